What follows belongs to an exercise in optimizing a design on an open flow for small area; a production flow would make more cautious choices.
Only simulation tests tie the RTL to the original design; equivalence was not proved.
Order is by start time. A run may have started before the one above it ended, and the first run may already hold edits.
The series may have gaps, and a smaller design here may also do less where the tests do not look.
Power and IR drop assume default switching activity.

### design.v
module tv80_alu ( 
  Q, F_Out, 
  Arith16, Z16, ALU_Op, IR, ISet, BusA, BusB, F_In
  );
  parameter		Mode   = 0;
  parameter		Flag_C = 0;
  parameter		Flag_N = 1;
  parameter		Flag_P = 2;
  parameter		Flag_X = 3;
  parameter		Flag_H = 4;
  parameter		Flag_Y = 5;
  parameter		Flag_Z = 6;
  parameter		Flag_S = 7;
  input 		Arith16;
  input 		Z16;
  input [3:0]           ALU_Op ;
  input [5:0]           IR;
  input [1:0]           ISet;
  input [7:0]           BusA;
  input [7:0]           BusB;
  input [7:0]           F_In;
  output [7:0]          Q;
  output [7:0]          F_Out;
  reg [7:0]             Q;
  reg [7:0]             F_Out;
  function [4:0] AddSub4;
    input [3:0] A;
    input [3:0] B;
    input Sub;
    input Carry_In;
    begin
      AddSub4 = { 1'b0, A } + { 1'b0, (Sub)?~B:B } + Carry_In;
    end
  endfunction  
  function [3:0] AddSub3;
    input [2:0] A;
    input [2:0] B;
    input Sub;
    input Carry_In;
    begin
      AddSub3 = { 1'b0, A } + { 1'b0, (Sub)?~B:B } + Carry_In;
    end
  endfunction  
  function [1:0] AddSub1;
    input A;
    input B;
    input Sub;
    input Carry_In;
    begin
      AddSub1 = { 1'b0, A } + { 1'b0, (Sub)?~B:B } + Carry_In;
    end
  endfunction  
  reg UseCarry;
  reg Carry7_v;
  reg OverFlow_v;
  reg HalfCarry_v;
  reg Carry_v;
  reg [7:0] Q_v;
  reg [7:0] BitMask;
  always @( ALU_Op or BusA or BusB or F_In or IR)
    begin
      case (IR[5:3])
        3'b000 : BitMask = 8'b00000001;
        3'b001 : BitMask = 8'b00000010;
        3'b010 : BitMask = 8'b00000100; 
        3'b011 : BitMask = 8'b00001000; 
        3'b100 : BitMask = 8'b00010000; 
        3'b101 : BitMask = 8'b00100000; 
        3'b110 : BitMask = 8'b01000000; 
        default: BitMask = 8'b10000000; 
      endcase  
      UseCarry = ~ ALU_Op[2] && ALU_Op[0];
      { HalfCarry_v, Q_v[3:0] } = AddSub4(BusA[3:0], BusB[3:0], ALU_Op[1], ALU_Op[1] ^ (UseCarry && F_In[Flag_C]) );
      { Carry7_v, Q_v[6:4]  } = AddSub3(BusA[6:4], BusB[6:4], ALU_Op[1], HalfCarry_v);
      { Carry_v, Q_v[7] } = AddSub1(BusA[7], BusB[7], ALU_Op[1], Carry7_v);
      OverFlow_v = Carry_v ^ Carry7_v;
    end  
  reg [7:0] Q_t;
  reg [8:0] DAA_Q;
  always @ ( ALU_Op or Arith16 or BitMask or BusA or BusB
	    or Carry_v or F_In or HalfCarry_v or IR or ISet
	    or OverFlow_v or Q_v or Z16)
    begin
      Q_t = 8'hxx;
      DAA_Q = {9{1'bx}};
      F_Out = F_In;
      case (ALU_Op)
	4'b0000, 4'b0001,  4'b0010, 4'b0011, 4'b0100, 4'b0101, 4'b0110, 4'b0111 :
          begin
	    F_Out[Flag_N] = 1'b0;
	    F_Out[Flag_C] = 1'b0;
	    case (ALU_Op[2:0])
	      3'b000, 3'b001 :  
                begin
		  Q_t = Q_v;
		  F_Out[Flag_C] = Carry_v;
		  F_Out[Flag_H] = HalfCarry_v;
		  F_Out[Flag_P] = OverFlow_v;
                end
	      3'b010, 3'b011, 3'b111 :  
                begin
		  Q_t = Q_v;
		  F_Out[Flag_N] = 1'b1;
		  F_Out[Flag_C] = ~ Carry_v;
		  F_Out[Flag_H] = ~ HalfCarry_v;
		  F_Out[Flag_P] = OverFlow_v;
                end
	      3'b100 :  
                begin
		  Q_t[7:0] = BusA & BusB;
		  F_Out[Flag_H] = 1'b1;
                end
	      3'b101 :  
                begin
		  Q_t[7:0] = BusA ^ BusB;
		  F_Out[Flag_H] = 1'b0;
                end
	      default :  
                begin
		  Q_t[7:0] = BusA | BusB;
		  F_Out[Flag_H] = 1'b0;
                end
	    endcase  
	    if (ALU_Op[2:0] == 3'b111 ) 
              begin  
		F_Out[Flag_X] = BusB[3];
		F_Out[Flag_Y] = BusB[5];
	      end 
            else 
              begin
		F_Out[Flag_X] = Q_t[3];
		F_Out[Flag_Y] = Q_t[5];
	      end
	    if (Q_t[7:0] == 8'b00000000 ) 
              begin
		F_Out[Flag_Z] = 1'b1;
		if (Z16 == 1'b1 ) 
                  begin
		    F_Out[Flag_Z] = F_In[Flag_Z];	 
		  end
	      end 
            else 
              begin
		F_Out[Flag_Z] = 1'b0;
	      end  
	    F_Out[Flag_S] = Q_t[7];
	    case (ALU_Op[2:0])
	      3'b000, 3'b001, 3'b010, 3'b011, 3'b111 :  
                ;
	      default :
	        F_Out[Flag_P] = ~(^Q_t);                    
	    endcase  
	    if (Arith16 == 1'b1 ) 
              begin
		F_Out[Flag_S] = F_In[Flag_S];
		F_Out[Flag_Z] = F_In[Flag_Z];
		F_Out[Flag_P] = F_In[Flag_P];
	      end
          end  
	4'b1100 :
          begin
	    F_Out[Flag_H] = F_In[Flag_H];
	    F_Out[Flag_C] = F_In[Flag_C];
	    DAA_Q[7:0] = BusA;
	    DAA_Q[8] = 1'b0;
	    if (F_In[Flag_N] == 1'b0 ) 
              begin
		if (DAA_Q[3:0] > 9 || F_In[Flag_H] == 1'b1 ) 
                  begin
		    if ((DAA_Q[3:0] > 9) ) 
                      begin
			F_Out[Flag_H] = 1'b1;
		      end 
                    else 
                      begin
			F_Out[Flag_H] = 1'b0;
		      end
		    DAA_Q = DAA_Q + 6;
		  end  
		if (DAA_Q[8:4] > 9 || F_In[Flag_C] == 1'b1 ) 
                  begin
		    DAA_Q = DAA_Q + 96;  
		  end
	      end 
            else 
              begin
		if (DAA_Q[3:0] > 9 || F_In[Flag_H] == 1'b1 ) 
                  begin
		    if (DAA_Q[3:0] > 5 ) 
                      begin
			F_Out[Flag_H] = 1'b0;
		      end
		    DAA_Q[7:0] = DAA_Q[7:0] - 6;
		  end
		if (BusA > 153 || F_In[Flag_C] == 1'b1 ) 
                  begin
		    DAA_Q = DAA_Q - 352;  
		  end
	      end  
	    F_Out[Flag_X] = DAA_Q[3];
	    F_Out[Flag_Y] = DAA_Q[5];
	    F_Out[Flag_C] = F_In[Flag_C] || DAA_Q[8];
	    Q_t = DAA_Q[7:0];
	    if (DAA_Q[7:0] == 8'b00000000 ) 
              begin
		F_Out[Flag_Z] = 1'b1;
	      end 
            else 
              begin
		F_Out[Flag_Z] = 1'b0;
	      end
	    F_Out[Flag_S] = DAA_Q[7];
	    F_Out[Flag_P] = ~ (^DAA_Q);
          end  
	4'b1101, 4'b1110 :
          begin
	    Q_t[7:4] = BusA[7:4];
	    if (ALU_Op[0] == 1'b1 ) 
              begin
		Q_t[3:0] = BusB[7:4];
	      end 
            else 
              begin
		Q_t[3:0] = BusB[3:0];
	      end
	    F_Out[Flag_H] = 1'b0;
	    F_Out[Flag_N] = 1'b0;
	    F_Out[Flag_X] = Q_t[3];
	    F_Out[Flag_Y] = Q_t[5];
	    if (Q_t[7:0] == 8'b00000000 ) 
              begin
		F_Out[Flag_Z] = 1'b1;
	      end 
            else 
              begin
		F_Out[Flag_Z] = 1'b0;
	      end
	    F_Out[Flag_S] = Q_t[7];
            F_Out[Flag_P] = ~(^Q_t);
          end  
	4'b1001 :
          begin
	    Q_t[7:0] = BusB & BitMask;
	    F_Out[Flag_S] = Q_t[7];
	    if (Q_t[7:0] == 8'b00000000 ) 
              begin
		F_Out[Flag_Z] = 1'b1;
		F_Out[Flag_P] = 1'b1;
	      end 
            else 
              begin
		F_Out[Flag_Z] = 1'b0;
		F_Out[Flag_P] = 1'b0;
	      end
	    F_Out[Flag_H] = 1'b1;
	    F_Out[Flag_N] = 1'b0;
	    F_Out[Flag_X] = 1'b0;
	    F_Out[Flag_Y] = 1'b0;
	    if (IR[2:0] != 3'b110 ) 
              begin
		F_Out[Flag_X] = BusB[3];
		F_Out[Flag_Y] = BusB[5];
	      end
          end  
	4'b1010 :
	  Q_t[7:0] = BusB | BitMask;
	4'b1011 :
	  Q_t[7:0] = BusB & ~ BitMask;
	4'b1000 :
          begin
	    case (IR[5:3])
	      3'b000 :  
                begin
		  Q_t[7:1] = BusA[6:0];
		  Q_t[0] = BusA[7];
		  F_Out[Flag_C] = BusA[7];
                end
	      3'b010 :  
                begin
		  Q_t[7:1] = BusA[6:0];
		  Q_t[0] = F_In[Flag_C];
		  F_Out[Flag_C] = BusA[7];
                end
	      3'b001 :  
                begin
		  Q_t[6:0] = BusA[7:1];
		  Q_t[7] = BusA[0];
		  F_Out[Flag_C] = BusA[0];
                end
	      3'b011 :  
                begin                        
		  Q_t[6:0] = BusA[7:1];
		  Q_t[7] = F_In[Flag_C];
		  F_Out[Flag_C] = BusA[0];
                end
	      3'b100 :  
                begin
		  Q_t[7:1] = BusA[6:0];
		  Q_t[0] = 1'b0;
		  F_Out[Flag_C] = BusA[7];
                end
	      3'b110 :  
                begin
		  if (Mode == 3 ) 
                    begin
		      Q_t[7:4] = BusA[3:0];
		      Q_t[3:0] = BusA[7:4];
		      F_Out[Flag_C] = 1'b0;                            
		    end 
                  else 
                    begin
		      Q_t[7:1] = BusA[6:0];
		      Q_t[0] = 1'b1;
		      F_Out[Flag_C] = BusA[7];
		    end  
                end  
	      3'b101 :  
                begin
		  Q_t[6:0] = BusA[7:1];
		  Q_t[7] = BusA[7];
		  F_Out[Flag_C] = BusA[0];
                end
	      default :  
                begin
		  Q_t[6:0] = BusA[7:1];
		  Q_t[7] = 1'b0;
		  F_Out[Flag_C] = BusA[0];
                end
	    endcase  
	    F_Out[Flag_H] = 1'b0;
	    F_Out[Flag_N] = 1'b0;
	    F_Out[Flag_X] = Q_t[3];
	    F_Out[Flag_Y] = Q_t[5];
	    F_Out[Flag_S] = Q_t[7];
	    if (Q_t[7:0] == 8'b00000000 ) 
              begin
		F_Out[Flag_Z] = 1'b1;
	      end 
            else 
              begin
		F_Out[Flag_Z] = 1'b0;
	      end
            F_Out[Flag_P] = ~(^Q_t);
	    if (ISet == 2'b00 ) 
              begin
		F_Out[Flag_P] = F_In[Flag_P];
		F_Out[Flag_S] = F_In[Flag_S];
		F_Out[Flag_Z] = F_In[Flag_Z];
	      end
          end  
	default :
	  ;
      endcase  
      Q = Q_t;
    end  
endmodule  
module tv80_mcode 
  ( 
   MCycles, TStates, Prefix, Inc_PC, Inc_WZ, IncDec_16, Read_To_Reg, 
   Read_To_Acc, Set_BusA_To, Set_BusB_To, ALU_Op, Save_ALU, PreserveC, 
   Arith16, Set_Addr_To, IORQ, Jump, JumpE, JumpXY, Call, RstP, LDZ, 
   LDW, LDSPHL, Special_LD, ExchangeDH, ExchangeRp, ExchangeAF, 
   ExchangeRS, I_DJNZ, I_CPL, I_CCF, I_SCF, I_RETN, I_BT, I_BC, I_BTR, 
   I_RLD, I_RRD, I_INRC, SetDI, SetEI, IMode, Halt, NoRead, Write, 
   IR, ISet, MCycle, F, NMICycle, IntCycle
   );
  parameter             Mode   = 0;
  parameter             Flag_C = 0;
  parameter             Flag_N = 1;
  parameter             Flag_P = 2;
  parameter             Flag_X = 3;
  parameter             Flag_H = 4;
  parameter             Flag_Y = 5;
  parameter             Flag_Z = 6;
  parameter             Flag_S = 7;
  input [7:0]           IR;
  input [1:0]           ISet                    ;
  input [6:0]           MCycle                  ;
  input [7:0]           F                       ;
  input                 NMICycle                ;
  input                 IntCycle                ;
  output [2:0]          MCycles                 ;
  output [2:0]          TStates                 ;
  output [1:0]          Prefix                  ;  
  output                Inc_PC                  ;
  output                Inc_WZ                  ;
  output [3:0]          IncDec_16               ;  
  output                Read_To_Reg             ;
  output                Read_To_Acc             ;
  output [3:0]          Set_BusA_To     ;  
  output [3:0]          Set_BusB_To     ;  
  output [3:0]          ALU_Op                  ;
  output                Save_ALU                ;
  output                PreserveC               ;
  output                Arith16                 ;
  output [2:0]          Set_Addr_To             ;  
  output                IORQ                    ;
  output                Jump                    ;
  output                JumpE                   ;
  output                JumpXY                  ;
  output                Call                    ;
  output                RstP                    ;
  output                LDZ                     ;
  output                LDW                     ;
  output                LDSPHL                  ;
  output [2:0]          Special_LD              ;  
  output                ExchangeDH              ;
  output                ExchangeRp              ;
  output                ExchangeAF              ;
  output                ExchangeRS              ;
  output                I_DJNZ                  ;
  output                I_CPL                   ;
  output                I_CCF                   ;
  output                I_SCF                   ;
  output                I_RETN                  ;
  output                I_BT                    ;
  output                I_BC                    ;
  output                I_BTR                   ;
  output                I_RLD                   ;
  output                I_RRD                   ;
  output                I_INRC                  ;
  output                SetDI                   ;
  output                SetEI                   ;
  output [1:0]          IMode                   ;
  output                Halt                    ;
  output                NoRead                  ;
  output                Write   ;                
  reg [2:0]             MCycles                 ;
  reg [2:0]             TStates                 ;
  reg [1:0]             Prefix                  ;  
  reg                   Inc_PC                  ;
  reg                   Inc_WZ                  ;
  reg [3:0]             IncDec_16               ;  
  reg                   Read_To_Reg             ;
  reg                   Read_To_Acc             ;
  reg [3:0]             Set_BusA_To     ;  
  reg [3:0]             Set_BusB_To     ;  
  reg [3:0]             ALU_Op                  ;
  reg                   Save_ALU                ;
  reg                   PreserveC               ;
  reg                   Arith16                 ;
  reg [2:0]             Set_Addr_To             ;  
  reg                   IORQ                    ;
  reg                   Jump                    ;
  reg                   JumpE                   ;
  reg                   JumpXY                  ;
  reg                   Call                    ;
  reg                   RstP                    ;
  reg                   LDZ                     ;
  reg                   LDW                     ;
  reg                   LDSPHL                  ;
  reg [2:0]             Special_LD              ;  
  reg                   ExchangeDH              ;
  reg                   ExchangeRp              ;
  reg                   ExchangeAF              ;
  reg                   ExchangeRS              ;
  reg                   I_DJNZ                  ;
  reg                   I_CPL                   ;
  reg                   I_CCF                   ;
  reg                   I_SCF                   ;
  reg                   I_RETN                  ;
  reg                   I_BT                    ;
  reg                   I_BC                    ;
  reg                   I_BTR                   ;
  reg                   I_RLD                   ;
  reg                   I_RRD                   ;
  reg                   I_INRC                  ;
  reg                   SetDI                   ;
  reg                   SetEI                   ;
  reg [1:0]             IMode                   ;
  reg                   Halt                    ;
  reg                   NoRead                  ;
  reg                   Write   ;                
  parameter             aNone   = 3'b111;
  parameter             aBC     = 3'b000;
  parameter             aDE     = 3'b001;
  parameter             aXY     = 3'b010;
  parameter             aIOA    = 3'b100;
  parameter             aSP     = 3'b101;
  parameter             aZI     = 3'b110;
  function is_cc_true;
    input [7:0] F;
    input [2:0] cc;
    begin
      if (Mode == 3 ) 
        begin
          case (cc)
            3'b000  : is_cc_true = F[7] == 1'b0;  
            3'b001  : is_cc_true = F[7] == 1'b1;  
            3'b010  : is_cc_true = F[4] == 1'b0;  
            3'b011  : is_cc_true = F[4] == 1'b1;  
            3'b100  : is_cc_true = 0;
            3'b101  : is_cc_true = 0;
            3'b110  : is_cc_true = 0;
            3'b111  : is_cc_true = 0;
          endcase
        end 
      else 
        begin
          case (cc)
            3'b000  : is_cc_true = F[6] == 1'b0;  
            3'b001  : is_cc_true = F[6] == 1'b1;  
            3'b010  : is_cc_true = F[0] == 1'b0;  
            3'b011  : is_cc_true = F[0] == 1'b1;  
            3'b100  : is_cc_true = F[2] == 1'b0;  
            3'b101  : is_cc_true = F[2] == 1'b1;  
            3'b110  : is_cc_true = F[7] == 1'b0;  
            3'b111  : is_cc_true = F[7] == 1'b1;  
          endcase
        end
    end
  endfunction  
  reg [2:0] DDD;
  reg [2:0] SSS;
  reg [1:0] DPAIR;
  reg [7:0] IRB;
  always @ ( F or IR or ISet or IntCycle or MCycle
            or NMICycle)
    begin
      DDD = IR[5:3];
      SSS = IR[2:0];
      DPAIR = IR[5:4];
      IRB = IR;
      MCycles = 3'b001;
      if (MCycle[0] ) 
        begin
          TStates = 3'b100;
        end 
      else 
        begin
          TStates = 3'b011;
        end
      Prefix = 2'b00;
      Inc_PC = 1'b0;
      Inc_WZ = 1'b0;
      IncDec_16 = 4'b0000;
      Read_To_Acc = 1'b0;
      Read_To_Reg = 1'b0;
      Set_BusB_To = 4'b0000;
      Set_BusA_To = 4'b0000;
      ALU_Op = { 1'b0, IR[5:3] };
      Save_ALU = 1'b0;
      PreserveC = 1'b0;
      Arith16 = 1'b0;
      IORQ = 1'b0;
      Set_Addr_To = aNone;
      Jump = 1'b0;
      JumpE = 1'b0;
      JumpXY = 1'b0;
      Call = 1'b0;
      RstP = 1'b0;
      LDZ = 1'b0;
      LDW = 1'b0;
      LDSPHL = 1'b0;
      Special_LD = 3'b000;
      ExchangeDH = 1'b0;
      ExchangeRp = 1'b0;
      ExchangeAF = 1'b0;
      ExchangeRS = 1'b0;
      I_DJNZ = 1'b0;
      I_CPL = 1'b0;
      I_CCF = 1'b0;
      I_SCF = 1'b0;
      I_RETN = 1'b0;
      I_BT = 1'b0;
      I_BC = 1'b0;
      I_BTR = 1'b0;
      I_RLD = 1'b0;
      I_RRD = 1'b0;
      I_INRC = 1'b0;
      SetDI = 1'b0;
      SetEI = 1'b0;
      IMode = 2'b11;
      Halt = 1'b0;
      NoRead = 1'b0;
      Write = 1'b0;
      case (ISet)
        2'b00  :
          begin
            casex (IRB)
              8'b01xxxxxx :
                begin
                  if (IRB[5:0] == 6'b110110)
                    Halt = 1'b1;
                  else if (IRB[2:0] == 3'b110)
                    begin
                      MCycles = 3'b010;
                      if (MCycle[0])
                        Set_Addr_To = aXY;
                      if (MCycle[1])
                        begin
                          Set_BusA_To[2:0] = DDD;
                          Read_To_Reg = 1'b1;
                        end
                    end  
                  else if (IRB[5:3] == 3'b110)
                    begin
                      MCycles = 3'b010;
                      if (MCycle[0])
                        begin
                          Set_Addr_To = aXY;
                          Set_BusB_To[2:0] = SSS;
                          Set_BusB_To[3] = 1'b0;
                        end
                      if (MCycle[1])
                        Write = 1'b1;
                    end  
                  else
                    begin
                      Set_BusB_To[2:0] = SSS;
                      ExchangeRp = 1'b1;
                      Set_BusA_To[2:0] = DDD;
                      Read_To_Reg = 1'b1;
                    end  
                end  
              8'b00xxx110 :
                begin
                  if (IRB[5:3] == 3'b110)
                    begin
                      MCycles = 3'b011;
                      if (MCycle[1])
                        begin
                          Inc_PC = 1'b1;
                          Set_Addr_To = aXY;
                          Set_BusB_To[2:0] = SSS;
                          Set_BusB_To[3] = 1'b0;
                        end
                      if (MCycle[2])
                        Write = 1'b1;
                    end  
                  else
                    begin
                      MCycles = 3'b010;
                      if (MCycle[1])
                        begin
                          Inc_PC = 1'b1;
                          Set_BusA_To[2:0] = DDD;
                          Read_To_Reg = 1'b1;
                        end
                    end
                end
              8'b00001010  :
                begin
                  MCycles = 3'b010;
                  if (MCycle[0])
                    Set_Addr_To = aBC;
                  if (MCycle[1])
                    Read_To_Acc = 1'b1;
                end  
              8'b00011010  :
                begin
                  MCycles = 3'b010;
                  if (MCycle[0])
                    Set_Addr_To = aDE;
                  if (MCycle[1])
                    Read_To_Acc = 1'b1;
                end  
              8'b00111010  :
                begin
                  if (Mode == 3 ) 
                    begin
                      MCycles = 3'b010;
                      if (MCycle[0])
                        Set_Addr_To = aXY;
                      if (MCycle[1])
                        begin
                          Read_To_Acc = 1'b1;
                          IncDec_16 = 4'b1110;
                        end
                    end 
                  else 
                    begin
                      MCycles = 3'b100;
                      if (MCycle[1])
                        begin
                          Inc_PC = 1'b1;
                          LDZ = 1'b1;
                        end
                      if (MCycle[2])
                        begin
                          Set_Addr_To = aZI;
                          Inc_PC = 1'b1;
                        end
                      if (MCycle[3])
                        begin
                          Read_To_Acc = 1'b1;
                        end
                    end  
                end  
              8'b00000010  :
                begin
                  MCycles = 3'b010;
                  if (MCycle[0])
                    begin
                      Set_Addr_To = aBC;
                      Set_BusB_To = 4'b0111;
                    end
                  if (MCycle[1])
                    begin
                      Write = 1'b1;
                    end
                end  
              8'b00010010  :
                begin
                  MCycles = 3'b010;
                  case (1'b1)  
                    MCycle[0] :
                      begin
                        Set_Addr_To = aDE;
                        Set_BusB_To = 4'b0111;
                      end
                    MCycle[1] :
                      Write = 1'b1;
                    default :;
                  endcase  
                end  
              8'b00110010  :
                begin
                  if (Mode == 3 ) 
                    begin
                      MCycles = 3'b010;
                      case (1'b1)  
                        MCycle[0] :
                          begin
                            Set_Addr_To = aXY;
                            Set_BusB_To = 4'b0111;
                          end
                        MCycle[1] :
                          begin
                            Write = 1'b1;
                            IncDec_16 = 4'b1110;
                          end
                        default :;
                      endcase  
                    end 
                  else 
                    begin
                      MCycles = 3'b100;
                      case (1'b1)  
                        MCycle[1] :
                          begin
                            Inc_PC = 1'b1;
                            LDZ = 1'b1;
                          end
                        MCycle[2] :
                          begin
                            Set_Addr_To = aZI;
                            Inc_PC = 1'b1;
                            Set_BusB_To = 4'b0111;
                          end
                        MCycle[3] :
                          begin
                            Write = 1'b1;
                          end
                        default :;
                      endcase
                    end  
                end  
              8'b00000001,8'b00010001,8'b00100001,8'b00110001  :
                begin
                  MCycles = 3'b011;
                  case (1'b1)  
                    MCycle[1] :
                      begin
                        Inc_PC = 1'b1;
                        Read_To_Reg = 1'b1;
                        if (DPAIR == 2'b11 ) 
                          begin
                            Set_BusA_To[3:0] = 4'b1000;
                          end 
                        else 
                          begin
                            Set_BusA_To[2:1] = DPAIR;
                            Set_BusA_To[0] = 1'b1;
                          end
                      end  
                    MCycle[2] :
                      begin
                        Inc_PC = 1'b1;
                        Read_To_Reg = 1'b1;
                        if (DPAIR == 2'b11 ) 
                          begin
                            Set_BusA_To[3:0] = 4'b1001;
                          end 
                        else 
                          begin
                            Set_BusA_To[2:1] = DPAIR;
                            Set_BusA_To[0] = 1'b0;
                          end
                      end  
                    default :;
                  endcase  
                end  
              8'b00101010  :
                begin
                  if (Mode == 3 ) 
                    begin
                      MCycles = 3'b010;
                      case (1'b1)  
                        MCycle[0] :
                          Set_Addr_To = aXY;
                        MCycle[1] :
                          begin
                            Read_To_Acc = 1'b1;
                            IncDec_16 = 4'b0110;
                          end
                        default :;
                      endcase
                    end 
                  else 
                    begin
                      MCycles = 3'b101;
                      case (1'b1)  
                        MCycle[1] :
                          begin
                            Inc_PC = 1'b1;
                            LDZ = 1'b1;
                          end
                        MCycle[2] :
                          begin
                            Set_Addr_To = aZI;
                            Inc_PC = 1'b1;
                            LDW = 1'b1;
                          end
                        MCycle[3] :
                          begin
                            Set_BusA_To[2:0] = 3'b101;  
                            Read_To_Reg = 1'b1;
                            Inc_WZ = 1'b1;
                            Set_Addr_To = aZI;
                          end
                        MCycle[4] :
                          begin
                            Set_BusA_To[2:0] = 3'b100;  
                            Read_To_Reg = 1'b1;
                          end
                        default :;
                      endcase
                    end  
                end  
              8'b00100010  :
                begin
                  if (Mode == 3 ) 
                    begin
                      MCycles = 3'b010;
                      case (1'b1)  
                        MCycle[0] :
                          begin
                            Set_Addr_To = aXY;
                            Set_BusB_To = 4'b0111;
                          end
                        MCycle[1] :
                          begin
                            Write = 1'b1;
                            IncDec_16 = 4'b0110;
                          end
                        default :;
                      endcase
                    end 
                  else 
                    begin
                      MCycles = 3'b101;
                      case (1'b1)  
                        MCycle[1] :
                          begin
                            Inc_PC = 1'b1;
                            LDZ = 1'b1;
                          end
                        MCycle[2] :
                          begin
                            Set_Addr_To = aZI;
                            Inc_PC = 1'b1;
                            LDW = 1'b1;
                            Set_BusB_To = 4'b0101;  
                          end
                        MCycle[3] :
                          begin
                            Inc_WZ = 1'b1;
                            Set_Addr_To = aZI;
                            Write = 1'b1;
                            Set_BusB_To = 4'b0100;  
                          end
                        MCycle[4] :                          
                          Write = 1'b1;
                        default :;
                      endcase
                    end  
                end  
              8'b11111001  :
                begin
                  TStates = 3'b110;
                  LDSPHL = 1'b1;
                end
              8'b11xx0101 :
                begin
                  MCycles = 3'b011;
                  case (1'b1)  
                    MCycle[0] :
                      begin
                        TStates = 3'b101;
                        IncDec_16 = 4'b1111;
                        Set_Addr_To = aSP;
                        if (DPAIR == 2'b11 ) 
                          begin
                            Set_BusB_To = 4'b0111;
                          end 
                        else
                          begin
                            Set_BusB_To[2:1] = DPAIR;
                            Set_BusB_To[0] = 1'b0;
                            Set_BusB_To[3] = 1'b0;
                          end
                      end  
                    MCycle[1] :
                      begin
                        IncDec_16 = 4'b1111;
                        Set_Addr_To = aSP;
                        if (DPAIR == 2'b11 ) 
                          begin
                            Set_BusB_To = 4'b1011;
                          end 
                        else 
                          begin
                            Set_BusB_To[2:1] = DPAIR;
                            Set_BusB_To[0] = 1'b1;
                            Set_BusB_To[3] = 1'b0;
                          end
                        Write = 1'b1;
                      end  
                    MCycle[2] :
                      Write = 1'b1;
                    default :;
                  endcase  
                end  
              8'b11xx0001 :
                begin
                  MCycles = 3'b011;
                  case (1'b1)  
                    MCycle[0] :
                      Set_Addr_To = aSP;
                    MCycle[1] :
                      begin
                        IncDec_16 = 4'b0111;
                        Set_Addr_To = aSP;
                        Read_To_Reg = 1'b1;
                        if (DPAIR == 2'b11 ) 
                          begin
                            Set_BusA_To[3:0] = 4'b1011;
                          end 
                        else 
                          begin
                            Set_BusA_To[2:1] = DPAIR;
                            Set_BusA_To[0] = 1'b1;
                          end
                      end  
                    MCycle[2] :
                      begin
                        IncDec_16 = 4'b0111;
                        Read_To_Reg = 1'b1;
                        if (DPAIR == 2'b11 ) 
                          begin
                            Set_BusA_To[3:0] = 4'b0111;
                          end 
                        else 
                          begin
                            Set_BusA_To[2:1] = DPAIR;
                            Set_BusA_To[0] = 1'b0;
                          end
                      end  
                    default :;
                  endcase  
                end  
              8'b11101011  :
                begin
                  if (Mode != 3 ) 
                    begin
                      ExchangeDH = 1'b1;
                    end
                end
              8'b00001000  :
                begin
                  if (Mode == 3 ) 
                    begin
                      MCycles = 3'b101;
                      case (1'b1)  
                        MCycle[1] :
                          begin
                            Inc_PC = 1'b1;
                            LDZ = 1'b1;
                          end
                        MCycle[2] :
                          begin
                            Set_Addr_To = aZI;
                            Inc_PC = 1'b1;
                            LDW = 1'b1;
                            Set_BusB_To = 4'b1000;
                          end
                        MCycle[3] :
                          begin
                            Inc_WZ = 1'b1;
                            Set_Addr_To = aZI;
                            Write = 1'b1;
                            Set_BusB_To = 4'b1001;
                          end
                        MCycle[4] :
                          Write = 1'b1;
                        default :;
                      endcase
                    end 
                  else if (Mode < 2 ) 
                    begin
                      ExchangeAF = 1'b1;
                    end
                end  
              8'b11011001  :
                begin
                  if (Mode == 3 ) 
                    begin
                      MCycles = 3'b011;
                      case (1'b1)  
                        MCycle[0] :
                          Set_Addr_To = aSP;
                        MCycle[1] :
                          begin
                            IncDec_16 = 4'b0111;
                            Set_Addr_To = aSP;
                            LDZ = 1'b1;
                          end
                        MCycle[2] :
                          begin
                            Jump = 1'b1;
                            IncDec_16 = 4'b0111;
                            I_RETN = 1'b1;
                            SetEI = 1'b1;
                          end
                        default :;
                      endcase
                    end 
                  else if (Mode < 2 ) 
                    begin
                      ExchangeRS = 1'b1;
                    end
                end  
              8'b11100011  :
                begin
                  if (Mode != 3 ) 
                    begin
                      MCycles = 3'b101;
                      case (1'b1)  
                        MCycle[0] :
                          Set_Addr_To = aSP;
                        MCycle[1] :
                          begin
                            Read_To_Reg = 1'b1;
                            Set_BusA_To = 4'b0101;
                            Set_BusB_To = 4'b0101;
                            Set_Addr_To = aSP;
                          end
                        MCycle[2] :
                          begin
                            IncDec_16 = 4'b0111;
                            Set_Addr_To = aSP;
                            TStates = 3'b100;
                            Write = 1'b1;
                          end
                        MCycle[3] :
                          begin
                            Read_To_Reg = 1'b1;
                            Set_BusA_To = 4'b0100;
                            Set_BusB_To = 4'b0100;
                            Set_Addr_To = aSP;
                          end
                        MCycle[4] :
                          begin
                            IncDec_16 = 4'b1111;
                            TStates = 3'b101;
                            Write = 1'b1;
                          end
                        default :;
                      endcase
                    end  
                end  
              8'b10xxxxxx :
                begin
                  if (IR[2:0] == 3'b110)
                    begin
                      MCycles = 3'b010;
                      case (1'b1)  
                        MCycle[0] :
                          Set_Addr_To = aXY;
                        MCycle[1] :
                          begin
                            Read_To_Reg = 1'b1;
                            Save_ALU = 1'b1;
                            Set_BusB_To[2:0] = SSS;
                            Set_BusA_To[2:0] = 3'b111;
                          end
                        default :;
                      endcase  
                    end  
                  else
                    begin
                      Set_BusB_To[2:0] = SSS;
                      Set_BusA_To[2:0] = 3'b111;
                      Read_To_Reg = 1'b1;
                      Save_ALU = 1'b1;
                    end  
                end  
              8'b11xxx110 :
                begin
                  MCycles = 3'b010;
                  if (MCycle[1] ) 
                    begin
                      Inc_PC = 1'b1;
                      Read_To_Reg = 1'b1;
                      Save_ALU = 1'b1;
                      Set_BusB_To[2:0] = SSS;
                      Set_BusA_To[2:0] = 3'b111;
                    end
                end
              8'b00xxx100 :
                begin
                  if (IRB[5:3] == 3'b110)
                    begin
                      MCycles = 3'b011;
                      case (1'b1)  
                        MCycle[0] :
                          Set_Addr_To = aXY;
                        MCycle[1] :
                          begin
                            TStates = 3'b100;
                            Set_Addr_To = aXY;
                            Read_To_Reg = 1'b1;
                            Save_ALU = 1'b1;
                            PreserveC = 1'b1;
                            ALU_Op = 4'b0000;
                            Set_BusB_To = 4'b1010;
                            Set_BusA_To[2:0] = DDD;
                          end  
                        MCycle[2] :
                          Write = 1'b1;
                        default :;
                      endcase  
                    end  
                  else
                    begin
                      Set_BusB_To = 4'b1010;
                      Set_BusA_To[2:0] = DDD;
                      Read_To_Reg = 1'b1;
                      Save_ALU = 1'b1;
                      PreserveC = 1'b1;
                      ALU_Op = 4'b0000;
                    end
                end
              8'b00xxx101 :
                begin               
                  if (IRB[5:3] == 3'b110)
                    begin
                      MCycles = 3'b011;
                      case (1'b1)  
                        MCycle[0] :
                          Set_Addr_To = aXY;
                        MCycle[1] :
                          begin
                            TStates = 3'b100;
                            Set_Addr_To = aXY;
                            ALU_Op = 4'b0010;
                            Read_To_Reg = 1'b1;
                            Save_ALU = 1'b1;
                            PreserveC = 1'b1;
                            Set_BusB_To = 4'b1010;
                            Set_BusA_To[2:0] = DDD;
                          end  
                        MCycle[2] :
                          Write = 1'b1;
                        default :;
                      endcase  
                    end
                  else
                    begin
                      Set_BusB_To = 4'b1010;
                      Set_BusA_To[2:0] = DDD;
                      Read_To_Reg = 1'b1;
                      Save_ALU = 1'b1;
                      PreserveC = 1'b1;
                      ALU_Op = 4'b0010;
                    end
                end
              8'b00100111  :
                begin
                  Set_BusA_To[2:0] = 3'b111;
                  Read_To_Reg = 1'b1;
                  ALU_Op = 4'b1100;
                  Save_ALU = 1'b1;
                end
              8'b00101111  :
                I_CPL = 1'b1;
              8'b00111111  :
                I_CCF = 1'b1;
              8'b00110111  :
                I_SCF = 1'b1;
              8'b00000000  :
                begin
                  if (NMICycle == 1'b1 ) 
                    begin
                      MCycles = 3'b011;
                      case (1'b1)  
                        MCycle[0] :
                          begin
                            TStates = 3'b101;
                            IncDec_16 = 4'b1111;
                            Set_Addr_To = aSP;
                            Set_BusB_To = 4'b1101;
                          end
                        MCycle[1] :
                          begin
                            TStates = 3'b100;
                            Write = 1'b1;
                            IncDec_16 = 4'b1111;
                            Set_Addr_To = aSP;
                            Set_BusB_To = 4'b1100;
                          end
                        MCycle[2] :
                          begin
                            TStates = 3'b100;
                            Write = 1'b1;
                          end
                        default :;
                      endcase  
                    end 
                  else if (IntCycle == 1'b1 ) 
                    begin
                      MCycles = 3'b101;
                      case (1'b1)  
                        MCycle[0] :
                          begin
                            LDZ = 1'b1;
                            TStates = 3'b101;
                            IncDec_16 = 4'b1111;
                            Set_Addr_To = aSP;
                            Set_BusB_To = 4'b1101;
                          end
                        MCycle[1] :
                          begin
                            TStates = 3'b100;
                            Write = 1'b1;
                            IncDec_16 = 4'b1111;
                            Set_Addr_To = aSP;
                            Set_BusB_To = 4'b1100;
                          end
                        MCycle[2] :
                          begin
                            TStates = 3'b100;
                            Write = 1'b1;
                          end
                        MCycle[3] :
                          begin
                            Inc_PC = 1'b1;
                            LDZ = 1'b1;
                          end
                        MCycle[4] :
                          Jump = 1'b1;
                        default :;
                      endcase
                    end
                end  
              8'b11110011  :
                SetDI = 1'b1;
              8'b11111011  :
                SetEI = 1'b1;
              8'b00001001,8'b00011001,8'b00101001,8'b00111001  :
                begin
                  MCycles = 3'b011;
                  case (1'b1)  
                    MCycle[1] :
                      begin
                        NoRead = 1'b1;
                        ALU_Op = 4'b0000;
                        Read_To_Reg = 1'b1;
                        Save_ALU = 1'b1;
                        Set_BusA_To[2:0] = 3'b101;
                        case (IR[5:4])
                          0,1,2  :
                            begin
                              Set_BusB_To[2:1] = IR[5:4];
                              Set_BusB_To[0] = 1'b1;
                            end
                          default :
                            Set_BusB_To = 4'b1000;
                        endcase  
                        TStates = 3'b100;
                        Arith16 = 1'b1;
                      end  
                    MCycle[2] :
                      begin
                        NoRead = 1'b1;
                        Read_To_Reg = 1'b1;
                        Save_ALU = 1'b1;
                        ALU_Op = 4'b0001;
                        Set_BusA_To[2:0] = 3'b100;
                        case (IR[5:4])
                          0,1,2  :
                            Set_BusB_To[2:1] = IR[5:4];
                          default :
                            Set_BusB_To = 4'b1001;
                        endcase
                        Arith16 = 1'b1;
                      end  
                    default :;
                  endcase  
                end  
              8'b00000011,8'b00010011,8'b00100011,8'b00110011  :
                begin
                  TStates = 3'b110;
                  IncDec_16[3:2] = 2'b01;
                  IncDec_16[1:0] = DPAIR;
                end
              8'b00001011,8'b00011011,8'b00101011,8'b00111011  :
                begin
                  TStates = 3'b110;
                  IncDec_16[3:2] = 2'b11;
                  IncDec_16[1:0] = DPAIR;
                end
              8'b00000111,
                  8'b00010111,
                  8'b00001111,
                  8'b00011111 :
                    begin
                      Set_BusA_To[2:0] = 3'b111;
                      ALU_Op = 4'b1000;
                      Read_To_Reg = 1'b1;
                      Save_ALU = 1'b1;
                    end  
              8'b11000011  :
                begin
                  MCycles = 3'b011;
                  if (MCycle[1])
                    begin
                      Inc_PC = 1'b1;
                      LDZ = 1'b1;
                    end
                  if (MCycle[2])
                    begin
                      Inc_PC = 1'b1;
                      Jump = 1'b1;
                    end
                end  
              8'b11000010,8'b11001010,8'b11010010,8'b11011010,8'b11100010,8'b11101010,8'b11110010,8'b11111010  :
                begin
                  if (IR[5] == 1'b1 && Mode == 3 ) 
                    begin
                      case (IRB[4:3])
                        2'b00  :
                          begin
                            MCycles = 3'b010;
                            case (1'b1)  
                              MCycle[0] :
                                begin
                                  Set_Addr_To = aBC;
                                  Set_BusB_To   = 4'b0111;
                                end
                              MCycle[1] :
                                begin
                                  Write = 1'b1;
                                  IORQ = 1'b1;
                                end
                              default :;
                            endcase  
                          end  
                        2'b01  :
                          begin
                            MCycles = 3'b100;
                            case (1'b1)  
                              MCycle[1] :
                                begin
                                  Inc_PC = 1'b1;
                                  LDZ = 1'b1;
                                end
                              MCycle[2] :
                                begin
                                  Set_Addr_To = aZI;
                                  Inc_PC = 1'b1;
                                  Set_BusB_To = 4'b0111;
                                end
                              MCycle[3] :
                                Write = 1'b1;
                              default :;
                            endcase  
                          end  
                        2'b10  :
                          begin
                            MCycles = 3'b010;
                            case (1'b1)  
                              MCycle[0] :
                                Set_Addr_To = aBC;
                              MCycle[1] :
                                begin
                                  Read_To_Acc = 1'b1;
                                  IORQ = 1'b1;
                                end
                              default :;
                            endcase  
                          end  
                        2'b11  :
                          begin
                            MCycles = 3'b100;
                            case (1'b1)  
                              MCycle[1] :
                                begin
                                  Inc_PC = 1'b1;
                                  LDZ = 1'b1;
                                end
                              MCycle[2] :
                                begin
                                  Set_Addr_To = aZI;
                                  Inc_PC = 1'b1;
                                end
                              MCycle[3] :
                                Read_To_Acc = 1'b1;
                              default :;
                            endcase  
                          end
                      endcase
                    end 
                  else 
                    begin
                      MCycles = 3'b011;
                      case (1'b1)  
                        MCycle[1] :
                          begin
                            Inc_PC = 1'b1;
                            LDZ = 1'b1;
                          end
                        MCycle[2] :
                          begin
                            Inc_PC = 1'b1;
                            if (is_cc_true(F, IR[5:3]) ) 
                              begin
                                Jump = 1'b1;
                              end
                          end
                        default :;
                      endcase
                    end  
                end  
              8'b00011000  :
                begin
                  if (Mode != 2 ) 
                    begin
                      MCycles = 3'b011;
                      case (1'b1)  
                        MCycle[1] :
                          Inc_PC = 1'b1;
                        MCycle[2] :
                          begin
                            NoRead = 1'b1;
                            JumpE = 1'b1;
                            TStates = 3'b101;
                          end
                        default :;
                      endcase
                    end  
                end  
              8'b00111000  :
                begin
                  if (Mode != 2 ) 
                    begin
                      MCycles = 3'b011;
                      case (1'b1)  
                        MCycle[1] :
                          begin
                            Inc_PC = 1'b1;
                            if (F[Flag_C] == 1'b0 ) 
                              begin
                                MCycles = 3'b010;
                              end
                          end
                        MCycle[2] :
                          begin
                            NoRead = 1'b1;
                            JumpE = 1'b1;
                            TStates = 3'b101;
                          end
                        default :;
                      endcase
                    end  
                end  
              8'b00110000  :
                begin
                  if (Mode != 2 ) 
                    begin
                      MCycles = 3'b011;
                      case (1'b1)  
                        MCycle[1] :
                          begin
                            Inc_PC = 1'b1;
                            if (F[Flag_C] == 1'b1 ) 
                              begin
                                MCycles = 3'b010;
                              end
                          end
                        MCycle[2] :
                          begin
                            NoRead = 1'b1;
                            JumpE = 1'b1;
                            TStates = 3'b101;
                          end
                        default :;
                      endcase
                    end  
                end  
              8'b00101000  :
                begin
                  if (Mode != 2 ) 
                    begin
                      MCycles = 3'b011;
                      case (1'b1)  
                        MCycle[1] :
                          begin
                            Inc_PC = 1'b1;
                            if (F[Flag_Z] == 1'b0 ) 
                              begin
                                MCycles = 3'b010;
                              end
                          end
                        MCycle[2] :
                          begin
                            NoRead = 1'b1;
                            JumpE = 1'b1;
                            TStates = 3'b101;
                          end
                        default :;
                      endcase
                    end  
                end  
              8'b00100000  :
                begin
                  if (Mode != 2 ) 
                    begin
                      MCycles = 3'b011;
                      case (1'b1)  
                        MCycle[1] :
                          begin
                            Inc_PC = 1'b1;
                            if (F[Flag_Z] == 1'b1 ) 
                              begin
                                MCycles = 3'b010;
                              end
                          end
                        MCycle[2] :
                          begin                            
                            NoRead = 1'b1;
                            JumpE = 1'b1;
                            TStates = 3'b101;
                          end
                        default :;
                      endcase
                    end  
                end  
              8'b11101001  :
                JumpXY = 1'b1;
              8'b00010000  :
                begin
                  if (Mode == 3 ) 
                    begin
                      I_DJNZ = 1'b1;
                    end 
                  else if (Mode < 2 ) 
                    begin
                      MCycles = 3'b011;
                      case (1'b1)  
                        MCycle[0] :
                          begin
                            TStates = 3'b101;
                            I_DJNZ = 1'b1;
                            Set_BusB_To = 4'b1010;
                            Set_BusA_To[2:0] = 3'b000;
                            Read_To_Reg = 1'b1;
                            Save_ALU = 1'b1;
                            ALU_Op = 4'b0010;
                          end
                        MCycle[1] :
                          begin
                            I_DJNZ = 1'b1;
                            Inc_PC = 1'b1;
                          end
                        MCycle[2] :
                          begin
                            NoRead = 1'b1;
                            JumpE = 1'b1;
                            TStates = 3'b101;
                          end
                        default :;
                      endcase
                    end  
                end  
              8'b11001101  :
                begin
                  MCycles = 3'b101;
                  case (1'b1)  
                    MCycle[1] :
                      begin
                        Inc_PC = 1'b1;
                        LDZ = 1'b1;
                      end
                    MCycle[2] :
                      begin
                        IncDec_16 = 4'b1111;
                        Inc_PC = 1'b1;
                        TStates = 3'b100;
                        Set_Addr_To = aSP;
                        LDW = 1'b1;
                        Set_BusB_To = 4'b1101;
                      end
                    MCycle[3] :
                      begin
                        Write = 1'b1;
                        IncDec_16 = 4'b1111;
                        Set_Addr_To = aSP;
                        Set_BusB_To = 4'b1100;
                      end
                    MCycle[4] :
                      begin
                        Write = 1'b1;
                        Call = 1'b1;
                      end
                    default :;
                  endcase  
                end  
              8'b11000100,8'b11001100,8'b11010100,8'b11011100,8'b11100100,8'b11101100,8'b11110100,8'b11111100  :
                begin
                  if (IR[5] == 1'b0 || Mode != 3 ) 
                    begin
                      MCycles = 3'b101;
                      case (1'b1)  
                        MCycle[1] :
                          begin
                            Inc_PC = 1'b1;
                            LDZ = 1'b1;
                          end
                        MCycle[2] :
                          begin
                            Inc_PC = 1'b1;
                            LDW = 1'b1;
                            if (is_cc_true(F, IR[5:3]) ) 
                              begin
                                IncDec_16 = 4'b1111;
                                Set_Addr_To = aSP;
                                TStates = 3'b100;
                                Set_BusB_To = 4'b1101;
                              end 
                            else 
                              begin
                                MCycles = 3'b011;
                              end  
                          end  
                        MCycle[3] :
                          begin
                            Write = 1'b1;
                            IncDec_16 = 4'b1111;
                            Set_Addr_To = aSP;
                            Set_BusB_To = 4'b1100;
                          end
                        MCycle[4] :
                          begin
                            Write = 1'b1;
                            Call = 1'b1;
                          end
                        default :;
                      endcase
                    end  
                end  
              8'b11001001  :
                begin
                  MCycles = 3'b011;
                  case (1'b1)  
                    MCycle[0] :
                      begin
                        TStates = 3'b101;
                        Set_Addr_To = aSP;
                      end
                    MCycle[1] :
                      begin
                        IncDec_16 = 4'b0111;
                        Set_Addr_To = aSP;
                        LDZ = 1'b1;
                      end
                    MCycle[2] :
                      begin
                        Jump = 1'b1;
                        IncDec_16 = 4'b0111;
                      end
                    default :;
                  endcase  
                end  
              8'b11000000,8'b11001000,8'b11010000,8'b11011000,8'b11100000,8'b11101000,8'b11110000,8'b11111000  :
                begin                  
                  if (IR[5] == 1'b1 && Mode == 3 ) 
                    begin
                      case (IRB[4:3])
                        2'b00  :
                          begin
                            MCycles = 3'b011;
                            case (1'b1)  
                              MCycle[1] :
                                begin
                                  Inc_PC = 1'b1;
                                  Set_Addr_To = aIOA;
                                  Set_BusB_To   = 4'b0111;
                                end
                              MCycle[2] :
                                Write = 1'b1;
                              default :;
                            endcase  
                          end  
                        2'b01  :
                          begin
                            MCycles = 3'b011;
                            case (1'b1)  
                              MCycle[1] :
                                begin
                                  ALU_Op = 4'b0000;
                                  Inc_PC = 1'b1;
                                  Read_To_Reg = 1'b1;
                                  Save_ALU = 1'b1;
                                  Set_BusA_To = 4'b1000;
                                  Set_BusB_To = 4'b0110;
                                end
                              MCycle[2] :
                                begin
                                  NoRead = 1'b1;
                                  Read_To_Reg = 1'b1;
                                  Save_ALU = 1'b1;
                                  ALU_Op = 4'b0001;
                                  Set_BusA_To = 4'b1001;
                                  Set_BusB_To = 4'b1110;         
                                end
                              default :;
                            endcase  
                          end  
                        2'b10  :
                          begin
                            MCycles = 3'b011;
                            case (1'b1)  
                              MCycle[1] :
                                begin
                                  Inc_PC = 1'b1;
                                  Set_Addr_To = aIOA;
                                end
                              MCycle[2] :
                                Read_To_Acc = 1'b1;
                              default :;
                            endcase  
                          end  
                        2'b11  :
                          begin
                            MCycles = 3'b101;
                            case (1'b1)  
                              MCycle[1] :
                                begin
                                  Inc_PC = 1'b1;
                                  LDZ = 1'b1;
                                end
                              MCycle[2] :
                                begin
                                  Set_Addr_To = aZI;
                                  Inc_PC = 1'b1;
                                  LDW = 1'b1;
                                end
                              MCycle[3] :
                                begin
                                  Set_BusA_To[2:0] = 3'b101;  
                                  Read_To_Reg = 1'b1;
                                  Inc_WZ = 1'b1;
                                  Set_Addr_To = aZI;
                                end
                              MCycle[4] :
                                begin
                                  Set_BusA_To[2:0] = 3'b100;  
                                  Read_To_Reg = 1'b1;
                                end
                              default :;
                            endcase  
                          end  
                      endcase  
                    end 
                  else 
                    begin
                      MCycles = 3'b011;
                      case (1'b1)  
                        MCycle[0] :
                          begin
                            if (is_cc_true(F, IR[5:3]) )                              
                              begin
                                Set_Addr_To = aSP;
                              end 
                            else 
                              begin
                                MCycles = 3'b001;
                              end
                            TStates = 3'b101;
                          end  
                        MCycle[1] :
                          begin
                            IncDec_16 = 4'b0111;
                            Set_Addr_To = aSP;
                            LDZ = 1'b1;
                          end
                        MCycle[2] :
                          begin
                            Jump = 1'b1;
                            IncDec_16 = 4'b0111;
                          end
                        default :;
                      endcase
                    end  
                end  
              8'b11000111,8'b11001111,8'b11010111,8'b11011111,8'b11100111,8'b11101111,8'b11110111,8'b11111111  :
                begin
                  MCycles = 3'b011;
                  case (1'b1)  
                    MCycle[0] :
                      begin
                        TStates = 3'b101;
                        IncDec_16 = 4'b1111;
                        Set_Addr_To = aSP;
                        Set_BusB_To = 4'b1101;
                      end
                    MCycle[1] :
                      begin
                        Write = 1'b1;
                        IncDec_16 = 4'b1111;
                        Set_Addr_To = aSP;
                        Set_BusB_To = 4'b1100;
                      end
                    MCycle[2] :
                      begin
                        Write = 1'b1;
                        RstP = 1'b1;
                      end
                    default :;
                  endcase  
                end  
              8'b11011011  :
                begin
                  if (Mode != 3 ) 
                    begin
                      MCycles = 3'b011;
                      case (1'b1)  
                        MCycle[1] :
                          begin
                            Inc_PC = 1'b1;
                            Set_Addr_To = aIOA;
                          end
                        MCycle[2] :
                          begin
                            Read_To_Acc = 1'b1;
                            IORQ = 1'b1;
                          end
                        default :;
                      endcase
                    end  
                end  
              8'b11010011  :
                begin
                  if (Mode != 3 ) 
                    begin
                      MCycles = 3'b011;
                      case (1'b1)  
                        MCycle[1] :
                          begin
                            Inc_PC = 1'b1;
                            Set_Addr_To = aIOA;
                            Set_BusB_To = 4'b0111;
                          end
                        MCycle[2] :
                          begin
                            Write = 1'b1;
                            IORQ = 1'b1;
                          end
                        default :;
                      endcase
                    end  
                end  
              8'b11001011  :
                begin
                  if (Mode != 2 ) 
                    begin
                      Prefix = 2'b01;
                    end
                end              
              8'b11101101  :
                begin
                  if (Mode < 2 ) 
                    begin
                      Prefix = 2'b10;
                    end
                end
              8'b11011101,8'b11111101  :
                begin
                  if (Mode < 2 ) 
                    begin
                      Prefix = 2'b11;
                    end
                end
            endcase  
          end  
        2'b01  :
          begin
            Set_BusA_To[2:0] = IR[2:0];
            Set_BusB_To[2:0] = IR[2:0];
            case (IRB)
              8'b00000000,8'b00000001,8'b00000010,8'b00000011,8'b00000100,8'b00000101,8'b00000111,
              8'b00010000,8'b00010001,8'b00010010,8'b00010011,8'b00010100,8'b00010101,8'b00010111,
              8'b00001000,8'b00001001,8'b00001010,8'b00001011,8'b00001100,8'b00001101,8'b00001111,
              8'b00011000,8'b00011001,8'b00011010,8'b00011011,8'b00011100,8'b00011101,8'b00011111,
              8'b00100000,8'b00100001,8'b00100010,8'b00100011,8'b00100100,8'b00100101,8'b00100111,
              8'b00101000,8'b00101001,8'b00101010,8'b00101011,8'b00101100,8'b00101101,8'b00101111,
              8'b00110000,8'b00110001,8'b00110010,8'b00110011,8'b00110100,8'b00110101,8'b00110111,
              8'b00111000,8'b00111001,8'b00111010,8'b00111011,8'b00111100,8'b00111101,8'b00111111 :
                begin
                  if (MCycle[0] ) begin
                    ALU_Op = 4'b1000;
                    Read_To_Reg = 1'b1;
                    Save_ALU = 1'b1;
                  end
                end  
              8'b00000110,8'b00010110,8'b00001110,8'b00011110,8'b00101110,8'b00111110,8'b00100110,8'b00110110  :
                begin
                  MCycles = 3'b011;
                  case (1'b1)  
                    MCycle[0], MCycle[6] :
                      Set_Addr_To = aXY;
                    MCycle[1] :
                      begin
                        ALU_Op = 4'b1000;
                        Read_To_Reg = 1'b1;
                        Save_ALU = 1'b1;
                        Set_Addr_To = aXY;
                        TStates = 3'b100;
                      end
                    MCycle[2] :
                      Write = 1'b1;
                    default :;
                  endcase  
                end  
              8'b01000000,8'b01000001,8'b01000010,8'b01000011,8'b01000100,8'b01000101,8'b01000111,
                  8'b01001000,8'b01001001,8'b01001010,8'b01001011,8'b01001100,8'b01001101,8'b01001111,
                  8'b01010000,8'b01010001,8'b01010010,8'b01010011,8'b01010100,8'b01010101,8'b01010111,
                  8'b01011000,8'b01011001,8'b01011010,8'b01011011,8'b01011100,8'b01011101,8'b01011111,
                  8'b01100000,8'b01100001,8'b01100010,8'b01100011,8'b01100100,8'b01100101,8'b01100111,
                  8'b01101000,8'b01101001,8'b01101010,8'b01101011,8'b01101100,8'b01101101,8'b01101111,
                  8'b01110000,8'b01110001,8'b01110010,8'b01110011,8'b01110100,8'b01110101,8'b01110111,
                  8'b01111000,8'b01111001,8'b01111010,8'b01111011,8'b01111100,8'b01111101,8'b01111111 :
                    begin
                      if (MCycle[0] )
                        begin
                          Set_BusB_To[2:0] = IR[2:0];
                          ALU_Op = 4'b1001;
                        end
                    end  
              8'b01000110,8'b01001110,8'b01010110,8'b01011110,8'b01100110,8'b01101110,8'b01110110,8'b01111110  :
                begin
                  MCycles = 3'b010;
                  case (1'b1)  
                    MCycle[0], MCycle[6] :
                      Set_Addr_To = aXY;
                    MCycle[1] :
                      begin
                        ALU_Op = 4'b1001;
                        TStates = 3'b100;
                      end
                    default :;
                  endcase  
                end  
              8'b11000000,8'b11000001,8'b11000010,8'b11000011,8'b11000100,8'b11000101,8'b11000111,
                  8'b11001000,8'b11001001,8'b11001010,8'b11001011,8'b11001100,8'b11001101,8'b11001111,
                  8'b11010000,8'b11010001,8'b11010010,8'b11010011,8'b11010100,8'b11010101,8'b11010111,
                  8'b11011000,8'b11011001,8'b11011010,8'b11011011,8'b11011100,8'b11011101,8'b11011111,
                  8'b11100000,8'b11100001,8'b11100010,8'b11100011,8'b11100100,8'b11100101,8'b11100111,
                  8'b11101000,8'b11101001,8'b11101010,8'b11101011,8'b11101100,8'b11101101,8'b11101111,
                  8'b11110000,8'b11110001,8'b11110010,8'b11110011,8'b11110100,8'b11110101,8'b11110111,
                  8'b11111000,8'b11111001,8'b11111010,8'b11111011,8'b11111100,8'b11111101,8'b11111111 :
                    begin
                      if (MCycle[0] ) 
                        begin
                          ALU_Op = 4'b1010;
                          Read_To_Reg = 1'b1;
                          Save_ALU = 1'b1;
                        end
                    end  
              8'b11000110,8'b11001110,8'b11010110,8'b11011110,8'b11100110,8'b11101110,8'b11110110,8'b11111110  :
                begin
                  MCycles = 3'b011;
                  case (1'b1)  
                    MCycle[0], MCycle[6] :
                      Set_Addr_To = aXY;
                    MCycle[1] :
                      begin
                        ALU_Op = 4'b1010;
                        Read_To_Reg = 1'b1;
                        Save_ALU = 1'b1;
                        Set_Addr_To = aXY;
                        TStates = 3'b100;
                      end
                    MCycle[2] :
                      Write = 1'b1;
                    default :;
                  endcase  
                end  
              8'b10000000,8'b10000001,8'b10000010,8'b10000011,8'b10000100,8'b10000101,8'b10000111,
                  8'b10001000,8'b10001001,8'b10001010,8'b10001011,8'b10001100,8'b10001101,8'b10001111,
                  8'b10010000,8'b10010001,8'b10010010,8'b10010011,8'b10010100,8'b10010101,8'b10010111,
                  8'b10011000,8'b10011001,8'b10011010,8'b10011011,8'b10011100,8'b10011101,8'b10011111,
                  8'b10100000,8'b10100001,8'b10100010,8'b10100011,8'b10100100,8'b10100101,8'b10100111,
                  8'b10101000,8'b10101001,8'b10101010,8'b10101011,8'b10101100,8'b10101101,8'b10101111,
                  8'b10110000,8'b10110001,8'b10110010,8'b10110011,8'b10110100,8'b10110101,8'b10110111,
                  8'b10111000,8'b10111001,8'b10111010,8'b10111011,8'b10111100,8'b10111101,8'b10111111 :
                    begin
                      if (MCycle[0] ) 
                        begin
                          ALU_Op = 4'b1011;
                          Read_To_Reg = 1'b1;
                          Save_ALU = 1'b1;
                        end
                    end  
              8'b10000110,8'b10001110,8'b10010110,8'b10011110,8'b10100110,8'b10101110,8'b10110110,8'b10111110  :
                begin
                  MCycles = 3'b011;
                  case (1'b1)  
                    MCycle[0], MCycle[6] :
                      Set_Addr_To = aXY;
                    MCycle[1] :
                      begin
                        ALU_Op = 4'b1011;
                        Read_To_Reg = 1'b1;
                        Save_ALU = 1'b1;
                        Set_Addr_To = aXY;
                        TStates = 3'b100;
                      end
                    MCycle[2] :
                      Write = 1'b1;
                    default :;
                  endcase  
                end  
            endcase  
          end  
        default :
          begin : default_ed_block
            case (IRB)
              8'b00000000,8'b00000001,8'b00000010,8'b00000011,8'b00000100,8'b00000101,8'b00000110,8'b00000111
                ,8'b00001000,8'b00001001,8'b00001010,8'b00001011,8'b00001100,8'b00001101,8'b00001110,8'b00001111
                  ,8'b00010000,8'b00010001,8'b00010010,8'b00010011,8'b00010100,8'b00010101,8'b00010110,8'b00010111
                    ,8'b00011000,8'b00011001,8'b00011010,8'b00011011,8'b00011100,8'b00011101,8'b00011110,8'b00011111
                      ,8'b00100000,8'b00100001,8'b00100010,8'b00100011,8'b00100100,8'b00100101,8'b00100110,8'b00100111
                        ,8'b00101000,8'b00101001,8'b00101010,8'b00101011,8'b00101100,8'b00101101,8'b00101110,8'b00101111
                          ,8'b00110000,8'b00110001,8'b00110010,8'b00110011,8'b00110100,8'b00110101,8'b00110110,8'b00110111
                            ,8'b00111000,8'b00111001,8'b00111010,8'b00111011,8'b00111100,8'b00111101,8'b00111110,8'b00111111
                              ,8'b10000000,8'b10000001,8'b10000010,8'b10000011,8'b10000100,8'b10000101,8'b10000110,8'b10000111
                                ,8'b10001000,8'b10001001,8'b10001010,8'b10001011,8'b10001100,8'b10001101,8'b10001110,8'b10001111
                                  ,8'b10010000,8'b10010001,8'b10010010,8'b10010011,8'b10010100,8'b10010101,8'b10010110,8'b10010111
                                    ,8'b10011000,8'b10011001,8'b10011010,8'b10011011,8'b10011100,8'b10011101,8'b10011110,8'b10011111
                                      ,                                            8'b10100100,8'b10100101,8'b10100110,8'b10100111
                                        ,                                            8'b10101100,8'b10101101,8'b10101110,8'b10101111
                                          ,                                            8'b10110100,8'b10110101,8'b10110110,8'b10110111
                                            ,                                            8'b10111100,8'b10111101,8'b10111110,8'b10111111
                                              ,8'b11000000,8'b11000001,8'b11000010,8'b11000011,8'b11000100,8'b11000101,8'b11000110,8'b11000111
                                                ,8'b11001000,8'b11001001,8'b11001010,8'b11001011,8'b11001100,8'b11001101,8'b11001110,8'b11001111
                                                  ,8'b11010000,8'b11010001,8'b11010010,8'b11010011,8'b11010100,8'b11010101,8'b11010110,8'b11010111
                                                    ,8'b11011000,8'b11011001,8'b11011010,8'b11011011,8'b11011100,8'b11011101,8'b11011110,8'b11011111
                                                      ,8'b11100000,8'b11100001,8'b11100010,8'b11100011,8'b11100100,8'b11100101,8'b11100110,8'b11100111
                                                        ,8'b11101000,8'b11101001,8'b11101010,8'b11101011,8'b11101100,8'b11101101,8'b11101110,8'b11101111
                                                          ,8'b11110000,8'b11110001,8'b11110010,8'b11110011,8'b11110100,8'b11110101,8'b11110110,8'b11110111
                                                            ,8'b11111000,8'b11111001,8'b11111010,8'b11111011,8'b11111100,8'b11111101,8'b11111110,8'b11111111 :
                                                              ;  
              8'b01111110,8'b01111111  :
                ;
              8'b01010111  :
                begin
                  Special_LD = 3'b100;
                  TStates = 3'b101;
                end
              8'b01011111  :
                begin
                  Special_LD = 3'b101;
                  TStates = 3'b101;
                end
              8'b01000111  :
                begin
                  Special_LD = 3'b110;
                  TStates = 3'b101;
                end
              8'b01001111  :
                begin
                  Special_LD = 3'b111;
                  TStates = 3'b101;
                end
              8'b01001011,8'b01011011,8'b01101011,8'b01111011  :
                begin
                  MCycles = 3'b101;
                  case (1'b1)  
                    MCycle[1] :
                      begin
                        Inc_PC = 1'b1;
                        LDZ = 1'b1;
                      end
                    MCycle[2] :
                      begin
                        Set_Addr_To = aZI;
                        Inc_PC = 1'b1;
                        LDW = 1'b1;
                      end
                    MCycle[3] :
                      begin
                        Read_To_Reg = 1'b1;
                        if (IR[5:4] == 2'b11 ) 
                          begin
                            Set_BusA_To = 4'b1000;
                          end 
                        else 
                          begin
                            Set_BusA_To[2:1] = IR[5:4];
                            Set_BusA_To[0] = 1'b1;
                          end
                        Inc_WZ = 1'b1;
                        Set_Addr_To = aZI;
                      end  
                    MCycle[4] :
                      begin
                        Read_To_Reg = 1'b1;
                        if (IR[5:4] == 2'b11 ) 
                          begin
                            Set_BusA_To = 4'b1001;
                          end 
                        else 
                          begin
                            Set_BusA_To[2:1] = IR[5:4];
                            Set_BusA_To[0] = 1'b0;
                          end
                      end  
                    default :;
                  endcase  
                end  
              8'b01000011,8'b01010011,8'b01100011,8'b01110011  :
                begin
                  MCycles = 3'b101;
                  case (1'b1)  
                    MCycle[1] :
                      begin
                        Inc_PC = 1'b1;
                        LDZ = 1'b1;
                      end
                    MCycle[2] :
                      begin
                        Set_Addr_To = aZI;
                        Inc_PC = 1'b1;
                        LDW = 1'b1;
                        if (IR[5:4] == 2'b11 ) 
                          begin
                            Set_BusB_To = 4'b1000;
                          end 
                        else 
                          begin
                            Set_BusB_To[2:1] = IR[5:4];
                            Set_BusB_To[0] = 1'b1;
                            Set_BusB_To[3] = 1'b0;
                          end
                      end  
                    MCycle[3] :
                      begin
                        Inc_WZ = 1'b1;
                        Set_Addr_To = aZI;
                        Write = 1'b1;
                        if (IR[5:4] == 2'b11 ) 
                          begin
                            Set_BusB_To = 4'b1001;
                          end 
                        else 
                          begin
                            Set_BusB_To[2:1] = IR[5:4];
                            Set_BusB_To[0] = 1'b0;
                            Set_BusB_To[3] = 1'b0;
                          end
                      end  
                    MCycle[4] :
                      begin
                        Write = 1'b1;
                      end
                    default :;
                  endcase  
                end  
              8'b10100000 , 8'b10101000 , 8'b10110000 , 8'b10111000  :
                begin
                  MCycles = 3'b100;
                  case (1'b1)  
                    MCycle[0] :
                      begin
                        Set_Addr_To = aXY;
                        IncDec_16 = 4'b1100;  
                      end
                    MCycle[1] :
                      begin
                        Set_BusB_To = 4'b0110;
                        Set_BusA_To[2:0] = 3'b111;
                        ALU_Op = 4'b0000;
                        Set_Addr_To = aDE;
                        if (IR[3] == 1'b0 ) 
                          begin
                            IncDec_16 = 4'b0110;  
                          end 
                        else 
                          begin
                            IncDec_16 = 4'b1110;
                          end
                      end  
                    MCycle[2] :
                      begin
                        I_BT = 1'b1;
                        TStates = 3'b101;
                        Write = 1'b1;
                        if (IR[3] == 1'b0 ) 
                          begin
                            IncDec_16 = 4'b0101;  
                          end 
                        else 
                          begin
                            IncDec_16 = 4'b1101;
                          end
                      end  
                    MCycle[3] :
                      begin
                        NoRead = 1'b1;
                        TStates = 3'b101;
                      end
                    default :;
                  endcase  
                end  
              8'b10100001 , 8'b10101001 , 8'b10110001 , 8'b10111001  :
                begin
                  MCycles = 3'b100;
                  case (1'b1)  
                    MCycle[0] :
                      begin
                        Set_Addr_To = aXY;
                        IncDec_16 = 4'b1100;  
                      end
                    MCycle[1] :
                      begin
                        Set_BusB_To = 4'b0110;
                        Set_BusA_To[2:0] = 3'b111;
                        ALU_Op = 4'b0111;
                        Save_ALU = 1'b1;
                        PreserveC = 1'b1;
                        if (IR[3] == 1'b0 ) 
                          begin
                            IncDec_16 = 4'b0110;
                          end 
                        else 
                          begin
                            IncDec_16 = 4'b1110;
                          end
                      end  
                    MCycle[2] :
                      begin
                        NoRead = 1'b1;
                        I_BC = 1'b1;
                        TStates = 3'b101;
                      end
                    MCycle[3] :
                      begin
                        NoRead = 1'b1;
                        TStates = 3'b101;
                      end
                    default :;
                  endcase  
                end  
              8'b01000100,8'b01001100,8'b01010100,8'b01011100,8'b01100100,8'b01101100,8'b01110100,8'b01111100  :
                begin
                  ALU_Op = 4'b0010;
                  Set_BusB_To = 4'b0111;
                  Set_BusA_To = 4'b1010;
                  Read_To_Acc = 1'b1;
                  Save_ALU = 1'b1;
                end
              8'b01000110,8'b01001110,8'b01100110,8'b01101110  :
                begin
                  IMode = 2'b00;
                end
              8'b01010110,8'b01110110  :
                IMode = 2'b01;
              8'b01011110,8'b01110111  :
                IMode = 2'b10;
              8'b01001010,8'b01011010,8'b01101010,8'b01111010  :
                begin
                  MCycles = 3'b011;
                  case (1'b1)  
                    MCycle[1] :
                      begin
                        NoRead = 1'b1;
                        ALU_Op = 4'b0001;
                        Read_To_Reg = 1'b1;
                        Save_ALU = 1'b1;
                        Set_BusA_To[2:0] = 3'b101;
                        case (IR[5:4])
                          0,1,2  :
                            begin
                              Set_BusB_To[2:1] = IR[5:4];
                              Set_BusB_To[0] = 1'b1;
                            end
                          default :
                            Set_BusB_To = 4'b1000;
                        endcase
                        TStates = 3'b100;
                      end  
                    MCycle[2] :
                      begin
                        NoRead = 1'b1;
                        Read_To_Reg = 1'b1;
                        Save_ALU = 1'b1;
                        ALU_Op = 4'b0001;
                        Set_BusA_To[2:0] = 3'b100;
                        case (IR[5:4])
                          0,1,2  :
                            begin
                              Set_BusB_To[2:1] = IR[5:4];
                              Set_BusB_To[0] = 1'b0;
                            end
                          default :
                            Set_BusB_To = 4'b1001;
                        endcase  
                      end  
                    default :;
                  endcase  
                end  
              8'b01000010,8'b01010010,8'b01100010,8'b01110010  :
                begin
                  MCycles = 3'b011;
                  case (1'b1)  
                    MCycle[1] :
                      begin
                        NoRead = 1'b1;
                        ALU_Op = 4'b0011;
                        Read_To_Reg = 1'b1;
                        Save_ALU = 1'b1;
                        Set_BusA_To[2:0] = 3'b101;
                        case (IR[5:4])
                          0,1,2  :
                            begin
                              Set_BusB_To[2:1] = IR[5:4];
                              Set_BusB_To[0] = 1'b1;
                            end
                          default :
                            Set_BusB_To = 4'b1000;
                        endcase
                        TStates = 3'b100;
                      end  
                    MCycle[2] :
                      begin
                        NoRead = 1'b1;
                        ALU_Op = 4'b0011;
                        Read_To_Reg = 1'b1;
                        Save_ALU = 1'b1;
                        Set_BusA_To[2:0] = 3'b100;
                        case (IR[5:4])
                          0,1,2  :
                            Set_BusB_To[2:1] = IR[5:4];
                          default :
                            Set_BusB_To = 4'b1001;
                        endcase
                      end  
                    default :;
                  endcase  
                end  
              8'b01101111  :
                begin
                  MCycles = 3'b100;
                  case (1'b1)  
                    MCycle[1] :
                      begin
                        NoRead = 1'b1;
                        Set_Addr_To = aXY;
                      end
                    MCycle[2] :
                      begin
                        Read_To_Reg = 1'b1;
                        Set_BusB_To[2:0] = 3'b110;
                        Set_BusA_To[2:0] = 3'b111;
                        ALU_Op = 4'b1101;
                        TStates = 3'b100;
                        Set_Addr_To = aXY;
                        Save_ALU = 1'b1;
                      end
                    MCycle[3] :
                      begin
                        I_RLD = 1'b1;
                        Write = 1'b1;
                      end
                    default :;
                  endcase  
                end  
              8'b01100111  :
                begin
                  MCycles = 3'b100;
                  case (1'b1)  
                    MCycle[1] :
                      Set_Addr_To = aXY;
                    MCycle[2] :
                      begin
                        Read_To_Reg = 1'b1;
                        Set_BusB_To[2:0] = 3'b110;
                        Set_BusA_To[2:0] = 3'b111;
                        ALU_Op = 4'b1110;
                        TStates = 3'b100;
                        Set_Addr_To = aXY;
                        Save_ALU = 1'b1;
                      end
                    MCycle[3] :
                      begin
                        I_RRD = 1'b1;
                        Write = 1'b1;
                      end
                    default :;
                  endcase  
                end  
              8'b01000101,8'b01001101,8'b01010101,8'b01011101,8'b01100101,8'b01101101,8'b01110101,8'b01111101  :
                begin
                  MCycles = 3'b011;
                  case (1'b1)  
                    MCycle[0] :
                      Set_Addr_To = aSP;
                    MCycle[1] :
                      begin
                        IncDec_16 = 4'b0111;
                        Set_Addr_To = aSP;
                        LDZ = 1'b1;
                      end
                    MCycle[2] :
                      begin
                        Jump = 1'b1;
                        IncDec_16 = 4'b0111;
                        I_RETN = 1'b1;
                      end
                    default :;
                  endcase  
                end  
              8'b01000000,8'b01001000,8'b01010000,8'b01011000,8'b01100000,8'b01101000,8'b01110000,8'b01111000  :
                begin
                  MCycles = 3'b010;
                  case (1'b1)  
                    MCycle[0] :
                      Set_Addr_To = aBC;
                    MCycle[1] :
                      begin
                        IORQ = 1'b1;
                        if (IR[5:3] != 3'b110 ) 
                          begin
                            Read_To_Reg = 1'b1;
                            Set_BusA_To[2:0] = IR[5:3];
                          end
                        I_INRC = 1'b1;
                      end
                    default :;
                  endcase  
                end  
              8'b01000001,8'b01001001,8'b01010001,8'b01011001,8'b01100001,8'b01101001,8'b01110001,8'b01111001  :
                begin
                  MCycles = 3'b010;
                  case (1'b1)  
                    MCycle[0] :
                      begin
                        Set_Addr_To = aBC;
                        Set_BusB_To[2:0]        = IR[5:3];
                        if (IR[5:3] == 3'b110 ) 
                          begin
                            Set_BusB_To[3] = 1'b1;
                          end
                      end
                    MCycle[1] :
                      begin
                        Write = 1'b1;
                        IORQ = 1'b1;
                      end
                    default :;
                  endcase  
                end  
              8'b10100010 , 8'b10101010 , 8'b10110010 , 8'b10111010  :
                begin
                  MCycles = 3'b100;
                  case (1'b1)  
                    MCycle[0] :
                      begin
                        Set_Addr_To = aBC;
                        Set_BusB_To = 4'b1010;
                        Set_BusA_To = 4'b0000;
                        Read_To_Reg = 1'b1;
                        Save_ALU = 1'b1;
                        ALU_Op = 4'b0010;
                      end
                    MCycle[1] :
                      begin
                        IORQ = 1'b1;
                        Set_BusB_To = 4'b0110;
                        Set_Addr_To = aXY;
                      end
                    MCycle[2] :
                      begin
                        if (IR[3] == 1'b0 ) 
                          begin
			    IncDec_16 = 4'b0110;
                          end 
                        else 
                          begin
			    IncDec_16 = 4'b1110;
                          end
                        TStates = 3'b100;
                        Write = 1'b1;
                        I_BTR = 1'b1;
                      end  
                    MCycle[3] :
                      begin
                        NoRead = 1'b1;
                        TStates = 3'b101;
                      end
                    default :;
                  endcase  
                end  
              8'b10100011 , 8'b10101011 , 8'b10110011 , 8'b10111011  :
                begin
                  MCycles = 3'b100;
                  case (1'b1)  
                    MCycle[0] :
                      begin
                        TStates = 3'b101;
                        Set_Addr_To = aXY;
                        Set_BusB_To = 4'b1010;
                        Set_BusA_To = 4'b0000;
                        Read_To_Reg = 1'b1;
                        Save_ALU = 1'b1;
                        ALU_Op = 4'b0010;
                      end
                    MCycle[1] :
                      begin
                        Set_BusB_To = 4'b0110;
                        Set_Addr_To = aBC;
                        if (IR[3] == 1'b0 ) 
                          begin
                            IncDec_16 = 4'b0110;
                          end 
                        else 
                          begin
                            IncDec_16 = 4'b1110;
                          end
                      end
                    MCycle[2] :
                      begin
                        if (IR[3] == 1'b0 ) 
                          begin
                            IncDec_16 = 4'b0010;
                          end 
                        else 
                          begin
                            IncDec_16 = 4'b1010;
                          end
                        IORQ = 1'b1;
                        Write = 1'b1;
                        I_BTR = 1'b1;
                      end  
                    MCycle[3] :
                      begin
                        NoRead = 1'b1;
                        TStates = 3'b101;
                      end
                    default :;
                  endcase  
                end  
            endcase  
          end  
      endcase  
      if (Mode == 1 ) 
        begin
          if (MCycle[0] ) 
            begin
            end 
          else 
            begin
              TStates = 3'b011;
            end
        end
      if (Mode == 3 ) 
        begin
          if (MCycle[0] ) 
            begin
            end 
          else 
            begin
              TStates = 3'b100;
            end
        end
      if (Mode < 2 ) 
        begin
          if (MCycle[5] ) 
            begin
              Inc_PC = 1'b1;
              if (Mode == 1 ) 
                begin
                  Set_Addr_To = aXY;
                  TStates = 3'b100;
                  Set_BusB_To[2:0] = SSS;
                  Set_BusB_To[3] = 1'b0;
                end
              if (IRB == 8'b00110110 || IRB == 8'b11001011 ) 
                begin
                  Set_Addr_To = aNone;
                end
            end
          if (MCycle[6] ) 
            begin
              if (Mode == 0 ) 
                begin
                  TStates = 3'b101;
                end
              if (ISet != 2'b01 ) 
                begin
                  Set_Addr_To = aXY;
                end
              Set_BusB_To[2:0] = SSS;
              Set_BusB_To[3] = 1'b0;
              if (IRB == 8'b00110110 || ISet == 2'b01 ) 
                begin
                  Inc_PC = 1'b1;
                end 
              else 
                begin
                  NoRead = 1'b1;
                end
            end
        end  
    end  
endmodule  
module tv80_reg ( 
  DOBH, DOAL, DOCL, DOBL, DOCH, DOAH, 
  AddrC, AddrA, AddrB, DIH, DIL, clk, CEN, WEH, WEL
  );
    input  [2:0] AddrC;
    output [7:0] DOBH;
    input  [2:0] AddrA;
    input  [2:0] AddrB;
    input  [7:0] DIH;
    output [7:0] DOAL;
    output [7:0] DOCL;
    input  [7:0] DIL;
    output [7:0] DOBL;
    output [7:0] DOCH;
    output [7:0] DOAH;
    input  clk, CEN, WEH, WEL;
  reg [7:0] RegsH [0:7];
  reg [7:0] RegsL [0:7];
  always @(posedge clk)
    begin
      if (CEN)
        begin
          if (WEH) RegsH[AddrA] <= DIH;
          if (WEL) RegsL[AddrA] <= DIL;
        end
    end
  assign DOAH = RegsH[AddrA];
  assign DOAL = RegsL[AddrA];
  assign DOBH = RegsH[AddrB];
  assign DOBL = RegsL[AddrB];
  assign DOCH = RegsH[AddrC];
  assign DOCL = RegsL[AddrC];
  wire [7:0] H = RegsH[2];
  wire [7:0] L = RegsL[2];
endmodule
module tv80_core ( 
  m1_n, iorq, no_read, write, rfsh_n, halt_n, busak_n, A, data_out, mc, ts,
  intcycle_n, IntE, stop, 
  reset_n, clk, cen, wait_n, int_n, nmi_n, busrq_n, dinst, data_in
  );
  parameter Mode = 1;    
  parameter IOWait = 1;  
  parameter Flag_C = 0;
  parameter Flag_N = 1;
  parameter Flag_P = 2;
  parameter Flag_X = 3;
  parameter Flag_H = 4;
  parameter Flag_Y = 5;
  parameter Flag_Z = 6;
  parameter Flag_S = 7;
  input     reset_n;            
  input     clk;                
  input     cen;                
  input     wait_n;             
  input     int_n;              
  input     nmi_n;              
  input     busrq_n;            
  output    m1_n;               
  output    iorq;               
  output    no_read;            
  output    write;              
  output    rfsh_n;             
  output    halt_n;             
  output    busak_n;            
  output [15:0] A; 
  input [7:0]   dinst;  
  input [7:0]   data_in;
  output [7:0]  data_out;
  output [6:0]  mc;     
  output [6:0]  ts;     
  output        intcycle_n;     
  output        IntE;           
  output        stop;           
  reg    m1_n;          
  reg    iorq;          
  reg    rfsh_n;                
  reg    halt_n;                
  reg    busak_n;               
  reg [15:0] A; 
  reg [7:0]  data_out;
  reg [6:0]  mc;        
  reg [6:0]  ts;        
  reg   intcycle_n;     
  reg   IntE;           
  reg   stop;           
  parameter     aNone    = 3'b111;
  parameter     aBC      = 3'b000;
  parameter     aDE      = 3'b001;
  parameter     aXY      = 3'b010;
  parameter     aIOA     = 3'b100;
  parameter     aSP      = 3'b101;
  parameter     aZI      = 3'b110;
  reg [7:0]     ACC, F;
  reg [7:0]     Ap, Fp;
  reg [7:0]     I;
  reg [7:0]     R;
  reg [15:0]    SP, PC;
  reg [7:0]     RegDIH;
  reg [7:0]     RegDIL;
  wire [15:0]   RegBusA;
  wire [15:0]   RegBusB;
  wire [15:0]   RegBusC;
  reg [2:0]     RegAddrA_r;
  reg [2:0]     RegAddrA;
  reg [2:0]     RegAddrB_r;
  reg [2:0]     RegAddrB;
  reg [2:0]     RegAddrC;
  reg           RegWEH;
  reg           RegWEL;
  reg           Alternate;
  reg [15:0]    TmpAddr;         
  reg [7:0]     IR;              
  reg [1:0]     ISet;            
  reg [15:0]    RegBusA_r;
  reg [15:0]    ID16;
  reg [7:0]     Save_Mux;
  reg [6:0]     tstate;
  reg [6:0]     mcycle;
  reg           last_mcycle, last_tstate;
  reg           IntE_FF1;
  reg           IntE_FF2;
  reg           Halt_FF;
  reg           BusReq_s;
  reg           BusAck;
  reg           ClkEn;
  reg           NMI_s;
  reg           INT_s;
  reg [1:0]     IStatus;
  reg [7:0]     data_in_reg;
  reg           T_Res;
  reg [1:0]     XY_State;
  reg [2:0]     Pre_XY_F_M;
  reg           NextIs_XY_Fetch;
  reg           XY_Ind;
  reg           No_BTR;
  reg           BTR_r;
  reg           Auto_Wait;
  reg           Auto_Wait_t1;
  reg           Auto_Wait_t2;
  reg           IncDecZ;
  reg [7:0]     BusB;
  reg [7:0]     BusA;
  wire [7:0]    ALU_Q;
  wire [7:0]    F_Out;
  reg [4:0]     Read_To_Reg_r;
  reg           Arith16_r;
  reg           Z16_r;
  reg [3:0]     ALU_Op_r;
  reg           Save_ALU_r;
  reg           PreserveC_r;
  reg [2:0]     mcycles;
  wire [2:0]    mcycles_d;
  wire [2:0]    tstates;
  reg           IntCycle;
  reg           NMICycle;
  wire          Inc_PC;
  wire          Inc_WZ;
  wire [3:0]    IncDec_16;
  wire [1:0]    Prefix;
  wire          Read_To_Acc;
  wire          Read_To_Reg;
  wire [3:0]     Set_BusB_To;
  wire [3:0]     Set_BusA_To;
  wire [3:0]     ALU_Op;
  wire           Save_ALU;
  wire           PreserveC;
  wire           Arith16;
  wire [2:0]     Set_Addr_To;
  wire           Jump;
  wire           JumpE;
  wire           JumpXY;
  wire           Call;
  wire           RstP;
  wire           LDZ;
  wire           LDW;
  wire           LDSPHL;
  wire           iorq_i;
  wire [2:0]     Special_LD;
  wire           ExchangeDH;
  wire           ExchangeRp;
  wire           ExchangeAF;
  wire           ExchangeRS;
  wire           I_DJNZ;
  wire           I_CPL;
  wire           I_CCF;
  wire           I_SCF;
  wire           I_RETN;
  wire           I_BT;
  wire           I_BC;
  wire           I_BTR;
  wire           I_RLD;
  wire           I_RRD;
  wire           I_INRC;
  wire           SetDI;
  wire           SetEI;
  wire [1:0]     IMode;
  wire           Halt;
  reg [15:0]     PC16;
  reg [15:0]     PC16_B;
  reg [15:0]     SP16, SP16_A, SP16_B;
  reg [15:0]     ID16_B;
  reg            Oldnmi_n;
  tv80_mcode #(Mode, Flag_C, Flag_N, Flag_P, Flag_X, Flag_H, Flag_Y, Flag_Z, Flag_S) i_mcode
    (
     .IR                   (IR),
     .ISet                 (ISet),
     .MCycle               (mcycle),
     .F                    (F),
     .NMICycle             (NMICycle),
     .IntCycle             (IntCycle),
     .MCycles              (mcycles_d),
     .TStates              (tstates),
     .Prefix               (Prefix),
     .Inc_PC               (Inc_PC),
     .Inc_WZ               (Inc_WZ),
     .IncDec_16            (IncDec_16),
     .Read_To_Acc          (Read_To_Acc),
     .Read_To_Reg          (Read_To_Reg),
     .Set_BusB_To          (Set_BusB_To),
     .Set_BusA_To          (Set_BusA_To),
     .ALU_Op               (ALU_Op),
     .Save_ALU             (Save_ALU),
     .PreserveC            (PreserveC),
     .Arith16              (Arith16),
     .Set_Addr_To          (Set_Addr_To),
     .IORQ                 (iorq_i),
     .Jump                 (Jump),
     .JumpE                (JumpE),
     .JumpXY               (JumpXY),
     .Call                 (Call),
     .RstP                 (RstP),
     .LDZ                  (LDZ),
     .LDW                  (LDW),
     .LDSPHL               (LDSPHL),
     .Special_LD           (Special_LD),
     .ExchangeDH           (ExchangeDH),
     .ExchangeRp           (ExchangeRp),
     .ExchangeAF           (ExchangeAF),
     .ExchangeRS           (ExchangeRS),
     .I_DJNZ               (I_DJNZ),
     .I_CPL                (I_CPL),
     .I_CCF                (I_CCF),
     .I_SCF                (I_SCF),
     .I_RETN               (I_RETN),
     .I_BT                 (I_BT),
     .I_BC                 (I_BC),
     .I_BTR                (I_BTR),
     .I_RLD                (I_RLD),
     .I_RRD                (I_RRD),
     .I_INRC               (I_INRC),
     .SetDI                (SetDI),
     .SetEI                (SetEI),
     .IMode                (IMode),
     .Halt                 (Halt),
     .NoRead               (no_read),
     .Write                (write)
     );
  tv80_alu #(Mode, Flag_C, Flag_N, Flag_P, Flag_X, Flag_H, Flag_Y, Flag_Z, Flag_S) i_alu
    (
     .Arith16              (Arith16_r),
     .Z16                  (Z16_r),
     .ALU_Op               (ALU_Op_r),
     .IR                   (IR[5:0]),
     .ISet                 (ISet),
     .BusA                 (BusA),
     .BusB                 (BusB),
     .F_In                 (F),
     .Q                    (ALU_Q),
     .F_Out                (F_Out)
     );
  function [6:0] number_to_bitvec;
    input [2:0] num;
    begin
      case (num)
        1 : number_to_bitvec = 7'b0000001;
        2 : number_to_bitvec = 7'b0000010;
        3 : number_to_bitvec = 7'b0000100;
        4 : number_to_bitvec = 7'b0001000;
        5 : number_to_bitvec = 7'b0010000;
        6 : number_to_bitvec = 7'b0100000;
        7 : number_to_bitvec = 7'b1000000;
        default : number_to_bitvec = 7'bx;
      endcase  
    end
  endfunction  
  always @( mcycle or mcycles or tstate or tstates)
    begin
      case (mcycles)
        1 : last_mcycle = mcycle[0];
        2 : last_mcycle = mcycle[1];
        3 : last_mcycle = mcycle[2];
        4 : last_mcycle = mcycle[3];
        5 : last_mcycle = mcycle[4];
        6 : last_mcycle = mcycle[5];
        7 : last_mcycle = mcycle[6];
        default : last_mcycle = 1'bx;
      endcase  
      case (tstates)
        0 : last_tstate = tstate[0];
        1 : last_tstate = tstate[1];
        2 : last_tstate = tstate[2];
        3 : last_tstate = tstate[3];
        4 : last_tstate = tstate[4];
        5 : last_tstate = tstate[5];
        6 : last_tstate = tstate[6];
        default : last_tstate = 1'bx;
      endcase
    end  
  always @( ALU_Q or BusAck or BusB or data_in_reg
           or ExchangeRp or IR or Save_ALU_r or Set_Addr_To or XY_Ind
           or XY_State or cen or last_tstate or mcycle)
    begin
      ClkEn = cen && ~ BusAck;
      if (last_tstate)
        T_Res = 1'b1;
      else T_Res = 1'b0;
      if (XY_State != 2'b00 && XY_Ind == 1'b0 &&
          ((Set_Addr_To == aXY) ||
           (mcycle[0] && IR == 8'b11001011) ||
           (mcycle[0] && IR == 8'b00110110)))
        NextIs_XY_Fetch = 1'b1;
      else 
        NextIs_XY_Fetch = 1'b0;
      if (ExchangeRp)
        Save_Mux = BusB;
      else if (!Save_ALU_r)
        Save_Mux = data_in_reg;
      else
        Save_Mux = ALU_Q;
    end  
  always @ (posedge clk)
    begin
      if (reset_n == 1'b0 ) 
        begin
          PC <= 0;   
          A <= 0;
          TmpAddr <= 0;
          IR <= 8'b00000000;
          ISet <= 2'b00;
          XY_State <= 2'b00;
          IStatus <= 2'b00;
          mcycles <= 3'b000;
          data_out <= 8'b00000000;
          ACC <= 8'hFF;
          F <= 8'hFF;
          Ap <= 8'hFF;
          Fp <= 8'hFF;
          I <= 0;
          R <= 0;
          SP <= 16'hFFFF;
          Alternate <= 1'b0;
          Read_To_Reg_r <= 5'b00000;
          Arith16_r <= 1'b0;
          BTR_r <= 1'b0;
          Z16_r <= 1'b0;
          ALU_Op_r <= 4'b0000;
          Save_ALU_r <= 1'b0;
          PreserveC_r <= 1'b0;
          XY_Ind <= 1'b0;
        end 
      else 
        begin
          if (ClkEn == 1'b1 ) 
            begin
              ALU_Op_r <= 4'b0000;
              Save_ALU_r <= 1'b0;
              Read_To_Reg_r <= 5'b00000;
              mcycles <= mcycles_d;
              if (IMode != 2'b11 ) 
                begin
                  IStatus <= IMode;
                end
              Arith16_r <= Arith16;
              PreserveC_r <= PreserveC;
              if (ISet == 2'b10 && ALU_Op[2] == 1'b0 && ALU_Op[0] == 1'b1 && mcycle[2] ) 
                begin
                  Z16_r <= 1'b1;
                end 
              else 
                begin
                  Z16_r <= 1'b0;
                end
              if (mcycle[0] && (tstate[1] | tstate[2] | tstate[3] )) 
                begin
                  if (tstate[2] && wait_n == 1'b1 ) 
                    begin
                      if (Mode < 2 ) 
                        begin
                          A[7:0] <= R;
                          A[15:8] <= I;
                          R[6:0] <= R[6:0] + 1;
                        end
                      if (Jump == 1'b0 && Call == 1'b0 && NMICycle == 1'b0 && IntCycle == 1'b0 && ~ (Halt_FF == 1'b1 || Halt == 1'b1) ) 
                        begin
                          PC <= PC16;
                        end
                      if (IntCycle == 1'b1 && IStatus == 2'b01 ) 
                        begin
                          IR <= 8'b11111111;
                        end 
                      else if (Halt_FF == 1'b1 || (IntCycle == 1'b1 && IStatus == 2'b10) || NMICycle == 1'b1 ) 
                        begin
                          IR <= 8'b00000000;
                        end 
                      else 
                        begin
                          IR <= dinst;
                        end
                      ISet <= 2'b00;
                      if (Prefix != 2'b00 ) 
                        begin
                          if (Prefix == 2'b11 ) 
                            begin
                              if (IR[5] == 1'b1 ) 
                                begin
                                  XY_State <= 2'b10;
                                end 
                              else 
                                begin
                                  XY_State <= 2'b01;
                                end
                            end 
                          else 
                            begin
                              if (Prefix == 2'b10 ) 
                                begin
                                  XY_State <= 2'b00;
                                  XY_Ind <= 1'b0;
                                end
                              ISet <= Prefix;
                            end
                        end 
                      else 
                        begin
                          XY_State <= 2'b00;
                          XY_Ind <= 1'b0;
                        end
                    end  
                end 
              else 
                begin
                  if (mcycle[5] ) 
                    begin
                      XY_Ind <= 1'b1;
                      if (Prefix == 2'b01 ) 
                        begin
                          ISet <= 2'b01;
                        end
                    end
                  if (T_Res == 1'b1 ) 
                    begin
                      BTR_r <= (I_BT || I_BC || I_BTR) && ~ No_BTR;
                      if (Jump == 1'b1 ) 
                        begin
                          A[15:8] <= data_in_reg;
                          A[7:0] <= TmpAddr[7:0];
                          PC[15:8] <= data_in_reg;
                          PC[7:0] <= TmpAddr[7:0];
                        end 
                      else if (JumpXY == 1'b1 ) 
                        begin
                          A <= RegBusC;
                          PC <= RegBusC;
                        end else if (Call == 1'b1 || RstP == 1'b1 ) 
                          begin
                            A <= TmpAddr;
                            PC <= TmpAddr;
                          end 
                        else if (last_mcycle && NMICycle == 1'b1 ) 
                          begin
                            A <= 16'b0000000001100110;
                            PC <= 16'b0000000001100110;
                          end 
                        else if (mcycle[2] && IntCycle == 1'b1 && IStatus == 2'b10 ) 
                          begin
                            A[15:8] <= I;
                            A[7:0] <= TmpAddr[7:0];
                            PC[15:8] <= I;
                            PC[7:0] <= TmpAddr[7:0];
                          end 
                        else 
                          begin
                            case (Set_Addr_To)
                              aXY :
                                begin
                                  if (XY_State == 2'b00 ) 
                                    begin
                                      A <= RegBusC;
                                    end 
                                  else 
                                    begin
                                      if (NextIs_XY_Fetch == 1'b1 )
                                        begin
                                          A <= PC;
                                        end 
                                      else 
                                        begin
                                          A <= TmpAddr;
                                        end
                                    end  
                                end  
                              aIOA :
                                begin
                                  if (Mode == 3 ) 
                                    begin
                                      A[15:8] <= 8'hFF;
                                    end 
                                  else if (Mode == 2 ) 
                                    begin
                                      A[15:8] <= data_in_reg;
                                    end 
                                  else 
                                    begin
                                      A[15:8] <= ACC;
                                    end
                                  A[7:0] <= data_in_reg;
                                end  
                              aSP :
                                begin
                                  A <= SP;
                                end
                              aBC :
                                begin
                                  if (Mode == 3 && iorq_i == 1'b1 ) 
                                    begin
                                      A[15:8] <= 8'hFF;
                                      A[7:0] <= RegBusC[7:0];
                                    end 
                                  else 
                                    begin
                                      A <= RegBusC;
                                    end
                                end  
                              aDE :
                                begin
                                  A <= RegBusC;
                                end
                              aZI :
                                begin                                  
                                  if (Inc_WZ == 1'b1 ) 
                                    begin
                                      A <= TmpAddr + 1;
                                    end 
                                  else 
                                    begin
                                      A[15:8] <= data_in_reg;
                                      A[7:0] <= TmpAddr[7:0];
                                    end
                                end  
                              default   :
                                begin                                    
                                  A <= PC;
                                end
                            endcase  
                          end  
                      Save_ALU_r <= Save_ALU;
                      ALU_Op_r <= ALU_Op;
                      if (I_CPL == 1'b1 ) 
                        begin
                          ACC <= ~ ACC;
                          F[Flag_Y] <= ~ ACC[5];
                          F[Flag_H] <= 1'b1;
                          F[Flag_X] <= ~ ACC[3];
                          F[Flag_N] <= 1'b1;
                        end
                      if (I_CCF == 1'b1 ) 
                        begin
                          F[Flag_C] <= ~ F[Flag_C];
                          F[Flag_Y] <= ACC[5];
                          F[Flag_H] <= F[Flag_C];
                          F[Flag_X] <= ACC[3];
                          F[Flag_N] <= 1'b0;
                        end
                      if (I_SCF == 1'b1 ) 
                        begin
                          F[Flag_C] <= 1'b1;
                          F[Flag_Y] <= ACC[5];
                          F[Flag_H] <= 1'b0;
                          F[Flag_X] <= ACC[3];
                          F[Flag_N] <= 1'b0;
                        end
                    end  
                  if (tstate[2] && wait_n == 1'b1 ) 
                    begin
                      if (ISet == 2'b01 && mcycle[6] ) 
                        begin
                          IR <= dinst;
                        end
                      if (JumpE == 1'b1 ) 
                        begin
                          PC <= PC16;
                        end 
                      else if (Inc_PC == 1'b1 ) 
                        begin
                          PC <= PC16;
                        end
                      if (BTR_r == 1'b1 ) 
                        begin
                          PC <= PC16;
                        end
                      if (RstP == 1'b1 ) 
                        begin
                          TmpAddr <= { 10'h0, IR[5:3], 3'h0 };
                        end
                    end
                  if (tstate[3] && mcycle[5] ) 
                    begin
                      TmpAddr <= SP16;
                    end
                  if ((tstate[2] && wait_n == 1'b1) || (tstate[4] && mcycle[0]) ) 
                    begin
                      if (IncDec_16[2:0] == 3'b111 ) 
                        begin
                          SP <= SP16;
                        end
                    end
                  if (LDSPHL == 1'b1 ) 
                    begin
                      SP <= RegBusC;
                    end
                  if (ExchangeAF == 1'b1 ) 
                    begin
                      Ap <= ACC;
                      ACC <= Ap;
                      Fp <= F;
                      F <= Fp;
                    end
                  if (ExchangeRS == 1'b1 ) 
                    begin
                      Alternate <= ~ Alternate;
                    end
                end  
              if (tstate[3] ) 
                begin
                  if (LDZ == 1'b1 ) 
                    begin
                      TmpAddr[7:0] <= data_in_reg;
                    end
                  if (LDW == 1'b1 ) 
                    begin
                      TmpAddr[15:8] <= data_in_reg;
                    end
                  if (Special_LD[2] == 1'b1 ) 
                    begin
                      case (Special_LD[1:0])
                        2'b00 :
                          begin
                            ACC <= I;
                            F[Flag_P] <= IntE_FF2;
                          end
                        2'b01 :
                          begin
                            ACC <= R;
                            F[Flag_P] <= IntE_FF2;
                          end
                        2'b10 :
                          I <= ACC;
                        default :
                          R <= ACC;
                      endcase
                    end
                end  
              if ((I_DJNZ == 1'b0 && Save_ALU_r == 1'b1) || ALU_Op_r == 4'b1001 ) 
                begin
                  if (Mode == 3 ) 
                    begin
                      F[6] <= F_Out[6];
                      F[5] <= F_Out[5];
                      F[7] <= F_Out[7];
                      if (PreserveC_r == 1'b0 ) 
                        begin
                          F[4] <= F_Out[4];
                        end
                    end 
                  else 
                    begin
                      F[7:1] <= F_Out[7:1];
                      if (PreserveC_r == 1'b0 ) 
                        begin
                          F[Flag_C] <= F_Out[0];
                        end
                    end
                end  
              if (T_Res == 1'b1 && I_INRC == 1'b1 ) 
                begin
                  F[Flag_H] <= 1'b0;
                  F[Flag_N] <= 1'b0;
                  if (data_in_reg[7:0] == 8'b00000000 )
                    begin
                      F[Flag_Z] <= 1'b1;
                    end 
                  else 
                    begin
                      F[Flag_Z] <= 1'b0;
                    end
                  F[Flag_S] <= data_in_reg[7];
                  F[Flag_P] <= ~ (^data_in_reg[7:0]);
                end  
              if (tstate[1] && Auto_Wait_t1 == 1'b0 ) 
                begin
                  data_out <= BusB;
                  if (I_RLD == 1'b1 ) 
                    begin
                      data_out[3:0] <= BusA[3:0];
                      data_out[7:4] <= BusB[3:0];
                    end
                  if (I_RRD == 1'b1 ) 
                    begin
                      data_out[3:0] <= BusB[7:4];
                      data_out[7:4] <= BusA[3:0];
                    end
                end
              if (T_Res == 1'b1 ) 
                begin
                  Read_To_Reg_r[3:0] <= Set_BusA_To;
                  Read_To_Reg_r[4] <= Read_To_Reg;
                  if (Read_To_Acc == 1'b1 ) 
                    begin
                      Read_To_Reg_r[3:0] <= 4'b0111;
                      Read_To_Reg_r[4] <= 1'b1;
                    end
                end
              if (tstate[1] && I_BT == 1'b1 ) 
                begin
                  F[Flag_X] <= ALU_Q[3];
                  F[Flag_Y] <= ALU_Q[1];
                  F[Flag_H] <= 1'b0;
                  F[Flag_N] <= 1'b0;
                end
              if (I_BC == 1'b1 || I_BT == 1'b1 ) 
                begin
                  F[Flag_P] <= IncDecZ;
                end
              if ((tstate[1] && Save_ALU_r == 1'b0 && Auto_Wait_t1 == 1'b0) ||
                  (Save_ALU_r == 1'b1 && ALU_Op_r != 4'b0111) ) 
                begin
                  case (Read_To_Reg_r)
                    5'b10111 :
                      ACC <= Save_Mux;
                    5'b10110 :
                      data_out <= Save_Mux;
                    5'b11000 :
                      SP[7:0] <= Save_Mux;
                    5'b11001 :
                      SP[15:8] <= Save_Mux;
                    5'b11011 :
                      F <= Save_Mux;
                  endcase
                end  
            end  
        end  
    end
  always @ (posedge clk)
    begin
      if (ClkEn == 1'b1 ) 
        begin
          RegAddrA_r <=  { Alternate, Set_BusA_To[2:1] };
          if (XY_Ind == 1'b0 && XY_State != 2'b00 && Set_BusA_To[2:1] == 2'b10 ) 
            begin
              RegAddrA_r <= { XY_State[1],  2'b11 };
            end
          RegAddrB_r <= { Alternate, Set_BusB_To[2:1] };
          if (XY_Ind == 1'b0 && XY_State != 2'b00 && Set_BusB_To[2:1] == 2'b10 ) 
            begin
              RegAddrB_r <= { XY_State[1],  2'b11 };
            end
          RegAddrC <= { Alternate,  Set_Addr_To[1:0] };
          if ((JumpXY == 1'b1 || LDSPHL == 1'b1) ) 
            begin
              RegAddrC <= { Alternate, 2'b10 };
            end
          if (((JumpXY == 1'b1 || LDSPHL == 1'b1) && XY_State != 2'b00) || (mcycle[5]) ) 
            begin
              RegAddrC <= { XY_State[1],  2'b11 };
            end
          if (I_DJNZ == 1'b1 && Save_ALU_r == 1'b1 && Mode < 2 ) 
            begin
              IncDecZ <= F_Out[Flag_Z];
            end
          if ((tstate[2] || (tstate[3] && mcycle[0])) && IncDec_16[2:0] == 3'b100 ) 
            begin
              if (ID16 == 0 ) 
                begin
                  IncDecZ <= 1'b0;
                end 
              else 
                begin
                  IncDecZ <= 1'b1;
                end
            end
          RegBusA_r <= RegBusA;
        end
    end  
  always @( Alternate or ExchangeDH or IncDec_16
           or RegAddrA_r or RegAddrB_r or XY_State or mcycle or tstate)
    begin
      if ((tstate[2] || (tstate[3] && mcycle[0] && IncDec_16[2] == 1'b1)) && XY_State == 2'b00)
        RegAddrA = { Alternate, IncDec_16[1:0] };
      else if ((tstate[2] || (tstate[3] && mcycle[0] && IncDec_16[2] == 1'b1)) && IncDec_16[1:0] == 2'b10)
        RegAddrA = { XY_State[1], 2'b11 };
      else if (ExchangeDH == 1'b1 && tstate[3])
        RegAddrA = { Alternate, 2'b10 };
      else if (ExchangeDH == 1'b1 && tstate[4])
        RegAddrA = { Alternate, 2'b01 };
      else
        RegAddrA = RegAddrA_r;
      if (ExchangeDH == 1'b1 && tstate[3])
        RegAddrB = { Alternate, 2'b01 };
      else
        RegAddrB = RegAddrB_r;
    end  
  always @( ALU_Op_r or Auto_Wait_t1 or ExchangeDH
           or IncDec_16 or Read_To_Reg_r or Save_ALU_r or mcycle
           or tstate or wait_n)
    begin
      RegWEH = 1'b0;
      RegWEL = 1'b0;
      if ((tstate[1] && Save_ALU_r == 1'b0 && Auto_Wait_t1 == 1'b0) ||
          (Save_ALU_r == 1'b1 && ALU_Op_r != 4'b0111) ) 
        begin
          case (Read_To_Reg_r)
            5'b10000 , 5'b10001 , 5'b10010 , 5'b10011 , 5'b10100 , 5'b10101 :
              begin
                RegWEH = ~ Read_To_Reg_r[0];
                RegWEL = Read_To_Reg_r[0];
              end
          endcase  
        end  
      if (ExchangeDH == 1'b1 && (tstate[3] || tstate[4]) ) 
        begin
          RegWEH = 1'b1;
          RegWEL = 1'b1;
        end
      if (IncDec_16[2] == 1'b1 && ((tstate[2] && wait_n == 1'b1 && mcycle != 3'b001) || (tstate[3] && mcycle[0])) ) 
        begin
          case (IncDec_16[1:0])
            2'b00 , 2'b01 , 2'b10 :
              begin
                RegWEH = 1'b1;
                RegWEL = 1'b1;
              end
          endcase
        end
    end  
  always @( ExchangeDH or ID16 or IncDec_16 or RegBusA_r
           or RegBusB or Save_Mux or mcycle or tstate)
    begin
      RegDIH = Save_Mux;
      RegDIL = Save_Mux;
      if (ExchangeDH == 1'b1 && tstate[3] ) 
        begin
          RegDIH = RegBusB[15:8];
          RegDIL = RegBusB[7:0];
        end
      else if (ExchangeDH == 1'b1 && tstate[4] ) 
        begin
          RegDIH = RegBusA_r[15:8];
          RegDIL = RegBusA_r[7:0];
        end
      else if (IncDec_16[2] == 1'b1 && ((tstate[2] && mcycle != 3'b001) || (tstate[3] && mcycle[0])) ) 
        begin
          RegDIH = ID16[15:8];
          RegDIL = ID16[7:0];
        end
    end
  tv80_reg i_reg
    (
     .clk                  (clk),
     .CEN                  (ClkEn),
     .WEH                  (RegWEH),
     .WEL                  (RegWEL),
     .AddrA                (RegAddrA),
     .AddrB                (RegAddrB),
     .AddrC                (RegAddrC),
     .DIH                  (RegDIH),
     .DIL                  (RegDIL),
     .DOAH                 (RegBusA[15:8]),
     .DOAL                 (RegBusA[7:0]),
     .DOBH                 (RegBusB[15:8]),
     .DOBL                 (RegBusB[7:0]),
     .DOCH                 (RegBusC[15:8]),
     .DOCL                 (RegBusC[7:0])
     );
  always @ (posedge clk)
    begin
      if (ClkEn == 1'b1 ) 
        begin
          case (Set_BusB_To)
            4'b0111 :
              BusB <= ACC;
            4'b0000 , 4'b0001 , 4'b0010 , 4'b0011 , 4'b0100 , 4'b0101 :
              begin
                if (Set_BusB_To[0] == 1'b1 ) 
                  begin
                    BusB <= RegBusB[7:0];
                  end 
                else 
                  begin
                    BusB <= RegBusB[15:8];
                  end
              end
            4'b0110 :
              BusB <= data_in_reg;
            4'b1000 :
              BusB <= SP[7:0];
            4'b1001 :
              BusB <= SP[15:8];
            4'b1010 :
              BusB <= 8'b00000001;
            4'b1011 :
              BusB <= F;
            4'b1100 :
              BusB <= PC[7:0];
            4'b1101 :
              BusB <= PC[15:8];
            4'b1110 :
              BusB <= 8'b00000000;
            default :
              BusB <= 8'hxx;
          endcase
          case (Set_BusA_To)
            4'b0111 :
              BusA <= ACC;
            4'b0000 , 4'b0001 , 4'b0010 , 4'b0011 , 4'b0100 , 4'b0101 :
              begin
                if (Set_BusA_To[0] == 1'b1 )
                  begin
                    BusA <= RegBusA[7:0];
                  end 
                else 
                  begin
                    BusA <= RegBusA[15:8];
                  end
              end
            4'b0110 :
              BusA <= data_in_reg;
            4'b1000 :
              BusA <= SP[7:0];
            4'b1001 :
              BusA <= SP[15:8];
            4'b1010 :
              BusA <= 8'b00000000;
            default :
              BusB <=  8'hxx;
          endcase
        end
    end
  always @ (posedge clk)
    begin
      if (reset_n == 1'b0 ) 
        begin
          rfsh_n <= 1'b1;
        end 
      else
        begin
          if (cen == 1'b1 ) 
            begin
              if (mcycle[0] && ((tstate[2]  && wait_n == 1'b1) || tstate[3]) ) 
                begin
                  rfsh_n <= 1'b0;
                end 
              else 
                begin
                  rfsh_n <= 1'b1;
                end
            end
        end
    end
  always @( BusAck or Halt_FF or I_DJNZ or IntCycle
           or IntE_FF1 or data_in or iorq_i or mcycle or tstate)
    begin
      mc = mcycle;
      ts = tstate;
      data_in_reg = data_in;
      halt_n = ~ Halt_FF;
      busak_n = ~ BusAck;
      intcycle_n = ~ IntCycle;
      IntE = IntE_FF1;
      iorq = iorq_i;
      stop = I_DJNZ;
    end
  always @ (posedge clk)
    begin : sync_inputs
      if (reset_n == 1'b0 ) 
        begin
          BusReq_s <= 1'b0;
          INT_s <= 1'b0;
          NMI_s <= 1'b0;
          Oldnmi_n <= 1'b0;
        end 
      else
        begin
          if (cen == 1'b1 ) 
            begin
              BusReq_s <= ~ busrq_n;
              INT_s <= ~ int_n;
              if (NMICycle == 1'b1 ) 
                begin
                  NMI_s <= 1'b0;
                end 
              else if (nmi_n == 1'b0 && Oldnmi_n == 1'b1 ) 
                begin
                  NMI_s <= 1'b1;
                end
              Oldnmi_n <= nmi_n;
            end
        end
    end
  always @ (posedge clk)
    begin
      if (reset_n == 1'b0 ) 
        begin
          mcycle <= 7'b0000001;
          tstate <= 7'b0000001;
          Pre_XY_F_M <= 3'b000;
          Halt_FF <= 1'b0;
          BusAck <= 1'b0;
          NMICycle <= 1'b0;
          IntCycle <= 1'b0;
          IntE_FF1 <= 1'b0;
          IntE_FF2 <= 1'b0;
          No_BTR <= 1'b0;
          Auto_Wait_t1 <= 1'b0;
          Auto_Wait_t2 <= 1'b0;
          m1_n <= 1'b1;
        end 
      else
        begin
          if (cen == 1'b1 ) 
            begin
              if (T_Res == 1'b1 ) 
                begin
                  Auto_Wait_t1 <= 1'b0;
                end 
              else 
                begin
                  Auto_Wait_t1 <= Auto_Wait || iorq_i;
                end
              Auto_Wait_t2 <= Auto_Wait_t1;
              No_BTR <= (I_BT && (~ IR[4] || ~ F[Flag_P])) ||
                        (I_BC && (~ IR[4] || F[Flag_Z] || ~ F[Flag_P])) ||
                        (I_BTR && (~ IR[4] || F[Flag_Z]));
              if (tstate[2] ) 
                begin
                  if (SetEI == 1'b1 ) 
                    begin
                      IntE_FF1 <= 1'b1;
                      IntE_FF2 <= 1'b1;
                    end
                  if (I_RETN == 1'b1 ) 
                    begin
                      IntE_FF1 <= IntE_FF2;
                    end
                end
              if (tstate[3] ) 
                begin
                  if (SetDI == 1'b1 ) 
                    begin
                      IntE_FF1 <= 1'b0;
                      IntE_FF2 <= 1'b0;
                    end
                end
              if (IntCycle == 1'b1 || NMICycle == 1'b1 ) 
                begin
                  Halt_FF <= 1'b0;
                end
              if (mcycle[0] && tstate[2] && wait_n == 1'b1 ) 
                begin
                  m1_n <= 1'b1;
                end
              if (BusReq_s == 1'b1 && BusAck == 1'b1 ) 
                begin
                end 
              else 
                begin
                  BusAck <= 1'b0;
                  if (tstate[2] && wait_n == 1'b0 ) 
                    begin
                    end 
                  else if (T_Res == 1'b1 ) 
                    begin
                      if (Halt == 1'b1 ) 
                        begin
                          Halt_FF <= 1'b1;
                        end
                      if (BusReq_s == 1'b1 ) 
                        begin
                          BusAck <= 1'b1;
                        end 
                      else 
                        begin
                          tstate <= 7'b0000010;
                          if (NextIs_XY_Fetch == 1'b1 ) 
                            begin
                              mcycle <= 7'b0100000;
                              Pre_XY_F_M <= mcycle;
                              if (IR == 8'b00110110 && Mode == 0 ) 
                                begin
                                  Pre_XY_F_M <= 3'b010;
                                end
                            end 
                          else if ((mcycle[6]) || (mcycle[5] && Mode == 1 && ISet != 2'b01) ) 
                            begin
                              mcycle <= number_to_bitvec(Pre_XY_F_M + 1);
                            end 
                          else if ((last_mcycle) ||
                                   No_BTR == 1'b1 ||
                                   (mcycle[1] && I_DJNZ == 1'b1 && IncDecZ == 1'b1) ) 
                            begin
                              m1_n <= 1'b0;
                              mcycle <= 7'b0000001;
                              IntCycle <= 1'b0;
                              NMICycle <= 1'b0;
                              if (NMI_s == 1'b1 && Prefix == 2'b00 ) 
                                begin
                                  NMICycle <= 1'b1;
                                  IntE_FF1 <= 1'b0;
                                end 
                              else if ((IntE_FF1 == 1'b1 && INT_s == 1'b1) && Prefix == 2'b00 && SetEI == 1'b0 ) 
                                begin
                                  IntCycle <= 1'b1;
                                  IntE_FF1 <= 1'b0;
                                  IntE_FF2 <= 1'b0;
                                end
                            end 
                          else 
                            begin
                              mcycle <= { mcycle[5:0], mcycle[6] };
                            end
                        end
                    end 
                  else 
                    begin    
                      if ( ~(Auto_Wait == 1'b1 && Auto_Wait_t2 == 1'b0) &&
                           ~(IOWait == 1 && iorq_i == 1'b1 && Auto_Wait_t1 == 1'b0) ) 
                        begin
                          tstate <= { tstate[5:0], tstate[6] };
                        end
                    end
                end
              if (tstate[0]) 
                begin
                  m1_n <= 1'b0;
                end
            end
        end
    end
  always @( BTR_r or data_in_reg or IncDec_16 or JumpE or PC
           or RegBusA or RegBusC or SP or tstate)
    begin
      if (JumpE == 1'b1 ) 
        begin
          PC16_B = { {8{data_in_reg[7]}}, data_in_reg };
        end 
      else if (BTR_r == 1'b1 ) 
        begin
          PC16_B = -2;
        end
      else
        begin
          PC16_B = 1;
        end
      if (tstate[3])
        begin
          SP16_A = RegBusC;
          SP16_B = { {8{data_in_reg[7]}}, data_in_reg };
        end
      else
        begin
          SP16_A = SP;
          if (IncDec_16[3] == 1'b1)
            SP16_B = -1;
          else
            SP16_B = 1;
        end
      if (IncDec_16[3])  
        ID16_B = -1;
      else
        ID16_B = 1;
      ID16 = RegBusA + ID16_B;
      PC16 = PC + PC16_B;
      SP16 = SP16_A + SP16_B;
    end  
  always @( IntCycle or NMICycle or mcycle)
    begin
      Auto_Wait = 1'b0;
      if (IntCycle == 1'b1 || NMICycle == 1'b1 ) 
        begin
          if (mcycle[0] ) 
            begin
              Auto_Wait = 1'b1;
            end
        end
    end  
endmodule  
module tv80s ( 
  m1_n, mreq_n, iorq_n, rd_n, wr_n, rfsh_n, halt_n, busak_n, A, data_out,
  reset_n, clk, wait_n, int_n, nmi_n, busrq_n, data_in
  );
  parameter Mode = 0;     
  parameter T2Write = 1;  
  parameter IOWait  = 1;  
  input         reset_n; 
  input         clk; 
  input         wait_n; 
  input         int_n; 
  input         nmi_n; 
  input         busrq_n; 
  output        m1_n; 
  output        mreq_n; 
  output        iorq_n; 
  output        rd_n; 
  output        wr_n; 
  output        rfsh_n; 
  output        halt_n; 
  output        busak_n; 
  output [15:0] A;
  input [7:0]   data_in;
  output [7:0]  data_out;
  reg           mreq_n; 
  reg           iorq_n; 
  reg           rd_n; 
  reg           wr_n; 
  wire          cen;
  wire          intcycle_n;
  wire          no_read;
  wire          write;
  wire          iorq;
  reg [7:0]     data_in_reg;
  wire [6:0]    mcycle;
  wire [6:0]    tstate;
  assign    cen = 1;
  tv80_core #(Mode, IOWait) i_tv80_core
    (
     .cen (cen),
     .m1_n (m1_n),
     .iorq (iorq),
     .no_read (no_read),
     .write (write),
     .rfsh_n (rfsh_n),
     .halt_n (halt_n),
     .wait_n (wait_n),
     .int_n (int_n),
     .nmi_n (nmi_n),
     .reset_n (reset_n),
     .busrq_n (busrq_n),
     .busak_n (busak_n),
     .clk (clk),
     .IntE (),
     .stop (),
     .A (A),
     .dinst (data_in),
     .data_in (data_in_reg),
     .data_out (data_out),
     .mc (mcycle),
     .ts (tstate),
     .intcycle_n (intcycle_n)
     );  
  always @(posedge clk)
    begin
      if (!reset_n)
        begin
          rd_n   <= 1'b1;
          wr_n   <= 1'b1;
          iorq_n <= 1'b1;
          mreq_n <= 1'b1;
          data_in_reg <= 0;
        end
      else
        begin
          rd_n <= 1'b1;
          wr_n <= 1'b1;
          iorq_n <= 1'b1;
          mreq_n <= 1'b1;
          if (mcycle[0])
            begin
              if (tstate[1] || (tstate[2] && wait_n == 1'b0))
                begin
                  rd_n <= ~ intcycle_n;
                  mreq_n <= ~ intcycle_n;
                  iorq_n <= intcycle_n;
                end
              if (tstate[3])
            mreq_n <= 1'b0;
            end  
          else
            begin
              if ((tstate[1] || (tstate[2] && wait_n == 1'b0)) && no_read == 1'b0 && write == 1'b0)
                begin
                  rd_n <= 1'b0;
                  iorq_n <= ~ iorq;
                  mreq_n <= iorq;
                end
              if (T2Write == 0)
                begin                          
                  if (tstate[2] && write == 1'b1)
                    begin
                      wr_n <= 1'b0;
                      iorq_n <= ~ iorq;
                      mreq_n <= iorq;
                    end
                end
              else
                begin
                  if ((tstate[1] || (tstate[2] && wait_n == 1'b0)) && write == 1'b1)
                    begin
                      wr_n <= 1'b0;
                      iorq_n <= ~ iorq;
                      mreq_n <= iorq;
                  end
                end  
            end  
          if (tstate[2] && wait_n == 1'b1)
            data_in_reg <= data_in;
        end  
    end  
endmodule  
### run.sh
#!/bin/bash
# synth_recipe.tcl (not shown) runs the flow's synth.tcl, then flattens the netlist and writes it again
# the make line also repeats each setting of config.mk as NAME=value (left out here)
make -C /OpenROAD-flow-scripts/flow DESIGN_CONFIG=/design/flow/config.mk WORK_HOME=/design/flow/orfs CLKGATE_MAP_FILE= SYNTH_SCRIPT=/design/flow/synth_recipe.tcl finish
### config.mk
export PLATFORM = sky130hd
export DESIGN_NAME = tv80s
export DESIGN_NICKNAME = tv80s
export VERILOG_FILES = /design/flow/design.v
export SDC_FILE = /design/flow/constraint.sdc
export NUM_CORES = 4
export LEC_CHECK = 0
export CAP_MARGIN = 20
export CORE_MARGIN = 2
export CORE_UTILIZATION = 40
export SLEW_MARGIN = 20
### constraint.sdc
create_clock -name core_clock -period 10.0 [get_ports {clk}]
set_input_delay 2.0000 -clock core_clock [delete_from_list [all_inputs] [get_ports {clk}]]
set_output_delay 2.0000 -clock core_clock [all_outputs]
set_load 0.01 [all_outputs]
==> results of run 1 <==
-- critical path, delay by kind of cell (launching register included) --
kind / cells / cell delay (ps)
adders and majority gates: 1 / 390
DFF: 1 / 880
and+or+nand+nor: 7 / 1820
buffers and inverters: 1 / 310
muxes: 2 / 200
AOI/OAI and AO/OA: 16 / 4570
xor gates and xnor gates: 1 / 170
-- final cells by class --
cell class / instances / area (um^2) / area share
clock buffer: 60 / 1285 / 0.03236
sequential: 367 / 9076 / 0.2285
tap: 1176 / 1471 / 0.03705
clock inverter: 22 / 282.8 / 0.007120
timing repair buffer: 294 / 2330 / 0.05866
multi-input combinational: 3959 / 24850 / 0.6258
inverter: 105 / 397.9 / 0.01002
antenna: 8 / 20.02 / 0.0005041
-- layout by cell type, fill, tap and decap left out, types with 35 or more instances in the layout --
cell type                         synthesis  layout
sky130_fd_sc_hd__a21oi_1                475     473
sky130_fd_sc_hd__ha_1                    98      98
sky130_fd_sc_hd__nor2_1                 545     534
sky130_fd_sc_hd__clkbuf_16                0      47
sky130_fd_sc_hd__a22oi_1                 70      70
sky130_fd_sc_hd__nand4_1                 41      41
sky130_fd_sc_hd__dfxtp_1                197     187
sky130_fd_sc_hd__clkdlybuf4s50_1          0      44
sky130_fd_sc_hd__o211ai_1                80      80
sky130_fd_sc_hd__edfxtp_1               170     170
sky130_fd_sc_hd__and2_1                  38      38
sky130_fd_sc_hd__a31oi_1                 94      94
sky130_fd_sc_hd__nor3_1                 154     144
sky130_fd_sc_hd__o221ai_1                35      35
sky130_fd_sc_hd__xor2_1                  37      37
sky130_fd_sc_hd__nand2_1                589     588
sky130_fd_sc_hd__inv_1                   97      96
sky130_fd_sc_hd__a21o_1                  38      38
sky130_fd_sc_hd__nand3_1                102     102
sky130_fd_sc_hd__a221oi_1                62      62
sky130_fd_sc_hd__o21ai_0                369     369
sky130_fd_sc_hd__o22ai_1                 84      84
sky130_fd_sc_hd__buf_4                   15     248
sky130_fd_sc_hd__nand2b_1                52      51
sky130_fd_sc_hd__a211oi_1               111     108
sky130_fd_sc_hd__xnor2_1                 69      69
sky130_fd_sc_hd__nor2b_1                 44      43
sky130_fd_sc_hd__mux4_2                  37      37
sky130_fd_sc_hd__mux2i_1                127     126
-- synthesized netlist by cell type, types with 17 or more instances --
library cell | instances | area (um^2)
sky130_fd_sc_hd__nand2_1 | 589 | 2211
sky130_fd_sc_hd__nor2_1 | 545 | 2046
sky130_fd_sc_hd__a21oi_1 | 475 | 2377
sky130_fd_sc_hd__o21ai_0 | 369 | 1847
sky130_fd_sc_hd__clkbuf_1 | 314 | 1179
sky130_fd_sc_hd__dfxtp_1 | 197 | 3944
sky130_fd_sc_hd__edfxtp_1 | 170 | 5105
sky130_fd_sc_hd__nor3_1 | 154 | 770.7
sky130_fd_sc_hd__mux2i_1 | 127 | 1271
sky130_fd_sc_hd__a211oi_1 | 111 | 833.3
sky130_fd_sc_hd__nand3_1 | 102 | 510.5
sky130_fd_sc_hd__ha_1 | 98 | 1226
sky130_fd_sc_hd__inv_1 | 97 | 364.1
sky130_fd_sc_hd__a31oi_1 | 94 | 588.1
sky130_fd_sc_hd__o22ai_1 | 84 | 525.5
sky130_fd_sc_hd__o211ai_1 | 80 | 600.6
sky130_fd_sc_hd__buf_2 | 77 | 385.4
sky130_fd_sc_hd__a22oi_1 | 70 | 525.5
sky130_fd_sc_hd__xnor2_1 | 69 | 604.3
sky130_fd_sc_hd__a221oi_1 | 62 | 543.0
sky130_fd_sc_hd__nand2b_1 | 52 | 325.3
sky130_fd_sc_hd__buf_1 | 46 | 172.7
sky130_fd_sc_hd__nor2b_1 | 44 | 275.3
sky130_fd_sc_hd__nand4_1 | 41 | 256.5
sky130_fd_sc_hd__nor4_1 | 39 | 244.0
sky130_fd_sc_hd__a21o_1 | 38 | 285.3
sky130_fd_sc_hd__and2_1 | 38 | 237.7
sky130_fd_sc_hd__mux4_2 | 37 | 833.3
sky130_fd_sc_hd__xor2_1 | 37 | 324.1
sky130_fd_sc_hd__o221ai_1 | 35 | 306.5
sky130_fd_sc_hd__o31ai_1 | 28 | 210.2
sky130_fd_sc_hd__and3_1 | 27 | 168.9
sky130_fd_sc_hd__or2_2 | 23 | 143.9
sky130_fd_sc_hd__mux2_2 | 22 | 247.7
sky130_fd_sc_hd__or3_1 | 22 | 137.6
sky130_fd_sc_hd__a32oi_1 | 21 | 183.9
sky130_fd_sc_hd__o2111ai_1 | 20 | 175.2
sky130_fd_sc_hd__o311ai_0 | 20 | 175.2
sky130_fd_sc_hd__a2111oi_0 | 18 | 157.7
sky130_fd_sc_hd__o21a_1 | 17 | 127.6
-- cells by family after synthesis --
kind of cell / after synthesis
muxes: 186
buffers and inverters: 568
and+or+nand+nor: 1805
AOI/OAI and AO/OA: 1755
xor gates and xnor gates: 107
DFF: 367
adders and majority gates: 106
-- worst min path at each step --
stage | from | endpoint | slack (ps)
finish | i_tv80_core.A[11] | i_tv80_core.A[11] | 460
global route | i_tv80_core.A[11] | i_tv80_core.A[11] | 470
CTS | i_tv80_core.A[11] | i_tv80_core.A[11] | 460
detailed placement | i_tv80_core.A[11] | i_tv80_core.A[11] | 450
global placement | i_tv80_core.A[8] | i_tv80_core.A[8] | 440
floorplan | i_tv80_core.Fp[5] | i_tv80_core.Fp[5] | 430
-- power by group --
part | leakage [uW] | internal (uW) | total [uW] | switching [uW]
clock network | 0.000760 | 1020 | 1760 | 744
registers | 0.00323 | 2010 | 2560 | 543
logic | 0.0103 | 2650 | 8200 | 5540
-- routing by layer --
layer,vias to the layer above,part of all wire,global-route usage
li1,18110,-,-
met5,-,0.0017,0.01602
met2,3736,0.39,0.6713
met1,21420,0.39,0.6425
met3,850,0.16,0.2124
met4,32,0.062,0.2470
-- metrics by stage --
step                total power [uW]  hold WS, ps
detailed placement             10280        447.4
finish                         12520        456.1
floorplan                       7196        434.0
CTS                            12060        456.7
global placement               10270        438.9
global route                   12930        473.3
==> metrics.json, run 1 <==
{
  "outcome": "complete, no violations",
  "combinational_family_with_the_most_area_after_synthesis": "compound AO/OA/AOI/OAI gates",
  "cts_setup_buffers": 0,
  "final.period_utilization": 0.8707,
  "dieWidth_um": 304.1,
  "r2r_setup_slack_ps": 1290,
  "post_synth_fa_ha_maj_area_fraction": 0.03848,
  "cp_data_required_time_ps": 10310,
  "setup_slack_ps": 1293,
  "fp-row-count": 110,
  "route.detailed.wl_per_inst_um": 39.29,
  "place_ws_ps": 1701,
  "synth_enable_flop_cells": 170,
  "vdd.ir_drop.worst_uv": 215.4,
  "detailed_placer_s_ending_hpwl_um": 177800,
  "firstDrtPassIters": 9,
  "worst_r2r_path_depth": 28,
  "tritoncts": "done",
  "final_core_util": 0.4432,
  "cts.clk_slew.worst_paths_ps": 60,
  "final_max_slew_viol_count": 0,
  "r2r_end": "i_tv80_core.i_reg.RegsH[0][6]",
  "numPlacedInstances": 5900,
  "fin_skew_ps": 58.31,
  "regToRegStartpoint": "i_tv80_core.IR[4]",
  "timing.critical_path.from_type": "flop",
  "postPlaceCellArea_um2": 38100,
  "fillCellCount": 9203,
  "reg_top3": "i_tv80_core.i_reg.RegsH (64), i_tv80_core.i_reg.RegsL (64)",
  "ys_types": 120,
  "remaining_number_of_nets_flagged_by_the_antenna_check_after_routing": 0,
  "vias": 44150,
  "hold_path_depth": 2,
  "clock_tree.htree_level_count": 2,
  "netlist_instances": 4894,
  "detailedRoute.firstIterationViolations": 7760,
  "clk-insertion-delay-late_ps": 660,
  "timing.max_slew.rel_slack": 0.09524,
  "grt_start_max_net_pins": 57,
  "finish.cell_count_without_fillers": 5991,
  "cts.repair.resized": 0,
  "portBuffers": 45,
  "cts-root-buf": "sky130_fd_sc_hd__clkbuf_16",
  "wl_um": 235400,
  "cellPowerDensity_nw_per_um2": 315.2,
  "path_common_cell": "sky130_fd_sc_hd__o21ai_0",
  "drt_drc_violations_left": 0,
  "maximum_fanout_along_the_worst_path": 53,
  "synth_top_flop_cell": "sky130_fd_sc_hd__dfxtp_1",
  "cts.sink_count": 367,
  "overflow": 0,
  "report.final.setup_viol": 0,
  "final_area_um2": 39710,
  "synth_xor_area_frac": 0.02622,
  "finalHoldViolCount": 0,
  "ioPinCount": 46,
  "area_fraction_in_and_or_nand_and_nor_cells_after_synthesis": 0.2364,
  "place.gp.congestion": 1.132,
  "count_of_yosys_warnings_during_synthesis": 5,
  "multiplexer_fraction_of_the_synthesized_cell_area": 0.06529,
  "coreArea_um2": 89600,
  "timing.critical_path.arrival_ps": 9010,
  "postSynthRegisterBits": 367,
  "setup_repair_after_global_routing_missed_its_margin": "no",
  "post_route_cells_drive_above_1_share": 0.1076,
  "synth_compound_gate_area_share": 0.3167,
  "max_stage_delay_ps": 880,
  "synth.net_count": 5014,
  "global_route.usage.total": 0.4885,
  "syn_area_per_cell_um2": 7.361,
  "layout_min_cycle_time_ps": 8707,
  "floorplan.initialDensity": 0.4021,
  "layout-area-overhead-vs-synth_pct": 10.24,
  "drv_cap": 0,
  "die_ar_um2": 92480,
  "fin_nets": 4892,
  "static-leakage-power_uw": 0.01428,
  "crit_path_end_kind": "flop",
  "first_global_vias": 40050,
  "max_slew.worst_pin.slew_ps": 1354,
  "viasPerCell": 7.369,
  "synthArstFlopShare": 0,
  "worst_setup_path_startpoint": "i_tv80_core.IR[4]",
  "synth.cell_area_um2": 36030,
  "fmax_ghz": 0.1149,
  "grt_pass1_wl_um": 323800,
  "cts.path.max_buffers": 3,
  "end_of_the_critical_path": "i_tv80_core.i_reg.RegsH[0][6]",
  "path_class": "flop to flop",
  "setup_tns_final_ps": 0,
  "cts_hold_buffers": 0,
  "die_height_um": 304.1,
  "antenna_violations_before_repair": 26,
  "hold_path_class": "flop to flop",
  "yosysSeqAreaShare": 0.2512,
  "cts_inserted_buffers": 45,
  "slowest_stage": "sky130_fd_sc_hd__dfxtp_4"
}
==> inputs of run 2 (changes only) <==
==> flow/run.sh (new file) <==
#!/bin/bash
# Standard synthesis, then an area-oriented re-mapping of the combinational
# logic only (flip-flops keep their names and cell types), then the standard
# layout steps.
set -euo pipefail
HERE=$(pwd)
R=$HERE/orfs/results/$FLOW_PLATFORM/tv80s/base
EXTRA=$(cat flow/extra_make_args 2>/dev/null || true)

bash standard.sh synth > $HERE/1_standard_synth.log 2>&1
cp $R/1_2_yosys.v $HERE/1_2_yosys.standard.v

export REMAP_LIB=$FLOW_HOME/platforms/$FLOW_PLATFORM/lib/sky130_fd_sc_hd__tt_025C_1v80.lib
export REMAP_IN=$HERE/1_2_yosys.standard.v
export REMAP_OUT=$HERE/1_2_yosys.remap.v
export REMAP_TOP=$FLOW_TOP
export REMAP_SCRIPT=$HERE/flow/remap.abc
export REMAP_DONT_USE="$(sed -n '/^export DONT_USE_CELLS += /,/^$/p' $FLOW_HOME/platforms/$FLOW_PLATFORM/config.mk | tr -d '\\' | sed 's/export DONT_USE_CELLS +=//' | grep -o 'sky130_[A-Za-z0-9_]*' | tr '\n' ' ')"
yosys -c flow/remap.tcl > $HERE/1_remap.log 2>&1

# the remapped netlist replaces the standard one; make then rebuilds only 1_synth.odb
cp $REMAP_OUT $R/1_2_yosys.v
rm -f $R/1_synth.odb $R/1_synth.sdc
bash standard.sh $EXTRA synth > $HERE/1_odb.log 2>&1
bash standard.sh $EXTRA finish > $HERE/2_finish.log 2>&1
==> flow/remap.abc (new file) <==
strash
&get -n
&deepsyn -T 120
&put
dch -f
map -D 5000
topo
==> flow/remap.tcl (new file) <==
# Re-map the combinational logic of the standard synthesis netlist with an
# area-oriented ABC script. Flip-flops (and their instance names and cell
# types) are kept exactly as the standard synthesis made them.
yosys -import
set lib $::env(REMAP_LIB)
read_liberty -ignore_miss_func $lib
read_verilog $::env(REMAP_IN)
hierarchy -top $::env(REMAP_TOP)
setattr -mod -set keep_hierarchy 1 sky130_fd_sc_hd__df* sky130_fd_sc_hd__edf* sky130_fd_sc_hd__sdf* sky130_fd_sc_hd__dl* sky130_fd_sc_hd__conb*
tee -o $::env(REMAP_OUT).before.stat stat
flatten
opt_clean -purge
set dontuse {}
foreach c $::env(REMAP_DONT_USE) { lappend dontuse -dont_use $c }
abc -liberty $lib {*}$dontuse -script $::env(REMAP_SCRIPT) $::env(REMAP_TOP)
opt_clean -purge
hilomap -singleton -hicell sky130_fd_sc_hd__conb_1 HI -locell sky130_fd_sc_hd__conb_1 LO $::env(REMAP_TOP)
splitnets
opt_clean -purge
tee -o $::env(REMAP_OUT).after.stat stat
select $::env(REMAP_TOP)
write_verilog -noattr -noexpr -nohex -nodec -selected $::env(REMAP_OUT)
==> standard.sh (new file) <==
#!/bin/bash
# synth_recipe.tcl (not shown) runs the flow's synth.tcl, then flattens the netlist and writes it again
# the make line also repeats each setting of config.mk as NAME=value (left out here)
make -C /OpenROAD-flow-scripts/flow DESIGN_CONFIG=/design/flow/config.mk WORK_HOME=/design/flow/orfs CLKGATE_MAP_FILE= SYNTH_SCRIPT=/design/flow/synth_recipe.tcl "${@:-finish}"
removed: run.sh
==> run 2 against run 1 <==
Against the previous run: synthesized area fell by 29%; critical path depth up 11; worst hold slack got worse by 2.7 ps; die area shrank 28%; clock-buffer cell count fell by 9; routed wire length down 28%; flip-flop and latch count is the same; combinational power decreased by 53%; cell count down 20%; maximum frequency is 2.6% lower; total power down 40%; first-iteration DRC count shrank 14%; critical path type unchanged; largest power group unchanged; highest routed layer unchanged.
==> metrics.json, run 2 <==
{
  "fillCellCount": 6551,
  "synth.net_count": 3684,
  "coreArea_um2": 63200,
  "cts_setup_buffers": 0,
  "detailed_placer_s_ending_hpwl_um": 132900,
  "clk-insertion-delay-late_ps": 620,
  "final.period_utilization": 0.8941,
  "vias": 33710,
  "crit_path_end_kind": "flop",
  "ioPinCount": 46,
  "fp-row-count": 92,
  "cts.path.max_buffers": 3,
  "cellPowerDensity_nw_per_um2": 252.0,
  "cts.clk_slew.worst_paths_ps": 60,
  "hold_path_class": "flop to flop",
  "tritoncts": "done",
  "cts_hold_buffers": 0,
  "timing.critical_path.from_type": "flop",
  "maximum_fanout_along_the_worst_path": 11,
  "antenna_violations_before_repair": 8,
  "route.detailed.wl_per_inst_um": 35.29,
  "die_height_um": 257.2,
  "finalHoldViolCount": 0,
  "outcome": "complete, no violations",
  "portBuffers": 45,
  "finish.cell_count_without_fillers": 4804,
  "firstDrtPassIters": 10,
  "max_slew.worst_pin.slew_ps": 1308,
  "drv_cap": 0,
  "fmax_ghz": 0.1119,
  "max_stage_delay_ps": 520,
  "timing.max_slew.rel_slack": 0.1214,
  "final_max_slew_viol_count": 0,
  "remaining_number_of_nets_flagged_by_the_antenna_check_after_routing": 0,
  "layout_commonest_cell": "sky130_fd_sc_hd__nor2_1",
  "vdd.ir_drop.worst_uv": 176.7,
  "cts-root-buf": "sky130_fd_sc_hd__clkbuf_16",
  "place.gp.congestion": 1.150,
  "register_area_um2": 9049,
  "syn_area_per_cell_um2": 6.988,
  "layout_common_cells": "605 x sky130_fd_sc_hd__nor2_1, 583 x sky130_fd_sc_hd__clkinv_1, 496 x sky130_fd_sc_hd__nand2_1",
  "cts.sink_count": 367,
  "clock_tree.htree_level_count": 2,
  "floorplan.initialDensity": 0.4058,
  "setup_repair_after_global_routing_missed_its_margin": "no",
  "cp_data_required_time_ps": 10390,
  "detailedRoute.firstIterationViolations": 6679,
  "fin_nets": 3932,
  "numPlacedInstances": 4719,
  "post_route_cells_drive_above_1_share": 0.06884,
  "cp_num_buf_inv": 7,
  "timing.critical_path.arrival_ps": 9330,
  "global_route.usage.total": 0.4950,
  "wl_um": 169500,
  "report.final.setup_viol": 0,
  "overflow": 0,
  "slowest_stage": "sky130_fd_sc_hd__nor2_1",
  "dieWidth_um": 257.2,
  "count_of_yosys_warnings_during_synthesis": 5,
  "worst_path_dominant_cell_family": "simple AND/OR/NAND/NOR gates",
  "first_global_vias": 30660,
  "setup_tns_final_ps": 0,
  "path_common_cell": "sky130_fd_sc_hd__clkinv_1",
  "cts.repair.resized": 0,
  "grt_start_max_net_pins": 45,
  "grt_pass1_wl_um": 234600,
  "netlist_instances": 3670,
  "reg_top3": "i_tv80_core.i_reg.RegsH (64), i_tv80_core.i_reg.RegsL (64)",
  "die_ar_um2": 66160,
  "layout-area-overhead-vs-synth_pct": 16.50,
  "viasPerCell": 7.017,
  "path_class": "flop to flop",
  "cts_inserted_buffers": 43,
  "synth.cell_area_um2": 25650,
  "multiInputGateArea_um2": 14480,
  "layout_min_cycle_time_ps": 8941,
  "drt_drc_violations_left": 0,
  "static-leakage-power_uw": 0.01035,
  "fin_skew_ps": 32.95
}
run 2: final timing paths:
| check | start | to | slack (ps) | cells past startpoint |
|---|---|---|---|---|
| hold / removal | i_tv80_core.Ap[7] | i_tv80_core.Ap[7] | 450 | 2 |
| setup reg to reg | i_tv80_core.IR[5] | i_tv80_core.i_reg.RegsH[3][7] | 1060 | 39 |
| hold reg to reg | i_tv80_core.Ap[7] | i_tv80_core.Ap[7] | 450 | 2 |
| setup / recovery | i_tv80_core.IR[5] | i_tv80_core.i_reg.RegsH[3][7] | 1060 | 39 |
run 2: worst register-to-register path, delay by kind of cell (launching register included):
family                 cells  cell delay (ps)
AND/OR/NAND/NOR           17             3650
buffers and inverters      7             1050
XOR/XNOR                   3              740
flip-flops                 1              310
AO/OA/AOI/OAI             11             2810
multiplexers               1              170
run 2: metal layers:
metal | track usage | up-vias | wire length, um
li1 | - | 13870 | -
met1 | 0.6259 | 15850 | 61910
met2 | 0.6995 | 3157 | 66800
met3 | 0.2030 | 831 | 27380
met4 | 0.2988 | 6 | 13330
met5 | 0.007310 | - | 95
run 2: layout make-up:
type,count,area share
clock buffer,51,0.03840
inverter,580,0.07287
clock inverter,27,0.01043
multi-input combinational,2723,0.4848
sequential,367,0.3029
tap,846,0.03543
timing repair buffer,203,0.05461
antenna,7,0.0005863
run 2: power breakdown:
part	internal (uW)	switching, uW	total (uW)
Clock	961	729	1690
Sequential	1770	225	1990
Combinational	1050	2800	3850
Total	3780	3750	7530
run 2: stage by stage:
stage / instance area [um^2] / power (uW) / hold slack [ps] / setup WS, ps / utilization
floorplan: 25650 / 4006 / 412.1 / 1707 / -
global placement: 28370 / 5622 / 441.1 / 1184 / 0.4490
finish: 29880 / 7529 / 453.4 / 1060 / 0.4728
detailed placement: 28380 / 5583 / 443.1 / 876.4 / 0.4491
global route: 29860 / 7717 / 470.0 / 98.35 / 0.4725
CTS: 29840 / 7258 / 453.8 / 833.0 / 0.4722
==> inputs of run 3 (changes only) <==
--- a/design.v
+++ b/design.v
@@ -2751,5 +2751,4 @@
   reg [7:0]     IR;              
   reg [1:0]     ISet;            
-  reg [15:0]    RegBusA_r;
   reg [15:0]    ID16;
   reg [7:0]     Save_Mux;
@@ -3428,5 +3427,4 @@
                 end
             end
-          RegBusA_r <= RegBusA;
         end
     end  
@@ -3482,5 +3480,5 @@
         end
     end  
-  always @( ExchangeDH or ID16 or IncDec_16 or RegBusA_r
+  always @( ExchangeDH or ID16 or IncDec_16 or BusA or BusB
            or RegBusB or Save_Mux or mcycle or tstate)
     begin
@@ -3494,6 +3492,6 @@
       else if (ExchangeDH == 1'b1 && tstate[4] ) 
         begin
-          RegDIH = RegBusA_r[15:8];
-          RegDIL = RegBusA_r[7:0];
+          RegDIH = BusA;
+          RegDIL = BusB;
         end
       else if (IncDec_16[2] == 1'b1 && ((tstate[2] && mcycle != 3'b001) || (tstate[3] && mcycle[0])) ) 
@@ -3583,4 +3581,9 @@
               BusB <=  8'hxx;
           endcase
+          if (ExchangeDH == 1'b1 && tstate[3])
+            begin
+              BusA <= RegBusA[15:8];
+              BusB <= RegBusA[7:0];
+            end
         end
     end
--- a/flow/run.sh
+++ b/flow/run.sh
@@ -6,5 +6,7 @@
 HERE=$(pwd)
 R=$HERE/orfs/results/$FLOW_PLATFORM/tv80s/base
-EXTRA=$(cat flow/extra_make_args 2>/dev/null || true)
+# extra make variables for the layout steps, one per line
+EXTRA=()
+if [[ -f flow/make_args.txt ]]; then mapfile -t EXTRA < flow/make_args.txt; fi
 
 bash standard.sh synth > $HERE/1_standard_synth.log 2>&1
@@ -22,4 +24,4 @@
 cp $REMAP_OUT $R/1_2_yosys.v
 rm -f $R/1_synth.odb $R/1_synth.sdc
-bash standard.sh $EXTRA synth > $HERE/1_odb.log 2>&1
-bash standard.sh $EXTRA finish > $HERE/2_finish.log 2>&1
+bash standard.sh "${EXTRA[@]}" synth > $HERE/1_odb.log 2>&1
+bash standard.sh "${EXTRA[@]}" finish > $HERE/2_finish.log 2>&1
==> flow/make_args.txt (new file) <==
BUFFER_PORTS_ARGS=-buffer_cell sky130_fd_sc_hd__buf_1
==> flow/remap.abc (replaced) <==
strash
&get -n
&deepsyn -T 600
&put
dch -f
map -D 5000 -F 1
topo
==> run 3 against run 2 <==
Against the previous run: still clean; setup slack got worse by 620 ps; utilization decreased by 0.72 points; final area decreased by 4.0%; combinational power increased by 28%; routed wire length decreased by 0.41%; sequential share of layout area decreased by 0.41 points; flip-flop and latch count decreased by 16; critical endpoint is now i_tv80_core.i_reg.RegsH[2][6]; largest cell class unchanged; largest power group unchanged; highest routed layer unchanged.
==> metrics.json, run 3 <==
{
  "syn_area_per_cell_um2": 6.911,
  "die_height_um": 253.2,
  "fin_skew_ps": 53.23,
  "route.met3.wl_um": 28230,
  "post_route_cells_drive_above_1_share": 0.06693,
  "timing.critical_path.arrival_ps": 9830,
  "drt_drc_violations_left": 0,
  "overflow": 0,
  "clock_tree.htree_level_count": 2,
  "cts.clk_slew.worst_paths_ps": 70,
  "cts.sink_count": 351,
  "wl_um": 168800,
  "power.sequential.fraction": 0.230,
  "clk-insertion-delay-late_ps": 620,
  "cts_hold_buffers": 0,
  "report.final.setup_viol": 0,
  "cts.repair.resized": 0,
  "final_max_slew_viol_count": 0,
  "final.period_utilization": 0.9562,
  "max_stage_delay_ps": 660,
  "grt_start_max_net_pins": 41,
  "path_class": "flop to flop",
  "place.gp.congestion": 1.189,
  "synth.net_count": 3609,
  "coreArea_um2": 61600,
  "remaining_number_of_nets_flagged_by_the_antenna_check_after_routing": 0,
  "vdd.ir_drop.worst_uv": 204.8,
  "cts_setup_buffers": 0,
  "met2RoutedLength_um": 64270,
  "setup_repair_after_global_routing_missed_its_margin": "no",
  "setup_tns_final_ps": 0,
  "slowest_stage": "sky130_fd_sc_hd__a31oi_1",
  "path_common_cell": "sky130_fd_sc_hd__nand2_1",
  "firstDrtPassIters": 9,
  "r2r_end": "i_tv80_core.i_reg.RegsH[2][6]",
  "cts.path.max_buffers": 3,
  "hp-start": "i_tv80_core.Ap[3]",
  "die_ar_um2": 64120,
  "layout-area-overhead-vs-synth_pct": 15.43,
  "maximum_fanout_along_the_worst_path": 13,
  "outcome": "complete, no violations",
  "final_area_um2": 28680,
  "detailed_placer_s_ending_hpwl_um": 134700,
  "hold_path_class": "flop to flop",
  "cts_inserted_buffers": 42,
  "worst_path_dominant_cell_family": "simple AND/OR/NAND/NOR gates",
  "crit_path_end_kind": "flop",
  "fmax_ghz": 0.1046,
  "grt_pass1_wl_um": 232100,
  "global_route.usage.total": 0.5144,
  "netlist_instances": 3595,
  "cts-root-buf": "sky130_fd_sc_hd__clkbuf_16",
  "finish.cell_count_without_fillers": 4721,
  "dieWidth_um": 253.2,
  "synth.cell_area_um2": 24840,
  "finalHoldViolCount": 0,
  "regToRegStartpoint": "i_tv80_core.IR[4]",
  "power_frac_comb": 0.582,
  "static-leakage-power_uw": 0.009698,
  "wl_met1_um": 62000,
  "route.detailed.wl_per_inst_um": 35.76,
  "portBuffers": 45,
  "p_switching_uw": 4618,
  "floorplan.initialDensity": 0.4033,
  "r2r_setup_slack_ps": 440,
  "reg_top3": "i_tv80_core.i_reg.RegsH (64), i_tv80_core.i_reg.RegsL (64)",
  "timing.critical_path.from_type": "flop",
  "layout_min_cycle_time_ps": 9562,
  "intPower_uw": 3878,
  "highest_routed_layer": "met5",
  "ioPinCount": 46,
  "first_global_vias": 30270,
  "cp_num_buf_inv": 7,
  "worst_r2r_path_depth": 41,
  "drv_cap": 0,
  "layout_commonest_cell": "sky130_fd_sc_hd__nor2_1",
  "clock_power_share": 0.188,
  "hold_path_depth": 2,
  "max_slew.worst_pin.slew_ps": 1271,
  "timing.max_slew.rel_slack": 0.1306,
  "fillCellCount": 6440,
  "cellPowerDensity_nw_per_um2": 296.2,
  "viasPerCell": 7.046,
  "power.switching_fraction": 0.5435,
  "numPlacedInstances": 4633,
  "fp-row-count": 91,
  "holdPathEnd": "i_tv80_core.Ap[3]",
  "count_of_yosys_warnings_during_synthesis": 5,
  "layout_common_cells": "621 x sky130_fd_sc_hd__nor2_1, 601 x sky130_fd_sc_hd__clkinv_1, 434 x sky130_fd_sc_hd__nand2_1",
  "fin_nets": 3854,
  "antenna_violations_before_repair": 19,
  "postPlaceCellArea_um2": 27250,
  "cp_data_required_time_ps": 10270,
  "tritoncts": "done",
  "vias": 33270,
  "detailedRoute.firstIterationViolations": 6293
}
## run 3: metal layers
| metal | up-vias | global-route usage |
|---|---|---|
| met3 | 883 | 0.2378 |
| met2 | 3337 | 0.7050 |
| met1 | 15490 | 0.6465 |
| li1 | 13550 | - |
| met4 | 12 | 0.3246 |
| met5 | - | 0 |
## run 3: worst reg2reg max path: cells and delay by family, from the launching register on
family          cells  cell delay (ps)
compound gates     12             3120
xor+xnor            3              450
buf+inv             7             1610
flops               1              630
simple gates       19             3380
## run 3: final cells by class
| type | count | area [um^2] | share of cell area |
|---|---|---|---|
| Sequential cell | 351 | 8568 | 0.2988 |
| Timing Repair Buffer | 201 | 1341 | 0.04677 |
| Clock inverter | 26 | 289.0 | 0.01008 |
| Antenna cell | 14 | 35.03 | 0.001222 |
| Clock buffer | 48 | 1094 | 0.03813 |
| Inverter | 598 | 2245 | 0.07827 |
| Tap cell | 837 | 1047 | 0.03652 |
| Multi-Input combinational cell | 2646 | 14060 | 0.4902 |
## run 3: stage by stage
step / power [uW] / worst slack, ps / utilization / hold slack (ps)
after detailed placement: 6504 / 996.2 / 0.4424 / 444.4
after global routing: 8615 / 19.72 / 0.4650 / 471.2
after CTS: 8086 / 964.4 / 0.4648 / 455.9
final: 8495 / 438.2 / 0.4656 / 455.9
after global placement: 6555 / 1319 / 0.4423 / 440.9
after floorplan: 4401 / 2195 / - / 414.9
## run 3: power by group through the flow
stage               Sequential [uW]  Clock (uW)  Combinational [uW]
global route                   1940        1630                5040
floorplan                      1890           0                2510
finish                         1950        1600                4940
detailed placement             1950           0                4550
global placement               1950           0                4610
CTS                            1920        1590                4580
## run 3: worst max path at each step
stage	from	end	slack, ps	depth (start not counted)
after floorplan	i_tv80_core.IR[3]	i_tv80_core.i_reg.RegsH[0][7]	2200	37
after global placement	i_tv80_core.IR[4]	i_tv80_core.i_reg.RegsH[0][6]	1320	41
after detailed placement	i_tv80_core.IR[4]	i_tv80_core.i_reg.RegsH[0][6]	1000	41
after CTS	i_tv80_core.IR[4]	i_tv80_core.i_reg.RegsH[5][6]	960	41
after global routing	i_tv80_core.IR[4]	i_tv80_core.i_reg.RegsH[2][6]	20	42
final	i_tv80_core.IR[4]	i_tv80_core.i_reg.RegsH[2][6]	440	41
==> inputs of run 4 (changes only) <==
--- a/config.mk
+++ b/config.mk
@@ -9,3 +9,4 @@
 export CORE_MARGIN = 2
 export CORE_UTILIZATION = 40
+export SETUP_SLACK_MARGIN = 0.3
 export SLEW_MARGIN = 20
==> run 4 against run 3 <==
Against the previous run: still clean; combinational power up 15%; clock skew decreased by 18 ps; sequential share of layout area increased by 0.16 points; clock-buffer cell count grew 2; flip-flop and latch count is the same; setup slack better by 530 ps; via count fell by 2.2%; largest power group unchanged.
==> metrics.json, run 4 <==
{
  "path_class": "flop to flop",
  "portBuffers": 45,
  "drt_drc_violations_left": 0,
  "r2r_end": "i_tv80_core.i_reg.RegsH[3][5]",
  "timing.critical_path.arrival_ps": 9360,
  "p_switching_uw": 5276,
  "grt_start_max_net_pins": 38,
  "static-leakage-power_uw": 0.009720,
  "remaining_number_of_nets_flagged_by_the_antenna_check_after_routing": 0,
  "timing.critical_path.from_type": "flop",
  "worst_setup_path_startpoint": "i_tv80_core.IR[0]",
  "synth.net_count": 3607,
  "layout_common_cells": "616 x sky130_fd_sc_hd__nor2_1, 567 x sky130_fd_sc_hd__clkinv_1, 498 x sky130_fd_sc_hd__nand2_1",
  "finish.cell_count_without_fillers": 4658,
  "grt_pass1_wl_um": 228200,
  "layout_commonest_cell": "sky130_fd_sc_hd__nor2_1",
  "power_frac_comb": 0.602,
  "cts.sink_count": 351,
  "final.period_utilization": 0.9033,
  "cts-root-buf": "sky130_fd_sc_hd__clkbuf_16",
  "coreArea_um2": 61480,
  "postPlaceCellArea_um2": 27020,
  "timing.max_slew.rel_slack": 0.05689,
  "overflow": 0,
  "reg_top3": "i_tv80_core.i_reg.RegsH (64), i_tv80_core.i_reg.RegsL (64)",
  "wl_um": 165400,
  "global_route.usage.total": 0.5050,
  "die_height_um": 252.8,
  "hold_path_class": "flop to flop",
  "end_of_the_critical_path": "i_tv80_core.i_reg.RegsH[3][5]",
  "cp_num_buf_inv": 7,
  "regToRegStartpoint": "i_tv80_core.IR[0]",
  "r2r_setup_slack_ps": 970,
  "fp-row-count": 91,
  "cts_inserted_buffers": 42,
  "detailedRoute.firstIterationViolations": 5341,
  "power.switching_fraction": 0.5603,
  "worst-path-stages": 43,
  "synth.cell_area_um2": 24760,
  "viasPerCell": 6.982,
  "setup_slack_ps": 966.7,
  "route.detailed.wl_per_inst_um": 35.52,
  "clock_power_share": 0.174,
  "power.sequential.fraction": 0.223,
  "post_route_cells_drive_above_1_share": 0.06737,
  "slowest_stage": "sky130_fd_sc_hd__nor2_1",
  "maximum_fanout_along_the_worst_path": 10,
  "cts_setup_buffers": 0,
  "cts.clk_slew.worst_paths_ps": 60,
  "tritoncts": "done",
  "finalHoldViolCount": 0,
  "report.final.setup_viol": 0,
  "crit_path_end_kind": "flop",
  "first_global_vias": 29780,
  "setup_tns_final_ps": 0,
  "cellPowerDensity_nw_per_um2": 330.1,
  "fin_nets": 3839,
  "intPower_uw": 4141,
  "vias": 32520,
  "antenna_violations_before_repair": 14,
  "firstDrtPassIters": 6,
  "fmax_ghz": 0.1107,
  "place_ws_ps": 789.7,
  "place.gp.congestion": 1.155,
  "drv_cap": 0,
  "syn_area_per_cell_um2": 6.891,
  "layout_min_cycle_time_ps": 9033,
  "outcome": "complete, no violations",
  "die_ar_um2": 63900,
  "max_stage_delay_ps": 510,
  "netlist_instances": 3593,
  "dieWidth_um": 252.8,
  "floorplan.initialDensity": 0.4027,
  "vdd.ir_drop.worst_uv": 221.9,
  "cp_data_required_time_ps": 10320,
  "clock_tree.htree_level_count": 2,
  "layout-area-overhead-vs-synth_pct": 15.22,
  "worst_r2r_path_depth": 43,
  "count_of_yosys_warnings_during_synthesis": 5,
  "fin_skew_ps": 35.30,
  "final_area_um2": 28530,
  "max_slew.worst_pin.slew_ps": 1405,
  "detailed_placer_s_ending_hpwl_um": 130600,
  "clk-insertion-delay-late_ps": 620,
  "cts.path.max_buffers": 3,
  "worst_path_dominant_cell_family": "simple AND/OR/NAND/NOR gates",
  "numPlacedInstances": 4571,
  "ioPinCount": 46,
  "final_max_slew_viol_count": 0,
  "setup_repair_after_global_routing_missed_its_margin": "no"
}
==> run 4: power by group through the flow <==
stage | combinational, uW | sequential, uW | clock, uW
3_3_place_gp | 5280 | 2090 | 0
4_1_cts | 5270 | 2050 | 1630
6_report | 5670 | 2100 | 1640
2_1_floorplan | 2990 | 1960 | 0
5_1_grt | 5840 | 2080 | 1680
3_5_place_dp | 5250 | 2080 | 0
==> run 4: tightest hold or removal path: stages (launching register included) <==
cell,delay [ps]
sky130_fd_sc_hd__dfxtp_1,300
sky130_fd_sc_hd__clkinv_1,50
sky130_fd_sc_hd__a22oi_1,60
==> run 4: worst min-delay path by stage <==
stage                             startpoint                       end  slack [ps]  cells after the start
floorplan           i_tv80_core.Auto_Wait_t1  i_tv80_core.Auto_Wait_t2         420                      2
global placement    i_tv80_core.Auto_Wait_t1  i_tv80_core.Auto_Wait_t2         440                      2
detailed placement  i_tv80_core.Auto_Wait_t1  i_tv80_core.Auto_Wait_t2         450                      2
CTS                        i_tv80_core.Fp[1]         i_tv80_core.Fp[1]         460                      2
global route               i_tv80_core.Fp[4]         i_tv80_core.Fp[4]         480                      2
finish                     i_tv80_core.Fp[0]         i_tv80_core.Fp[0]         460                      2
==> run 4: per-layer routing <==
metal | wire [um] | vias to the layer above | GRT usage
li1 | - | 13500 | -
met1 | 59010 | 15180 | 0.6163
met2 | 65940 | 2952 | 0.7194
met3 | 25220 | 876 | 0.1984
met4 | 15160 | 14 | 0.3665
met5 | 114 | - | 0
==> run 4: layout make-up <==
| cell class | instances | area [um^2] |
|---|---|---|
| Sequential cell | 351 | 8568 |
| Tap cell | 790 | 988.4 |
| Inverter | 565 | 2128 |
| Multi-Input combinational cell | 2677 | 14140 |
| Clock inverter | 28 | 267.8 |
| Clock buffer | 50 | 1164 |
| Antenna cell | 9 | 22.52 |
| Fill cell | 6537 | 32960 |
| Timing Repair Buffer | 188 | 1244 |
==> run 4: repair_timing <==
item / in CTS / in global routing
endpoints found under the setup margin: 0 / 42
gates resized for setup: 0 / 6
hold buffers: 0 / 0
==> run 4: per-stage QoR <==
stage,hold WS (ps),total power [uW],util
after floorplan,418.4,4954,-
after global placement,435.1,7364,0.4394
after detailed placement,447.0,7333,0.4395
after CTS,457.8,8962,0.4628
after global routing,480.5,9600,0.4636
final,460.5,9417,0.4640
==> inputs of run 5 (changes only) <==
--- a/config.mk
+++ b/config.mk
@@ -9,4 +9,5 @@
 export CORE_MARGIN = 2
 export CORE_UTILIZATION = 40
+export CTS_BUF_LIST = sky130_fd_sc_hd__clkbuf_8
 export SETUP_SLACK_MARGIN = 0.3
 export SLEW_MARGIN = 20
==> run 5 against run 4 <==
Against the previous run: register-to-register slack better by 190 ps; final area down 0.97%; sequential share of layout area up 0.30 points; synthesized cell count down 1.6%; largest cell class unchanged; still clean; largest power group unchanged; clock skew up 17 ps; clock-buffer cell count up 22; critical path depth down 2.
==> metrics.json, run 5 <==
{
  "outcome": "complete, no violations",
  "overflow": 0,
  "coreArea_um2": 61370,
  "antenna_violations_before_repair": 15,
  "fin_skew_ps": 52.20,
  "floorplan.initialDensity": 0.4020,
  "drv_cap": 0,
  "clk-insertion-delay-late_ps": 720,
  "synth.net_count": 3549,
  "fmax_ghz": 0.1131,
  "gr-usage-met2": 0.6990,
  "postPlaceCellArea_um2": 26940,
  "static-leakage-power_uw": 0.009630,
  "die_ar_um2": 63690,
  "timing.critical_path.arrival_ps": 9140,
  "max_stage_delay_ps": 550,
  "hold_path_class": "flop to flop",
  "netlist_instances": 3535,
  "cts-root-buf": "sky130_fd_sc_hd__clkbuf_8",
  "ioPinCount": 46,
  "timing.critical_path.from_type": "flop",
  "tritoncts": "done",
  "drt_drc_violations_left": 0,
  "max_slew.worst_pin.slew_ps": 1178,
  "final_area_um2": 28250,
  "cts.sink_count": 351,
  "reg_top3": "i_tv80_core.i_reg.RegsH (64), i_tv80_core.i_reg.RegsL (64)",
  "route.detailed.wl_per_inst_um": 35.12,
  "globalRoute.busiestLayer": "met2",
  "crit_path_end_kind": "flop",
  "path_class": "flop to flop",
  "cts_inserted_buffers": 66,
  "cp_data_required_time_ps": 10300,
  "syn_area_per_cell_um2": 6.980,
  "first_global_vias": 29670,
  "dieWidth_um": 252.4,
  "viasPerCell": 6.999,
  "grt_start_max_net_pins": 34,
  "grt_pass1_wl_um": 225500,
  "cts.path.max_buffers": 3,
  "final_max_slew_viol_count": 0,
  "fin_nets": 3810,
  "detailed_placer_s_ending_hpwl_um": 126000,
  "layout-area-overhead-vs-synth_pct": 14.50,
  "global_routing_usage_on_met3": 0.2042,
  "grt.met1_usage": 0.6213,
  "finalHoldViolCount": 0,
  "report.final.setup_viol": 0,
  "portBuffers": 45,
  "clock_tree.htree_level_count": 3,
  "cellPowerDensity_nw_per_um2": 315.9,
  "slowest_stage": "sky130_fd_sc_hd__dfxtp_2",
  "setup_repair_after_global_routing_missed_its_margin": "no",
  "maximum_fanout_along_the_worst_path": 10,
  "vdd.ir_drop.worst_uv": 138.7,
  "detailedRoute.firstIterationViolations": 5629,
  "fp-row-count": 91,
  "global_route.usage.total": 0.4987,
  "layout_min_cycle_time_ps": 8841,
  "firstDrtPassIters": 9,
  "vias": 32480,
  "timing.max_slew.rel_slack": 0.2114,
  "fillCellCount": 6563,
  "place.gp.congestion": 1.162,
  "wl_um": 163000,
  "die_height_um": 252.4,
  "post_route_cells_drive_above_1_share": 0.07386,
  "setup_tns_final_ps": 0,
  "layout_commonest_cell": "sky130_fd_sc_hd__nor2_1",
  "layout_common_cells": "575 x sky130_fd_sc_hd__nor2_1, 566 x sky130_fd_sc_hd__clkinv_1, 451 x sky130_fd_sc_hd__nand2_1",
  "synth.cell_area_um2": 24670,
  "cts.clk_slew.worst_paths_ps": 60,
  "remaining_number_of_nets_flagged_by_the_antenna_check_after_routing": 0,
  "count_of_yosys_warnings_during_synthesis": 5,
  "final.period_utilization": 0.8841
}
run 5: final timing paths:
check | cells past startpoint | to | from | slack, ps
setup / recovery | 41 | i_tv80_core.i_reg.RegsH[2][4] | i_tv80_core.IR[4] | 1160
setup reg to reg | 41 | i_tv80_core.i_reg.RegsH[2][4] | i_tv80_core.IR[4] | 1160
hold / removal | 2 | i_tv80_core.Auto_Wait_t2 | i_tv80_core.Auto_Wait_t1 | 440
hold reg to reg | 2 | i_tv80_core.Auto_Wait_t2 | i_tv80_core.Auto_Wait_t1 | 440
run 5: critical path, delay by kind of cell, from the launching register on:
family | cells | cell delay [ps]
compound gates | 16 | 3620
xor+xnor | 3 | 640
buf+inv | 8 | 1360
flops | 1 | 550
simple gates | 14 | 2260
run 5: layout make-up:
class | count | area [um^2] | share of cell area
Tap cell | 790 | 988.4 | 0.03499
Timing Repair Buffer | 193 | 1279 | 0.04526
Multi-Input combinational cell | 2621 | 14030 | 0.4967
Clock buffer | 72 | 991.0 | 0.03508
Inverter | 563 | 2117 | 0.07494
Sequential cell | 351 | 8569 | 0.3033
Antenna cell | 6 | 15.01 | 0.0005315
Clock inverter | 45 | 260.3 | 0.009212
run 5: per-stage QoR:
stage | worst slack (ps) | utilization | total power, uW | hold slack (ps) | std cells
after floorplan | 2508 | - | 4727 | 418.0 | 3535
after global placement | 997.7 | 0.4389 | 7095 | 432.1 | 4516
after detailed placement | 766.1 | 0.4390 | 7050 | 436.5 | 4517
after CTS | 757.4 | 0.4594 | 8477 | 445.8 | 4634
after global routing | 360.6 | 0.4602 | 9095 | 465.6 | 4637
final | 1159 | 0.4603 | 8925 | 443.0 | 4641
run 5: metal layers:
layer	wire length, um	vias to the layer above	share of wire
met5	108	-	0.00066
met4	14560	14	0.089
met3	25000	892	0.15
met2	63610	2992	0.39
met1	59720	15110	0.37
li1	-	13480	-
run 5: timing repair:
action / 4_1_cts / 5_1_grt
resized for setup: 0 / 5
endpoints found under the hold margin: 0 / 0
hold buffers: 0 / 0
setup buffers: 0 / 0
endpoints found under the setup margin: 0 / 33
run 5: report_power, final:
part	switching (uW)	internal, uW	leakage, uW
combinational	4050	1420	0.00584
sequential	273	1740	0.00306
clock	722	718	0.000729
==> inputs of run 6 (changes only) <==
==> flow/remap.abc (replaced) <==
strash
&get -n
&deepsyn -T 600
&put
dch -f
map -D 5000
topo
--- a/config.mk
+++ b/config.mk
@@ -9,5 +9,4 @@
 export CORE_MARGIN = 2
 export CORE_UTILIZATION = 40
-export CTS_BUF_LIST = sky130_fd_sc_hd__clkbuf_8
-export SETUP_SLACK_MARGIN = 0.3
+export SETUP_SLACK_MARGIN = 0.2
 export SLEW_MARGIN = 20
==> run 6 against run 5 <==
Against the previous run: total power up 3.4%; flip-flop and latch count stayed put; synthesized area is 0.17% higher; worst hold slack better by 2.5 ps; via count is 0.23% lower; routed wire length rose by 0.14%; first-iteration DRC count is 8.1% higher; setup slack got worse by 150 ps; clock power grew 17%; critical path depth up 2; highest routed layer unchanged.
==> metrics.json, run 6 <==
{
  "overflow": 0,
  "die_ar_um2": 63790,
  "holdPathEnd": "i_tv80_core.Auto_Wait_t2",
  "die_height_um": 252.6,
  "crit_path_end_kind": "flop",
  "layout_commonest_cell": "sky130_fd_sc_hd__nor2_1",
  "grt_pass1_wl_um": 225800,
  "dieWidth_um": 252.6,
  "vdd.ir_drop.worst_uv": 171.6,
  "clock_tree.htree_level_count": 2,
  "cts_hold_buffers": 0,
  "floorplan.initialDensity": 0.4027,
  "finalHoldViolCount": 0,
  "cp_data_required_time_ps": 10300,
  "detailedRoute.firstIterationViolations": 6085,
  "cts.sink_count": 351,
  "setup_repair_after_global_routing_missed_its_margin": "no",
  "path_class": "flop to flop",
  "drt_drc_violations_left": 0,
  "wl_um": 163200,
  "fp-row-count": 91,
  "cts.clk_slew.worst_paths_ps": 70,
  "power.switching_fraction": 0.5445,
  "maximum_fanout_along_the_worst_path": 8,
  "setup_tns_final_ps": 0,
  "grt_start_max_net_pins": 29,
  "hold_ws_ps": 445.5,
  "synth.net_count": 3566,
  "r2r_end": "i_tv80_core.i_reg.RegsH[6][6]",
  "cts.path.max_buffers": 3,
  "postPlaceCellArea_um2": 27110,
  "static-leakage-power_uw": 0.009770,
  "layout_min_cycle_time_ps": 8995,
  "hold_path_depth": 2,
  "slowest_stage": "sky130_fd_sc_hd__dfxtp_1",
  "cts.repair.resized": 0,
  "worst_path_dominant_cell_family": "compound AO/OA/AOI/OAI gates",
  "max_slew.worst_pin.slew_ps": 1351,
  "first_global_vias": 29410,
  "power.total_uw": 9226,
  "timing.critical_path.from_type": "flop",
  "timing.critical_path.arrival_ps": 9290,
  "final_area_um2": 28640,
  "worst_setup_path_startpoint": "i_tv80_core.IR[5]",
  "cts_setup_buffers": 0,
  "cellPowerDensity_nw_per_um2": 322.1,
  "timing.max_slew.rel_slack": 0.08974,
  "clk-insertion-delay-late_ps": 660,
  "netlist_instances": 3552,
  "count_of_yosys_warnings_during_synthesis": 5,
  "fmax_ghz": 0.1112,
  "final_max_slew_viol_count": 0,
  "drv_cap": 0,
  "regToRegStartpoint": "i_tv80_core.IR[5]",
  "r2r_setup_slack_ps": 1010,
  "antenna_violations_before_repair": 12,
  "layout_common_cells": "597 x sky130_fd_sc_hd__nor2_1, 570 x sky130_fd_sc_hd__clkinv_1, 463 x sky130_fd_sc_hd__nand2_1",
  "path_common_cell": "sky130_fd_sc_hd__clkinv_1",
  "fillCellCount": 6469,
  "report.final.setup_viol": 0,
  "vias": 32410,
  "cts_inserted_buffers": 43,
  "layout-area-overhead-vs-synth_pct": 15.88,
  "viasPerCell": 6.986,
  "portBuffers": 45,
  "post_route_cells_drive_above_1_share": 0.06976,
  "hold_path_class": "flop to flop",
  "global_route.usage.total": 0.4997,
  "cp_num_buf_inv": 9,
  "coreArea_um2": 61370,
  "route.detailed.wl_per_inst_um": 35.19,
  "fin_skew_ps": 36.50,
  "remaining_number_of_nets_flagged_by_the_antenna_check_after_routing": 0,
  "reg_top3": "i_tv80_core.i_reg.RegsH (64), i_tv80_core.i_reg.RegsL (64)",
  "place.gp.congestion": 1.132,
  "outcome": "complete, no violations",
  "hp-start": "i_tv80_core.Auto_Wait_t1",
  "syn_area_per_cell_um2": 6.958,
  "clock_power_share": 0.183,
  "synth.cell_area_um2": 24710,
  "tritoncts": "done",
  "worst_r2r_path_depth": 43,
  "max_stage_delay_ps": 530,
  "final_core_util": 0.4667,
  "firstDrtPassIters": 9,
  "intPower_uw": 4203,
  "fin_nets": 3821,
  "power_frac_comb": 0.597,
  "final.period_utilization": 0.8995,
  "cts-root-buf": "sky130_fd_sc_hd__clkbuf_16",
  "p_switching_uw": 5023,
  "power.sequential.fraction": 0.220,
  "ioPinCount": 46,
  "detailed_placer_s_ending_hpwl_um": 128400
}
[run 6: cell type report]
type	count	area (um^2)	share of cell area
timing repair buffer	210	1409	0.04919
sequential	351	8569	0.2992
multi-input combinational	2632	14040	0.4901
tap	790	988.4	0.03451
antenna	7	17.52	0.0006116
clock inverter	23	301.5	0.01053
clock buffer	57	1179	0.04115
inverter	569	2140	0.07470
[run 6: power by group through the flow]
stage,Sequential (uW),Clock [uW],Combinational (uW)
6_report,2030,1680,5510
5_1_grt,2020,1740,5650
4_1_cts,1990,1670,5150
3_5_place_dp,2020,0,5130
3_3_place_gp,2020,0,5180
2_1_floorplan,1950,0,2880
[run 6: worst max path at each step]
stage | to | cells after the start
6_report | i_tv80_core.i_reg.RegsH[6][6] | 43
3_5_place_dp | i_tv80_core.i_reg.RegsH[6][6] | 43
4_1_cts | i_tv80_core.i_reg.RegsH[6][6] | 43
3_3_place_gp | i_tv80_core.i_reg.RegsH[6][6] | 43
5_1_grt | i_tv80_core.i_reg.RegsH[3][6] | 43
2_1_floorplan | i_tv80_core.i_reg.RegsH[0][6] | 39
[run 6: worst register-to-register path, delay by kind of cell (launching register included)]
family                 cells  cell delay (ps)
AO/OA/AOI/OAI             14             3250
buffers and inverters      9             1570
XOR/XNOR                   3              690
AND/OR/NAND/NOR           17             2600
flip-flops                 1              530
[run 6: metrics by stage]
stage                     worst slack [ps]  std cells
after floorplan                       2037       3552
after global placement                1144       4550
after detailed placement              1038       4551
after CTS                            984.3       4631
after global routing                 348.9       4632
final                                 1005       4639
[run 6: per-layer routing]
metal / vias up / part of all wire / GRT usage
li1: 13470 / - / -
met1: 15240 / 0.37 / 0.6283
met2: 2858 / 0.39 / 0.6927
met3: 826 / 0.15 / 0.2055
met4: 11 / 0.088 / 0.3374
met5: - / 0.0011 / 0.01158

re-timing with driven ports:
In the flow no input, the clock included, has a driving cell. The finished layouts below were timed again as built, in two steps. Step 1: set_driving_cell puts a clkbuf_16 on clk and a buf_2 on each other input, an assumption about the parent block. Step 2 adds t to the input delays and takes it off the output delays; t is the mean of the earliest and latest rising clock arrival at the registers after step 1. Input paths then give back, and output paths get back, about the clock's delay inside the block. Three values: ideal, step 1, step 2; two values: the first two.
run | t (ns) | slack for setup (ns) | latest minus earliest clock arrival (ns) | cell pins on the clock port's net
run 1 | 0.697 | 1.293 / 1.293 / 1.293 | 0.058 / 0.059 | 1
run 2 | 0.667 | 1.059 / 1.060 / 1.060 | 0.033 / 0.033 | 1
run 3 | 0.661 | 0.438 / 0.438 / 0.438 | 0.053 / 0.053 | 1
run 4 | 0.669 | 0.967 / 0.967 / 0.967 | 0.036 / 0.036 | 1
run 5 | 0.756 | 1.159 / 1.159 / 1.159 | 0.052 / 0.052 | 1
run 6 | 0.710 | 1.005 / 1.005 / 1.005 | 0.038 / 0.038 | 1
After both steps every run listed still meets setup and hold.
